From an optimization exercise on the open Yosys and OpenROAD flow, aimed at small area; shortcuts taken in it are not production practice. RTL that was checked went through simulation tests only; none was proved equivalent to the original. Order is by start time. A run may have started before the one above it ended, and the first run may already hold edits. Some runs may be left out. An edit can pass the tests and still lose a function that they never use. No functional check of the RTL was part of run 1. No activity file was given, so power comes from the tool's default toggle rates.

`flow/design.v`:
```
module regfile_forward ( 
   rs_data, rt_data,
   rs_num, rt_num, rd_num, rd_data, rd_we, clk, rst_b, halted
   );
	input       [4:0]  rs_num, rt_num, rd_num; 
	input       [31:0] rd_data;
	input              rd_we, clk, rst_b, halted;
	output wire [31:0] rs_data, rt_data;
	reg         [31:0] mem[0:31];
	integer            i;
	always @(posedge clk or negedge rst_b) begin 
		if (!rst_b) begin
			 for (i = 0; i < 32; i = i+1)
	mem[i] <= 32'b0;
		end else if (rd_we && (rd_num != 0)) begin 
			mem[rd_num] <= rd_data; 
		end
	end 
	assign rs_data = (rs_num == 0) ? 32'h0 : ((rd_we&&(rd_num==rs_num))?rd_data:mem[rs_num]);
	assign rt_data = (rt_num == 0) ? 32'h0 : ((rd_we&&(rd_num==rt_num))?rd_data:mem[rt_num]);
endmodule
module btbsram #(parameter WIDTH=62, SIZE_LG2=7) (
   rd_data,
   rd_idx, wr_idx, wr_data, wr_we, clk, rst_b
   );
	input       [SIZE_LG2-1:0]  rd_idx, wr_idx; 
	input       [WIDTH-1:0] wr_data;
	input              wr_we, clk, rst_b ;
	output wire [WIDTH-1:0] rd_data ;
	reg         [WIDTH-1:0] mem[0:(2**SIZE_LG2)-1];
	integer            i;
	always @(posedge clk or negedge rst_b) begin 
		if (!rst_b) begin
		   for (i = 0; i < (2**SIZE_LG2); i = i+1) begin
		     mem[i] <= 0;
		   end
		end else if (wr_we) begin 
			mem[wr_idx] <= wr_data;
		end 
	end 
	assign rd_data = (!rst_b)? 0 : mem[rd_idx];
endmodule
module exception_unit( 
   exception_halt, load_ex_regs, load_bva, cause, load_bva_sel,
   pc, IBE, DBE, RI, Ov, BP, AdEL_inst, AdEL_data, AdES, CpU, clk,
   rst_b
   );
	output wire      exception_halt, load_ex_regs, load_bva;
	output reg [4:0] cause;
	output wire      load_bva_sel;
	input     [31:0] pc;
	input            IBE, DBE, RI, Ov, BP, AdEL_inst, AdEL_data, AdES, CpU;
	input            clk, rst_b;
	assign exception_halt = rst_b && (AdEL_inst || IBE);
	assign load_ex_regs = rst_b && (IBE || DBE || RI || Ov || BP || AdEL_inst ||
	                                AdEL_data || AdES || CpU);
	assign load_bva = rst_b && (AdEL_inst || AdEL_data || AdES || IBE || DBE);
	assign load_bva_sel = AdEL_data || AdES || DBE;
	always @(*) begin
		cause = 0;
		case (1'b1)
		AdEL_inst: cause = 5'd4;
		AdEL_data: cause = 5'd4;
		AdES:      cause = 5'd5;
		IBE:       cause = 5'd6;
		DBE:       cause = 5'd7;
		CpU:       cause = 5'd11;
		RI:        cause = 5'd10;
		Ov:        cause = 5'd12;
		BP:        cause = 5'd9;
		endcase
	end
	always @(posedge clk or negedge rst_b) begin
		if (rst_b) begin
			if(AdEL_inst == 1'b1)
				$display("[Address error exception on load at 0x%h]", pc);
			else if(AdEL_data == 1'b1)
				$display("[Address error exception on load at 0x%h]", pc);
			else if(AdES == 1'b1)
				$display("[Address error exception on store at 0x%h]", pc);
			else if(IBE == 1'b1)
				$display("[Instruction bus error exception at 0x%h]", pc);
			else if(DBE == 1'b1)
				$display("[Data bus error exception at 0x%h]", pc);
			else if(CpU == 1'b1)
				$display("[Coprocessor unusable exception at 0x%h]", pc);
			else if(RI == 1'b1)
				$display("[Reserved instruction exception at 0x%h]", pc);
			else if(Ov == 1'b1)
				$display("[Arithmetic overflow exception at 0x%h]", pc);
			else if(BP == 1'b1)
				$display("[Breakpoint exception at 0x%h]", pc);
		end
	end
endmodule
module syscall_unit( 
   syscall_halt,
   pc, r_v0, Sys, rst_b, clk
   );
	output wire        syscall_halt;
	input       [31:0] pc, r_v0;
	input 	           Sys, rst_b, clk;
	assign 	syscall_halt = rst_b && Sys && (r_v0 == 32'h0a);
	always @(posedge clk)
		if (rst_b && Sys)
			case(r_v0)
			32'h0a: begin
				$display("[End of program at 0x%h]", pc);
			end
			endcase
endmodule
module mips_decode( 
   ctrl_we, ctrl_Sys, ctrl_RI, alu__sel, regdst, pcMuxSel, jLink_en,
   memtoreg, alusrc1, alusrc2, se, mem_write_en, hi_en,lo_en,
   load_sel, brcond, store_sel,
   load_stall,
   dcd_op, dcd_funct2, dcd_rt
   );
   input       [5:0] dcd_op, dcd_funct2;
   input       [4:0] dcd_rt;
   output reg        ctrl_we, ctrl_Sys, ctrl_RI, regdst, jLink_en, alusrc1, alusrc2, se, hi_en, lo_en;
   output reg  [1:0] memtoreg, pcMuxSel;
   output reg  [3:0] alu__sel, mem_write_en;
   output reg  [2:0] load_sel,brcond;
   output reg  [1:0] store_sel;
   output reg        load_stall;
   always_comb begin
     alu__sel = 4'h0;  
     ctrl_we = 1'b1;  
     ctrl_Sys = 1'b0;
     ctrl_RI = 1'b0;
     regdst = 1'b0;  
     pcMuxSel = 2'b00;  
     jLink_en = 1'b0;  
     memtoreg = 2'b00;  
     alusrc1 = 1'b0;  
     alusrc2 = 1'b0;  
     se = 1'b0;  
     mem_write_en = 4'b0;  
     load_sel = 3'b0;
     store_sel = 2'b0;
     load_stall = 1'b0;  
     hi_en = 1'b0;  
     lo_en = 1'b0;  
     brcond = 3'b111; 
     case(dcd_op)  
       6'h00:  
         begin
           regdst = 1'b1;  
         case(dcd_funct2)
           6'h00:
             begin
               alu__sel = 4'b0010;
               alusrc1 = 1'b1;
               alusrc2 = 1'b1;
             end
          6'h02:
             begin
               alu__sel = 4'b0011;
               alusrc1 = 1'b1;
               alusrc2 = 1'b1;
             end
           6'h03:
             begin
               alu__sel = 4'b0100;
               alusrc1 = 1'b1;
               alusrc2 = 1'b1;
             end
           6'h04:
             alu__sel = 4'b0101;
           6'h06:
             alu__sel = 4'b0110;
           6'h07:
             alu__sel = 4'b0111;
           6'h08:  
             begin
               ctrl_we = 1'b0;
               pcMuxSel = 2'b10;
             end
           6'h09:
             begin
               pcMuxSel = 2'b10;
               jLink_en = 1'b1;
               ctrl_we = 1'b1;
             end
           6'h0c:
             ctrl_Sys = 1'b1;
           6'h10:  
             begin
               memtoreg=2'b10;
               load_stall=1'b1;
             end
           6'h11:  
             hi_en = 1'b1;
           6'h12:  
             begin
               memtoreg=2'b11;
               load_stall=1'b1;
             end
           6'h13:  
             lo_en = 1'b1;
           6'h20: 
               alu__sel = 4'b0000;
           6'h21:
             alu__sel = 4'b0000;  
           6'h22:
             alu__sel = 4'b0001;
           6'h23:
             alu__sel = 4'b0001;  
           6'h24:
             alu__sel = 4'b1000;
           6'h25:
             alu__sel = 4'b1001;
           6'h26:
             alu__sel = 4'b1010;
           6'h27:
             alu__sel = 4'b1011;
           6'h2a:
             alu__sel = 4'b1100;
           6'h2b:
             alu__sel = 4'b1101;
           default:
             ctrl_RI = 1'b1;
         endcase  
         end  
       6'h01:  
         case(dcd_rt)
           5'h00:
             begin
               alu__sel = 4'b0001;
               ctrl_we = 1'b0;
               pcMuxSel = 2'b01;
               brcond = 3'b000;
             end
           5'h01:
             begin
               alu__sel = 4'b0001;
               ctrl_we = 1'b0;
               pcMuxSel = 2'b01;
               brcond = 3'b001;
             end
           5'h10:
             begin
               alu__sel = 4'b0001;
               pcMuxSel = 2'b01;
               jLink_en = 1'b1;
               brcond = 3'b000;
             end
           5'h11:
             begin
               alu__sel = 4'b0001;  
               pcMuxSel = 2'b01;
               jLink_en = 1'b1;
               brcond = 3'b001;
             end
           default:
             ctrl_RI = 1'b1;
         endcase  
       6'h02:
         begin
           ctrl_we = 1'b0;
           pcMuxSel = 2'b11;
         end
       6'h03:
         begin
           ctrl_we = 1'b1;  
           pcMuxSel = 2'b11;
           jLink_en = 1'b1;
         end
       6'h04:
         begin
           alu__sel = 4'b0001;  
           ctrl_we = 1'b0;
           pcMuxSel = 2'b01;
           brcond = 3'b010;
           se = 1'b1;
         end
       6'h05:
         begin
           alu__sel = 4'b0001;  
           ctrl_we = 1'b0;
           pcMuxSel = 2'b01;
           brcond = 3'b011;
           se = 1'b1;
         end
       6'h06:
         begin
           alu__sel = 4'b0001;  
           ctrl_we = 1'b0;
           pcMuxSel = 2'b01;
           brcond = 3'b100;
           se = 1'b1;
         end
       6'h07:
         begin
           alu__sel = 4'b0001;  
           ctrl_we = 1'b0;
           pcMuxSel = 2'b01;
           brcond = 3'b101;
           se = 1'b1;
         end
       6'h08:
         begin
           alu__sel = 4'b0000;
           alusrc2 = 1'b1;
           se = 1'b1;
         end
       6'h09:
         begin
           alu__sel = 4'b0000;
           alusrc2 = 1'b1;
           se = 1'b1;  
         end
       6'h0a:
         begin
           alu__sel = 4'b1100;
           alusrc2 = 1'b1;
           se = 1'b1;
         end
       6'h0b:
         begin
           alu__sel = 4'b1101;
           alusrc2 = 1'b1;
         end
       6'h0c:
         begin
           alu__sel = 4'b1000;
           alusrc2 = 1'b1;
         end
       6'h0d:
         begin
           alu__sel = 4'b1001;
           alusrc2 = 1'b1;
         end
       6'h0e:
         begin
           alu__sel = 4'b1010;
           alusrc2 = 1'b1;
         end
       6'h0f:
         begin
           memtoreg = 2'b01;
           load_stall = 1'b1;
           load_sel = 3'b000;
         end
       6'h20:
         begin
           load_stall = 1'b1;
           alu__sel = 4'b0000;
           se = 1'b1;
           alusrc2 = 1'b1;
           memtoreg = 1'b1;
           load_sel = 3'b001;
         end
       6'h21:
         begin
           load_stall = 1'b1;
           alu__sel = 4'b0000;
           se = 1'b1;
           alusrc2 = 1'b1;
           memtoreg = 1'b1;
           load_sel = 3'b010;
         end
       6'h23:
         begin
           load_stall = 1'b1;
           alu__sel = 4'b0000;
           se = 1'b1;
           alusrc2 = 1'b1;
           memtoreg = 1'b1;
           load_sel = 3'b011;
         end
       6'h24:
         begin
           load_stall = 1'b1;
           alu__sel = 4'b0000;
           se = 1'b1;
           alusrc2 = 1'b1;
           memtoreg = 1'b1;
           load_sel = 3'b100;
         end
       6'h25:
         begin
           load_stall = 1'b1;
           alu__sel = 4'b0000;
           se = 1'b1;
           alusrc2 = 1'b1;
           memtoreg = 1'b1;
           load_sel = 3'b101;
         end
       6'h28:
         begin
           ctrl_we = 1'b0;
           alu__sel = 4'b0000;
           alusrc2 = 1'b1;
           se = 1'b1;
           regdst = 1'b1;
           mem_write_en = 4'b1000;
           store_sel = 2'b00;
         end
       6'h29:
         begin
           ctrl_we = 1'b0;
           alu__sel = 4'b0000;
           alusrc2 = 1'b1;
           se = 1'b1;
           regdst = 1'b1;
           mem_write_en = 4'b1100;
           store_sel = 2'b01;
         end
       6'h2b:
         begin
           ctrl_we = 1'b0;
           alu__sel = 4'b0000;
           alusrc2 = 1'b1;
           se = 1'b1;
           regdst = 1'b1;
           mem_write_en = 4'b1111;
           store_sel = 2'b10;
         end
       default:
         begin
            ctrl_RI = 1'b1;
         end
     endcase  
   end
endmodule
module mips_core( 
   inst_addr, mem_addr, mem_data_in, mem_write_en, halted,
   clk, inst_excpt, mem_excpt, inst, mem_data_out, rst_b
   );
   parameter text_start  = 32'h00400000;  
   input         clk, inst_excpt, mem_excpt;
   output [29:0] inst_addr;
   output [29:0] mem_addr;
   input  [31:0] inst, mem_data_out;
   output [31:0] mem_data_in;
   output [3:0]  mem_write_en;
   output        halted;
   input         rst_b;
   wire [31:0]   pc, nextpc, nextnextpc;
   wire          exception_halt, syscall_halt, internal_halt;
   wire          load_epc, load_bva, load_bva_sel;
   wire [31:0]   rt_data, rs_data, rd_data, alu__out, r_v0;
   wire [31:0]   epc, cause, bad_v_addr;
   wire [4:0]    cause_code;
   wire [31:0]   dcd_se_imm, dcd_se_offset, dcd_e_imm, dcd_se_mem_offset;
   wire [5:0]    dcd_op, dcd_funct2;
   wire [4:0]    dcd_rs, dcd_funct1, dcd_rt, dcd_rd, dcd_shamt;
   wire [15:0]   dcd_offset, dcd_imm;
   wire [25:0]   dcd_target;
   wire [19:0]   dcd_code;
   wire          dcd_bczft;
   wire[1:0] pcMuxSel;
   wire[1:0] pcMuxSelFinal;
   wire [31:0] newpc;  
   wire [31:0] stallpc;  
   wire [31:0] inst_ID;  
   wire [61:0] btb_rd_data;
   wire[31:0] tagPC, nextPCGuess, pcCorr, pcPred;
   wire[1:0] state_new, history;
   wire btb_wr_we, btbPred, mispredict, EXen, IFen;
   wire btbHit;
   register #(32, text_start) PCReg(pc, pcCorr, clk, ~internal_halt, rst_b);
   mux2to1 predPC1(pcCorr, pcPred, newpc, mispredict);
   mux2to1 predPC2(pcPred, stallpc, nextPCGuess, btbPred && IFen);
   add_const #(4) NextPCAdder(nextpc, pc);
   assign        inst_addr = pc[31:2];
   assign        dcd_op = inst_ID[31:26];     
   assign        dcd_rs = inst_ID[25:21];     
   assign        dcd_rt = inst_ID[20:16];     
   assign        dcd_rd = inst_ID[15:11];     
   assign        dcd_shamt = inst_ID[10:6];   
   assign        dcd_bczft = inst_ID[16];     
   assign        dcd_funct1 = inst_ID[4:0];   
   assign        dcd_funct2 = inst_ID[5:0];   
   assign        dcd_offset = inst_ID[15:0];  
   assign        dcd_se_offset = { {14{dcd_offset[15]}}, dcd_offset, 2'b00 };
   assign        dcd_se_mem_offset = { {16{dcd_offset[15]}}, dcd_offset };
   assign        dcd_imm = inst_ID[15:0];         
   assign        dcd_e_imm = { 16'h0, dcd_imm };   
   assign        dcd_se_imm = { {16{dcd_imm[15]}}, dcd_imm };
   assign        dcd_target = inst_ID[25:0];      
   assign        dcd_code = inst_ID[25:6];        
   wire [3:0]		alu__sel;		 
   wire			ctrl_RI;		 
   wire			ctrl_Sys;		 
   wire			ctrl_we;		 
   wire regdst;
   wire jLink_en;
   wire[2:0] brcond;
   wire branchTrue;
   wire [1:0] memtoreg;
   wire alusrc1;
   wire alusrc2;
   wire se;
   wire [3:0] mem_en;  
   wire [2:0] load_sel;  
   wire hi_en;
   wire lo_en;
   wire [1:0] store_sel;  
   wire load_stall;  
   mips_decode Decoder( 
		       .ctrl_we		(ctrl_we),
		       .ctrl_Sys	(ctrl_Sys),
		       .ctrl_RI		(ctrl_RI),
		       .alu__sel	(alu__sel[3:0]),
                       .regdst          (regdst),
                       .pcMuxSel        (pcMuxSel),
                       .jLink_en        (jLink_en),
                       .memtoreg        (memtoreg),
                       .alusrc1         (alusrc1),
                       .alusrc2         (alusrc2),
                       .se              (se),
                       .mem_write_en    (mem_en),
                       .hi_en           (hi_en),
                       .lo_en           (lo_en),
                       .load_sel        (load_sel),
                       .brcond          (brcond),
                       .store_sel       (store_sel),
                       .load_stall      (load_stall),
		       .dcd_op		(dcd_op[5:0]),
		       .dcd_funct2	(dcd_funct2[5:0]),
                       .dcd_rt          (dcd_rt));
   wire [4:0] wr_reg;  
   wire [31:0] imm;  
   wire [31:0] wr_data;  
   wire [31:0] wr_dataMem;  
   wire [4:0] wr_regNum; 
   wire [4:0] rt_regNum; 
   wire [31:0] br_target;  
   wire [31:0] j_target;  
   wire [31:0] hi_out;  
   wire [31:0] lo_out;  
   wire [31:0] hi_in;  
   wire [31:0] lo_in;  
   wire [31:0] load_data;  
   wire [31:0] store_data;  
   wire [31:0] alu_in1;  
   wire [31:0] alu_in2;  
   wire [31:0] rs_fwd;  
   wire [31:0] rt_fwd;  
   wire [1:0] fwd_rs_sel, fwd_rt_sel;  
   mux2to1 stallMux(stallpc, pc, pc+4, IFen);
   wire IDen;  
   wire [31:0] pc_ID;
   wire pcLinkSel;
   wire btbHit_ID;
   register pcID(pc_ID, pc, clk, IDen, rst_b);
   register irID(inst_ID, inst, clk, IDen, rst_b);
   register #(1) bhitID(btbHit_ID, btbHit, clk, IDen, rst_b);
   wire [31:0] pc_EX;
   wire pcLinkSel_EX;
   wire [31:0] rs_data_EX;
   wire [31:0] rt_data_EX;
   wire [31:0] imm_EX;
   wire [4:0] wr_reg_EX;
   wire [1:0] fwd_rs_sel_EX, fwd_rt_sel_EX;
   wire [25:0] dcd_target_EX;
   wire btbHit_EX;
   register pcEX(pc_EX, pc_ID, clk, EXen, rst_b);
   register rsEX(rs_data_EX, rs_data, clk, EXen, rst_b);
   register rtEX(rt_data_EX, rt_data, clk, EXen, rst_b);
   register iEX(imm_EX, imm, clk, EXen, rst_b);
   register #(5) wrEX(wr_reg_EX, wr_regNum, clk, EXen, rst_b);
   register #(2) fwdrsEX(fwd_rs_sel_EX, fwd_rs_sel, clk, EXen, rst_b);
   register #(2) fwdrtEX(fwd_rt_sel_EX, fwd_rt_sel, clk, EXen, rst_b);
   register #(26) targetEX(dcd_target_EX, dcd_target, clk, EXen, rst_b);
   register #(1) bhitEX(btbHit_EX, btbHit_ID, clk, EXen, rst_b);
   register #(1)pcLinkSelEX(pcLinkSel_EX, pcLinkSel, clk, EXen, rst_b);
   wire ctrl_we_EX, ctrl_Sys_EX, ctrl_RI_EX, regdst_EX, jLink_en_EX;
   wire alusrc1_EX, alusrc2_EX, se_EX, hi_en_EX, lo_en_EX, load_stall_EX; 
   wire [1:0] memtoreg_EX, pcMuxSel_EX, store_sel_EX;
   wire [3:0] alu__sel_EX, mem_write_en_EX;
   wire [2:0] load_sel_EX, brcond_EX;
   cntlRegister cntlEX(ctrl_we_EX, ctrl_Sys_EX, ctrl_RI_EX, regdst_EX, jLink_en_EX,
                       alusrc1_EX, alusrc2_EX, se_EX, hi_en_EX, lo_en_EX, memtoreg_EX, pcMuxSel_EX,
                       alu__sel_EX, mem_write_en_EX, load_sel_EX, brcond_EX, store_sel_EX, load_stall_EX,
                       ctrl_we, ctrl_Sys, ctrl_RI, regdst, jLink_en, 
                       alusrc1, alusrc2, se, hi_en, lo_en, memtoreg, pcMuxSel,
                       alu__sel, mem_en, load_sel, brcond, store_sel,load_stall,
                       clk, EXen, rst_b);
   wire MEMen;  
   wire [31:0] pc_MEM;
   wire [31:0] pcLink_MEM;
   wire [31:0] alu__out_MEM;
   wire [31:0] rt_data_MEM;
   wire [31:0] imm_MEM;
   wire [4:0] wr_reg_MEM;
   assign MEMen = 1;  
   register pcMEM(pc_MEM, pc_EX, clk, MEMen, rst_b);
   register aluMEM(alu__out_MEM, alu__out, clk, MEMen, rst_b);
   register rtMEM(rt_data_MEM, rt_fwd, clk, MEMen, rst_b);
   register iMEM(imm_MEM, imm_EX, clk, MEMen, rst_b);
   register #(5) wrMEM(wr_reg_MEM, wr_reg_EX, clk, MEMen, rst_b);
   register pcLinkMEM(pcLink_MEM, pc_EX+4, clk, MEMen, rst_b);
   wire ctrl_we_MEM, ctrl_Sys_MEM, ctrl_RI_MEM, regdst_MEM, jLink_en_MEM;
   wire alusrc1_MEM, alusrc2_MEM, se_MEM, hi_en_MEM, lo_en_MEM, load_stall_MEM;
   wire [1:0] memtoreg_MEM, pcMuxSel_MEM, store_sel_MEM;
   wire [3:0] alu__sel_MEM, mem_write_en_MEM;
   wire [2:0] load_sel_MEM, brcond_MEM;
   cntlRegister cntlMEM(ctrl_we_MEM, ctrl_Sys_MEM, ctrl_RI_MEM, regdst_MEM, jLink_en_MEM,
                       alusrc1_MEM, alusrc2_MEM, se_MEM, hi_en_MEM, lo_en_MEM, memtoreg_MEM, pcMuxSel_MEM,
                       alu__sel_MEM, mem_write_en_MEM, load_sel_MEM, brcond_MEM, store_sel_MEM,load_stall_MEM,
                       ctrl_we_EX, ctrl_Sys_EX, ctrl_RI_EX, regdst_EX, jLink_en_EX,
                       alusrc1_EX, alusrc2_EX, se_EX, hi_en_EX, lo_en_EX, memtoreg_EX, pcMuxSel_EX,
                       alu__sel_EX, mem_write_en_EX, load_sel_EX, brcond_EX, store_sel_EX,load_stall_EX,
                       clk, MEMen, rst_b);
   wire WBen;  
   wire [31:0] pc_WB;
   wire [31:0] pcLink_WB;
   wire [31:0] HIout_WB, LOout_WB, load_data_WB, alu__out_WB;
   wire [31:0] rt_data_WB;
   wire [4:0] wr_reg_WB;
   assign WBen = 1;  
   register pcWB(pc_WB, pc_MEM, clk, WBen, rst_b);
   register MDRw(load_data_WB, load_data, clk, WBen, rst_b);
   register Aoutw(alu__out_WB, alu__out_MEM, clk, WBen, rst_b);
   register HIwb(HIout_WB, hi_out, clk, WBen, rst_b);  
   register LOwb(LOout_WB, lo_out, clk, WBen, rst_b);  
   register rtWB(rt_data_WB, rt_data_MEM, clk, WBen, rst_b);
   register #(5) wrWB(wr_reg_WB, wr_reg_MEM, clk, WBen, rst_b);
   register pcLinkWB(pcLink_WB, pcLink_MEM, clk, WBen, rst_b);
   wire ctrl_we_WB, ctrl_Sys_WB, ctrl_RI_WB, regdst_WB, jLink_en_WB;
   wire alusrc1_WB, alusrc2_WB, se_WB, hi_en_WB, lo_en_WB, load_stall_WB;
   wire [1:0] memtoreg_WB, pcMuxSel_WB, store_sel_WB;
   wire [3:0] alu__sel_WB, mem_write_en_WB;
   wire [2:0] load_sel_WB, brcond_WB;
   cntlRegister cntlWB(ctrl_we_WB, ctrl_Sys_WB, ctrl_RI_WB, regdst_WB, jLink_en_WB,
                       alusrc1_WB, alusrc2_WB, se_WB, hi_en_WB, lo_en_WB, memtoreg_WB, pcMuxSel_WB,
                       alu__sel_WB, mem_write_en_WB, load_sel_WB, brcond_WB, store_sel_WB,load_stall_WB,
                       ctrl_we_MEM, ctrl_Sys_MEM, ctrl_RI_MEM, regdst_MEM, jLink_en_MEM,
                       alusrc1_MEM, alusrc2_MEM, se_MEM, hi_en_MEM, lo_en_MEM, memtoreg_MEM, pcMuxSel_MEM,
                       alu__sel_MEM, mem_write_en_MEM, load_sel_MEM, brcond_MEM, store_sel_MEM, load_stall_MEM,
                       clk, WBen, rst_b);
   wire CDen, EXenStall;
   wire [2:0] CDAmt;
   stallDetector sD(wr_reg_EX,wr_reg_MEM,wr_reg_WB,rt_regNum,dcd_rs,
                    mem_write_en_EX, mem_write_en_MEM, mem_write_en,
                    ctrl_we_EX, ctrl_we_MEM, ctrl_we_WB, regdst, stall,
                    load_stall_EX,
                    EXenStall, IDen, IFen, 
                    CDen, CDAmt);
   countdownReg cdsDReg(CDen, clk, rst_b,
                      CDAmt,
                      stall);
   wire flush, CDFlushen,EXenFlush;
   wire [2:0] CDFlushAmt;
   flushMod fM(pcMuxSelFinal, pcMuxSel_EX, pc_ID, pc_EX, br_target, rs_fwd, j_target,
               flush,
               EXenFlush, CDFlushen, mispredict,
               CDFlushAmt);
   countdownReg cdFlushReg(CDFlushen, clk, rst_b,
                           CDFlushAmt,
                           flush);
   assign EXen = (EXenFlush & EXenStall);
   regfile_forward RegFile(rs_data, rt_data, dcd_rs, rt_regNum, wr_reg, wr_data, ctrl_we_WB, clk, rst_b, halted);
   mux2to1 #(5) regDest(wr_regNum, dcd_rt, dcd_rd, regdst);  
   mux2to1 #(5) regRt(rt_regNum, dcd_rt, 5'd2, ctrl_Sys);  
   register #(32,0) hiReg(hi_out, rs_fwd, clk, hi_en_EX, rst_b);
   register #(32,0) loReg(lo_out, rs_fwd, clk, lo_en_EX, rst_b);
   mux2to1 aluSrc1(alu_in1, rs_fwd, rt_fwd, alusrc1_EX);  
   mux2to1 aluSrc2(alu_in2, rt_fwd, imm_EX, alusrc2_EX);  
   mux2to1 signext(imm, dcd_e_imm, dcd_se_imm, se);  
   wire [31:0] pcfwd;
   mux2to1 fwdpc(pcfwd, pcLink_MEM, pcLink_WB, pcLinkSel_EX);
   mux4to1 fwdrs(rs_fwd, rs_data_EX, alu__out_MEM, wr_dataMem, pcfwd, fwd_rs_sel_EX);
   mux4to1 fwdrt(rt_fwd, rt_data_EX, alu__out_MEM, wr_dataMem, pcfwd, fwd_rt_sel_EX);
   forwardData fwd(wr_reg_EX, wr_reg_MEM, wr_reg_WB, rt_regNum, dcd_rs,
                   mem_write_en_EX, mem_write_en_MEM, mem_write_en,
                   ctrl_we_EX, ctrl_we_MEM, ctrl_we_WB, jLink_en_EX, jLink_en_MEM,
                   pcLinkSel,
                   fwd_rs_sel, fwd_rt_sel);
   mux4to1 memToReg(wr_dataMem, alu__out_WB, load_data_WB, HIout_WB, LOout_WB, memtoreg_WB);
   assign mem_addr = alu__out_MEM[31:2];  
   assign mem_data_in = store_data;  
   loader loader(load_data, imm_MEM, mem_data_out, load_sel_MEM, alu__out_MEM);  
   storer storer(store_data, mem_write_en, rt_data_MEM, store_sel_MEM, alu__out_MEM, mem_write_en_MEM);  
   wire [31:0] stallpc_EX;
   mux2to1 stallpcEX(stallpc_EX, pc_EX, pc_EX+4, IFen);
   mux4to1 pcMux(newpc, stallpc_EX, br_target, rs_fwd, j_target, pcMuxSelFinal);  
   adder brtarget(br_target, pc_EX+4, (imm_EX << 2), 1'b0);  
   concat conc(j_target, pc_EX, dcd_target_EX);  
   pcSelector choosePcMuxSel(pcMuxSelFinal, pcMuxSel_EX, branchTrue);  
   wire [1:0] history_ID, history_EX;
   wire [31:0] pred;
   wire [1:0] first_state, next_state;
   mux4to1 predMux(pred, 32'b0, br_target, rs_fwd, j_target, pcMuxSel_EX);
   btbsram #(62, 4) btb(btb_rd_data, pc[5:2], pc_EX[5:2], {pc_EX[31:2], state_new, pred[31:2]}, btb_wr_we, clk, rst_b);
   mux2to1 #(2)histMux1(state_new, first_state, next_state, btbHit_EX);
   mux2to1 #(2)histMux2(first_state, 2'b01, 2'b10, mispredict);
   saturationCounter satCounter(next_state, history_EX, pcMuxSelFinal!=2'b00, clk, rst_b);
   assign tagPC = {btb_rd_data[61:32],2'b00};
   assign history = btb_rd_data[31:30];
   assign nextPCGuess = {btb_rd_data[29:0],2'b00};
   assign btb_wr_we = (pcMuxSelFinal!=2'b00) ? 1'b1 : 1'b0;
   assign btbPred = (pc[31:2]==tagPC[31:2] && history[1]) ? 1'b1 : 1'b0;
   assign btbHit = pc[31:2]==tagPC[31:2] ? 1'b1 : 1'b0;
   register #(2,0) histID(history_ID, history, clk, IDen, rst_b);
   register #(2,0) histEX(history_EX, history_ID, clk, EXen, rst_b);
   mux2to1 dataToReg(wr_data, wr_dataMem, pc_WB+4, jLink_en_WB); 
   mux2to1 #(5)regNumber(wr_reg, wr_reg_WB, 5'd31, jLink_en_WB);
   mips_ALU ALU(.alu__out(alu__out),
                .branchTrue(branchTrue), 
                .alu__op1(alu_in1),
                .alu__op2(alu_in2),
                .alu__sel(alu__sel_EX),
                .brcond(brcond_EX));
   exception_unit EU(.exception_halt(exception_halt), .pc(pc), .rst_b(rst_b),
                     .clk(clk), .load_ex_regs(load_ex_regs),
                     .load_bva(load_bva), .load_bva_sel(load_bva_sel),
                     .cause(cause_code),
                     .IBE(inst_excpt),
                     .DBE(1'b0),
                     .RI(ctrl_RI),
                     .Ov(1'b0),
                     .BP(1'b0),
                     .AdEL_inst(pc[1:0]?1'b1:1'b0),
                     .AdEL_data(1'b0),
                     .AdES(1'b0),
                     .CpU(1'b0));
   assign r_v0 = rt_data_WB;  
   syscall_unit SU(.syscall_halt(syscall_halt), .pc(pc), .clk(clk), .Sys(ctrl_Sys_WB),
                   .r_v0(r_v0), .rst_b(rst_b));
   assign        internal_halt = exception_halt | syscall_halt;
   register #(1, 0) Halt(halted, internal_halt, clk, 1'b1, rst_b);
   register #(32, 0) EPCReg(epc, pc, clk, load_ex_regs, rst_b);
   register #(32, 0) CauseReg(cause,
                              {25'b0, cause_code, 2'b0}, 
                              clk, load_ex_regs, rst_b);
   register #(32, 0) BadVAddrReg(bad_v_addr, pc, clk, load_bva, rst_b);
endmodule  
module mips_ALU(alu__out, branchTrue, alu__op1, alu__op2, alu__sel, brcond);
   output logic [31:0] alu__out;
   output logic branchTrue;
   input logic [31:0]  alu__op1, alu__op2;
   input logic [3:0]   alu__sel;
   input logic [2:0]   brcond;
   always_comb begin
    alu__out = 0;
    branchTrue = 0;
    case (alu__sel)
      4'b0000:
        alu__out = alu__op1+alu__op2;
      4'b0001:
        begin  
	  alu__out = alu__op1 - alu__op2;
          case(brcond)
            3'b000:
              begin
                if ($signed(alu__op1)<0)
                  branchTrue = 1'b1;
              end
            3'b001:
              begin
                if ($signed(alu__op1)>=0)
                  branchTrue = 1'b1;
              end
            3'b010:
              begin
                if (alu__op1 == alu__op2)
                  branchTrue = 1'b1;
              end
            3'b011:
              begin
                if (alu__op1!=alu__op2)
                  branchTrue = 1'b1;
              end
            3'b100:
              begin
                if ($signed(alu__op1)<=$signed(0))
                  branchTrue = 1'b1;
              end
            3'b101:
              begin
                if ($signed(alu__op1)>$signed(0))
                  branchTrue = 1'b1;
              end
            default:
              alu__out = alu__op1-alu__op2;
          endcase
        end
      4'b0010:
        alu__out = alu__op1<<{27'b0, alu__op2[10:6]};
      4'b0011:
        alu__out = alu__op1>>{27'b0, alu__op2[10:6]};
      4'b0100:
        alu__out = $signed($signed(alu__op1) >>> {27'b0, alu__op2[10:6]});
      4'b0101:
        alu__out = alu__op2<<{27'b0, alu__op1[4:0]};
      4'b0110:
        alu__out = alu__op2>>{27'b0, alu__op1[4:0]};
      4'b0111:
        alu__out = $signed($signed(alu__op2) >>> {27'b0, alu__op1[4:0]});
      4'b1000:
        alu__out = alu__op1 & alu__op2;
      4'b1001:
        alu__out = alu__op1 | alu__op2;
      4'b1010:
        alu__out = alu__op1 ^ alu__op2;
      4'b1011:
        alu__out = ~(alu__op1 | alu__op2);
      4'b1100: 
        alu__out = ($signed(alu__op1) < $signed(alu__op2)) ? 32'b1 : 32'b0;
      4'b1101: 
        alu__out = (alu__op1 < alu__op2) ? 32'b1 : 32'b0;
    endcase
   end
endmodule
module saturationCounter(
  output logic [1:0] q,
  input logic [1:0] d,
  input logic isBranch, clk, rst_b);
  always_comb begin
    q = d;
    if (~rst_b)
      q = 2'b11;
    else if (isBranch) begin
     if (d==2'b00)
       q=2'b01;
     else if (d==2'b01)
       q=2'b10;
     else if (d==2'b10)
       q=2'b11;
     else if (d==2'b11)
       q=2'b11;
    end
    else if (~isBranch) begin
      if (d==2'b00)
       q=2'b00;
     else if (d==2'b01)
       q=2'b00;
     else if (d==2'b10)
       q=2'b01;
     else if (d==2'b11)
       q=2'b10;
    end
   end
endmodule
module resetregister(q, d, clk, enable, clear, rst_b);
   parameter
            width = 32,
            reset_value = 0;
   output [(width-1):0] q;
   reg [(width-1):0]    q;
   input [(width-1):0]  d;
   input                 clk, enable, clear, rst_b;
   always @(posedge clk or negedge rst_b)
     if (~rst_b)
       q <= reset_value;
     else if (clear)
       q <= 32'b0;
     else if (enable)
       q <= d;
endmodule  
module register(q, d, clk, enable, rst_b);
   parameter
            width = 32,
            reset_value = 0;
   output [(width-1):0] q;
   reg [(width-1):0]    q;
   input [(width-1):0]  d;
   input                 clk, enable, rst_b;
   always @(posedge clk or negedge rst_b)
     if (~rst_b)
       q <= reset_value;
     else if (enable)
       q <= d;
endmodule  
module cntlRegister (
   output logic ctrl_we, ctrl_Sys, ctrl_RI, regdst, jLink_en, alusrc1, alusrc2, se, hi_en, lo_en,
   output logic [1:0] memtoreg, pcMuxSel,
   output logic [3:0] alu__sel, mem_write_en,
   output logic [2:0] load_sel,brcond,
   output logic [1:0] store_sel,
   output logic       load_stall,
   input logic ctrl_we_in, ctrl_Sys_in, ctrl_RI_in, regdst_in, jLink_en_in, alusrc1_in, alusrc2_in, se_in, hi_en_in, lo_en_in,
   input logic [1:0] memtoreg_in, pcMuxSel_in,
   input logic [3:0] alu__sel_in, mem_write_en_in,
   input logic [2:0] load_sel_in, brcond_in,
   input logic [1:0] store_sel_in,
   input logic       load_stall_in,
   input logic clk, enable, rst_b);
   always_ff @(posedge clk or negedge rst_b)
     if (~rst_b)
       begin
         ctrl_we <= 1'b0;
         ctrl_Sys <= 1'b0;
         ctrl_RI <= 1'b0;
         regdst <= 1'b0;
         jLink_en <= 1'b0;
         alusrc1 <= 1'b0;
         alusrc2 <= 1'b0; 
         se <= 1'b0;
         hi_en <= 1'b0;
         lo_en <= 1'b0;
         memtoreg <= 2'b0; 
         pcMuxSel <= 2'b0;
         alu__sel <= 4'b0; 
         mem_write_en <= 4'b0;
         load_sel <= 3'b0;
         brcond <= 3'b0;
         store_sel <= 2'b0;
         load_stall <= 1'b0;
       end
     else if (enable)
       begin
         ctrl_we <= ctrl_we_in; 
         ctrl_Sys <= ctrl_Sys_in; 
         ctrl_RI <= ctrl_RI_in; 
         regdst <= regdst_in;
         jLink_en <= jLink_en_in;
         alusrc1 <= alusrc1_in; 
         alusrc2 <= alusrc2_in; 
         se <= se_in; 
         hi_en <= hi_en_in;
         lo_en <= lo_en_in;
         memtoreg <= memtoreg_in; 
         pcMuxSel <= pcMuxSel_in;
         alu__sel <= alu__sel_in;
         mem_write_en <= mem_write_en_in;      
         load_sel <= load_sel_in;
         brcond <= brcond_in;
         store_sel <= store_sel_in;
         load_stall <= load_stall_in;
       end
     else if (~enable)
       begin
         ctrl_we <= 1'b0;
         ctrl_Sys <= ctrl_Sys_in;
         ctrl_RI <= ctrl_RI_in;
         regdst <= regdst_in;
         jLink_en <= jLink_en_in;
         alusrc1 <= alusrc1_in;
         alusrc2 <= alusrc2_in;
         se <= se_in;
         hi_en <= 1'b0;
         lo_en <= 1'b0;
         memtoreg <= memtoreg_in;
         pcMuxSel <= 2'b0;
         alu__sel <= alu__sel_in;
         mem_write_en <= 1'b0;
         load_sel <= load_sel_in;
         brcond <= brcond_in;
         store_sel <= store_sel_in;
         load_stall <=load_stall_in;
       end
endmodule
module forwardData(
  input logic [4:0] wr_reg_EX, wr_reg_MEM, wr_reg_WB, dcd_rt, dcd_rs,
  input logic [3:0] mem_write_en_EX, mem_write_en_MEM, mem_write_en,
  input logic ctrl_we_EX, ctrl_we_MEM, ctrl_we_WB, jLink_en_EX, jLink_en_MEM,
  output logic pcLinkSel,
  output logic [1:0] rsfwd, rtfwd);
  always_comb begin
    rsfwd = 2'b0;
    rtfwd = 2'b0;
    pcLinkSel = 1'b0;
    if (ctrl_we_MEM != 0) begin
      if (dcd_rs != 0) begin
        if (dcd_rs == wr_reg_MEM) begin
          rsfwd = 2'b10;
        end
        if (jLink_en_MEM && dcd_rs == 5'd31) begin
          rsfwd = 2'b11;
          pcLinkSel = 1'b1;
        end
      end
      if (dcd_rt != 0) begin
        if (dcd_rt == wr_reg_MEM) begin
          rtfwd = 2'b10;
        end
        if (jLink_en_MEM && dcd_rt == 5'd31) begin
          rtfwd = 2'b11;
          pcLinkSel = 1'b1;
        end
      end
    end
    if (ctrl_we_EX != 0) begin
      if (dcd_rs != 0) begin
        if (dcd_rs == wr_reg_EX) begin
          rsfwd = 2'b01;
        end
        if (jLink_en_EX && dcd_rs == 5'd31) begin
          rsfwd = 2'b11;
        end
      end
      if (dcd_rt != 0) begin
        if (dcd_rt == wr_reg_EX) begin
          rtfwd = 2'b01;
        end
        if (jLink_en_EX && dcd_rt == 5'd31) begin
          rtfwd = 2'b11;
        end
      end
    end
  end
endmodule
module flushMod(
  input logic [1:0] pcMuxSelFinal, pcMuxSel_EX,
  input logic [31:0] pc_ID, pc_EX, br_target, rs_fwd, j_target,
  input logic flush,
  output logic EXen, CDFlushen, mispredict,
  output logic [2:0] CDFlushAmt);
  always_comb begin
    EXen = 1'b1;
    CDFlushAmt = 3'b0;
    CDFlushen = 1'b0;
    mispredict = 1'b0;
    if (flush == 1'b1) begin
      EXen = 1'b0;
    end
    else if(pcMuxSel_EX!=2'b00 && flush==1'b0 && ((pcMuxSelFinal==2'b00 && pc_ID!=pc_EX+4) || 
                                                  (pcMuxSelFinal==2'b01 && pc_ID!=br_target) ||
                                                  (pcMuxSelFinal==2'b10 && pc_ID!=rs_fwd) ||
                                                  (pcMuxSelFinal==2'b11 && pc_ID!=j_target))) begin
      CDFlushen = 1'b1;
      EXen = 1'b0;
      CDFlushAmt = 1'd1;
      mispredict = 1'b1;
    end
  end
endmodule
module stallDetector(
  input logic [4:0] wr_reg_EX, wr_reg_MEM, wr_reg_WB, dcd_rt, dcd_rs,
  input logic [3:0] mem_write_en_EX, mem_write_en_MEM, mem_write_en,
  input logic ctrl_we_EX, ctrl_we_MEM, ctrl_we_WB, regdst, stall,
  input logic load_stall_EX,
  output logic EXen, IDen, IFen, CDen,
  output logic [2:0] CDAmt);
  always_comb begin
    IFen = 1'b1;
    IDen = 1'b1;
    EXen = 1'b1;
    CDen = 1'b0;
    CDAmt = 3'b0;
    if (stall == 1'b1) begin
      IFen = 1'b0;
      IDen = 1'b0;
      EXen = 1'b0;
    end
    else if(stall == 1'b0 && load_stall_EX == 1'b1) begin
      if ((ctrl_we_EX != 0 || mem_write_en_EX != 0) && (((regdst == 1) && (dcd_rt != 0) && (dcd_rt == wr_reg_EX)) || ((dcd_rs != 0) && (dcd_rs == wr_reg_EX)))) begin
        CDen = 1'b1;
        CDAmt = 3'd0;
        IFen = 1'b0;
        IDen = 1'b0;
        EXen = 1'b0;
      end 
    end
  end
endmodule
module countdownReg #(parameter reset_value = 0) (
  input logic CDen, clk, rst_b,
  input logic [2:0] CDAmt,
  output logic stall);
  logic [2:0] CDAmtq; 
  assign stall = (CDAmtq == 3'd0) ? 1'b0: 1'b1;
  always_ff @(posedge clk or negedge rst_b) begin
    if (~rst_b) begin
      CDAmtq <= 3'b0;
    end
    else if (CDen) begin
      CDAmtq <= CDAmt;
    end
    else if (CDAmtq != 3'd0) begin
      CDAmtq <= CDAmtq-1;
    end
  end
endmodule
module counter #(parameter reset_value = 32'd0) (
  output logic [31:0] count,
  input logic en, clk, rst_b);
  always_ff @(posedge clk or negedge rst_b) begin
    if (~rst_b) begin
      count <= reset_value;
    end
    else if (en) begin
      count <= count + 1;
    end
  end
endmodule
module adder(out, in1, in2, sub);
   output [31:0] out;
   input [31:0]  in1, in2;
   input         sub;
   assign        out = sub?(in1 - in2):(in1 + in2);
endmodule  
module add_const(out, in); 
   parameter add_value = 1;
   output logic [31:0] out;
   input logic  [31:0] in;
   assign out = in+add_value;
endmodule  
module mux2to1 #(parameter width = 32) (
      output logic [width - 1:0] out,
      input logic [width - 1:0] in0, in1, 
      input logic sel);
    assign out = sel ? in1 : in0;
endmodule
module mux4to1 #(parameter width = 32) (
      output logic [width - 1:0] out,
      input logic [width - 1:0] in0, in1, in2, in3,
      input logic [1:0] sel);
    assign out = sel[1] ? (sel[0] ? in3 : in2) : (sel[0] ? in1 : in0);
endmodule
module pcSelector #(parameter width = 2) (
      output logic [width - 1:0] pcMuxSelFinal,
      input logic [width - 1:0] pcMuxSel,
      input logic branchTrue);
    always_comb
      begin
        pcMuxSelFinal=2'b00;
        if (branchTrue == 1'b0 && pcMuxSel == 2'b01)
          pcMuxSelFinal = 2'b00;
        else
          pcMuxSelFinal = pcMuxSel;
      end
endmodule
module concat (
      output logic [31:0] j_target,
      input logic [31:0] cur_pc,
      input logic [25:0] dcd_target);
    assign j_target = {cur_pc[31:28], dcd_target[25:0], 2'b00};
endmodule
module loader (
      output logic [31:0] load_data,
      input logic [15:0] dcd_imm,
      input logic [31:0] mem_data,
      input logic [2:0] load_sel,
      input logic [31:0] offset);
    logic [31:0] data;
    assign data = (mem_data >> ((offset & 32'h3) * 8));
    always_comb begin
      case(load_sel)
        3'b000:  
          load_data = {dcd_imm, 16'b0};
        3'b001:  
          load_data = {{24{data[7]}}, data[7:0] };
        3'b010:
          load_data = {{16{data[15]}}, data[15:0]};
        3'b011:
          load_data = mem_data;
        3'b100:
          load_data = {24'b0, data[7:0]};
        3'b101:
          load_data = {16'b0, data[15:0]};
        default:
          load_data = 32'h0;
      endcase
    end
endmodule
module storer (
      output logic [31:0] store_data,
      output logic [3:0] mem_write_en,
      input logic [31:0] rt_data,
      input logic [1:0] store_sel,
      input logic [31:0] offset,
      input logic [3:0] mem_en);
    always_comb begin
      case(store_sel)
        2'b00:  
          begin
            store_data = {24'b0, rt_data[7:0]} << ((offset & 32'h3) * 8);
            mem_write_en = {mem_en[0], mem_en[1], mem_en[2], mem_en[3]} << (offset & 32'h3);
          end
        2'b01:
          begin
            store_data = {16'b0, rt_data[15:0]} << ((offset & 32'h3) * 8);
            mem_write_en = {mem_en[0], mem_en[1], mem_en[2], mem_en[3]} << (offset & 32'h3);
          end
        2'b10:
          begin
            store_data = rt_data;
            mem_write_en = mem_en;
          end
        default:
          begin
            store_data = 32'h0;
            mem_write_en = 4'b0000;
          end
      endcase
    end
endmodule
```
`flow/run.sh`:
```
#!/bin/bash
# synth_recipe.tcl (not shown) runs the flow's synth.tcl, then flattens the netlist and writes it again
# the make line also repeats each setting of config.mk as NAME=value (left out here)
make -C /OpenROAD-flow-scripts/flow DESIGN_CONFIG=/design/flow/config.mk WORK_HOME=/design/flow/orfs CLKGATE_MAP_FILE= SYNTH_SCRIPT=/design/flow/synth_recipe.tcl finish
```
`flow/config.mk`:
```
export PLATFORM = sky130hd
export DESIGN_NAME = mips_core
export DESIGN_NICKNAME = mips_core
export VERILOG_FILES = /design/flow/design.v
export SDC_FILE = /design/flow/constraint.sdc
export NUM_CORES = 4
export LEC_CHECK = 0
export CAP_MARGIN = 20
export CORE_MARGIN = 2
export CORE_UTILIZATION = 40
export PLACE_DENSITY = 0.6
export SLEW_MARGIN = 20
```
`flow/constraint.sdc`:
```
create_clock -name core_clock -period 15.0 [get_ports {clk}]
set_input_delay 3.0000 -clock core_clock [delete_from_list [all_inputs] [get_ports {clk}]]
set_output_delay 3.0000 -clock core_clock [all_outputs]
set_load 0.01 [all_outputs]
```
==> results of run 1 <==
[metal layers]
metal | part of all wire (%) | wire (um) | global-route usage, %
met3 | 12 | 74200 | 9.80
met4 | 6.9 | 42000 | 18.8
met5 | 0.018 | 108 | 0.0541
met1 | 40 | 245000 | 46.8
met2 | 41 | 252000 | 48.6
[cells in the final DEF, fill, tap and decap left out, types with 56 or more instances in the layout]
cell type / n
buf_4: 337
o41ai_1: 60
clkdlybuf4s50_1: 162
nor3_1: 95
mux4_2: 97
mux2_2: 1228
o22ai_1: 92
nand3_1: 174
clkbuf_1: 72
nor2_1: 466
nor4_1: 57
and3_1: 70
inv_1: 130
xor2_1: 118
mux2i_1: 219
mux2_1: 81
clkbuf_16: 312
a221oi_1: 385
o21ai_0: 1412
o211ai_1: 70
xnor2_1: 229
a22oi_1: 505
dfrtp_1: 2697
a211oi_1: 63
a22o_1: 363
nand2_1: 1571
a21oi_1: 423
nand2b_1: 57
ha_1: 140
nor2_4: 56
nand4_1: 202
a222oi_1: 99
[stage by stage]
| step | area (um2) | hold slack (ns) | power (uW) |
|---|---|---|---|
| 6_report | 155000 | 0.301 | 27400 |
| 3_5_place_dp | 145000 | 0.335 | 19400 |
| 2_1_floorplan | 138000 | 0.331 | 15200 |
| 3_3_place_gp | 144000 | 0.332 | 19300 |
| 4_1_cts | 155000 | 0.302 | 27000 |
| 5_1_grt | 155000 | 0.330 | 28400 |
[layout make-up]
class                   instances  share of cell area [%]
flip-flops and latches       2709                    43.8
multi-input cells            9187                    42.7
clock buffers                 439                    5.71
well taps                    4557                    3.69
repair buffers                515                    2.89
clock inverters                98                   0.780
inverters                     140                   0.340
diodes                         29                  0.0469
[kinds of logic after synthesis]
logic type               synth area share, %
adder cells (fa/ha/maj)                 1.36
AO/OA/AOI/OAI                           19.3
AND/OR/NAND/NOR                         9.89
multiplexers                            13.9
XOR/XNOR                                2.31
buffers and inverters                   4.23
flip-flops                              49.0
[report_power, final]
| group | total [uW] | internal [uW] | switching, uW |
|---|---|---|---|
| clock network | 7680 | 4460 | 3210 |
| logic | 9290 | 2840 | 6450 |
| registers | 10500 | 8800 | 1680 |
[final timing paths]
check / end / slack (ns) / cells after the start
worst max register to register: histEX.q[1] / 4.73 / 21
worst max-delay path: histEX.q[1] / 4.73 / 21
min in group asynchronous: btb.mem[9][34] / 2.07 / 1
worst min-delay path: pcWB.q[2] / 0.30 / 0
worst min register to register: pcWB.q[2] / 0.30 / 0
max in group asynchronous: RegFile.mem[11][18] / 8.50 / 6
==> impl_metrics.yaml, run 1 <==
run_status:
  status: "finished clean"
logic_synthesis:
  syn-cell-area_um2: 138000
  yosys-top-cells-area: "dfrtp_1 (49%), mux2_2 (10%), o21ai_0 (5.3%), nand2_1 (4.4%), a22oi_1 (2.7%)"
  ys_types: 97
  synth-main-ff-cell: "dfrtp_1"
  yosysWarnings: 29
  synth_top_cells_by_count: "dfrtp_1 (2708), nand2_1 (1606), o21ai_0 (1465)"
  synth_nets: 13500
  ys_ff_latch: 2709
  yosysMostFrequentCell: "dfrtp_1"
  syn_area_per_cell_um2: 10.4
  synth_edf_count: 0
  yosys.area.top_type: "dfrtp_1"
  synthCells: 13300
  synth-async-reset-ratio_pct: 100
  seq_area_frac_synth_pct: 49.0
  synth_top_cell_area_share_pct: 49.0
timing:
  finalSetupViolations: 0
  final_period_minus_worst_setup_slack_ns: 10.27
  clock-skew-final_ns: 0.0934
  setup_ws_ns: 4.73
  max_freq_mhz: 97.3
  timing_hold_violations_final: 0
  worstMarginPinSlew_ns: 1.27
  fin_crit_sh_pct: 68.5
  rsz0062_at_grt: "no"
  slew_headroom_pct: 14.9
  slew_viol_final: 0
  tns_ns: 0
hold_path:
  worstHoldStart: "pcMEM.q[2]"
  min_path_type: "reg2reg"
layout:
  layoutNonFillerInstCount: 17700
  fill_cells: 32500
  drive_above_1_share_pct: 18.4
  nets: 13100
  biggestRegsByFlops: "RegFile.mem x992, btb.mem x992"
  multi_input_area_um2: 66100
  area_growth_pct: 11.8
  ff_latch_area_um2: 67800
  utilization_pct: 45.0
global_route:
  grt_pass1_vias: 112000
  antenna_found_initial: 50
  track_usage_pct: 34.2
  grt_max_degree: 188
  grt-ovfl-total: 0
  grt_pass1_wl_um: 864000
floorplanning:
  die_h_um: 592
  ioPinCount: 165
  row_count: 215
  core-area_um2: 344000
  fp.dieArea_um2: 351000
  initial_core_util_pct: 40.3
  fp.dieW_um: 592
cts:
  cts.sinks: 2709
  clock_latency_ns: 0.96
  htreeDepth: 5
  cts_resized: 0
  tritoncts: "done"
  cts_hold_buf: 0
  postCtsSetupBuffers: 0
  clk_pin_slew_ns: 0.06
  cts-buffers-inserted: 302
  cts_root_buffer: "clkbuf_16"
  cts_buffer_depth: 4
place:
  dp_cells: 17100
  place.gp.congestion: 1.02
  hpwl_um: 384000
  io_buffer_count: 163
  place_ws_ns: 4.98
critical_path:
  cp_common_cell: "or4_1"
  cp-end-kind: "register"
  cp_max_fo: 50
  critPathKind: "reg2reg"
  startpoint_type: "register"
  crit_path_start: "pcEX.q[3]"
  cpPeakStageDelay_ns: 1.07
  worst-path-buf-inv: 2
  crit_family: "simple AND/OR/NAND/NOR gates"
  cp.arrival_ns: 11.02
  rr_startpoint: "pcEX.q[3]"
  slowest_stage: "dfrtp_1"
  path_cells: "ha_1 > nand4_1 > nor4_1 > buf_4 > and4_1 > a31oi_1 > nand2b_1 > ha_1 > xnor2_1 > a22oi_1 > o311ai_0 > or4_1 > or4_1 > nor4_1 > nand4_1 > or4_1 > nor4b_1 > o31ai_4 > nor2_4 > buf_4 > mux2_2"
  worstPathRequired_ns: 15.75
power:
  powerDensity_nw_per_um2: 177
  p_leak_uw: 0.0685
  irDropWorstVdd_mv: 0.102
detailed_routing:
  viasPerCell: 6.67
  routedWlPerCell_um: 34.7
  drtPass1Iterations: 9
  drc: 0
  drt_iter0_drc: 17300
  routed_wl_um: 613000
  vias: 118000
  ant_nets: 0
job:
  cap_violations: 0
==> run 2, diff against run 1 <==
==> flow/design.v (replaced) <==
module regfile_forward(rs_data, rt_data, rs_num, rt_num, rd_num, rd_data, rd_we, clk, rst_b);
	input       [4:0]  rs_num, rt_num, rd_num;
	input       [31:0] rd_data;
	input              rd_we, clk, rst_b;
	output wire [31:0] rs_data, rt_data;
	reg         [31:0] mem[1:31];
	reg         [31:1] valid;
	wire wr = rd_we && (rd_num != 0);
	always @(posedge clk or negedge rst_b)
		if (!rst_b)
			valid <= 31'b0;
		else if (wr)
			valid[rd_num] <= 1'b1;
	always @(posedge clk)
		if (wr)
			mem[rd_num] <= rd_data;
	wire rs_byp = rd_we && (rd_num == rs_num) && (rs_num != 0);
	wire rt_byp = rd_we && (rd_num == rt_num) && (rt_num != 0);
	reg  [31:0] rs_or, rt_or;
	integer k;
	always @(*) begin
		rs_or = rs_byp ? rd_data : 32'h0;
		rt_or = rt_byp ? rd_data : 32'h0;
		for (k = 1; k < 32; k = k + 1) begin
			rs_or = rs_or | ({32{!rs_byp && valid[k] && (rs_num == k)}} & mem[k]);
			rt_or = rt_or | ({32{!rt_byp && valid[k] && (rt_num == k)}} & mem[k]);
		end
	end
	assign rs_data = rs_or;
	assign rt_data = rt_or;
endmodule
module btb16(rd_idx, pc_hi, tag_hit, hist, target, wr_idx, wr_tag, wr_hist, wr_target, wr_we, clk, rst_b);
	input       [3:0]  rd_idx, wr_idx;
	input       [29:0] pc_hi;       
	output wire        tag_hit;     
	output wire [1:0]  hist;
	output wire [29:0] target;
	input       [25:0] wr_tag;
	input       [1:0]  wr_hist;
	input       [29:0] wr_target;
	input              wr_we, clk, rst_b;
	reg         [25:0] tag_mem[0:15];
	reg         [1:0]  hist_mem[0:15];
	reg         [29:0] tgt_mem[0:15];
	reg         [15:0] valid;
	always @(posedge clk or negedge rst_b)
		if (!rst_b)
			valid <= 16'b0;
		else if (wr_we)
			valid[wr_idx] <= 1'b1;
	always @(posedge clk)
		if (wr_we) begin
			tag_mem[wr_idx]  <= wr_tag;
			hist_mem[wr_idx] <= wr_hist;
			tgt_mem[wr_idx]  <= wr_target;
		end
	reg  [25:0] tag_or;
	reg  [1:0]  hist_or;
	reg  [29:0] tgt_or;
	reg         v;
	integer k;
	always @(*) begin
		tag_or = 26'h0;
		hist_or = 2'b00;
		tgt_or = 30'h0;
		v = 1'b0;
		for (k = 0; k < 16; k = k + 1)
			if (rd_idx == k) v = valid[k];
		for (k = 0; k < 16; k = k + 1) begin
			tag_or  = tag_or  | ({26{valid[k] && (rd_idx == k)}} & tag_mem[k]);
			hist_or = hist_or | ({2{valid[k] && (rd_idx == k)}} & hist_mem[k]);
			tgt_or  = tgt_or  | ({30{valid[k] && (rd_idx == k)}} & tgt_mem[k]);
		end
	end
	assign tag_hit = v ? (tag_or == pc_hi[29:4]) : (pc_hi == 30'h0);
	assign hist    = hist_or;
	assign target  = tgt_or;
endmodule
module exception_unit(exception_halt, pc, IBE);
	output wire      exception_halt;
	input     [31:0] pc;
	input            IBE;
	assign exception_halt = (pc[1:0] != 2'b00) || IBE;
endmodule
module syscall_unit(syscall_halt, r_v0, Sys);
	output wire        syscall_halt;
	input       [31:0] r_v0;
	input              Sys;
	assign syscall_halt = Sys && (r_v0 == 32'h0a);
endmodule
module mips_decode( 
   ctrl_we, ctrl_Sys, ctrl_RI, alu__sel, regdst, pcMuxSel, jLink_en,
   memtoreg, alusrc1, alusrc2, se, mem_write_en, hi_en,lo_en,
   load_sel, brcond, store_sel,
   load_stall,
   dcd_op, dcd_funct2, dcd_rt
   );
   input       [5:0] dcd_op, dcd_funct2;
   input       [4:0] dcd_rt;
   output reg        ctrl_we, ctrl_Sys, ctrl_RI, regdst, jLink_en, alusrc1, alusrc2, se, hi_en, lo_en;
   output reg  [1:0] memtoreg, pcMuxSel;
   output reg  [3:0] alu__sel, mem_write_en;
   output reg  [2:0] load_sel,brcond;
   output reg  [1:0] store_sel;
   output reg        load_stall;
   always_comb begin
     alu__sel = 4'h0;  
     ctrl_we = 1'b1;  
     ctrl_Sys = 1'b0;
     ctrl_RI = 1'b0;
     regdst = 1'b0;  
     pcMuxSel = 2'b00;  
     jLink_en = 1'b0;  
     memtoreg = 2'b00;  
     alusrc1 = 1'b0;  
     alusrc2 = 1'b0;  
     se = 1'b0;  
     mem_write_en = 4'b0;  
     load_sel = 3'b0;
     store_sel = 2'b0;
     load_stall = 1'b0;  
     hi_en = 1'b0;  
     lo_en = 1'b0;  
     brcond = 3'b111; 
     case(dcd_op)  
       6'h00:  
         begin
           regdst = 1'b1;  
         case(dcd_funct2)
           6'h00:
             begin
               alu__sel = 4'b0010;
               alusrc1 = 1'b1;
               alusrc2 = 1'b1;
             end
          6'h02:
             begin
               alu__sel = 4'b0011;
               alusrc1 = 1'b1;
               alusrc2 = 1'b1;
             end
           6'h03:
             begin
               alu__sel = 4'b0100;
               alusrc1 = 1'b1;
               alusrc2 = 1'b1;
             end
           6'h04:
             alu__sel = 4'b0101;
           6'h06:
             alu__sel = 4'b0110;
           6'h07:
             alu__sel = 4'b0111;
           6'h08:  
             begin
               ctrl_we = 1'b0;
               pcMuxSel = 2'b10;
             end
           6'h09:
             begin
               pcMuxSel = 2'b10;
               jLink_en = 1'b1;
               ctrl_we = 1'b1;
             end
           6'h0c:
             ctrl_Sys = 1'b1;
           6'h10:  
             begin
               memtoreg=2'b10;
               load_stall=1'b1;
             end
           6'h11:  
             hi_en = 1'b1;
           6'h12:  
             begin
               memtoreg=2'b11;
               load_stall=1'b1;
             end
           6'h13:  
             lo_en = 1'b1;
           6'h20: 
               alu__sel = 4'b0000;
           6'h21:
             alu__sel = 4'b0000;  
           6'h22:
             alu__sel = 4'b0001;
           6'h23:
             alu__sel = 4'b0001;  
           6'h24:
             alu__sel = 4'b1000;
           6'h25:
             alu__sel = 4'b1001;
           6'h26:
             alu__sel = 4'b1010;
           6'h27:
             alu__sel = 4'b1011;
           6'h2a:
             alu__sel = 4'b1100;
           6'h2b:
             alu__sel = 4'b1101;
           default:
             ctrl_RI = 1'b1;
         endcase  
         end  
       6'h01:  
         case(dcd_rt)
           5'h00:
             begin
               alu__sel = 4'b0001;
               ctrl_we = 1'b0;
               pcMuxSel = 2'b01;
               brcond = 3'b000;
             end
           5'h01:
             begin
               alu__sel = 4'b0001;
               ctrl_we = 1'b0;
               pcMuxSel = 2'b01;
               brcond = 3'b001;
             end
           5'h10:
             begin
               alu__sel = 4'b0001;
               pcMuxSel = 2'b01;
               jLink_en = 1'b1;
               brcond = 3'b000;
             end
           5'h11:
             begin
               alu__sel = 4'b0001;  
               pcMuxSel = 2'b01;
               jLink_en = 1'b1;
               brcond = 3'b001;
             end
           default:
             ctrl_RI = 1'b1;
         endcase  
       6'h02:
         begin
           ctrl_we = 1'b0;
           pcMuxSel = 2'b11;
         end
       6'h03:
         begin
           ctrl_we = 1'b1;  
           pcMuxSel = 2'b11;
           jLink_en = 1'b1;
         end
       6'h04:
         begin
           alu__sel = 4'b0001;  
           ctrl_we = 1'b0;
           pcMuxSel = 2'b01;
           brcond = 3'b010;
           se = 1'b1;
         end
       6'h05:
         begin
           alu__sel = 4'b0001;  
           ctrl_we = 1'b0;
           pcMuxSel = 2'b01;
           brcond = 3'b011;
           se = 1'b1;
         end
       6'h06:
         begin
           alu__sel = 4'b0001;  
           ctrl_we = 1'b0;
           pcMuxSel = 2'b01;
           brcond = 3'b100;
           se = 1'b1;
         end
       6'h07:
         begin
           alu__sel = 4'b0001;  
           ctrl_we = 1'b0;
           pcMuxSel = 2'b01;
           brcond = 3'b101;
           se = 1'b1;
         end
       6'h08:
         begin
           alu__sel = 4'b0000;
           alusrc2 = 1'b1;
           se = 1'b1;
         end
       6'h09:
         begin
           alu__sel = 4'b0000;
           alusrc2 = 1'b1;
           se = 1'b1;  
         end
       6'h0a:
         begin
           alu__sel = 4'b1100;
           alusrc2 = 1'b1;
           se = 1'b1;
         end
       6'h0b:
         begin
           alu__sel = 4'b1101;
           alusrc2 = 1'b1;
         end
       6'h0c:
         begin
           alu__sel = 4'b1000;
           alusrc2 = 1'b1;
         end
       6'h0d:
         begin
           alu__sel = 4'b1001;
           alusrc2 = 1'b1;
         end
       6'h0e:
         begin
           alu__sel = 4'b1010;
           alusrc2 = 1'b1;
         end
       6'h0f:
         begin
           memtoreg = 2'b01;
           load_stall = 1'b1;
           load_sel = 3'b000;
         end
       6'h20:
         begin
           load_stall = 1'b1;
           alu__sel = 4'b0000;
           se = 1'b1;
           alusrc2 = 1'b1;
           memtoreg = 1'b1;
           load_sel = 3'b001;
         end
       6'h21:
         begin
           load_stall = 1'b1;
           alu__sel = 4'b0000;
           se = 1'b1;
           alusrc2 = 1'b1;
           memtoreg = 1'b1;
           load_sel = 3'b010;
         end
       6'h23:
         begin
           load_stall = 1'b1;
           alu__sel = 4'b0000;
           se = 1'b1;
           alusrc2 = 1'b1;
           memtoreg = 1'b1;
           load_sel = 3'b011;
         end
       6'h24:
         begin
           load_stall = 1'b1;
           alu__sel = 4'b0000;
           se = 1'b1;
           alusrc2 = 1'b1;
           memtoreg = 1'b1;
           load_sel = 3'b100;
         end
       6'h25:
         begin
           load_stall = 1'b1;
           alu__sel = 4'b0000;
           se = 1'b1;
           alusrc2 = 1'b1;
           memtoreg = 1'b1;
           load_sel = 3'b101;
         end
       6'h28:
         begin
           ctrl_we = 1'b0;
           alu__sel = 4'b0000;
           alusrc2 = 1'b1;
           se = 1'b1;
           regdst = 1'b1;
           mem_write_en = 4'b1000;
           store_sel = 2'b00;
         end
       6'h29:
         begin
           ctrl_we = 1'b0;
           alu__sel = 4'b0000;
           alusrc2 = 1'b1;
           se = 1'b1;
           regdst = 1'b1;
           mem_write_en = 4'b1100;
           store_sel = 2'b01;
         end
       6'h2b:
         begin
           ctrl_we = 1'b0;
           alu__sel = 4'b0000;
           alusrc2 = 1'b1;
           se = 1'b1;
           regdst = 1'b1;
           mem_write_en = 4'b1111;
           store_sel = 2'b10;
         end
       default:
         begin
            ctrl_RI = 1'b1;
         end
     endcase  
   end
endmodule
module mips_core( 
   inst_addr, mem_addr, mem_data_in, mem_write_en, halted,
   clk, inst_excpt, mem_excpt, inst, mem_data_out, rst_b
   );
   parameter text_start  = 32'h00400000;  
   input         clk, inst_excpt, mem_excpt;
   output [29:0] inst_addr;
   output [29:0] mem_addr;
   input  [31:0] inst, mem_data_out;
   output [31:0] mem_data_in;
   output [3:0]  mem_write_en;
   output        halted;
   input         rst_b;
   reg  [31:0] pc;
   reg  [31:0] pc_ID, inst_ID;
   reg         btbHit_ID;
   reg  [1:0]  history_ID;
   reg  [31:0] pc_EX, rs_data_EX, rt_data_EX;
   reg  [15:0] imm_EX;           
   reg         immhi_EX;         
   reg  [9:0]  target_EX;        
   reg  [4:0]  wr_reg_EX;
   reg  [1:0]  fwd_rs_sel_EX, fwd_rt_sel_EX;
   reg         btbHit_EX, pcLinkSel_EX;
   reg  [1:0]  history_EX;
   reg         ctrl_we_EX, hi_en_EX, lo_en_EX, st_EX;
   reg  [1:0]  pcMuxSel_EX;
   reg         ctrl_Sys_EX, jLink_en_EX, alusrc1_EX, alusrc2_EX, load_stall_EX;
   reg  [1:0]  memtoreg_EX, store_sel_EX;
   reg  [3:0]  alu__sel_EX;
   reg  [2:0]  load_sel_EX, brcond_EX;
   reg  [31:0] alu__out_MEM, rt_data_MEM, pcLink_MEM;
   reg  [15:0] imm_MEM;
   reg  [4:0]  wr_reg_MEM;
   reg         ctrl_we_MEM, ctrl_Sys_MEM, jLink_en_MEM, st_MEM;
   reg  [1:0]  memtoreg_MEM, store_sel_MEM;
   reg  [2:0]  load_sel_MEM;
   reg  [31:0] wr_dataMem, pcLink_WB;
   reg  [4:0]  wr_reg_WB;
   reg         ctrl_we_WB, jLink_en_WB, sys_halt_WB;
   reg  [31:0] hi_out, lo_out;
   reg         flush;
   reg         halted;
   wire        internal_halt, exception_halt, syscall_halt;
   wire        IFen, EXen, mispredict;
   wire [31:0] pc_plus4 = pc + 32'd4;
   wire [31:0] stallpc = IFen ? pc_plus4 : pc;
   wire        btbHit;
   wire [1:0]  history;
   wire [29:0] btb_target;
   wire [31:0] pcPred, pcCorr, newpc;
   wire        btbPred = btbHit && history[1];
   assign pcPred = (btbPred && IFen) ? {btb_target, 2'b00} : stallpc;
   assign pcCorr = mispredict ? newpc : pcPred;
   assign inst_addr = pc[31:2];
   always @(posedge clk or negedge rst_b)
     if (!rst_b)
       pc <= text_start;
     else if (!internal_halt)
       pc <= pcCorr;
   always @(posedge clk or negedge rst_b)
     if (!rst_b) begin
        pc_ID <= 32'h0;
        inst_ID <= 32'h0;
        btbHit_ID <= 1'b0;
        history_ID <= 2'b00;
     end else if (IFen) begin
        pc_ID <= pc;
        inst_ID <= inst;
        btbHit_ID <= btbHit;
        history_ID <= history;
     end
   wire [4:0]  dcd_rs = inst_ID[25:21];
   wire [4:0]  dcd_rt = inst_ID[20:16];
   wire [4:0]  dcd_rd = inst_ID[15:11];
   wire [15:0] dcd_imm = inst_ID[15:0];
   wire [3:0]  alu__sel;
   wire        ctrl_we, ctrl_Sys, ctrl_RI, regdst, jLink_en, alusrc1, alusrc2, se;
   wire        hi_en, lo_en, load_stall;
   wire [1:0]  memtoreg, pcMuxSel, store_sel;
   wire [3:0]  mem_en;
   wire [2:0]  load_sel, brcond;
   mips_decode Decoder(.ctrl_we(ctrl_we), .ctrl_Sys(ctrl_Sys), .ctrl_RI(ctrl_RI),
                       .alu__sel(alu__sel), .regdst(regdst), .pcMuxSel(pcMuxSel),
                       .jLink_en(jLink_en), .memtoreg(memtoreg), .alusrc1(alusrc1),
                       .alusrc2(alusrc2), .se(se), .mem_write_en(mem_en),
                       .hi_en(hi_en), .lo_en(lo_en), .load_sel(load_sel),
                       .brcond(brcond), .store_sel(store_sel), .load_stall(load_stall),
                       .dcd_op(inst_ID[31:26]), .dcd_funct2(inst_ID[5:0]), .dcd_rt(dcd_rt));
   wire [4:0]  rt_regNum = ctrl_Sys ? 5'd2 : dcd_rt;    
   wire [4:0]  wr_regNum = regdst ? dcd_rd : dcd_rt;
   wire [31:0] rs_data, rt_data, wr_data;
   wire [4:0]  wr_reg;
   regfile_forward RegFile(.rs_data(rs_data), .rt_data(rt_data), .rs_num(dcd_rs),
                           .rt_num(rt_regNum), .rd_num(wr_reg), .rd_data(wr_data),
                           .rd_we(ctrl_we_WB), .clk(clk), .rst_b(rst_b));
   wire [1:0]  fwd_rs_sel, fwd_rt_sel;
   wire        pcLinkSel;
   forwardData fwd(.wr_reg_EX(wr_reg_EX), .wr_reg_MEM(wr_reg_MEM), .dcd_rt(rt_regNum),
                   .dcd_rs(dcd_rs), .ctrl_we_EX(ctrl_we_EX), .ctrl_we_MEM(ctrl_we_MEM),
                   .jLink_en_EX(jLink_en_EX), .jLink_en_MEM(jLink_en_MEM),
                   .pcLinkSel(pcLinkSel), .rsfwd(fwd_rs_sel), .rtfwd(fwd_rt_sel));
   wire load_use = load_stall_EX && (ctrl_we_EX || st_EX) &&
                   ((regdst && (rt_regNum != 5'd0) && (rt_regNum == wr_reg_EX)) ||
                    ((dcd_rs != 5'd0) && (dcd_rs == wr_reg_EX)));
   assign IFen = !load_use;
   always @(posedge clk or negedge rst_b)
     if (!rst_b)
       flush <= 1'b0;
     else
       flush <= mispredict;
   assign EXen = !flush && !mispredict && IFen;
   always @(posedge clk or negedge rst_b)
     if (!rst_b) begin
        pc_EX <= 32'h0;
        rs_data_EX <= 32'h0;
        rt_data_EX <= 32'h0;
        imm_EX <= 16'h0;
        immhi_EX <= 1'b0;
        target_EX <= 10'h0;
        wr_reg_EX <= 5'h0;
        fwd_rs_sel_EX <= 2'b00;
        fwd_rt_sel_EX <= 2'b00;
        btbHit_EX <= 1'b0;
        pcLinkSel_EX <= 1'b0;
        history_EX <= 2'b00;
     end else if (EXen) begin
        pc_EX <= pc_ID;
        rs_data_EX <= rs_data;
        rt_data_EX <= rt_data;
        imm_EX <= dcd_imm;
        immhi_EX <= se & dcd_imm[15];
        target_EX <= inst_ID[25:16];
        wr_reg_EX <= wr_regNum;
        fwd_rs_sel_EX <= fwd_rs_sel;
        fwd_rt_sel_EX <= fwd_rt_sel;
        btbHit_EX <= btbHit_ID;
        pcLinkSel_EX <= pcLinkSel;
        history_EX <= history_ID;
     end
   always @(posedge clk or negedge rst_b)
     if (!rst_b) begin
        ctrl_we_EX <= 1'b0;
        hi_en_EX <= 1'b0;
        lo_en_EX <= 1'b0;
        st_EX <= 1'b0;
        pcMuxSel_EX <= 2'b00;
        ctrl_Sys_EX <= 1'b0;
        jLink_en_EX <= 1'b0;
        alusrc1_EX <= 1'b0;
        alusrc2_EX <= 1'b0;
        load_stall_EX <= 1'b0;
        memtoreg_EX <= 2'b00;
        store_sel_EX <= 2'b00;
        alu__sel_EX <= 4'h0;
        load_sel_EX <= 3'b000;
        brcond_EX <= 3'b000;
     end else begin
        ctrl_we_EX <= EXen & ctrl_we;
        hi_en_EX <= EXen & hi_en;
        lo_en_EX <= EXen & lo_en;
        st_EX <= EXen & (mem_en != 4'b0);
        pcMuxSel_EX <= EXen ? pcMuxSel : 2'b00;
        ctrl_Sys_EX <= ctrl_Sys;
        jLink_en_EX <= jLink_en;
        alusrc1_EX <= alusrc1;
        alusrc2_EX <= alusrc2;
        load_stall_EX <= load_stall;
        memtoreg_EX <= memtoreg;
        store_sel_EX <= store_sel;
        alu__sel_EX <= alu__sel;
        load_sel_EX <= load_sel;
        brcond_EX <= brcond;
     end
   wire [31:0] imm_full = {{16{immhi_EX}}, imm_EX};
   wire [31:0] pcfwd = pcLinkSel_EX ? pcLink_WB : pcLink_MEM;
   wire [31:0] rs_fwd, rt_fwd;
   mux4to1 fwdrs(rs_fwd, rs_data_EX, alu__out_MEM, wr_dataMem, pcfwd, fwd_rs_sel_EX);
   mux4to1 fwdrt(rt_fwd, rt_data_EX, alu__out_MEM, wr_dataMem, pcfwd, fwd_rt_sel_EX);
   wire [31:0] alu_in1 = alusrc1_EX ? rt_fwd : rs_fwd;
   wire [31:0] alu_in2 = alusrc2_EX ? imm_full : rt_fwd;
   wire [31:0] alu__out;
   wire        branchTrue;
   mips_ALU ALU(.alu__out(alu__out), .branchTrue(branchTrue), .alu__op1(alu_in1),
                .alu__op2(alu_in2), .alu__sel(alu__sel_EX), .brcond(brcond_EX));
   wire [1:0]  pcMuxSelFinal = (pcMuxSel_EX == 2'b01 && !branchTrue) ? 2'b00 : pcMuxSel_EX;
   wire [31:0] pc_EX4 = pc_EX + 32'd4;
   wire [31:0] br_target = pc_EX4 + {imm_full[29:0], 2'b00};
   wire [31:0] j_target = {pc_EX[31:28], target_EX, imm_EX, 2'b00};
   wire [31:0] ctl_target;
   mux4to1 pcMux(ctl_target, pc_EX4, br_target, rs_fwd, j_target, pcMuxSelFinal);
   assign newpc = (pcMuxSelFinal == 2'b00 && !IFen) ? pc_EX : ctl_target;
   assign mispredict = !flush && (pcMuxSel_EX != 2'b00) && (pc_ID != ctl_target);
   wire        btb_wr_we = (pcMuxSelFinal != 2'b00);
   wire [1:0]  sat_inc = (history_EX == 2'b11) ? 2'b11 : history_EX + 2'b01;
   wire [1:0]  state_new = btbHit_EX ? sat_inc : (mispredict ? 2'b10 : 2'b01);
   btb16 btb(.rd_idx(pc[5:2]), .pc_hi(pc[31:2]), .tag_hit(btbHit), .hist(history),
             .target(btb_target), .wr_idx(pc_EX[5:2]), .wr_tag(pc_EX[31:6]),
             .wr_hist(state_new), .wr_target(ctl_target[31:2]), .wr_we(btb_wr_we),
             .clk(clk), .rst_b(rst_b));
   always @(posedge clk or negedge rst_b)
     if (!rst_b)
       hi_out <= 32'h0;
     else if (hi_en_EX)
       hi_out <= rs_fwd;
   always @(posedge clk or negedge rst_b)
     if (!rst_b)
       lo_out <= 32'h0;
     else if (lo_en_EX)
       lo_out <= rs_fwd;
   always @(posedge clk or negedge rst_b)
     if (!rst_b) begin
        alu__out_MEM <= 32'h0;
        rt_data_MEM <= 32'h0;
        pcLink_MEM <= 32'h0;
        imm_MEM <= 16'h0;
        wr_reg_MEM <= 5'h0;
        ctrl_we_MEM <= 1'b0;
        ctrl_Sys_MEM <= 1'b0;
        jLink_en_MEM <= 1'b0;
        st_MEM <= 1'b0;
        memtoreg_MEM <= 2'b00;
        store_sel_MEM <= 2'b00;
        load_sel_MEM <= 3'b000;
     end else begin
        alu__out_MEM <= alu__out;
        rt_data_MEM <= rt_fwd;
        pcLink_MEM <= pc_EX4;
        imm_MEM <= imm_EX;
        wr_reg_MEM <= wr_reg_EX;
        ctrl_we_MEM <= ctrl_we_EX;
        ctrl_Sys_MEM <= ctrl_Sys_EX;
        jLink_en_MEM <= jLink_en_EX;
        st_MEM <= st_EX;
        memtoreg_MEM <= memtoreg_EX;
        store_sel_MEM <= store_sel_EX;
        load_sel_MEM <= load_sel_EX;
     end
   wire [1:0]  offset = alu__out_MEM[1:0];
   assign mem_addr = alu__out_MEM[31:2];
   wire [31:0] load_data;
   loader loader(.load_data(load_data), .dcd_imm(imm_MEM), .mem_data(mem_data_out),
                 .load_sel(load_sel_MEM), .offset(offset));
   storer storer(.store_data(mem_data_in), .mem_write_en(mem_write_en), .rt_data(rt_data_MEM),
                 .store_sel(store_sel_MEM), .offset(offset), .st(st_MEM));
   reg [31:0] wb_data;
   always_comb
     case (memtoreg_MEM)
       2'b00: wb_data = alu__out_MEM;
       2'b01: wb_data = load_data;
       2'b10: wb_data = hi_out;
       default: wb_data = lo_out;
     endcase
   wire sys_halt;
   syscall_unit SU(.syscall_halt(sys_halt), .r_v0(rt_data_MEM), .Sys(ctrl_Sys_MEM));
   always @(posedge clk or negedge rst_b)
     if (!rst_b) begin
        wr_dataMem <= 32'h0;
        pcLink_WB <= 32'h0;
        wr_reg_WB <= 5'h0;
        ctrl_we_WB <= 1'b0;
        jLink_en_WB <= 1'b0;
        sys_halt_WB <= 1'b0;
     end else begin
        wr_dataMem <= wb_data;
        pcLink_WB <= pcLink_MEM;
        wr_reg_WB <= wr_reg_MEM;
        ctrl_we_WB <= ctrl_we_MEM;
        jLink_en_WB <= jLink_en_MEM;
        sys_halt_WB <= sys_halt;
     end
   assign wr_data = jLink_en_WB ? pcLink_WB : wr_dataMem;
   assign wr_reg = jLink_en_WB ? 5'd31 : wr_reg_WB;
   exception_unit EU(.exception_halt(exception_halt), .pc(pc), .IBE(inst_excpt));
   assign syscall_halt = sys_halt_WB;
   assign internal_halt = exception_halt | syscall_halt;
   always @(posedge clk or negedge rst_b)
     if (!rst_b)
       halted <= 1'b0;
     else
       halted <= internal_halt;
endmodule  
module mips_ALU(alu__out, branchTrue, alu__op1, alu__op2, alu__sel, brcond);
   output logic [31:0] alu__out;
   output logic        branchTrue;
   input  logic [31:0] alu__op1, alu__op2;
   input  logic [3:0]  alu__sel;
   input  logic [2:0]  brcond;
   wire        sub = (alu__sel == 4'b0001) || (alu__sel == 4'b1100) || (alu__sel == 4'b1101);
   wire [32:0] sum = {1'b0, alu__op1} + {1'b0, alu__op2 ^ {32{sub}}} + {32'b0, sub};
   wire        sltu = !sum[32];
   wire        slt = (alu__op1[31] ^ alu__op2[31]) ? alu__op1[31] : sum[31];
   wire        sh_var = (alu__sel == 4'b0101) || (alu__sel == 4'b0110) || (alu__sel == 4'b0111);
   wire        sh_left = (alu__sel == 4'b0010) || (alu__sel == 4'b0101);
   wire        sh_arith = (alu__sel == 4'b0100) || (alu__sel == 4'b0111);
   wire [31:0] sh_data = sh_var ? alu__op2 : alu__op1;
   wire [4:0]  sh_amt = sh_var ? alu__op1[4:0] : alu__op2[10:6];
   logic [31:0] sh_in, sh_rev, sh_out;
   always_comb begin
      for (int i = 0; i < 32; i++) sh_rev[i] = sh_data[31 - i];
      sh_in = sh_left ? sh_rev : sh_data;
   end
   wire [31:0] sh_r = $signed({sh_arith & sh_data[31], sh_in}) >>> sh_amt;
   always_comb
      for (int i = 0; i < 32; i++) sh_out[i] = sh_left ? sh_r[31 - i] : sh_r[i];
   wire        op1_zero = (alu__op1 == 32'h0);
   always_comb begin
      case (alu__sel)
        4'b0000, 4'b0001: alu__out = sum[31:0];
        4'b0010, 4'b0011, 4'b0100,
        4'b0101, 4'b0110, 4'b0111: alu__out = sh_out;
        4'b1000:  alu__out = alu__op1 & alu__op2;
        4'b1001:   alu__out = alu__op1 | alu__op2;
        4'b1010:  alu__out = alu__op1 ^ alu__op2;
        4'b1011:  alu__out = ~(alu__op1 | alu__op2);
        4'b1100:  alu__out = {31'b0, slt};
        4'b1101: alu__out = {31'b0, sltu};
        default:   alu__out = 32'h0;
      endcase
      branchTrue = 1'b0;
      if (alu__sel == 4'b0001)
        case (brcond)
          3'b000: branchTrue = alu__op1[31];
          3'b001: branchTrue = !alu__op1[31];
          3'b010:  branchTrue = (sum[31:0] == 32'h0);
          3'b011:  branchTrue = (sum[31:0] != 32'h0);
          3'b100: branchTrue = alu__op1[31] || op1_zero;
          3'b101: branchTrue = !alu__op1[31] && !op1_zero;
          default:  branchTrue = 1'b0;
        endcase
   end
endmodule
module forwardData(
  input logic [4:0] wr_reg_EX, wr_reg_MEM, dcd_rt, dcd_rs,
  input logic ctrl_we_EX, ctrl_we_MEM, jLink_en_EX, jLink_en_MEM,
  output logic pcLinkSel,
  output logic [1:0] rsfwd, rtfwd);
  always_comb begin
    rsfwd = 2'b0;
    rtfwd = 2'b0;
    pcLinkSel = 1'b0;
    if (ctrl_we_MEM != 0) begin
      if (dcd_rs != 0) begin
        if (dcd_rs == wr_reg_MEM) begin
          rsfwd = 2'b10;
        end
        if (jLink_en_MEM && dcd_rs == 5'd31) begin
          rsfwd = 2'b11;
          pcLinkSel = 1'b1;
        end
      end
      if (dcd_rt != 0) begin
        if (dcd_rt == wr_reg_MEM) begin
          rtfwd = 2'b10;
        end
        if (jLink_en_MEM && dcd_rt == 5'd31) begin
          rtfwd = 2'b11;
          pcLinkSel = 1'b1;
        end
      end
    end
    if (ctrl_we_EX != 0) begin
      if (dcd_rs != 0) begin
        if (dcd_rs == wr_reg_EX) begin
          rsfwd = 2'b01;
        end
        if (jLink_en_EX && dcd_rs == 5'd31) begin
          rsfwd = 2'b11;
        end
      end
      if (dcd_rt != 0) begin
        if (dcd_rt == wr_reg_EX) begin
          rtfwd = 2'b01;
        end
        if (jLink_en_EX && dcd_rt == 5'd31) begin
          rtfwd = 2'b11;
        end
      end
    end
  end
endmodule
module mux4to1 #(parameter width = 32) (
      output logic [width - 1:0] out,
      input logic [width - 1:0] in0, in1, in2, in3,
      input logic [1:0] sel);
    assign out = sel[1] ? (sel[0] ? in3 : in2) : (sel[0] ? in1 : in0);
endmodule
module loader (
      output logic [31:0] load_data,
      input logic [15:0] dcd_imm,
      input logic [31:0] mem_data,
      input logic [2:0] load_sel,
      input logic [1:0] offset);
    logic [31:0] data;
    assign data = mem_data >> {offset, 3'b000};
    always_comb begin
      case(load_sel)
        3'b000:
          load_data = {dcd_imm, 16'b0};
        3'b001:
          load_data = {{24{data[7]}}, data[7:0]};
        3'b010:
          load_data = {{16{data[15]}}, data[15:0]};
        3'b011:
          load_data = mem_data;
        3'b100:
          load_data = {24'b0, data[7:0]};
        3'b101:
          load_data = {16'b0, data[15:0]};
        default:
          load_data = 32'h0;
      endcase
    end
endmodule
module storer (
      output logic [31:0] store_data,
      output logic [3:0] mem_write_en,
      input logic [31:0] rt_data,
      input logic [1:0] store_sel,
      input logic [1:0] offset,
      input logic st);
    wire sw = (store_sel == 2'b10);
    always_comb begin
      case (store_sel)
        2'b00: mem_write_en = 4'b0001 << offset;
        2'b01: mem_write_en = 4'b0011 << offset;
        2'b10: mem_write_en = 4'b1111;
        default: mem_write_en = 4'b0000;
      endcase
      if (!st)
        mem_write_en = 4'b0000;
      store_data[7:0]   = rt_data[7:0];
      store_data[15:8]  = (sw || !offset[0]) ? rt_data[15:8] : rt_data[7:0];
      store_data[23:16] = sw ? rt_data[23:16] : (offset[0] ? rt_data[15:8] : rt_data[7:0]);
      store_data[31:24] = sw ? rt_data[31:24] : (offset[0] ? rt_data[7:0] : rt_data[15:8]);
    end
endmodule
==> run 2 against run 1 <==
Clock-buffer cell count fell by 100; utilization rose by 0.20 points; sequential share of layout area rose by 12 points; design area fell by 16%; register-to-register slack got worse by 2.1 ns; combinational power fell by 43%; setup slack got worse by 2.1 ns; wire length fell by 20%; global-route usage fell by 2.1 points; critical endpoint is now rt_data_EX[14].
==> impl_metrics.yaml, run 2 <==
logic_synthesis:
  synth-async-reset-ratio_pct: 23.0
  ys_types: 96
  synth_top_cell_area_share_pct: 49.9
  seq_area_frac_synth_pct: 62.3
  yosysMostFrequentCell: "edfxtp_1"
  syn-cell-area_um2: 116000
  synth_nets: 9141
  yosysWarnings: 8
  synthCells: 8920
  synth_edf_count: 1920
  synth-main-ff-cell: "edfxtp_1"
  yosys.area.top_type: "edfxtp_1"
  syn_area_per_cell_um2: 13.0
  synth_top_cells_by_count: "edfxtp_1 (1920), a22oi_1 (959), dfrtp_1 (572)"
  yosys-top-cells-area: "edfxtp_1 (50%), dfrtp_1 (12%), a22oi_1 (6.2%), mux2i_1 (3.2%), mux2_2 (2.0%)"
  ys_ff_latch: 2493
place:
  io_buffer_count: 163
  place_ws_ns: 2.85
  hpwl_um: 288000
  dp_cells: 12400
  place.gp.congestion: 0.986
cts:
  cts_root_buffer: "clkbuf_16"
  cts_hold_buf: 0
  cts-buffers-inserted: 268
  clock_latency_ns: 0.89
  htreeDepth: 5
  cts_buffer_depth: 4
  postCtsSetupBuffers: 0
  tritoncts: "done"
  cts.sinks: 2493
  cts_resized: 0
  clk_pin_slew_ns: 0.06
global_route:
  track_usage_pct: 32.1
  grt_pass1_wl_um: 665000
  grt_max_degree: 148
  antenna_found_initial: 29
  grt_pass1_vias: 83600
  grt-ovfl-total: 0
layout:
  ff_latch_area_um2: 72000
  layoutNonFillerInstCount: 12800
  biggestRegsByFlops: "RegFile.mem x992, btb.tgt_mem x480, btb.tag_mem x416"
  nets: 9064
  area_growth_pct: 12.5
  largest-register: "RegFile.mem"
  multi_input_area_um2: 40600
  drive_above_1_share_pct: 12.9
  final_cell_mix: "edfxtp_1 (1920), a22oi_1 (959), dfrtp_1 (558), nand2_1 (441), nor2_1 (411)"
  mostFrequentLayoutCell: "edfxtp_1"
  largest_reg_flops: 992
  fill_cells: 25500
job:
  cap_violations: 0
critical_path:
  crit_path_start: "fwd_rt_sel_EX[0]"
  cp.arrival_ns: 13.06
  cpPeakStageDelay_ns: 1.11
  cp_common_cell: "buf_4"
  rrSetupSlack_ns: 2.63
  slowest_stage: "a2111oi_0"
  cp_max_fo: 61
  critPathKind: "reg2reg"
  rr_startpoint: "fwd_rt_sel_EX[0]"
  rr_worst_depth: 25
  worstPathRequired_ns: 15.69
  startpoint_type: "register"
  cp-end-kind: "register"
  worst_r2r_endpoint: "rt_data_EX[14]"
power:
  clkPwrFrac_pct: 31.2
  total_power_uw: 21100
  p_leak_uw: 0.0456
  p_int_uw: 13900
  switchingPower_uw: 7200
  swShare_pct: 34.1
  powerDensity_nw_per_um2: 162
  irDropWorstVdd_mv: 0.0897
  pwr-share-seq_pct: 43.7
  combPwrFrac_pct: 25.1
floorplanning:
  ioPinCount: 165
  fp.dieArea_um2: 293000
  die_h_um: 542
  fp.dieW_um: 542
  core-area_um2: 288000
  initial_core_util_pct: 40.2
  row_count: 197
timing:
  clock-skew-final_ns: 0.0917
  timing_hold_violations_final: 0
  final_period_minus_worst_setup_slack_ns: 12.37
  max_freq_mhz: 80.8
  setup_ws_ns: 2.63
  slew_viol_final: 0
  rsz0062_at_grt: "no"
  finalSetupViolations: 0
  worstMarginPinSlew_ns: 1.27
  tns_ns: 0
  slew_headroom_pct: 14.8
  fin_crit_sh_pct: 82.5
run_status:
  status: "finished clean"
detailed_routing:
  routedWlPerCell_um: 38.0
  drt_iter0_drc: 16100
  viasPerCell: 6.98
  vias: 89600
  routed_wl_um: 488000
  drc: 0
  ant_nets: 0
  drtPass1Iterations: 10
hold_path:
  worstHoldStart: "memtoreg_EX[0]"
  whs_path_depth: 0
  holdPathEnd: "memtoreg_MEM[0]"
  min_path_type: "reg2reg"
==> run 2: routing by layer <==
| metal | up-vias | part of all wire (%) | GRT usage (%) |
|---|---|---|---|
| li1 | 35200 | - | - |
| met1 | 44600 | 36 | 41.2 |
| met2 | 7793 | 42 | 47.0 |
| met3 | 1998 | 15 | 11.6 |
| met4 | 14 | 7.0 | 17.5 |
| met5 | - | 0.084 | 0.806 |
==> run 2: stage by stage <==
step	utilization [%]	instance area, um2	hold slack (ns)
after detailed placement	42.2	122000	0.335
final	45.2	130000	0.345
after floorplan	-	116000	0.331
after global routing	45.2	130000	0.349
after global placement	42.2	121000	0.335
after CTS	45.2	130000	0.348
==> run 2: critical path: cells and delay by family (launching register included) <==
family                     cells  cell delay, ns
AOI/OAI and AO/OA              9            5.17
and+or+nand+nor               10            4.00
buffers and inverters          4            1.65
adders and majority gates      1            0.42
muxes                          1            0.42
DFF                            1            0.34
==> run 2: how the worst max path moves through the flow <==
stage | end | slack, ns | depth (start not counted)
CTS | rt_data_EX[14] | 2.79 | 26
global placement | rt_data_EX[18] | 3.01 | 26
finish | rt_data_EX[14] | 2.63 | 25
floorplan | btb.valid[0] | 4.53 | 28
detailed placement | rt_data_EX[14] | 2.85 | 26
global route | rt_data_EX[22] | 2.39 | 26
==> run 2: layout make-up <==
cell class	instances	area share, %
Inverter	199	0.574
Tap cell	3781	3.64
Clock inverter	131	1.01
Clock buffer	339	5.55
Sequential cell	2493	55.3
Multi-Input combinational cell	5474	31.2
Timing Repair Buffer	407	2.69
Antenna cell	15	0.0288
==> run 2: kinds of logic (layout without fill, tap and decap cells) <==
group	after synthesis	in the layout	share of synthesized area [%]
AO/OA/AOI/OAI	2535	2535	16.1
XOR/XNOR	209	209	1.58
adder cells (fa/ha/maj)	153	153	1.67
buffers and inverters	953	1076	3.41
flip-flops	2493	2493	62.3
multiplexers	688	688	6.87
other	0	15	0
AND/OR/NAND/NOR	1889	1889	8.07
==> run 2: power groups by stage <==
stage	sequential (uW)	clock, uW	combinational [uW]
final	9220	6580	5300
after CTS	9170	6580	5110
after floorplan	8810	0	3170
after detailed placement	9300	0	5090
after global routing	9230	6870	5570
after global placement	9290	0	5020
==> run 3, diff against run 2 <==
--- a/flow/design.v
+++ b/flow/design.v
@@ -436,7 +436,6 @@
    reg  [3:0]  alu__sel_EX;
    reg  [2:0]  load_sel_EX, brcond_EX;
    reg  [31:0] alu__out_MEM, rt_data_MEM, pcLink_MEM;
-   reg  [15:0] imm_MEM;
    reg  [4:0]  wr_reg_MEM;
    reg         ctrl_we_MEM, ctrl_Sys_MEM, jLink_en_MEM, st_MEM;
    reg  [1:0]  memtoreg_MEM, store_sel_MEM;
@@ -445,34 +444,33 @@
    reg  [4:0]  wr_reg_WB;
    reg         ctrl_we_WB, jLink_en_WB, sys_halt_WB;
    reg  [31:0] hi_out, lo_out;
+   reg         hi_v, lo_v;       
    reg         flush;
    reg         halted;
    wire        internal_halt, exception_halt, syscall_halt;
    wire        IFen, EXen, mispredict;
    wire [31:0] pc_plus4 = pc + 32'd4;
-   wire [31:0] stallpc = IFen ? pc_plus4 : pc;
    wire        btbHit;
    wire [1:0]  history;
    wire [29:0] btb_target;
    wire [31:0] pcPred, pcCorr, newpc;
    wire        btbPred = btbHit && history[1];
-   assign pcPred = (btbPred && IFen) ? {btb_target, 2'b00} : stallpc;
+   assign pcPred = btbPred ? {btb_target, 2'b00} : pc_plus4;
    assign pcCorr = mispredict ? newpc : pcPred;
    assign inst_addr = pc[31:2];
    always @(posedge clk or negedge rst_b)
      if (!rst_b)
        pc <= text_start;
-     else if (!internal_halt)
+     else if (!internal_halt && (IFen || mispredict))
        pc <= pcCorr;
    always @(posedge clk or negedge rst_b)
-     if (!rst_b) begin
-        pc_ID <= 32'h0;
+     if (!rst_b)
         inst_ID <= 32'h0;
-        btbHit_ID <= 1'b0;
-        history_ID <= 2'b00;
-     end else if (IFen) begin
-        pc_ID <= pc;
+     else if (IFen)
         inst_ID <= inst;
+   always @(posedge clk)
+     if (IFen) begin
+        pc_ID <= pc;
         btbHit_ID <= btbHit;
         history_ID <= history;
      end
@@ -516,21 +514,8 @@
      else
        flush <= mispredict;
    assign EXen = !flush && !mispredict && IFen;
-   always @(posedge clk or negedge rst_b)
-     if (!rst_b) begin
-        pc_EX <= 32'h0;
-        rs_data_EX <= 32'h0;
-        rt_data_EX <= 32'h0;
-        imm_EX <= 16'h0;
-        immhi_EX <= 1'b0;
-        target_EX <= 10'h0;
-        wr_reg_EX <= 5'h0;
-        fwd_rs_sel_EX <= 2'b00;
-        fwd_rt_sel_EX <= 2'b00;
-        btbHit_EX <= 1'b0;
-        pcLinkSel_EX <= 1'b0;
-        history_EX <= 2'b00;
-     end else if (EXen) begin
+   always @(posedge clk)
+     if (EXen) begin
         pc_EX <= pc_ID;
         rs_data_EX <= rs_data;
         rt_data_EX <= rt_data;
@@ -552,15 +537,6 @@
         st_EX <= 1'b0;
         pcMuxSel_EX <= 2'b00;
         ctrl_Sys_EX <= 1'b0;
-        jLink_en_EX <= 1'b0;
-        alusrc1_EX <= 1'b0;
-        alusrc2_EX <= 1'b0;
-        load_stall_EX <= 1'b0;
-        memtoreg_EX <= 2'b00;
-        store_sel_EX <= 2'b00;
-        alu__sel_EX <= 4'h0;
-        load_sel_EX <= 3'b000;
-        brcond_EX <= 3'b000;
      end else begin
         ctrl_we_EX <= EXen & ctrl_we;
         hi_en_EX <= EXen & hi_en;
@@ -568,6 +544,8 @@
         st_EX <= EXen & (mem_en != 4'b0);
         pcMuxSel_EX <= EXen ? pcMuxSel : 2'b00;
         ctrl_Sys_EX <= ctrl_Sys;
+     end
+   always @(posedge clk) begin
         jLink_en_EX <= jLink_en;
         alusrc1_EX <= alusrc1;
         alusrc2_EX <= alusrc2;
@@ -577,7 +555,7 @@
         alu__sel_EX <= alu__sel;
         load_sel_EX <= load_sel;
         brcond_EX <= brcond;
-     end
+   end
    wire [31:0] imm_full = {{16{immhi_EX}}, imm_EX};
    wire [31:0] pcfwd = pcLinkSel_EX ? pcLink_WB : pcLink_MEM;
    wire [31:0] rs_fwd, rt_fwd;
@@ -605,47 +583,42 @@
              .wr_hist(state_new), .wr_target(ctl_target[31:2]), .wr_we(btb_wr_we),
              .clk(clk), .rst_b(rst_b));
    always @(posedge clk or negedge rst_b)
-     if (!rst_b)
-       hi_out <= 32'h0;
-     else if (hi_en_EX)
-       hi_out <= rs_fwd;
-   always @(posedge clk or negedge rst_b)
-     if (!rst_b)
-       lo_out <= 32'h0;
-     else if (lo_en_EX)
-       lo_out <= rs_fwd;
+     if (!rst_b) begin
+       hi_v <= 1'b0;
+       lo_v <= 1'b0;
+     end else begin
+       if (hi_en_EX) hi_v <= 1'b1;
+       if (lo_en_EX) lo_v <= 1'b1;
+     end
+   always @(posedge clk) begin
+     if (hi_en_EX) hi_out <= rs_fwd;
+     if (lo_en_EX) lo_out <= rs_fwd;
+   end
    always @(posedge clk or negedge rst_b)
      if (!rst_b) begin
-        alu__out_MEM <= 32'h0;
-        rt_data_MEM <= 32'h0;
-        pcLink_MEM <= 32'h0;
-        imm_MEM <= 16'h0;
-        wr_reg_MEM <= 5'h0;
         ctrl_we_MEM <= 1'b0;
         ctrl_Sys_MEM <= 1'b0;
-        jLink_en_MEM <= 1'b0;
         st_MEM <= 1'b0;
-        memtoreg_MEM <= 2'b00;
-        store_sel_MEM <= 2'b00;
-        load_sel_MEM <= 3'b000;
      end else begin
+        ctrl_we_MEM <= ctrl_we_EX;
+        ctrl_Sys_MEM <= ctrl_Sys_EX;
+        st_MEM <= st_EX;
+     end
+   always @(posedge clk) begin
         alu__out_MEM <= alu__out;
-        rt_data_MEM <= rt_fwd;
+        rt_data_MEM[15:0] <= rt_fwd[15:0];
+        rt_data_MEM[31:16] <= (memtoreg_EX == 2'b01) ? imm_EX : rt_fwd[31:16];
         pcLink_MEM <= pc_EX4;
-        imm_MEM <= imm_EX;
         wr_reg_MEM <= wr_reg_EX;
-        ctrl_we_MEM <= ctrl_we_EX;
-        ctrl_Sys_MEM <= ctrl_Sys_EX;
         jLink_en_MEM <= jLink_en_EX;
-        st_MEM <= st_EX;
         memtoreg_MEM <= memtoreg_EX;
         store_sel_MEM <= store_sel_EX;
         load_sel_MEM <= load_sel_EX;
-     end
+   end
    wire [1:0]  offset = alu__out_MEM[1:0];
    assign mem_addr = alu__out_MEM[31:2];
    wire [31:0] load_data;
-   loader loader(.load_data(load_data), .dcd_imm(imm_MEM), .mem_data(mem_data_out),
+   loader loader(.load_data(load_data), .dcd_imm(rt_data_MEM[31:16]), .mem_data(mem_data_out),
                  .load_sel(load_sel_MEM), .offset(offset));
    storer storer(.store_data(mem_data_in), .mem_write_en(mem_write_en), .rt_data(rt_data_MEM),
                  .store_sel(store_sel_MEM), .offset(offset), .st(st_MEM));
@@ -654,27 +627,25 @@
      case (memtoreg_MEM)
        2'b00: wb_data = alu__out_MEM;
        2'b01: wb_data = load_data;
-       2'b10: wb_data = hi_out;
-       default: wb_data = lo_out;
+       2'b10: wb_data = hi_v ? hi_out : 32'h0;
+       default: wb_data = lo_v ? lo_out : 32'h0;
      endcase
    wire sys_halt;
    syscall_unit SU(.syscall_halt(sys_halt), .r_v0(rt_data_MEM), .Sys(ctrl_Sys_MEM));
    always @(posedge clk or negedge rst_b)
      if (!rst_b) begin
-        wr_dataMem <= 32'h0;
-        pcLink_WB <= 32'h0;
-        wr_reg_WB <= 5'h0;
         ctrl_we_WB <= 1'b0;
-        jLink_en_WB <= 1'b0;
         sys_halt_WB <= 1'b0;
      end else begin
+        ctrl_we_WB <= ctrl_we_MEM;
+        sys_halt_WB <= sys_halt;
+     end
+   always @(posedge clk) begin
         wr_dataMem <= wb_data;
         pcLink_WB <= pcLink_MEM;
         wr_reg_WB <= wr_reg_MEM;
-        ctrl_we_WB <= ctrl_we_MEM;
         jLink_en_WB <= jLink_en_MEM;
-        sys_halt_WB <= sys_halt;
-     end
+   end
    assign wr_data = jLink_en_WB ? pcLink_WB : wr_dataMem;
    assign wr_reg = jLink_en_WB ? 5'd31 : wr_reg_WB;
    exception_unit EU(.exception_halt(exception_halt), .pc(pc), .IBE(inst_excpt));
@@ -728,8 +699,8 @@
         case (brcond)
           3'b000: branchTrue = alu__op1[31];
           3'b001: branchTrue = !alu__op1[31];
-          3'b010:  branchTrue = (sum[31:0] == 32'h0);
-          3'b011:  branchTrue = (sum[31:0] != 32'h0);
+          3'b010:  branchTrue = (alu__op1 == alu__op2);
+          3'b011:  branchTrue = (alu__op1 != alu__op2);
           3'b100: branchTrue = alu__op1[31] || op1_zero;
           3'b101: branchTrue = !alu__op1[31] && !op1_zero;
           default:  branchTrue = 1'b0;
--- a/flow/config.mk
+++ b/flow/config.mk
@@ -7,6 +7,8 @@
 export LEC_CHECK = 0
 export CAP_MARGIN = 20
 export CORE_MARGIN = 2
-export CORE_UTILIZATION = 40
-export PLACE_DENSITY = 0.6
+export CORE_UTILIZATION = 55
+export CTS_CLUSTER_DIAMETER = 200
+export CTS_CLUSTER_SIZE = 20
+export PLACE_DENSITY = 0.65
 export SLEW_MARGIN = 20
==> run 3 against run 2 <==
Setup slack better by 1.3 ns; utilization is 15 points higher; power is 5.1% lower; fmax is 12% higher; combinational power is 13% higher; sequential power is 7.4% higher.
==> impl_metrics.yaml, run 3 <==
critical_path:
  slowest_stage: "a221oi_1"
  path_cells: "buf_4 > buf_4 > mux2_2 > o2bb2ai_1 > a221oi_1 > ha_1 > nor4_1 > nand4_1 > o21a_1 > o21ai_0 > a21oi_1 > o21a_1 > o31ai_1 > o22a_1 > xor2_1 > a31oi_1 > o2111ai_1 > a2111oi_1 > nand4_2 > nand2_4 > inv_4 > nor3b_4 > buf_4 > buf_4"
  cp.arrival_ns: 11.53
  worstPathRequired_ns: 15.48
  critPathCapture: "rt_data_EX[11]"
  crit_path_start: "fwd_rs_sel_EX[0]"
  startpoint_type: "register"
  cp_common_cell: "buf_4"
  rr_worst_depth: 24
  rrSetupSlack_ns: 3.95
  rr_startpoint: "fwd_rs_sel_EX[0]"
  cp_max_fo: 70
  critPathKind: "reg2reg"
  cp-end-kind: "register"
  cpPeakStageDelay_ns: 0.91
  worst_r2r_endpoint: "rt_data_EX[11]"
layout:
  layoutNonFillerInstCount: 10800
  biggestRegsByFlops: "RegFile.mem x992, btb.tgt_mem x480, btb.tag_mem x416"
  largest_reg_flops: 992
  mostFrequentLayoutCell: "edfxtp_1"
  final_cell_mix: "edfxtp_1 (2155), a22oi_1 (560), nor2_1 (359), nand2_1 (342), mux2i_1 (337)"
  nets: 8283
  drive_above_1_share_pct: 9.34
  ff_latch_area_um2: 71800
  area_growth_pct: 7.86
  design_area_um2: 120000
  fill_cells: 15700
  largest-register: "RegFile.mem"
  multi_input_area_um2: 36300
global_route:
  use_met1_pct: 57.3
  track_usage_pct: 43.9
  grt-ovfl-total: 0
  grt_max_degree: 98
  antenna_found_initial: 22
  gr-usage-met3_pct: 16.0
  use_met2_pct: 62.7
  grt_pass1_vias: 78400
  grt_pass1_wl_um: 627000
  busiest_layer: "met2"
cts:
  clk_pin_slew_ns: 0.11
  cts_buffer_depth: 3
  clock_latency_ns: 0.88
  cts_resized: 0
  cts_root_buffer: "clkbuf_16"
  cts.sinks: 2479
  htreeDepth: 4
  cts-buffers-inserted: 141
  postCtsSetupBuffers: 0
  cts_hold_buf: 0
  tritoncts: "done"
logic_synthesis:
  synth_top_cell_area_share_pct: 58.3
  syn_area_per_cell_um2: 13.5
  synth-main-ff-cell: "edfxtp_1"
  yosys-top-cells-area: "edfxtp_1 (58%), a22oi_1 (3.8%), dfxtp_1 (3.6%), mux2i_1 (3.1%), dfrtp_1 (2.8%)"
  ys_types: 104
  ys_ff_latch: 2479
  yosysMostFrequentCell: "edfxtp_1"
  yosys.area.top_type: "edfxtp_1"
  syn-cell-area_um2: 111000
  seq_area_frac_synth_pct: 64.8
  synth_top_cells_by_count: "edfxtp_1 (2155), a22oi_1 (560), clkbuf_1 (527)"
  synthCells: 8196
  yosysWarnings: 8
  synth-async-reset-ratio_pct: 5.12
  synth_edf_count: 2155
  synth_nets: 8417
place:
  io_buffer_count: 163
  place_ws_ns: 4.36
  placed_area_um2: 116000
  hpwl_um: 266000
  place.gp.congestion: 0.985
  dp_cells: 10600
timing:
  clock-skew-final_ns: 0.0504
  slew_viol_final: 0
  hold_ws_ns: 0.343
  finalSetupViolations: 0
  timing_hold_violations_final: 0
  fin_crit_sh_pct: 73.7
  max_freq_mhz: 90.5
  setup_ws_ns: 3.95
  slew_headroom_pct: 15.8
  rsz0062_at_grt: "no"
  final_period_minus_worst_setup_slack_ns: 11.05
  tns_ns: 0
  worstMarginPinSlew_ns: 1.23
detailed_routing:
  viasPerCell: 7.82
  vias: 84600
  drt_iter0_drc: 17400
  routed_wl_um: 460000
  drtPass1Iterations: 10
  ant_nets: 0
  routedWlPerCell_um: 42.6
  drc: 0
power:
  powerDensity_nw_per_um2: 167
  irDropWorstVdd_mv: 0.115
  p_leak_uw: 0.0400
floorplanning:
  die_h_um: 453
  ioPinCount: 165
  fp.dieArea_um2: 205000
  initial_core_util_pct: 55.5
  fp.dieW_um: 453
  row_count: 164
  core-area_um2: 200000
run_status:
  status: "finished clean"
hold_path:
  worstHoldStart: "load_sel_EX[1]"
  min_path_type: "reg2reg"
job:
  cap_violations: 0
## run 3: worst max-delay path, delay by kind of cell, from the launching register on
family,cells,cell delay [ns]
adders and majority gates,1,0.43
DFF,1,0.34
AOI/OAI and AO/OA,11,4.66
and+or+nand+nor,5,1.63
buffers and inverters,5,2.82
xor gates and xnor gates,1,0.14
muxes,1,0.42
## run 3: worst min-delay path by stage
stage	to	cells past startpoint
5_1_grt	load_sel_MEM[1]	0
2_1_floorplan	load_sel_MEM[0]	0
4_1_cts	load_sel_MEM[1]	0
3_5_place_dp	store_sel_MEM[0]	0
6_report	load_sel_MEM[1]	0
3_3_place_gp	load_sel_MEM[1]	0
## run 3: through the flow
| step | utilization [%] | total power, uW |
|---|---|---|
| detailed placement | 57.8 | 15700 |
| CTS | 59.8 | 19700 |
| floorplan | - | 13000 |
| global placement | 57.7 | 15600 |
| global route | 59.8 | 20500 |
| finish | 59.8 | 20000 |
## run 3: where the power goes
part           total [uW]  internal, uW  switching, uW  leakage (uW)
registers            9900          8890           1010        0.0230
logic                6010          1990           4020        0.0151
clock network        4110          1810           2300       0.00194
## run 3: cell families (layout without fill, tap and decap cells)
group                      after synthesis  after routing  share of synthesized area, %
other                                    0             13                             0
adders and majority gates              153            153                          1.74
DFF                                   2479           2479                          64.8
and+or+nand+nor                       1595           1595                          7.22
xor gates and xnor gates               207            207                          1.63
muxes                                  476            476                          4.55
buffers and inverters                  866            820                          3.29
AOI/OAI and AO/OA                     2420           2420                          16.8
## run 3: final cells by class
type	count	area share, %
clock inverter	11	0.136
antenna	13	0.0272
sequential	2479	60.0
multi-input combinational	4851	30.3
inverter	182	0.573
tap	2656	2.78
timing repair buffer	407	2.90
clock buffer	220	3.25
## run 3: routing by layer
metal / vias up / wire (um)
li1: 32800 / -
met1: 41400 / 158000
met2: 8205 / 190000
met3: 2167 / 73700
met4: 32 / 37700
met5: - / 345
==> run 4, diff against run 3 <==
--- a/flow/design.v
+++ b/flow/design.v
@@ -72,7 +72,7 @@
 			tgt_or  = tgt_or  | ({30{valid[k] && (rd_idx == k)}} & tgt_mem[k]);
 		end
 	end
-	assign tag_hit = v ? (tag_or == pc_hi[29:4]) : (pc_hi == 30'h0);
+	assign tag_hit = (tag_or == pc_hi[29:4]) && (v || (pc_hi[3:0] == 4'h0));
 	assign hist    = hist_or;
 	assign target  = tgt_or;
 endmodule
@@ -424,14 +424,14 @@
    reg  [31:0] pc_EX, rs_data_EX, rt_data_EX;
    reg  [15:0] imm_EX;           
    reg         immhi_EX;         
-   reg  [9:0]  target_EX;        
+   reg  [4:0]  target_EX;        
    reg  [4:0]  wr_reg_EX;
    reg  [1:0]  fwd_rs_sel_EX, fwd_rt_sel_EX;
    reg         btbHit_EX, pcLinkSel_EX;
    reg  [1:0]  history_EX;
    reg         ctrl_we_EX, hi_en_EX, lo_en_EX, st_EX;
    reg  [1:0]  pcMuxSel_EX;
-   reg         ctrl_Sys_EX, jLink_en_EX, alusrc1_EX, alusrc2_EX, load_stall_EX;
+   reg         ctrl_Sys_EX, jLink_en_EX, alusrc2_EX, load_stall_EX;
    reg  [1:0]  memtoreg_EX, store_sel_EX;
    reg  [3:0]  alu__sel_EX;
    reg  [2:0]  load_sel_EX, brcond_EX;
@@ -514,17 +514,25 @@
      else
        flush <= mispredict;
    assign EXen = !flush && !mispredict && IFen;
+   always @(posedge clk or negedge rst_b)
+     if (!rst_b) begin
+        rs_data_EX <= 32'h0;
+        rt_data_EX <= 32'h0;
+        fwd_rs_sel_EX <= 2'b00;
+        fwd_rt_sel_EX <= 2'b00;
+     end else if (EXen) begin
+        rs_data_EX <= rs_data;
+        rt_data_EX <= rt_data;
+        fwd_rs_sel_EX <= fwd_rs_sel;
+        fwd_rt_sel_EX <= fwd_rt_sel;
+     end
    always @(posedge clk)
      if (EXen) begin
         pc_EX <= pc_ID;
-        rs_data_EX <= rs_data;
-        rt_data_EX <= rt_data;
         imm_EX <= dcd_imm;
         immhi_EX <= se & dcd_imm[15];
-        target_EX <= inst_ID[25:16];
+        target_EX <= inst_ID[25:21];
         wr_reg_EX <= wr_regNum;
-        fwd_rs_sel_EX <= fwd_rs_sel;
-        fwd_rt_sel_EX <= fwd_rt_sel;
         btbHit_EX <= btbHit_ID;
         pcLinkSel_EX <= pcLinkSel;
         history_EX <= history_ID;
@@ -537,6 +545,9 @@
         st_EX <= 1'b0;
         pcMuxSel_EX <= 2'b00;
         ctrl_Sys_EX <= 1'b0;
+        alusrc2_EX <= 1'b0;
+        alu__sel_EX <= 4'h0;
+        store_sel_EX <= 2'b00;
      end else begin
         ctrl_we_EX <= EXen & ctrl_we;
         hi_en_EX <= EXen & hi_en;
@@ -544,15 +555,14 @@
         st_EX <= EXen & (mem_en != 4'b0);
         pcMuxSel_EX <= EXen ? pcMuxSel : 2'b00;
         ctrl_Sys_EX <= ctrl_Sys;
+        alusrc2_EX <= alusrc2;
+        alu__sel_EX <= alu__sel;
+        store_sel_EX <= store_sel;
      end
    always @(posedge clk) begin
         jLink_en_EX <= jLink_en;
-        alusrc1_EX <= alusrc1;
-        alusrc2_EX <= alusrc2;
         load_stall_EX <= load_stall;
         memtoreg_EX <= memtoreg;
-        store_sel_EX <= store_sel;
-        alu__sel_EX <= alu__sel;
         load_sel_EX <= load_sel;
         brcond_EX <= brcond;
    end
@@ -561,16 +571,16 @@
    wire [31:0] rs_fwd, rt_fwd;
    mux4to1 fwdrs(rs_fwd, rs_data_EX, alu__out_MEM, wr_dataMem, pcfwd, fwd_rs_sel_EX);
    mux4to1 fwdrt(rt_fwd, rt_data_EX, alu__out_MEM, wr_dataMem, pcfwd, fwd_rt_sel_EX);
-   wire [31:0] alu_in1 = alusrc1_EX ? rt_fwd : rs_fwd;
    wire [31:0] alu_in2 = alusrc2_EX ? imm_full : rt_fwd;
    wire [31:0] alu__out;
    wire        branchTrue;
-   mips_ALU ALU(.alu__out(alu__out), .branchTrue(branchTrue), .alu__op1(alu_in1),
-                .alu__op2(alu_in2), .alu__sel(alu__sel_EX), .brcond(brcond_EX));
+   mips_ALU ALU(.alu__out(alu__out), .branchTrue(branchTrue), .alu__op1(rs_fwd),
+                .alu__op2(alu_in2), .sh_data(rt_fwd), .sh_const(imm_EX[10:6]),
+                .alu__sel(alu__sel_EX), .brcond(brcond_EX));
    wire [1:0]  pcMuxSelFinal = (pcMuxSel_EX == 2'b01 && !branchTrue) ? 2'b00 : pcMuxSel_EX;
    wire [31:0] pc_EX4 = pc_EX + 32'd4;
    wire [31:0] br_target = pc_EX4 + {imm_full[29:0], 2'b00};
-   wire [31:0] j_target = {pc_EX[31:28], target_EX, imm_EX, 2'b00};
+   wire [31:0] j_target = {pc_EX[31:28], target_EX, wr_reg_EX, imm_EX, 2'b00};
    wire [31:0] ctl_target;
    mux4to1 pcMux(ctl_target, pc_EX4, br_target, rs_fwd, j_target, pcMuxSelFinal);
    assign newpc = (pcMuxSelFinal == 2'b00 && !IFen) ? pc_EX : ctl_target;
@@ -599,20 +609,23 @@
         ctrl_we_MEM <= 1'b0;
         ctrl_Sys_MEM <= 1'b0;
         st_MEM <= 1'b0;
+        alu__out_MEM <= 32'h0;
+        rt_data_MEM <= 32'h0;
+        store_sel_MEM <= 2'b00;
      end else begin
         ctrl_we_MEM <= ctrl_we_EX;
         ctrl_Sys_MEM <= ctrl_Sys_EX;
         st_MEM <= st_EX;
-     end
-   always @(posedge clk) begin
         alu__out_MEM <= alu__out;
         rt_data_MEM[15:0] <= rt_fwd[15:0];
         rt_data_MEM[31:16] <= (memtoreg_EX == 2'b01) ? imm_EX : rt_fwd[31:16];
+        store_sel_MEM <= store_sel_EX;
+     end
+   always @(posedge clk) begin
         pcLink_MEM <= pc_EX4;
         wr_reg_MEM <= wr_reg_EX;
         jLink_en_MEM <= jLink_en_EX;
         memtoreg_MEM <= memtoreg_EX;
-        store_sel_MEM <= store_sel_EX;
         load_sel_MEM <= load_sel_EX;
    end
    wire [1:0]  offset = alu__out_MEM[1:0];
@@ -657,10 +670,12 @@
      else
        halted <= internal_halt;
 endmodule  
-module mips_ALU(alu__out, branchTrue, alu__op1, alu__op2, alu__sel, brcond);
+module mips_ALU(alu__out, branchTrue, alu__op1, alu__op2, sh_data, sh_const, alu__sel, brcond);
    output logic [31:0] alu__out;
    output logic        branchTrue;
    input  logic [31:0] alu__op1, alu__op2;
+   input  logic [31:0] sh_data;         
+   input  logic [4:0]  sh_const;        
    input  logic [3:0]  alu__sel;
    input  logic [2:0]  brcond;
    wire        sub = (alu__sel == 4'b0001) || (alu__sel == 4'b1100) || (alu__sel == 4'b1101);
@@ -670,8 +685,7 @@
    wire        sh_var = (alu__sel == 4'b0101) || (alu__sel == 4'b0110) || (alu__sel == 4'b0111);
    wire        sh_left = (alu__sel == 4'b0010) || (alu__sel == 4'b0101);
    wire        sh_arith = (alu__sel == 4'b0100) || (alu__sel == 4'b0111);
-   wire [31:0] sh_data = sh_var ? alu__op2 : alu__op1;
-   wire [4:0]  sh_amt = sh_var ? alu__op1[4:0] : alu__op2[10:6];
+   wire [4:0]  sh_amt = sh_var ? alu__op1[4:0] : sh_const;
    logic [31:0] sh_in, sh_rev, sh_out;
    always_comb begin
       for (int i = 0; i < 32; i++) sh_rev[i] = sh_data[31 - i];
@@ -681,19 +695,17 @@
    always_comb
       for (int i = 0; i < 32; i++) sh_out[i] = sh_left ? sh_r[31 - i] : sh_r[i];
    wire        op1_zero = (alu__op1 == 32'h0);
+   logic       is_as, is_sh;
    always_comb begin
-      case (alu__sel)
-        4'b0000, 4'b0001: alu__out = sum[31:0];
-        4'b0010, 4'b0011, 4'b0100,
-        4'b0101, 4'b0110, 4'b0111: alu__out = sh_out;
-        4'b1000:  alu__out = alu__op1 & alu__op2;
-        4'b1001:   alu__out = alu__op1 | alu__op2;
-        4'b1010:  alu__out = alu__op1 ^ alu__op2;
-        4'b1011:  alu__out = ~(alu__op1 | alu__op2);
-        4'b1100:  alu__out = {31'b0, slt};
-        4'b1101: alu__out = {31'b0, sltu};
-        default:   alu__out = 32'h0;
-      endcase
+      is_as   = (alu__sel == 4'b0000) || (alu__sel == 4'b0001);
+      is_sh   = (alu__sel >= 4'b0010) && (alu__sel <= 4'b0111);
+      alu__out = ({32{is_as}} & sum[31:0]) |
+                 ({32{is_sh}} & sh_out) |
+                 ({32{alu__sel == 4'b1000}} & (alu__op1 & alu__op2)) |
+                 ({32{alu__sel == 4'b1001}}  & (alu__op1 | alu__op2)) |
+                 ({32{alu__sel == 4'b1010}} & (alu__op1 ^ alu__op2)) |
+                 ({32{alu__sel == 4'b1011}} & ~(alu__op1 | alu__op2)) |
+                 {31'b0, ((alu__sel == 4'b1100) && slt) || ((alu__sel == 4'b1101) && sltu)};
       branchTrue = 1'b0;
       if (alu__sel == 4'b0001)
         case (brcond)
@@ -796,19 +808,26 @@
       input logic [1:0] store_sel,
       input logic [1:0] offset,
       input logic st);
-    wire sw = (store_sel == 2'b10);
     always_comb begin
       case (store_sel)
-        2'b00: mem_write_en = 4'b0001 << offset;
-        2'b01: mem_write_en = 4'b0011 << offset;
-        2'b10: mem_write_en = 4'b1111;
-        default: mem_write_en = 4'b0000;
+        2'b00: begin
+            store_data = {24'b0, rt_data[7:0]} << {offset, 3'b000};
+            mem_write_en = 4'b0001 << offset;
+          end
+        2'b01: begin
+            store_data = {16'b0, rt_data[15:0]} << {offset, 3'b000};
+            mem_write_en = 4'b0011 << offset;
+          end
+        2'b10: begin
+            store_data = rt_data;
+            mem_write_en = 4'b1111;
+          end
+        default: begin
+            store_data = 32'h0;
+            mem_write_en = 4'b0000;
+          end
       endcase
       if (!st)
         mem_write_en = 4'b0000;
-      store_data[7:0]   = rt_data[7:0];
-      store_data[15:8]  = (sw || !offset[0]) ? rt_data[15:8] : rt_data[7:0];
-      store_data[23:16] = sw ? rt_data[23:16] : (offset[0] ? rt_data[15:8] : rt_data[7:0]);
-      store_data[31:24] = sw ? rt_data[31:24] : (offset[0] ? rt_data[7:0] : rt_data[15:8]);
     end
 endmodule
--- a/flow/config.mk
+++ b/flow/config.mk
@@ -7,8 +7,8 @@
 export LEC_CHECK = 0
 export CAP_MARGIN = 20
 export CORE_MARGIN = 2
-export CORE_UTILIZATION = 55
+export CORE_UTILIZATION = 45
 export CTS_CLUSTER_DIAMETER = 200
 export CTS_CLUSTER_SIZE = 20
-export PLACE_DENSITY = 0.65
+export PLACE_DENSITY = 0.6
 export SLEW_MARGIN = 20
==> run 4 against run 3 <==
Register-to-register slack gained 0.91 ns; synthesized cell count is 1.8% higher; still clean; via count increased by 0.52%; power down 3.7%; global-route usage is 7.5 points lower; sequential share of layout area fell by 0.91 points.
==> impl_metrics.yaml, run 4 <==
layout:
  multi_input_area_um2: 36900
  largest_reg_flops: 992
  mostFrequentLayoutCell: "edfxtp_1"
  biggestRegsByFlops: "RegFile.mem x992, btb.tgt_mem x480, btb.tag_mem x416"
  design_area_um2: 121000
  largest-register: "RegFile.mem"
  ff_latch_area_um2: 71700
  final_cell_mix: "edfxtp_1 (2082), a22oi_1 (684), nand2_1 (459), a21oi_1 (355), nor2_1 (313)"
  fill_cells: 21100
  area_growth_pct: 8.84
  nets: 8449
  drive_above_1_share_pct: 10.0
detailed_routing:
  drc: 0
  drtPass1Iterations: 11
  viasPerCell: 7.29
  drt_iter0_drc: 16700
  routed_wl_um: 472000
  vias: 85000
  ant_nets: 0
  routedWlPerCell_um: 40.5
logic_synthesis:
  yosysMostFrequentCell: "edfxtp_1"
  yosys-top-cells-area: "edfxtp_1 (56%), dfrtp_1 (6.0%), a22oi_1 (4.6%), a222oi_1 (2.3%), dfxtp_1 (2.2%)"
  synth-main-ff-cell: "edfxtp_1"
  synth-async-reset-ratio_pct: 10.8
  yosys.area.top_type: "edfxtp_1"
  syn-cell-area_um2: 111000
  syn_area_per_cell_um2: 13.4
  synth_top_cell_area_share_pct: 56.1
  synth_edf_count: 2082
  ys_ff_latch: 2473
  synth_top_cells_by_count: "edfxtp_1 (2082), a22oi_1 (684), clkbuf_1 (521)"
  synth_nets: 8566
  seq_area_frac_synth_pct: 64.3
  ys_types: 95
  yosysWarnings: 8
  synthCells: 8345
place:
  io_buffer_count: 163
  placed_area_um2: 117000
  place_ws_ns: 5.21
  place.gp.congestion: 0.996
  hpwl_um: 283000
cts:
  cts-buffers-inserted: 141
  tritoncts: "done"
  postCtsSetupBuffers: 0
  cts_buffer_depth: 3
  htreeDepth: 4
  cts_root_buffer: "clkbuf_16"
  cts.sinks: 2473
  clock_latency_ns: 0.89
  clk_pin_slew_ns: 0.09
  cts_hold_buf: 0
  cts_resized: 0
global_route:
  grt_max_degree: 80
  grt_pass1_wl_um: 639000
  grt-ovfl-total: 0
  track_usage_pct: 36.4
  antenna_found_initial: 32
  grt_pass1_vias: 79200
critical_path:
  worstPathRequired_ns: 15.48
  slowest_stage: "buf_4"
  startpoint_type: "register"
  cp.arrival_ns: 10.62
  cpPeakStageDelay_ns: 0.79
  rr_startpoint: "fwd_rs_sel_EX[1]"
  cp_common_cell: "buf_4"
  rr_worst_depth: 25
  critPathKind: "reg2reg"
  worst_r2r_endpoint: "pc_EX[9]"
  crit_path_start: "fwd_rs_sel_EX[1]"
  rrSetupSlack_ns: 4.86
  cp-end-kind: "register"
  cp_max_fo: 77
power:
  powerDensity_nw_per_um2: 159
  p_leak_uw: 0.0407
  irDropWorstVdd_mv: 0.100
timing:
  tns_ns: 0
  setup_ws_ns: 4.86
  slew_headroom_pct: 7.24
  finalSetupViolations: 0
  slew_viol_final: 0
  final_period_minus_worst_setup_slack_ns: 10.14
  timing_hold_violations_final: 0
  rsz0062_at_grt: "no"
  clock-skew-final_ns: 0.0703
  hold_ws_ns: 0.326
  max_freq_mhz: 98.6
  fin_crit_sh_pct: 67.6
  worstMarginPinSlew_ns: 1.39
floorplanning:
  row_count: 182
  core-area_um2: 246000
  die_h_um: 502
  initial_core_util_pct: 45.3
  fp.dieW_um: 502
  ioPinCount: 165
  fp.dieArea_um2: 252000
hold_path:
  min_path_type: "reg2reg"
  worstHoldStart: "pcLink_MEM[1]"
  holdPathEnd: "pcLink_WB[1]"
  whs_path_depth: 0
job:
  cap_violations: 0
run_status:
  status: "finished clean"
-- run 4: changes by cell type after synthesis, moves of 67 or more --
cell | previous run | this run
nand4_1 | 248 | 181
nor3_1 | 72 | 153
mux2i_1 | 340 | 204
nor2_1 | 420 | 353
nand2_1 | 342 | 459
dfrtp_1 | 126 | 267
a22o_1 | 278 | 169
edfxtp_1 | 2155 | 2082
a22oi_1 | 560 | 684
dfxtp_1 | 197 | 123
-- run 4: worst max-delay path, delay by kind of cell, from the launching register on --
family | cells | cell delay (ns)
buffers and inverters | 7 | 3.11
AO/OA/AOI/OAI | 8 | 2.91
AND/OR/NAND/NOR | 9 | 2.67
flip-flops | 1 | 0.59
adder cells (fa/ha/maj) | 1 | 0.29
-- run 4: worst max path at each step --
stage / end / slack [ns] / cells past startpoint
2_1_floorplan: btb.hist_mem[0][1] / 7.45 / 27
3_3_place_gp: pc_EX[9] / 5.29 / 25
3_5_place_dp: pc_EX[7] / 5.21 / 23
4_1_cts: pc_EX[3] / 5.15 / 25
5_1_grt: pc_EX[11] / 4.51 / 24
6_report: pc_EX[9] / 4.86 / 25
-- run 4: report_power, final --
part | total (uW) | internal [uW] | leakage (uW) | switching [uW]
combinational | 5370 | 1790 | 0.0153 | 3580
sequential | 9720 | 8690 | 0.0234 | 1030
clock | 4200 | 1830 | 0.00198 | 2370
total | 19300 | 12300 | 0.0407 | 6980
-- run 4: logic make-up after synthesis --
family	Yosys count	share of synthesized area, %
flip-flops	2473	64.3
AND/OR/NAND/NOR	1746	7.80
multiplexers	406	4.32
adder cells (fa/ha/maj)	153	1.73
XOR/XNOR	244	1.92
AO/OA/AOI/OAI	2474	16.7
buffers and inverters	849	3.18
-- run 4: through the flow --
stage          total power [uW]  util (%)  cells
2_1_floorplan             12400         -   8345
3_3_place_gp              14900      47.5  11400
3_5_place_dp              14900      47.5  11400
4_1_cts                   19000      49.2  11600
5_1_grt                   19800      49.2  11600
6_report                  19300      49.3  11700
-- run 4: layer usage --
metal  wire, um  GRT usage (%)
met1     172000           48.4
met2     197000           52.7
met3      71600           12.7
met4      30600           18.4
met5        534          0.888
-- run 4: area by class of cell --
cell class / instances / share of cell area (%)
Clock inverter: 13 / 0.224
Antenna cell: 13 / 0.0268
Inverter: 157 / 0.490
Tap cell: 3312 / 3.42
Clock buffer: 238 / 3.25
Multi-Input combinational cell: 5023 / 30.4
Timing Repair Buffer: 432 / 3.02
Sequential cell: 2473 / 59.1
==> run 5, diff against run 4 <==
--- a/flow/design.v
+++ b/flow/design.v
@@ -14,16 +14,14 @@
 	always @(posedge clk)
 		if (wr)
 			mem[rd_num] <= rd_data;
-	wire rs_byp = rd_we && (rd_num == rs_num) && (rs_num != 0);
-	wire rt_byp = rd_we && (rd_num == rt_num) && (rt_num != 0);
 	reg  [31:0] rs_or, rt_or;
 	integer k;
 	always @(*) begin
-		rs_or = rs_byp ? rd_data : 32'h0;
-		rt_or = rt_byp ? rd_data : 32'h0;
+		rs_or = 32'h0;
+		rt_or = 32'h0;
 		for (k = 1; k < 32; k = k + 1) begin
-			rs_or = rs_or | ({32{!rs_byp && valid[k] && (rs_num == k)}} & mem[k]);
-			rt_or = rt_or | ({32{!rt_byp && valid[k] && (rt_num == k)}} & mem[k]);
+			rs_or = rs_or | ({32{valid[k] && (rs_num == k)}} & mem[k]);
+			rt_or = rt_or | ({32{valid[k] && (rt_num == k)}} & mem[k]);
 		end
 	end
 	assign rs_data = rs_or;
@@ -441,8 +439,7 @@
    reg  [1:0]  memtoreg_MEM, store_sel_MEM;
    reg  [2:0]  load_sel_MEM;
    reg  [31:0] wr_dataMem, pcLink_WB;
-   reg  [4:0]  wr_reg_WB;
-   reg         ctrl_we_WB, jLink_en_WB, sys_halt_WB;
+   reg         sys_halt_WB;
    reg  [31:0] hi_out, lo_out;
    reg         hi_v, lo_v;       
    reg         flush;
@@ -497,7 +494,7 @@
    wire [4:0]  wr_reg;
    regfile_forward RegFile(.rs_data(rs_data), .rt_data(rt_data), .rs_num(dcd_rs),
                            .rt_num(rt_regNum), .rd_num(wr_reg), .rd_data(wr_data),
-                           .rd_we(ctrl_we_WB), .clk(clk), .rst_b(rst_b));
+                           .rd_we(ctrl_we_MEM), .clk(clk), .rst_b(rst_b));
    wire [1:0]  fwd_rs_sel, fwd_rt_sel;
    wire        pcLinkSel;
    forwardData fwd(.wr_reg_EX(wr_reg_EX), .wr_reg_MEM(wr_reg_MEM), .dcd_rt(rt_regNum),
@@ -583,7 +580,7 @@
    wire [31:0] j_target = {pc_EX[31:28], target_EX, wr_reg_EX, imm_EX, 2'b00};
    wire [31:0] ctl_target;
    mux4to1 pcMux(ctl_target, pc_EX4, br_target, rs_fwd, j_target, pcMuxSelFinal);
-   assign newpc = (pcMuxSelFinal == 2'b00 && !IFen) ? pc_EX : ctl_target;
+   assign newpc = ctl_target;
    assign mispredict = !flush && (pcMuxSel_EX != 2'b00) && (pc_ID != ctl_target);
    wire        btb_wr_we = (pcMuxSelFinal != 2'b00);
    wire [1:0]  sat_inc = (history_EX == 2'b11) ? 2'b11 : history_EX + 2'b01;
@@ -646,21 +643,16 @@
    wire sys_halt;
    syscall_unit SU(.syscall_halt(sys_halt), .r_v0(rt_data_MEM), .Sys(ctrl_Sys_MEM));
    always @(posedge clk or negedge rst_b)
-     if (!rst_b) begin
-        ctrl_we_WB <= 1'b0;
+     if (!rst_b)
         sys_halt_WB <= 1'b0;
-     end else begin
-        ctrl_we_WB <= ctrl_we_MEM;
+     else
         sys_halt_WB <= sys_halt;
-     end
    always @(posedge clk) begin
         wr_dataMem <= wb_data;
         pcLink_WB <= pcLink_MEM;
-        wr_reg_WB <= wr_reg_MEM;
-        jLink_en_WB <= jLink_en_MEM;
    end
-   assign wr_data = jLink_en_WB ? pcLink_WB : wr_dataMem;
-   assign wr_reg = jLink_en_WB ? 5'd31 : wr_reg_WB;
+   assign wr_data = jLink_en_MEM ? pcLink_MEM : wb_data;
+   assign wr_reg = jLink_en_MEM ? 5'd31 : wr_reg_MEM;
    exception_unit EU(.exception_halt(exception_halt), .pc(pc), .IBE(inst_excpt));
    assign syscall_halt = sys_halt_WB;
    assign internal_halt = exception_halt | syscall_halt;
==> run 5 against run 4 <==
Via count is 2.0% lower; sequential share of layout area is 0.42 points higher; clock power hardly changed; sequential cell count is 7 lower; utilization is 0.052 points higher; hold slack better by 0.0076 ns; first-iteration DRC count is 2.9% lower; critical path depth is 3 lower; power is 14% lower; sequential power is about 10% lower; global-route usage is 0.71 points lower; critical endpoint is now rt_data_EX[20]; largest cell class unchanged; highest routed layer unchanged.
==> impl_metrics.yaml, run 5 <==
logic_synthesis:
  yosys.area_share.simple_pct: 7.62
  synth-xor-area-share_pct: 1.78
  synthCells: 8131
  ys_types: 95
  synth_top_cell_area_share_pct: 56.6
  yosysMostFrequentCell: "edfxtp_1"
  synth_nets: 8349
  synth_top_family_by_area: "compound AO/OA/AOI/OAI gates"
  syn_area_per_cell_um2: 13.6
  ys_ff_latch: 2466
  syn-cell-area_um2: 110000
  yosys.area.top_type: "edfxtp_1"
  synth_top_cells_by_count: "edfxtp_1 (2082), clkbuf_1 (491), a22oi_1 (462)"
  synth_edf_count: 2082
  synth-main-ff-cell: "edfxtp_1"
  synth_compound_gate_area_share_pct: 16.1
  synth_mux_area_share_pct: 4.85
  yosysWarnings: 8
  yosys-top-cells-area: "edfxtp_1 (57%), dfrtp_1 (6.0%), a221oi_1 (3.2%), a22oi_1 (3.1%), a22o_1 (3.1%)"
  synth-async-reset-ratio_pct: 10.8
  seq_area_frac_synth_pct: 64.8
  synthAdderAreaFrac_pct: 1.71
cts:
  cts_buffer_depth: 3
  cts_root_buffer: "clkbuf_16"
  cts.sinks: 2466
  tritoncts: "done"
  cts_resized: 0
  htreeDepth: 4
  postCtsSetupBuffers: 0
  clock_latency_ns: 0.88
  cts-buffers-inserted: 141
  cts_hold_buf: 0
  clk_pin_slew_ns: 0.09
critical_path:
  rr_worst_depth: 22
  cp_max_fo: 55
  cp-end-kind: "register"
  rrSetupSlack_ns: 4.16
  worst-path-buf-inv: 6
  critPathKind: "reg2reg"
  cp_common_cell: "buf_4"
  worstPathRequired_ns: 15.74
  startpoint_type: "register"
  slowest_stage: "nor3_1"
  cpPeakStageDelay_ns: 0.83
  path_cells: "buf_4 > inv_1 > mux4_2 > inv_1 > ha_1 > nor4_1 > nand4_1 > nor3_1 > or3_1 > nand3_1 > a21oi_2 > buf_4 > o31ai_1 > a31oi_4 > xor2_1 > nor4_1 > nand4_1 > or4_4 > a211oi_4 > buf_4 > buf_4 > mux2_2"
  crit_family: "simple AND/OR/NAND/NOR gates"
  rr_startpoint: "fwd_rs_sel_EX[0]"
  worst_r2r_endpoint: "rt_data_EX[20]"
  cp.arrival_ns: 11.58
timing:
  slew_headroom_pct: 18.5
  rsz0062_at_grt: "no"
  finalSetupViolations: 0
  timing_hold_violations_final: 0
  worstMarginPinSlew_ns: 1.21
  fin_crit_sh_pct: 72.3
  final_period_minus_worst_setup_slack_ns: 10.84
  max_freq_mhz: 92.3
  slew_viol_final: 0
  tns_ns: 0
  clock-skew-final_ns: 0.0758
layout:
  area_growth_pct: 8.84
  biggestRegsByFlops: "RegFile.mem x992, btb.tgt_mem x480, btb.tag_mem x416"
  design_area_um2: 120000
  fill_cells: 20800
  final_cell_mix: "edfxtp_1 (2082), a22oi_1 (462), nand2_1 (441), a221oi_1 (408), a22o_1 (391)"
  largest-register: "RegFile.mem"
  drive_above_1_share_pct: 9.95
  largest_reg_flops: 992
  layoutNonFillerInstCount: 11400
  nets: 8254
  mostFrequentLayoutCell: "edfxtp_1"
run_status:
  status: "finished clean"
floorplanning:
  fp.dieArea_um2: 249000
  fp.dieW_um: 499
  row_count: 181
  die_h_um: 499
  ioPinCount: 165
  core-area_um2: 244000
  initial_core_util_pct: 45.3
place:
  dp_cells: 11100
  hpwl_um: 270000
  placed_area_um2: 116000
  place.gp.congestion: 0.970
  io_buffer_count: 163
hold_path:
  worstHoldStart: "load_sel_EX[0]"
  holdPathEnd: "load_sel_MEM[0]"
  whs_path_depth: 0
  min_path_type: "reg2reg"
detailed_routing:
  routedWlPerCell_um: 40.4
  ant_nets: 0
  drtPass1Iterations: 8
  viasPerCell: 7.33
  vias: 83300
  drt_iter0_drc: 16300
  drc: 0
  routed_wl_um: 459000
power:
  powerDensity_nw_per_um2: 138
  total_power_uw: 16600
  irDropWorstVdd_mv: 0.107
  p_leak_uw: 0.0412
global_route:
  grt_pass1_wl_um: 625000
  grt_pass1_vias: 77000
  grt-ovfl-total: 0
  track_usage_pct: 35.7
  grt_max_degree: 78
  antenna_found_initial: 39
job:
  cap_violations: 0
run 5: cell types whose count changed after synthesis, moves of 25 or more:
cell      delta
a22o_1     +222
or4_1       +27
mux2_1      +30
nor3_1      -56
a22oi_1    -222
a221o_1     -45
o21ai_0     +25
nand3_1     +49
clkbuf_1    -30
a222oi_1    -96
a221oi_1   +141
nand4_1     -31
a21oi_1    -116
a31oi_1     -32
run 5: cells by family after synthesis:
group | count (synthesis)
compound gates | 2325
xor+xnor | 224
fa+ha+maj | 150
buf+inv | 820
flops | 2466
mux | 455
simple gates | 1691
run 5: worst max-delay path by stage:
stage | from | endpoint | slack (ns) | depth (start not counted)
after floorplan | fwd_rs_sel_EX[0] | btb.hist_mem[1][0] | 3.63 | 20
after global placement | fwd_rs_sel_EX[0] | rt_data_EX[9] | 4.26 | 21
after detailed placement | fwd_rs_sel_EX[0] | rt_data_EX[10] | 4.17 | 21
after CTS | fwd_rs_sel_EX[0] | rt_data_EX[16] | 4.19 | 21
after global routing | fwd_rs_sel_EX[0] | rt_data_EX[20] | 3.96 | 22
final | fwd_rs_sel_EX[0] | rt_data_EX[20] | 4.16 | 22
run 5: report_power, final:
part / switching (uW) / internal, uW / total (uW) / leakage (uW)
Sequential: 496 / 8210 / 8700 / 0.0238
Clock: 2360 / 1810 / 4170 / 0.00197
Combinational: 2530 / 1180 / 3700 / 0.0154
Total: 5380 / 11200 / 16600 / 0.0412
run 5: routing by layer:
metal  GRT usage (%)  wire, um
met5           0.830       479
met4            17.3     29600
met3            12.5     69600
met2            51.3    190000
met1            48.2    170000
run 5: cell type report:
| class | instances | area, um2 | share of cell area (%) |
|---|---|---|---|
| Tap cell | 3202 | 4010 | 3.33 |
| Clock buffer | 220 | 3870 | 3.22 |
| Timing Repair Buffer | 413 | 3510 | 2.92 |
| Antenna cell | 30 | 75.1 | 0.0625 |
| Inverter | 169 | 634 | 0.528 |
| Multi-Input combinational cell | 4845 | 36200 | 30.2 |
| Clock inverter | 15 | 277 | 0.230 |
| Sequential cell | 2466 | 71600 | 59.6 |
run 5: stage by stage:
step / util, % / hold WS (ns) / worst slack, ns
floorplan: - / 0.310 / 3.63
global placement: 47.5 / 0.316 / 4.26
detailed placement: 47.6 / 0.315 / 4.17
CTS: 49.3 / 0.336 / 4.19
global route: 49.3 / 0.342 / 3.96
finish: 49.3 / 0.334 / 4.16
==> run 6, diff against run 5 <==
--- a/flow/config.mk
+++ b/flow/config.mk
@@ -5,10 +5,10 @@
 export SDC_FILE = /design/flow/constraint.sdc
 export NUM_CORES = 4
 export LEC_CHECK = 0
-export CAP_MARGIN = 20
+export CAP_MARGIN = 40
 export CORE_MARGIN = 2
 export CORE_UTILIZATION = 45
 export CTS_CLUSTER_DIAMETER = 200
 export CTS_CLUSTER_SIZE = 20
 export PLACE_DENSITY = 0.6
-export SLEW_MARGIN = 20
+export SLEW_MARGIN = 40
==> run 6 against run 5 <==
Still clean; synthesized cell count unchanged; sequential cell count unchanged; sequential share of layout area is 0.33 points lower; critical path depth fell by 1; area after synthesis did not move; non-clock buffer count up 24; global-route usage barely moved; clock skew down 0.014 ns; design area grew 0.56%; critical path type unchanged; critical endpoint unchanged.
==> impl_metrics.yaml, run 6 <==
place:
  io_buffer_count: 163
  place.gp.congestion: 0.970
  hpwl_um: 273000
  place_ws_ns: 4.54
timing:
  finalSetupViolations: 0
  slew_viol_final: 0
  timing_hold_violations_final: 0
  setup_ws_ns: 4.22
  clock-skew-final_ns: 0.0616
  rsz0062_at_grt: "no"
  final_period_minus_worst_setup_slack_ns: 10.78
  worstMarginPinSlew_ns: 1.05
  fin_crit_sh_pct: 71.9
  max_freq_mhz: 92.8
  slew_headroom_pct: 30.0
  tns_ns: 0
global_route:
  grt-ovfl-total: 0
  antenna_found_initial: 33
  track_usage_pct: 35.8
  grt_max_degree: 78
  grt_pass1_vias: 76600
  grt_pass1_wl_um: 625000
floorplanning:
  die_h_um: 499
  initial_core_util_pct: 45.3
  core-area_um2: 244000
  fp.dieArea_um2: 249000
  ioPinCount: 165
  row_count: 181
  fp.dieW_um: 499
hold_path:
  whs_path_depth: 0
  worstHoldStart: "load_sel_EX[0]"
  min_path_type: "reg2reg"
  holdPathEnd: "load_sel_MEM[0]"
logic_synthesis:
  synth_top_cells_by_count: "edfxtp_1 (2082), clkbuf_1 (491), a22oi_1 (462)"
  syn-cell-area_um2: 110000
  synth_nets: 8349
  synth_top_cell_area_share_pct: 56.6
  synth-main-ff-cell: "edfxtp_1"
  yosys-top-cells-area: "edfxtp_1 (57%), dfrtp_1 (6.0%), a221oi_1 (3.2%), a22oi_1 (3.1%), a22o_1 (3.1%)"
  yosysMostFrequentCell: "edfxtp_1"
  ys_ff_latch: 2466
  synthCells: 8131
  seq_area_frac_synth_pct: 64.8
  synth-async-reset-ratio_pct: 10.8
  syn_area_per_cell_um2: 13.6
  yosysWarnings: 8
  ys_types: 95
  synth_edf_count: 2082
  yosys.area.top_type: "edfxtp_1"
cts:
  clock_latency_ns: 0.89
  postCtsSetupBuffers: 0
  cts_resized: 0
  tritoncts: "done"
  htreeDepth: 4
  clk_pin_slew_ns: 0.09
  cts-buffers-inserted: 141
  cts_buffer_depth: 3
  cts.sinks: 2466
  cts_root_buffer: "clkbuf_16"
  cts_hold_buf: 0
layout:
  utilization_pct: 49.6
  biggestRegsByFlops: "RegFile.mem x992, btb.tgt_mem x480, btb.tag_mem x416"
  final_cell_mix: "edfxtp_1 (2082), a22oi_1 (462), nand2_1 (441), a221oi_1 (406), a22o_1 (391)"
  drive_above_1_share_pct: 10.4
  largest_reg_flops: 992
  mostFrequentLayoutCell: "edfxtp_1"
  largest-register: "RegFile.mem"
  area_growth_pct: 9.45
  nets: 8278
critical_path:
  worst_r2r_endpoint: "rt_data_EX[20]"
  cp_max_fo: 55
  cp-end-kind: "register"
  critPathKind: "reg2reg"
  rr_worst_depth: 21
  startpoint_type: "register"
  rrSetupSlack_ns: 4.22
  rr_startpoint: "fwd_rs_sel_EX[0]"
  cp.arrival_ns: 11.52
  worstPathRequired_ns: 15.74
detailed_routing:
  vias: 82600
  drt_iter0_drc: 16500
  ant_nets: 0
  viasPerCell: 7.27
  routed_wl_um: 459000
  drtPass1Iterations: 10
  drc: 0
  routedWlPerCell_um: 40.4
power:
  irDropWorstVdd_mv: 0.109
  powerDensity_nw_per_um2: 137
  p_leak_uw: 0.0415
job:
  cap_violations: 0
run_status:
  status: "finished clean"
==> run 6: cell counts after synthesis <==
Identical to the previous run, type by type.
==> run 6: through the flow <==
stage / hold WS (ns) / total power [uW] / std cells / cell area, um2
after global routing: 0.341 / 17000 / 11400 / 121000
final: 0.333 / 16600 / 11400 / 121000
after global placement: 0.316 / 12300 / 11100 / 116000
after CTS: 0.335 / 16400 / 11300 / 121000
after floorplan: 0.310 / 10700 / 8131 / 110000
after detailed placement: 0.315 / 12400 / 11100 / 116000
==> run 6: worst max path at each step <==
stage / from / end / slack, ns / depth (start not counted)
detailed placement: fwd_rs_sel_EX[0] / rt_data_EX[10] / 4.54 / 21
floorplan: fwd_rs_sel_EX[0] / btb.hist_mem[1][0] / 3.63 / 20
finish: fwd_rs_sel_EX[0] / rt_data_EX[20] / 4.22 / 21
CTS: fwd_rs_sel_EX[0] / rt_data_EX[20] / 4.51 / 21
global route: fwd_rs_sel_EX[0] / rt_data_EX[20] / 3.94 / 22
global placement: fwd_rs_sel_EX[0] / rt_data_EX[9] / 4.26 / 21
==> run 6: logic make-up after synthesis <==
logic type               Yosys count  share of synthesized area, %
adder cells (fa/ha/maj)          150                          1.71
flip-flops                      2466                          64.8
multiplexers                     455                          4.85
AND/OR/NAND/NOR                 1691                          7.62
XOR/XNOR                         224                          1.78
buffers and inverters            820                          3.10
AO/OA/AOI/OAI                   2325                          16.1
==> run 6: power breakdown <==
| part | switching [uW] | internal, uW |
|---|---|---|
| registers | 484 | 8200 |
| clock network | 2370 | 1790 |
| logic | 2540 | 1190 |
==> run 6: routing by layer <==
metal	global-route usage, %	up-vias	routed length (um)
met2	51.8	7225	192000
met1	47.9	41300	169000
met4	16.8	38	28100
met3	12.6	1606	69400
met5	1.72	-	382
li1	-	32400	-
==> run 6: area by class of cell <==
| type | instances | area [um2] |
|---|---|---|
| multi-input cells | 4845 | 36300 |
| well taps | 3202 | 4010 |
| diodes | 29 | 72.6 |
| clock inverters | 17 | 427 |
| fillers | 20800 | 123000 |
| repair buffers | 437 | 4030 |
| inverters | 169 | 637 |
| flip-flops and latches | 2466 | 71600 |
| clock buffers | 202 | 3760 |
==> run 6: worst max-delay path, cell delays in order, from the launching register on <==
cell,delay [ns]
dfrtp_2,0.60
buf_4,0.61
mux4_2,0.79
inv_1,0.56
ha_1,0.42
nor4_1,0.31
nand4_1,0.27
nor3_1,0.85
or3_1,0.23
nand3_1,0.46
a21oi_2,0.27
buf_4,0.33
o31ai_1,0.17
a31oi_4,0.58
xor2_1,0.27
nor4_1,0.62
nand4_1,0.35
or4_4,0.75
a211oi_4,0.33
buf_4,0.59
buf_4,0.68
mux2_2,0.40
==> run 7, diff against run 6 <==
==> flow/config.mk (replaced) <==
export PLATFORM = sky130hd
export DESIGN_NAME = mips_core
export DESIGN_NICKNAME = mips_core
export VERILOG_FILES = /design/flow/design.v
export SDC_FILE = /design/flow/constraint.sdc
export NUM_CORES = 4
export LEC_CHECK = 0
export CAP_MARGIN = 20
export CORE_MARGIN = 2
export CORE_UTILIZATION = 45
export CTS_CLUSTER_DIAMETER = 100
export CTS_CLUSTER_SIZE = 25
export PLACE_DENSITY = 0.6
export SLEW_MARGIN = 20
==> run 7 against run 6 <==
Design area fell by 1.0%; clock-buffer cell count fell by 18; global-route usage down 0.19 points; clock skew rose by 0.018 ns; register-to-register slack got worse by 0.06 ns; sequential cell count unchanged; sequential power hardly changed; critical path type unchanged.
==> impl_metrics.yaml, run 7 <==
logic_synthesis:
  ys_types: 95
  synth_edf_count: 2082
  yosys-top-cells-area: "edfxtp_1 (57%), dfrtp_1 (6.0%), a221oi_1 (3.2%), a22oi_1 (3.1%), a22o_1 (3.1%)"
  ys_ff_latch: 2466
  synth_nets: 8349
  syn-cell-area_um2: 110000
  synth-async-reset-ratio_pct: 10.8
  syn_area_per_cell_um2: 13.6
  yosys.area.top_type: "edfxtp_1"
  yosysMostFrequentCell: "edfxtp_1"
  seq_area_frac_synth_pct: 64.8
  synth-main-ff-cell: "edfxtp_1"
  synthCells: 8131
  yosysWarnings: 8
  synth_top_cell_area_share_pct: 56.6
  synth_top_cells_by_count: "edfxtp_1 (2082), clkbuf_1 (491), a22oi_1 (462)"
timing:
  fin_crit_sh_pct: 72.2
  tns_ns: 0
  final_period_minus_worst_setup_slack_ns: 10.84
  slew_viol_final: 0
  max_freq_mhz: 92.3
  rsz0062_at_grt: "no"
  finalSetupViolations: 0
  clock-skew-final_ns: 0.0791
  slew_headroom_pct: 15.9
  worstMarginPinSlew_ns: 1.25
  timing_hold_violations_final: 0
floorplanning:
  initial_core_util_pct: 45.3
  row_count: 181
  fp.dieArea_um2: 249000
  fp.dieW_um: 499
  die_h_um: 499
  ioPinCount: 165
  core-area_um2: 244000
cts:
  postCtsSetupBuffers: 0
  htreeDepth: 3
  cts.sinks: 2466
  cts_resized: 0
  cts_buffer_depth: 3
  clock_latency_ns: 0.87
  clk_pin_slew_ns: 0.10
  cts-buffers-inserted: 115
  cts_root_buffer: "clkbuf_16"
  cts_hold_buf: 0
  tritoncts: "done"
critical_path:
  startpoint_type: "register"
  cp_max_fo: 55
  cp.arrival_ns: 11.56
  cpPeakStageDelay_ns: 0.88
  slowest_stage: "nor3_1"
  crit_family: "simple AND/OR/NAND/NOR gates"
  cp-end-kind: "register"
  worst_r2r_endpoint: "rt_data_EX[16]"
  worstPathRequired_ns: 15.73
  rr_worst_depth: 21
  rr_startpoint: "fwd_rs_sel_EX[0]"
  cp_common_cell: "buf_4"
  critPathKind: "reg2reg"
  worst-path-buf-inv: 5
  rrSetupSlack_ns: 4.16
  path_cells: "buf_4 > mux4_2 > inv_1 > ha_1 > nor4_1 > nand4_1 > nor3_1 > or3_1 > nand3_1 > a21oi_2 > buf_4 > o31ai_1 > a31oi_4 > xor2_1 > nor4_1 > nand4_1 > or4_4 > a211oi_4 > buf_4 > buf_4 > mux2_2"
global_route:
  grt_pass1_vias: 76700
  antenna_found_initial: 42
  track_usage_pct: 35.6
  grt-ovfl-total: 0
  grt_max_degree: 78
  grt_pass1_wl_um: 623000
detailed_routing:
  drt_iter0_drc: 16200
  routed_wl_um: 458000
  drtPass1Iterations: 12
  vias: 82700
  viasPerCell: 7.31
  drc: 0
  ant_nets: 0
  routedWlPerCell_um: 40.5
hold_path:
  whs_path_depth: 0
  min_path_type: "reg2reg"
  worstHoldStart: "load_sel_EX[0]"
  holdPathEnd: "load_sel_MEM[0]"
power:
  p_leak_uw: 0.0409
  powerDensity_nw_per_um2: 136
  irDropWorstVdd_mv: 0.108
  total_power_uw: 16200
layout:
  final_cell_mix: "edfxtp_1 (2082), a22oi_1 (462), nand2_1 (441), a221oi_1 (408), a22o_1 (391)"
  area_growth_pct: 8.30
  utilization_pct: 49.1
  largest-register: "RegFile.mem"
  drive_above_1_share_pct: 9.78
  design_area_um2: 120000
  layoutNonFillerInstCount: 11300
  nets: 8228
  mostFrequentLayoutCell: "edfxtp_1"
  biggestRegsByFlops: "RegFile.mem x992, btb.tgt_mem x480, btb.tag_mem x416"
  largest_reg_flops: 992
run_status:
  status: "finished clean"
place:
  place.gp.congestion: 0.970
  hpwl_um: 270000
  dp_cells: 11100
  io_buffer_count: 163
  placed_area_um2: 116000
job:
  cap_violations: 0
-- run 7: final cells by class --
class	instances	area, um2
fillers	20800	124000
repair buffers	413	3510
well taps	3202	4010
inverters	169	634
multi-input cells	4845	36200
diodes	21	52.6
clock inverters	22	382
clock buffers	184	3190
flip-flops and latches	2466	71600
-- run 7: worst max path at each step --
stage                          start  slack, ns                  to  depth (start not counted)
global route        fwd_rs_sel_EX[0]       3.98      rt_data_EX[12]                         22
global placement    fwd_rs_sel_EX[0]       4.26       rt_data_EX[9]                         21
finish              fwd_rs_sel_EX[0]       4.16      rt_data_EX[16]                         21
floorplan           fwd_rs_sel_EX[0]       3.63  btb.hist_mem[1][0]                         20
CTS                 fwd_rs_sel_EX[0]       4.16      rt_data_EX[16]                         21
detailed placement  fwd_rs_sel_EX[0]       4.17      rt_data_EX[10]                         21
-- run 7: kinds of logic (layout without fill, tap and decap cells) --
group | after synthesis | count (layout) | synth area share, %
XOR/XNOR | 224 | 224 | 1.78
other | 0 | 21 | 0
AND/OR/NAND/NOR | 1691 | 1691 | 7.62
adder cells (fa/ha/maj) | 150 | 150 | 1.71
flip-flops | 2466 | 2466 | 64.8
AO/OA/AOI/OAI | 2325 | 2325 | 16.1
buffers and inverters | 820 | 788 | 3.10
multiplexers | 455 | 455 | 4.85
-- run 7: metal layers --
layer / routed length [um] / share of wire, % / GRT usage, % / vias up
li1: - / - / - / 32300
met1: 169000 / 37 / 47.8 / 41600
met2: 191000 / 42 / 51.2 / 7071
met3: 68800 / 15 / 12.5 / 1680
met4: 28500 / 6.2 / 17.0 / 50
met5: 640 / 0.14 / 1.00 / -
-- run 7: through the flow --
stage / hold slack [ns] / setup slack, ns
finish: 0.335 / 4.16
global placement: 0.316 / 4.26
floorplan: 0.310 / 3.63
CTS: 0.337 / 4.16
global route: 0.344 / 3.98
detailed placement: 0.315 / 4.17
-- run 7: where the power goes --
| part | leakage, uW | total (uW) | internal [uW] | switching [uW] |
|---|---|---|---|---|
| registers | 0.0238 | 8700 | 8210 | 495 |
| clock network | 0.00170 | 3820 | 1540 | 2280 |
| logic | 0.0154 | 3700 | 1180 | 2520 |
==> run 8, diff against run 7 <==
--- a/flow/config.mk
+++ b/flow/config.mk
@@ -9,6 +9,6 @@
 export CORE_MARGIN = 2
 export CORE_UTILIZATION = 45
 export CTS_CLUSTER_DIAMETER = 100
-export CTS_CLUSTER_SIZE = 25
+export CTS_CLUSTER_SIZE = 28
 export PLACE_DENSITY = 0.6
 export SLEW_MARGIN = 20
==> run 8 against run 7 <==
Sequential power barely moved; area after synthesis did not move; die area did not move; non-clock buffer count rose by 1; clock power fell by 4%; hold slack improved by 0.0049 ns; synthesized cell count did not move; combinational power barely moved; utilization fell by 0.12 points; power fell by 0.89%.
==> impl_metrics.yaml, run 8 <==
global_route:
  grt_pass1_wl_um: 623000
  grt-ovfl-total: 0
  antenna_found_initial: 41
  track_usage_pct: 35.5
  grt_pass1_vias: 76500
  grt_max_degree: 78
cts:
  clk_pin_slew_ns: 0.11
  clock_latency_ns: 0.86
  tritoncts: "done"
  cts_resized: 0
  cts-buffers-inserted: 106
  postCtsSetupBuffers: 0
  cts_buffer_depth: 3
  cts_root_buffer: "clkbuf_16"
  cts.sinks: 2466
  htreeDepth: 3
  cts_hold_buf: 0
layout:
  ff_latch_area_um2: 71600
  mostFrequentLayoutCell: "edfxtp_1"
  multi_input_area_um2: 36200
  drive_above_1_share_pct: 9.79
  utilization_pct: 48.9
  largest-register: "RegFile.mem"
  final_cell_mix: "edfxtp_1 (2082), a22oi_1 (462), nand2_1 (441), a221oi_1 (408), a22o_1 (391)"
  biggestRegsByFlops: "RegFile.mem x992, btb.tgt_mem x480, btb.tag_mem x416"
  nets: 8220
  design_area_um2: 119000
  fill_cells: 20900
  area_growth_pct: 8.04
  largest_reg_flops: 992
  layoutNonFillerInstCount: 11300
detailed_routing:
  drtPass1Iterations: 13
  routedWlPerCell_um: 40.6
  routed_wl_um: 458000
  wl_met1_um: 170000
  top_layer: "met5"
  wl_met2_um: 191000
  drt_iter0_drc: 16800
  wl_met3_um: 69400
  drc: 0
  ant_nets: 0
  vias: 82600
  viasPerCell: 7.32
timing:
  tns_ns: 0
  fin_crit_sh_pct: 72.2
  max_freq_mhz: 92.3
  slew_viol_final: 0
  slew_headroom_pct: 20.8
  worstMarginPinSlew_ns: 1.18
  timing_hold_violations_final: 0
  final_period_minus_worst_setup_slack_ns: 10.84
  finalSetupViolations: 0
  rsz0062_at_grt: "no"
  clock-skew-final_ns: 0.0842
logic_synthesis:
  synth_top_cell_area_share_pct: 56.6
  seq_area_frac_synth_pct: 64.8
  synth_top_cells_by_count: "edfxtp_1 (2082), clkbuf_1 (491), a22oi_1 (462)"
  yosysWarnings: 8
  syn_area_per_cell_um2: 13.6
  synth-main-ff-cell: "edfxtp_1"
  syn-cell-area_um2: 110000
  synth_nets: 8349
  synthCells: 8131
  yosys.area.top_type: "edfxtp_1"
  ys_types: 95
  synth_edf_count: 2082
  synth-async-reset-ratio_pct: 10.8
  ys_ff_latch: 2466
  yosysMostFrequentCell: "edfxtp_1"
  yosys-top-cells-area: "edfxtp_1 (57%), dfrtp_1 (6.0%), a221oi_1 (3.2%), a22oi_1 (3.1%), a22o_1 (3.1%)"
run_status:
  status: "finished clean"
critical_path:
  worstPathRequired_ns: 15.75
  cp_max_fo: 55
  critPathKind: "reg2reg"
  cp.arrival_ns: 11.58
  startpoint_type: "register"
  cp-end-kind: "register"
place:
  placed_area_um2: 116000
  place.gp.congestion: 0.970
  io_buffer_count: 163
  hpwl_um: 270000
  dp_cells: 11100
floorplanning:
  fp.dieArea_um2: 249000
  row_count: 181
  ioPinCount: 165
  initial_core_util_pct: 45.3
  core-area_um2: 244000
  die_h_um: 499
  fp.dieW_um: 499
job:
  cap_violations: 0
power:
  total_power_uw: 16100
  irDropWorstVdd_mv: 0.108
  p_leak_uw: 0.0408
  powerDensity_nw_per_um2: 135
hold_path:
  min_path_type: "reg2reg"
[run 8: cell counts after synthesis]
No cell type changed its count.
[run 8: area by class of cell]
| type | instances | share of cell area [%] |
|---|---|---|
| antenna | 22 | 0.0462 |
| inverter | 169 | 0.532 |
| sequential | 2466 | 60.0 |
| tap | 3202 | 3.36 |
| clock inverter | 28 | 0.368 |
| clock buffer | 141 | 2.38 |
| multi-input combinational | 4845 | 30.4 |
| timing repair buffer | 414 | 2.95 |
[run 8: layer usage]
| metal | vias up | track usage (%) |
|---|---|---|
| li1 | 32300 | - |
| met1 | 41400 | 48.2 |
| met2 | 7237 | 51.4 |
| met3 | 1617 | 12.1 |
| met4 | 39 | 16.5 |
| met5 | - | 0.926 |
[run 8: worst max-delay path, stage by stage (launching register included)]
cell and delay, ns:
dfrtp_2 0.63, buf_4 0.62, mux4_2 0.79, inv_1 0.54, ha_1 0.42, nor4_1 0.33
nand4_1 0.26, nor3_1 0.87, or3_1 0.23, nand3_1 0.46, a21oi_2 0.26, buf_4 0.32
o31ai_1 0.18, a31oi_4 0.60, xor2_1 0.27, nor4_1 0.62, nand4_1 0.36, or4_4 0.76
a211oi_4 0.33, buf_4 0.61, buf_4 0.68, mux2_2 0.41
[run 8: cells by family (layout without fill, tap and decap cells)]
logic type,after synthesis,in the layout,share of synthesized area (%)
other cells,0,22,0
flops,2466,2466,64.8
buf+inv,820,752,3.10
compound gates,2325,2325,16.1
simple gates,1691,1691,7.62
fa+ha+maj,150,150,1.71
xor+xnor,224,224,1.78
mux,455,455,4.85
[run 8: path summary, 6_finish.rpt]
path,start,end,slack (ns),cells after the start
worst min register to register,load_sel_EX[0],load_sel_MEM[0],0.34,0
worst max register to register,fwd_rs_sel_EX[0],rt_data_EX[10],4.16,21
max in group asynchronous,rst_b,pc[21],11.26,2
min in group asynchronous,rst_b,alu__out_MEM[6],2.10,1
worst min-delay path,load_sel_EX[0],load_sel_MEM[0],0.34,0
worst max-delay path,fwd_rs_sel_EX[0],rt_data_EX[10],4.16,21
[run 8: per-stage QoR]
stage	worst slack [ns]	hold WS [ns]
4_1_cts	4.17	0.341
6_report	4.16	0.340
3_5_place_dp	4.17	0.315
3_3_place_gp	4.26	0.316
5_1_grt	4.00	0.347
2_1_floorplan	3.63	0.310
[run 8: where the power goes]
group | internal (uW) | leakage, uW | switching (uW) | total (uW)
combinational | 1180 | 0.0154 | 2530 | 3710
sequential | 8210 | 0.0238 | 497 | 8700
clock | 1410 | 0.00158 | 2260 | 3670
total | 10800 | 0.0408 | 5290 | 16100

-- separate check: timing with driven ports --
How much do the figures lean on ideal ports? The routed layouts below were timed once more, with nothing changed but the port constraints. Step 1 (the two cells are an assumption about what drives the block):
set clk [get_ports {clk}]
set_driving_cell -lib_cell sky130_fd_sc_hd__clkbuf_16 $clk
set_driving_cell -lib_cell sky130_fd_sc_hd__buf_2 [delete_from_list [all_inputs] $clk]
Step 2 also shifts input and output timing later by t, the mid clock arrival at the registers, as if the neighbouring blocks saw the same clock. Three values: no drivers, after step 1, after step 2; two values: the first two.
| run | shift t [ns] | setup WS [ns] | hold slack, ns |
|---|---|---|---|
| run 1 | 1.011 | 4.727 / 4.727 / 4.727 | 0.301 / 0.301 / 0.301 |
| run 2 | 0.956 | 2.631 / 2.631 / 2.631 | 0.345 / 0.345 / 0.345 |
| run 3 | 0.940 | 3.950 / 3.950 / 3.950 | 0.343 / 0.343 / 0.343 |
| run 4 | 0.941 | 4.859 / 4.859 / 4.859 | 0.326 / 0.326 / 0.326 |
| run 5 | 0.940 | 4.160 / 4.160 / 4.160 | 0.334 / 0.334 / 0.334 |
| run 6 | 0.964 | 4.222 / 4.222 / 4.222 | 0.333 / 0.333 / 0.333 |
| run 7 | 0.940 | 4.164 / 4.164 / 4.164 | 0.335 / 0.335 / 0.335 |
| run 8 | 0.920 | 4.165 / 4.165 / 4.165 | 0.340 / 0.340 / 0.340 |
After both steps setup and hold are still met in every run listed.
